This design comes from an exercise in tuning for small area on the open sky130 flow, not from production work. At most, simulation tests tie the RTL to the original design; equivalence was not proved. Order is by start time. A run may have started before the one above it ended, and the first run may already hold edits. Some runs may be left out. An edit can pass the tests and still lose a function that they never use. The RTL of runs 1, 4 to 6, 8, 9, 13 and 14 was laid out without a check of its function. The flow treats the clock pin as an ideal source, which a real chip does not have. Power is estimated from default activity; no workload was simulated.

File: flow/run.sh
#!/bin/bash
# synth_recipe.tcl (not shown) runs the flow's synth.tcl, then flattens the netlist and writes it again
# the make line also repeats each setting of config.mk as NAME=value (left out here)
make -C /OpenROAD-flow-scripts/flow DESIGN_CONFIG=/design/flow/config.mk WORK_HOME=/design/flow/orfs CLKGATE_MAP_FILE= SYNTH_SCRIPT=/design/flow/synth_recipe.tcl finish
File: flow/config.mk
export PLATFORM = sky130hd
export DESIGN_NAME = api_extension
export DESIGN_NICKNAME = api_extension
export VERILOG_FILES = /design/flow/design.v
export SDC_FILE = /design/flow/constraint.sdc
export NUM_CORES = 4
export LEC_CHECK = 0
export CAP_MARGIN = 20
export CORE_MARGIN = 2
export CORE_UTILIZATION = 40
export SLEW_MARGIN = 20
File: flow/constraint.sdc
create_clock -name core_clock -period 5.0 [get_ports {clk}]
set_input_delay 1.0000 -clock core_clock [delete_from_list [all_inputs] [get_ports {clk}]]
set_output_delay 1.0000 -clock core_clock [all_outputs]
set_load 0.01 [all_outputs]
File: flow/design.v
module api_extension(
                     input wire           clk,
                     input wire           reset,
                     input wire [1 : 0]   command,
                     output wire [1 : 0]  status,
                     input wire [31 : 0]  address,
                     input wire [31 : 0]  write_data,
                     output wire [31 : 0] read_data,
                     output wire          nts_cs,
                     output wire          nts_we,
                     output wire [23 : 0] nts_address,
                     output wire [31 : 0] nts_write_data,
                     input wire  [31 : 0] nts_read_data,
                     input wire           nts_ready,
                     output wire          pp_cs,
                     output wire          pp_we,
                     output wire [23 : 0] pp_address,
                     output wire [31 : 0] pp_write_data,
                     input wire  [31 : 0] pp_read_data,
                     input wire           pp_ready,
                     output wire          dp_cs,
                     output wire          dp_we,
                     output wire [23 : 0] dp_address,
                     output wire [31 : 0] dp_write_data,
                     input wire  [31 : 0] dp_read_data,
                     input wire           dp_ready,
                     output wire          merge_cs,
                     output wire          merge_we,
                     output wire [7 : 0]  merge_address,
                     output wire [31 : 0] merge_write_data,
                     input wire  [31 : 0] merge_read_data,
                     input wire           merge_ready,
                     output wire          rosc_cs,
                     output wire          rosc_we,
                     output wire [7 : 0]  rosc_address,
                     output wire [31 : 0] rosc_write_data,
                     input wire  [31 : 0] rosc_read_data,
                     input wire           rosc_ready
                    );
  localparam API_PREFIX       = 8'h00;
  localparam PP_PREFIX        = 8'h10;
  localparam NTS_PREFIX       = 8'h20;
  localparam DP_PREFIX        = 8'h40;
  localparam MERGE_PREFIX     = 8'h60;
  localparam ROSC_PREFIX      = 8'hfe;
  localparam API_ADDR_NAME0   = 8'h00;
  localparam API_ADDR_NAME1   = 8'h01;
  localparam API_ADDR_VERSION = 8'h02;
  localparam API_ADDR_OP_A    = 8'h10;
  localparam API_ADDR_OP_B    = 8'h11;
  localparam API_ADDR_SUM     = 8'h12;
  localparam CORE_NAME0       = 32'h6170692d;  
  localparam CORE_NAME1       = 32'h65787420;  
  localparam CORE_VERSION     = 32'h302e3232;  
  localparam COMMAND_IDLE     = 2'h0;
  localparam COMMAND_READ     = 2'h1;
  localparam COMMAND_WRITE    = 2'h3;
  localparam STATUS_BUSY      = 2'h0;
  localparam STATUS_READY     = 2'h1;
  localparam STATUS_ERROR     = 2'h3;
  localparam API_CTRL_IDLE    = 2'h0;
  localparam API_CTRL_WAIT    = 2'h1;
  localparam API_CTRL_DONE    = 2'h2;
  localparam DEF_WAIT_CYCLES  = 3'h2;
  reg [1 : 0]  command_reg;
  reg [1 : 0]  status_reg;
  reg [1 : 0]  status_new;
  reg          status_we;
  reg          ready_reg;
  reg          ready_new;
  reg          cs_reg;
  reg          cs_new;
  reg          cs_we;
  reg          we_reg;
  reg          we_new;
  reg          we_we;
  reg [31 : 0] address_reg;
  reg          address_we;
  reg [31 : 0] read_data_reg;
  reg [31 : 0] read_data_new;
  reg          read_data_we;
  reg [31 : 0] write_data_reg;
  reg          write_data_we;
  reg [31 : 0] op_a_reg;
  reg          op_a_we;
  reg [31 : 0] op_b_reg;
  reg          op_b_we;
  reg [31 : 0] sum_reg;
  reg [2 : 0]  wait_cycles_ctr_reg;
  reg [2 : 0]  wait_cycles_ctr_new;
  reg          wait_cycles_ctr_rst;
  reg          wait_cycles_ctr_inc;
  reg          wait_cycles_ctr_we;
  reg [1 : 0]  api_extension_ctrl_reg;
  reg [1 : 0]  api_extension_ctrl_new;
  reg          api_extension_ctrl_we;
  reg tmp_nts_cs;
  reg tmp_nts_we;
  reg tmp_pp_cs;
  reg tmp_pp_we;
  reg tmp_dp_cs;
  reg tmp_dp_we;
  reg tmp_merge_cs;
  reg tmp_merge_we;
  reg tmp_rosc_cs;
  reg tmp_rosc_we;
  reg address_error;
  assign status          = status_reg;
  assign read_data       = read_data_reg;
  assign nts_cs          = tmp_nts_cs;
  assign nts_we          = tmp_nts_we;
  assign nts_address     = address_reg[23 : 0];
  assign nts_write_data  = write_data_reg;
  assign pp_cs           = tmp_pp_cs;
  assign pp_we           = tmp_pp_we;
  assign pp_address      = address_reg[23 : 0];
  assign pp_write_data   = write_data_reg;
  assign dp_cs           = tmp_dp_cs;
  assign dp_we           = tmp_dp_we;
  assign dp_address      = address_reg[23 : 0];
  assign dp_write_data   = write_data_reg;
  assign merge_cs         = tmp_merge_cs;
  assign merge_we         = tmp_merge_we;
  assign merge_address    = address_reg[7 : 0];
  assign merge_write_data = write_data_reg;
  assign rosc_cs         = tmp_rosc_cs;
  assign rosc_we         = tmp_rosc_we;
  assign rosc_address    = address_reg[7 : 0];
  assign rosc_write_data = write_data_reg;
  always @ (posedge clk or posedge reset)
    begin : reg_update
      if (reset)
        begin
          command_reg            <= 2'h0;
          status_reg             <= STATUS_READY;
          ready_reg              <= 1'h0;
          cs_reg                 <= 1'h0;
          we_reg                 <= 1'h0;
          address_reg            <= 32'h0;
          read_data_reg          <= 32'h0;
          op_a_reg               <= 32'h0;
          op_b_reg               <= 32'h0;
          sum_reg                <= 32'h0;
          write_data_reg         <= 32'h0;
          wait_cycles_ctr_reg    <= DEF_WAIT_CYCLES;
          api_extension_ctrl_reg <= API_CTRL_IDLE;
        end
      else
        begin
          command_reg <= command;
          ready_reg   <= ready_new;
          sum_reg     <= op_a_reg + op_b_reg;
          if (status_we)
            status_reg <= status_new;
          if (cs_we)
            cs_reg <= cs_new;
          if (we_we)
            we_reg <= we_new;
          if (address_we)
            address_reg <= address;
          if (read_data_we)
            read_data_reg <= read_data_new;
          if (write_data_we)
            write_data_reg <= write_data;
          if (op_a_we)
            op_a_reg <= write_data;
          if (op_b_we)
            op_b_reg <= write_data;
          if (wait_cycles_ctr_we)
            wait_cycles_ctr_reg <= wait_cycles_ctr_new;
          if (api_extension_ctrl_we)
            api_extension_ctrl_reg <= api_extension_ctrl_new;
        end
    end  
  always @*
    begin : addr_mux
      tmp_nts_cs    = 1'h0;
      tmp_nts_we    = 1'h0;
      tmp_pp_cs     = 1'h0;
      tmp_pp_we     = 1'h0;
      tmp_dp_cs     = 1'h0;
      tmp_dp_we     = 1'h0;
      tmp_merge_cs  = 1'h0;
      tmp_merge_we  = 1'h0;
      tmp_rosc_cs   = 1'h0;
      tmp_rosc_we   = 1'h0;
      ready_new     = 1'h0;
      read_data_new = 32'h0;
      op_a_we       = 1'h0;
      op_b_we       = 1'h0;
      address_error = 1'h0;
      case (address_reg[31 : 24])
        API_PREFIX:
          begin
            ready_new = 1'h1;
            if (cs_reg)
              begin
                if (we_reg)
                  begin
                    if (address_reg[7 : 0] == API_ADDR_OP_A)
                      op_a_we = 1'h1;
                    if (address_reg[7 : 0] == API_ADDR_OP_B)
                      op_b_we = 1'h1;
                  end
                else
                  begin
                    case (address_reg[7 : 0])
                      API_ADDR_NAME0:   read_data_new = CORE_NAME0;
                      API_ADDR_NAME1:   read_data_new = CORE_NAME1;
                      API_ADDR_VERSION: read_data_new = CORE_VERSION;
                      API_ADDR_OP_A:    read_data_new = op_a_reg;
                      API_ADDR_OP_B:    read_data_new = op_b_reg;
                      API_ADDR_SUM:     read_data_new = sum_reg;
                      default:
                        begin
                        end
                    endcase  
                  end
              end
          end
        PP_PREFIX:
          begin
            tmp_pp_cs     = cs_reg;
            tmp_pp_we     = we_reg;
            ready_new     = pp_ready;
            read_data_new = pp_read_data;
          end
        NTS_PREFIX:
          begin
            tmp_nts_cs    = cs_reg;
            tmp_nts_we    = we_reg;
            ready_new     = nts_ready;
            read_data_new = nts_read_data;
          end
        DP_PREFIX:
          begin
            tmp_dp_cs     = cs_reg;
            tmp_dp_we     = we_reg;
            ready_new     = dp_ready;
            read_data_new = dp_read_data;
          end
        MERGE_PREFIX:
          begin
            tmp_merge_cs  = cs_reg;
            tmp_merge_we  = we_reg;
            ready_new     = merge_ready;
            read_data_new = merge_read_data;
          end
        ROSC_PREFIX:
          begin
            tmp_rosc_cs   = cs_reg;
            tmp_rosc_we   = we_reg;
            ready_new     = rosc_ready;
            read_data_new = rosc_read_data;
          end
        default:
          begin
            ready_new     = 1'h1;
            read_data_new = 32'hdeaddead;
            address_error = 1'h1;
          end
      endcase  
    end  
  always @*
    begin : wait_cycles_ctr
      wait_cycles_ctr_new = 3'h0;
      wait_cycles_ctr_we  = 1'h0;
      if (wait_cycles_ctr_rst)
        wait_cycles_ctr_we = 1'h1;
      if (wait_cycles_ctr_inc)
        begin
          wait_cycles_ctr_new = wait_cycles_ctr_reg + 1'h1;
          wait_cycles_ctr_we  = 1'h1;
        end
    end
  always @*
    begin : api_extension_ctrl
      status_new             = STATUS_READY;
      status_we              = 1'h0;
      cs_new                 = 1'h0;
      cs_we                  = 1'h0;
      we_new                 = 1'h0;
      we_we                  = 1'h0;
      address_we             = 1'h0;
      read_data_we           = 1'h0;
      write_data_we          = 1'h0;
      wait_cycles_ctr_rst    = 1'h0;
      wait_cycles_ctr_inc    = 1'h0;
      api_extension_ctrl_new = API_CTRL_IDLE;
      api_extension_ctrl_we  = 1'h0;
      case (api_extension_ctrl_reg)
        API_CTRL_IDLE:
          begin
            if (command_reg != COMMAND_IDLE)
              begin
                if (command_reg == COMMAND_WRITE)
                  begin
                    write_data_we = 1'h1;
                    we_new        = 1'h1;
                    we_we         = 1'h1;
                  end
                status_new             = STATUS_BUSY;
                status_we              = 1'h1;
                cs_new                 = 1'h1;
                cs_we                  = 1'h1;
                address_we             = 1'h1;
                wait_cycles_ctr_rst    = 1'h1;
                api_extension_ctrl_new = API_CTRL_WAIT;
                api_extension_ctrl_we  = 1'h1;
              end
          end
        API_CTRL_WAIT:
          begin
            if (wait_cycles_ctr_reg == DEF_WAIT_CYCLES)
              begin
                if (ready_reg)
                  begin
                    if (address_error)
                      status_new = STATUS_ERROR;
                    else
                      status_new = STATUS_READY;
                    status_we              = 1'h1;
                    cs_new                 = 1'h0;
                    cs_we                  = 1'h1;
                    we_new                 = 1'h0;
                    we_we                  = 1'h1;
                    read_data_we           = 1'h1;
                    api_extension_ctrl_new = API_CTRL_DONE;
                    api_extension_ctrl_we  = 1'h1;
                  end
              end
            else
              wait_cycles_ctr_inc = 1'h1;
          end
        API_CTRL_DONE:
          begin
            if (command_reg == COMMAND_IDLE)
              begin
                status_new             = STATUS_READY;
                status_we              = 1'h1;
                api_extension_ctrl_new = API_CTRL_IDLE;
                api_extension_ctrl_we  = 1'h1;
              end
          end
        default:
          begin
          end
      endcase  
    end  
endmodule  
==> flow_metrics.tcl, run 1 <==
set metrics [dict create \
    status "complete, no violations" \
    rsz0062_at_grt "no" \
    setup_tns_ns 0 \
    slew_headroom_pct 33.8 \
    wl_per_cell_um 23.4 \
    rows 65 \
    post_cts_buffers 0 \
    final-seq-area_um2 5110 \
    worstSetupStartpointType "flip-flop" \
    cap_violations 0 \
    grt-ovfl-total 0 \
    cp_cell_sequence "or4_1 > nor3_4 > nand2_1 > nor3b_1 > clkdlybuf4s50_1" \
    grt_usage_pct 26.9 \
    worstSetupPathType "flip-flop to output pin" \
    final_cell_mix "524 x clkdlybuf4s50_1, 201 x dfrtp_1, 77 x mux2_2" \
    ys_warn_count 1 \
    hold_buffers 0 \
    final_common_cell "clkdlybuf4s50_1" \
    grt_max_degree 87 \
    postLayoutCellArea_um2 17900 \
    via_per_inst 5.44 \
    peakVddDrop_mv 0.292 \
    async_flop_share_pct 100 \
    cts_buffers 24 \
    syn_inst 1291 \
    synth_cell_types 71 \
    synth-edff-count 0 \
    clock-skew-final_ns 0.00736 \
    fillCellCount 2821 \
    clock-sinks 204 \
    core_area_um2 31700 \
    cp_slowest_stage_delay_ns 0.75 \
    yosys.area.top_type "dfrtp_1" \
    drt-initial-drc-count 725 \
    hold_violations 0 \
    multi_input_area_um2 5970 \
    clk_latency_ns 0.52 \
    synth_top_cells_by_area "dfrtp_1 39%, buf_4 13%, mux2_2 6.7%" \
    num_io_pins 525 \
    hp-class "flip-flop to flip-flop" \
    fin_util_pct 56.4 \
    holdPathStages 2 \
    worst_pin_slew_ns 0.991 \
    nNetsFinal 1844 \
    antenna_found_initial 5 \
    crit_arrival_ns 3.07 \
    ant_nets 0 \
    drive_gt1_share_pct 9.60 \
    cts_htree_levels 1 \
    setup.worst_path.end_class "output pin" \
    die_y_um 184 \
    yosys.area.top_type_share_pct 39.0 \
    synth_area_per_cell_um2 10.1 \
    clockBufferDepth 3 \
    drv_slew 0 \
    slowest_stage "or4_1" \
    clk_pin_slew_ns 0.06 \
    fmaxAchievable_mhz 246 \
    drc_errors 0 \
    worst-path-max-fanout 8 \
    powerDensity_nw_per_um2 545 \
    syn_area_um2 13000 \
    wirelength_um 46800 \
    cts_root_buf "clkbuf_16" \
    gp_congestion 0.915 \
    placed_cell_area_um2 17100 \
    port_buffers 524 \
    layout_worst_path_cycle_share_pct 81.5 \
    period_minus_slack_ns 4.07 \
    die_w_um 184 \
    ff2ff_path_depth 5 \
    leakage_uw 0.00721 \
    cts_resized 0 \
    ys_ff_latch 204 \
    cp_data_required_time_ns 4.00 \
    cts_tree "yes" \
    dieArea_um2 33900 \
    rrSetupSlack_ns 1.78 \
    grt_pass1_wl_um 69600 \
    first_global_vias 10900 \
    start_util_pct 40.9 \
    synth_flop_cell "dfrtp_1" \
    ys_seq_area_share_pct 39.4 \
    vias 10900 \
    drt-pass1-iter-count 5 \
    dpl.hpwl_um 36200 \
    finalSetupViolCount 0 \
    syn_to_final_growth_pct 37.8 \
]
[cell type report]
type                       count  share of cell area (%)
inverter                      11                   0.252
clock buffer                  32                    3.65
sequential                   204                    28.6
multi-input combinational    790                    33.4
tap                          402                    2.81
clock inverter                10                   0.882
antenna                        4                  0.0560
timing repair buffer         546                    30.4
[through the flow]
stage               hold slack (ns)  power, µW  std cells  worst slack (ns)
floorplan                     0.461       5920       1291              1.36
global placement              0.469       7890       1953              1.55
detailed placement            0.474       7940       1953              1.50
CTS                           0.488       9800       1995             0.940
global route                  0.505      10200       1999             0.781
finish                        0.486       9740       1999             0.927
[synth_stat cells, drive strengths merged, types with 10 or more instances]
| cell type | instances |
|---|---|
| a211oi | 10 |
| mux2i | 39 |
| and3 | 10 |
| clkbuf | 57 |
| a21oi | 61 |
| o21a | 15 |
| dfrtp | 202 |
| buf | 229 |
| a221o | 12 |
| o211ai | 15 |
| nor3 | 28 |
| a22o | 15 |
| nand3 | 12 |
| ha | 33 |
| nand2 | 76 |
| nor2 | 56 |
| mux2 | 140 |
| a22oi | 26 |
| a221oi | 26 |
| nand2b | 13 |
| inv | 11 |
| nor2b | 12 |
| o21ai | 78 |
| xnor2 | 16 |
[critical path, delay by kind of cell (launching register included)]
kind / cells / cell delay, ns
flops: 1 / 0.40
buf+inv: 1 / 0.57
simple gates: 4 / 1.59
[final timing paths]
path                                      endpoint              start
worst max-delay path                         dp_we    address_reg[24]
worst min-delay path             read_data_reg[19]  read_data_reg[19]
worst max register to register        op_a_reg[13]    address_reg[24]
worst min register to register   read_data_reg[19]  read_data_reg[19]
max in group asynchronous       write_data_reg[21]              reset
min in group asynchronous        read_data_reg[16]              reset
[power breakdown]
| part | switching (µW) | total (µW) | internal (µW) |
|---|---|---|---|
| sequential | 594 | 2760 | 2170 |
| combinational | 2280 | 5150 | 2870 |
| clock | 700 | 1820 | 1120 |
[cells by family after synthesis]
| group | synth area share, % |
|---|---|
| AO/OA/AOI/OAI | 15.9 |
| XOR/XNOR | 1.62 |
| adder cells (fa/ha/maj) | 3.34 |
| buffers and inverters | 15.0 |
| flip-flops | 39.4 |
| multiplexers | 15.2 |
| AND/OR/NAND/NOR | 9.64 |
[metal layers]
metal / GRT usage [%] / share of wire [%]
met5: 0 / 0.028
met4: 7.10 / 2.1
met3: 4.13 / 6.0
met2: 45.4 / 49
met1: 36.0 / 43
==> inputs of run 2 (changes only) <==
==> flow/design.v (replaced) <==
module api_extension(
                     input wire           clk,
                     input wire           reset,
                     input wire [1 : 0]   command,
                     output wire [1 : 0]  status,
                     input wire [31 : 0]  address,
                     input wire [31 : 0]  write_data,
                     output wire [31 : 0] read_data,
                     output wire          nts_cs,
                     output wire          nts_we,
                     output wire [23 : 0] nts_address,
                     output wire [31 : 0] nts_write_data,
                     input wire  [31 : 0] nts_read_data,
                     input wire           nts_ready,
                     output wire          pp_cs,
                     output wire          pp_we,
                     output wire [23 : 0] pp_address,
                     output wire [31 : 0] pp_write_data,
                     input wire  [31 : 0] pp_read_data,
                     input wire           pp_ready,
                     output wire          dp_cs,
                     output wire          dp_we,
                     output wire [23 : 0] dp_address,
                     output wire [31 : 0] dp_write_data,
                     input wire  [31 : 0] dp_read_data,
                     input wire           dp_ready,
                     output wire          merge_cs,
                     output wire          merge_we,
                     output wire [7 : 0]  merge_address,
                     output wire [31 : 0] merge_write_data,
                     input wire  [31 : 0] merge_read_data,
                     input wire           merge_ready,
                     output wire          rosc_cs,
                     output wire          rosc_we,
                     output wire [7 : 0]  rosc_address,
                     output wire [31 : 0] rosc_write_data,
                     input wire  [31 : 0] rosc_read_data,
                     input wire           rosc_ready
                    );
  localparam CORE_NAME0       = 32'h6170692d;  
  localparam CORE_NAME1       = 32'h65787420;  
  localparam CORE_VERSION     = 32'h302e3232;  
  localparam ERROR_DATA       = 32'hdeaddead;
  reg          status_lo_reg;
  reg          status_hi_reg;
  reg [1 : 0]  phase_reg;
  reg          op_a_set_reg;
  reg          op_b_set_reg;
  reg [31 : 0] op_a_reg;
  reg [31 : 0] op_b_reg;
  reg [2 : 0]  carry_reg;
  reg [31 : 0] read_data_reg;
  wire       busy     = ~status_lo_reg;
  wire       cmd_act  = |command;
  wire       cmd_wr   = &command;
  wire [7:0] prefix   = address[31 : 24];
  wire [7:0] low      = address[7 : 0];
  wire hit_api   = prefix == 8'h00;
  wire hit_pp    = prefix == 8'h10;
  wire hit_nts   = prefix == 8'h20;
  wire hit_dp    = prefix == 8'h40;
  wire hit_merge = prefix == 8'h60;
  wire hit_rosc  = prefix == 8'hfe;
  wire hit_none  = ~(hit_api | hit_pp | hit_nts | hit_dp | hit_merge | hit_rosc);
  wire target_ready = (hit_pp    & pp_ready)    |
                      (hit_nts   & nts_ready)   |
                      (hit_dp    & dp_ready)    |
                      (hit_merge & merge_ready) |
                      (hit_rosc  & rosc_ready)  |
                      hit_api | hit_none;
  wire write_op_a = busy & cmd_wr & hit_api & (low == 8'h10);
  wire write_op_b = busy & cmd_wr & hit_api & (low == 8'h11);
  assign status           = {status_hi_reg, status_lo_reg};
  assign read_data        = read_data_reg;
  assign nts_cs           = busy & hit_nts;
  assign nts_we           = busy & hit_nts & cmd_wr;
  assign nts_address      = address[23 : 0];
  assign nts_write_data   = write_data;
  assign pp_cs            = busy & hit_pp;
  assign pp_we            = busy & hit_pp & cmd_wr;
  assign pp_address       = address[23 : 0];
  assign pp_write_data    = write_data;
  assign dp_cs            = busy & hit_dp;
  assign dp_we            = busy & hit_dp & cmd_wr;
  assign dp_address       = address[23 : 0];
  assign dp_write_data    = write_data;
  assign merge_cs         = busy & hit_merge;
  assign merge_we         = busy & hit_merge & cmd_wr;
  assign merge_address    = address[7 : 0];
  assign merge_write_data = write_data;
  assign rosc_cs          = busy & hit_rosc;
  assign rosc_we          = busy & hit_rosc & cmd_wr;
  assign rosc_address     = address[7 : 0];
  assign rosc_write_data  = write_data;
  wire [31 : 0] carry;
  wire [31 : 0] sum;
  assign carry[0]  = 1'b0;
  assign carry[8]  = carry_reg[0];
  assign carry[16] = carry_reg[1];
  assign carry[24] = carry_reg[2];
  genvar i;
  generate
    for (i = 0 ; i < 32 ; i = i + 1)
      begin : adder
        assign sum[i] = op_a_reg[i] ^ op_b_reg[i] ^ carry[i];
        if ((i % 8) != 7)
          assign carry[i + 1] = (op_a_reg[i] & op_b_reg[i]) |
                                (carry[i] & (op_a_reg[i] ^ op_b_reg[i]));
      end
  endgenerate
  wire cout7  = (op_a_reg[7]  & op_b_reg[7])  | (carry[7]  & (op_a_reg[7]  ^ op_b_reg[7]));
  wire cout15 = (op_a_reg[15] & op_b_reg[15]) | (carry[15] & (op_a_reg[15] ^ op_b_reg[15]));
  wire cout23 = (op_a_reg[23] & op_b_reg[23]) | (carry[23] & (op_a_reg[23] ^ op_b_reg[23]));
  wire use_a   = hit_api & op_a_set_reg & ((low == 8'h10) | ((low == 8'h12) & ~op_b_set_reg));
  wire use_b   = hit_api & op_b_set_reg & ((low == 8'h11) | ((low == 8'h12) & ~op_a_set_reg));
  wire use_sum = hit_api & op_a_set_reg & op_b_set_reg & (low == 8'h12);
  wire [31 : 0] read_data_new =
    ({32{hit_pp}}    & pp_read_data)    |
    ({32{hit_nts}}   & nts_read_data)   |
    ({32{hit_dp}}    & dp_read_data)    |
    ({32{hit_merge}} & merge_read_data) |
    ({32{hit_rosc}}  & rosc_read_data)  |
    ({32{hit_none}}  & ERROR_DATA)      |
    ({32{use_a}}     & op_a_reg)        |
    ({32{use_b}}     & op_b_reg)        |
    ({32{use_sum}}   & sum)             |
    ({32{hit_api & (low == 8'h00)}} & CORE_NAME0)   |
    ({32{hit_api & (low == 8'h01)}} & CORE_NAME1)   |
    ({32{hit_api & (low == 8'h02)}} & CORE_VERSION);
  always @ (posedge clk)
    begin : data_update
      carry_reg <= {cout23, cout15, cout7};
      if (write_op_a)
        op_a_reg <= write_data;
      if (write_op_b)
        op_b_reg <= write_data;
      if (busy)
        read_data_reg <= read_data_new;
    end
  always @ (posedge clk or posedge reset)
    begin : ctrl_update
      if (reset)
        begin
          status_lo_reg <= 1'b1;
          status_hi_reg <= 1'b0;
          phase_reg     <= 2'h0;
          op_a_set_reg  <= 1'b0;
          op_b_set_reg  <= 1'b0;
        end
      else
        begin
          if (write_op_a)
            op_a_set_reg <= 1'b1;
          if (write_op_b)
            op_b_set_reg <= 1'b1;
          if (status_lo_reg)
            begin
              case (phase_reg)
                2'h0:
                  if (cmd_act)
                    phase_reg <= 2'h1;
                2'h1:
                  begin
                    status_lo_reg <= 1'b0;
                    phase_reg     <= 2'h0;
                  end
                2'h2:
                  if (!cmd_act)
                    phase_reg <= 2'h3;
                2'h3:
                  begin
                    status_hi_reg <= 1'b0;
                    phase_reg     <= cmd_act ? 2'h1 : 2'h0;
                  end
              endcase
            end
          else
            begin
              case (phase_reg)
                2'h0:
                  phase_reg <= 2'h1;
                2'h1, 2'h2:
                  phase_reg <= target_ready ? 2'h3 : 2'h2;
                2'h3:
                  begin
                    status_lo_reg <= 1'b1;
                    status_hi_reg <= hit_none;
                    phase_reg     <= 2'h2;
                  end
              endcase
            end
        end
    end
endmodule  
==> flow_metrics.tcl, run 2 <==
set metrics [dict create \
    status "complete, no violations" \
    ys_top_cells_by_count "255 x buf_4, 96 x edfxtp_1, 60 x inv_1, 60 x nand2_1, 39 x nor2_1" \
    leakage_uw 0.00426 \
    grt_max_degree 36 \
    syn_inst 856 \
    synth_xor_xnor_area_share_pct 0.206 \
    placed_cell_area_um2 11500 \
    via_per_inst 5.26 \
    clock-skew-final_ns 0.0125 \
    cap_violations 0 \
    dieArea_um2 22400 \
    grt_usage_pct 28.1 \
    cts_resized 0 \
    rsz0062_at_grt "no" \
    hold_violations 0 \
    clk_latency_ns 0.36 \
    worst_pin_slew_ns 1.21 \
    first_global_vias 7014 \
    gp_congestion 0.902 \
    wl_per_cell_um 24.2 \
    holdWs_ns 0.543 \
    vias 7048 \
    worstSetupPathType "input port to output pin" \
    clk_pin_slew_ns 0.08 \
    start_util_pct 40.6 \
    grt-ovfl-total 0 \
    powerDensity_nw_per_um2 227 \
    synth.most_common_cell "buf_4" \
    crit_arrival_ns 3.26 \
    die_w_um 150 \
    yosys.area.top_type "edfxtp_1" \
    final_cell_mix "460 x clkdlybuf4s50_1, 96 x edfxtp_1, 60 x inv_1, 60 x nand2_1, 39 x nor2_1" \
    core_area_um2 21000 \
    cts_tree "yes" \
    multi_input_area_um2 3130 \
    clockBufferDepth 2 \
    cp_slowest_stage_delay_ns 0.63 \
    synth_top_family_by_area "buffers and inverters" \
    yosys.area_share.simple_pct 12.8 \
    clock-sinks 105 \
    synthMuxAreaShare_pct 2.05 \
    syn_to_final_growth_pct 39.7 \
    cts_buffers 9 \
    synth_area_per_cell_um2 9.93 \
    wirelength_um 32500 \
    die_y_um 150 \
    synthAdderAreaFrac_pct 7.65 \
    period_minus_slack_ns 4.26 \
    setup_tns_ns 0 \
    drt-pass1-iter-count 5 \
    fillCellCount 1887 \
    synth-edff-count 96 \
    synth_cell_types 67 \
    grt_pass1_wl_um 45200 \
    crit_top_cell "clkdlybuf4s50_1" \
    postLayoutCellArea_um2 11900 \
    setup.worst_path.end_class "output pin" \
    drive_gt1_share_pct 5.26 \
    drv_slew 0 \
    ant_nets 0 \
    synth_compound_area_share_pct 13.8 \
    cp_cell_sequence "clkdlybuf4s50_1 > or3_1 > nor2_8 > nand3_1 > nor2_1 > clkdlybuf4s50_1" \
    ys_warn_count 1 \
    synth_flop_cell "edfxtp_1" \
    async_flop_share_pct 5.71 \
    setup_ws_ns 0.736 \
    antenna_found_initial 5 \
    total_power_uw 2700 \
    ys_ff_latch 105 \
    crit_buf_inv 2 \
    post_cts_buffers 0 \
    hold_buffers 0 \
    syn_area_um2 8500 \
    final-seq-area_um2 3090 \
    yosys.area.top_type_share_pct 33.9 \
    nNetsFinal 1326 \
    cp_data_required_time_ns 4.00 \
    rows 53 \
    worst-path-max-fanout 10 \
    synth_top_cells_by_area "edfxtp_1 34%, buf_4 23%, fa_1 7.1%" \
    layout_worst_path_cycle_share_pct 85.3 \
    worstSetupStartpointType "input port" \
    dpl.hpwl_um 25600 \
    hp-class "flip-flop to flip-flop" \
    port_buffers 460 \
    final_common_cell "clkdlybuf4s50_1" \
    slowest_stage "or3_1" \
    slew_headroom_pct 17.0 \
    cts_root_buf "clkbuf_16" \
    fmaxAchievable_mhz 234 \
    num_io_pins 525 \
    crit_family "simple AND/OR/NAND/NOR gates" \
    ys_seq_area_share_pct 36.4 \
    drt-initial-drc-count 517 \
    pre_cts_slack_ns 0.713 \
    peakVddDrop_mv 0.234 \
    finalSetupViolCount 0 \
    drc_errors 0 \
    cts_htree_levels 3 \
]
run 2: changes by cell type after synthesis, sizes merged, moves of 19 or more:
| cell | delta |
|---|---|
| mux2i | -25 |
| clkbuf | -45 |
| a221oi | -19 |
| o21ai | -59 |
| mux2 | -137 |
| buf | +46 |
| a21oi | -48 |
| dfrtp | -197 |
| edfxtp | +96 |
| fa | +29 |
| ha | -29 |
| inv | +49 |
run 2: per-layer routing:
metal  global-route usage [%]  share of wire, %  routed length [µm]
met5                        0             0.089                  29
met4                     6.89               1.4                 455
met3                     7.01               9.7                3150
met2                     46.7                49               15900
met1                     37.0                40               13000
run 2: cells by family after synthesis:
logic type               Yosys count
XOR/XNOR                           2
multiplexers                      17
flip-flops                       105
buffers and inverters            347
adder cells (fa/ha/maj)           34
AO/OA/AOI/OAI                    154
AND/OR/NAND/NOR                  197
run 2: path summary, 6_finish.rpt:
check / from / end / slack (ns) / cells after the start
worst min-delay path: op_a_set_reg / op_a_set_reg / 0.54 / 1
worst max register to register: op_a_reg[8] / read_data_reg[15] / 0.90 / 13
worst min register to register: op_a_set_reg / op_a_set_reg / 0.54 / 1
max in group asynchronous: reset / asynchronous set/reset pin / 3.86 / 2
worst max-delay path: address[31] / merge_we / 0.74 / 6
min in group asynchronous: reset / phase_reg[0] / 0.87 / 2
run 2: through the flow:
step,cells,util [%]
after floorplan,856,-
after global placement,1323,55.1
after detailed placement,1323,55.1
after CTS,1339,56.7
after global routing,1340,56.7
final,1341,56.7
run 2: power breakdown:
part           total (µW)  switching [µW]  internal [µW]
Clock                 784             374            410
Combinational         826             382            444
Sequential           1090            45.2           1040
Total                2700             801           1900
run 2: final cells by class:
class | instances | share of cell area, %
well taps | 275 | 2.90
clock inverters | 7 | 0.885
multi-input cells | 404 | 26.4
repair buffers | 479 | 40.0
flip-flops and latches | 105 | 26.1
clock buffers | 9 | 1.90
inverters | 60 | 1.90
diodes | 2 | 0.0421
==> inputs of run 3 (changes only) <==
==> flow/flow/run.sh (new file) <==
#!/bin/bash
# Standard layout, with buf_1 as the port buffer cell.
set -euo pipefail
bash standard.sh 'BUFFER_PORTS_ARGS=-buffer_cell sky130_fd_sc_hd__buf_1' finish > standard.log 2>&1
==> flow/standard.sh (new file) <==
#!/bin/bash
# synth_recipe.tcl (not shown) runs the flow's synth.tcl, then flattens the netlist and writes it again
# the make line also repeats each setting of config.mk as NAME=value (left out here)
make -C /OpenROAD-flow-scripts/flow DESIGN_CONFIG=/design/flow/config.mk WORK_HOME=/design/flow/orfs CLKGATE_MAP_FILE= SYNTH_SCRIPT=/design/flow/synth_recipe.tcl "${@:-finish}"
removed: flow/run.sh
==> flow_metrics.tcl, run 3 <==
set metrics [dict create \
    vias 7018 \
    ys_warn_count 1 \
    setup_tns_ns 0 \
    rr_endpoint "read_data_reg[23]" \
    total_power_uw 2410 \
    dieArea_um2 22400 \
    period_minus_slack_ns 4.10 \
    wl_per_cell_um 22.8 \
    wirelength_um 30500 \
    ys_ff_latch 105 \
    final_common_cell "buf_1" \
    worstSetupStartpointType "flip-flop" \
    powerDensity_nw_per_um2 268 \
    ys_top_cells_by_count "255 x buf_4, 96 x edfxtp_1, 60 x inv_1, 60 x nand2_1, 39 x nor2_1" \
    ant_nets 0 \
    cp_slowest_stage_delay_ns 0.43 \
    cts_htree_levels 3 \
    drc_errors 0 \
    synth_top_cells_by_area "edfxtp_1 34%, buf_4 23%, fa_1 7.1%" \
    crit_path_end "read_data_reg[23]" \
    cts_root_buf "clkbuf_16" \
    status "complete, no violations" \
    hold_violations 0 \
    synth-edff-count 96 \
    drv_slew 0 \
    antenna_found_initial 2 \
    cp-startpoint "op_a_reg[16]" \
    rows 53 \
    cp_cell_sequence "inv_1 > fa_1 > fa_1 > fa_1 > fa_1 > fa_1 > fa_1 > inv_1 > fa_1 > fa_1 > a22o_1 > nand2_1 > nand3_1" \
    die_y_um 150 \
    clockBufferDepth 2 \
    final_cell_mix "459 x buf_1, 96 x edfxtp_1, 60 x inv_1, 60 x nand2_1, 39 x nor2_1" \
    cts_tree "yes" \
    cts_buffers 9 \
    cap_violations 0 \
    hold_buffers 0 \
    cp_data_required_time_ns 5.08 \
    die_w_um 150 \
    clock-skew-final_ns 0.00600 \
    nNetsFinal 1325 \
    crit_top_cell "fa_1" \
    rrSetupSlack_ns 0.90 \
    yosys.area.top_type_share_pct 33.9 \
    drive_gt1_share_pct 5.27 \
    first_global_vias 6452 \
    grt_max_degree 37 \
    power_frac_seq_pct 45.0 \
    synth.most_common_cell "buf_4" \
    rr_startpoint "op_a_reg[16]" \
    via_per_inst 5.24 \
    grt_pass1_wl_um 42100 \
    dpl.hpwl_um 24200 \
    hp-class "flip-flop to flip-flop" \
    num_io_pins 525 \
    yosys.area.top_type "edfxtp_1" \
    clk_pin_slew_ns 0.08 \
    p_clk_share_pct 32.0 \
    worst_pin_slew_ns 0.876 \
    gp_congestion 0.874 \
    combPwrFrac_pct 23.0 \
    worstSetupPathType "flip-flop to flip-flop" \
    post_cts_buffers 0 \
    clk_latency_ns 0.36 \
    ys_seq_area_share_pct 36.4 \
    leakage_uw 0.00299 \
    core_area_um2 21000 \
    crit_arrival_ns 4.18 \
    synth_flop_cell "edfxtp_1" \
    drt-pass1-iter-count 5 \
    drt-initial-drc-count 425 \
    fmaxAchievable_mhz 244 \
    setup.worst_path.end_class "flip-flop" \
    switching_share_pct 32.4 \
    port_buffers 460 \
    async_flop_share_pct 5.71 \
    syn_area_um2 8500 \
    syn_inst 856 \
    p_int_uw 1630 \
    grt-ovfl-total 0 \
    peakVddDrop_mv 0.155 \
    slew_headroom_pct 41.4 \
    p_switching_uw 781 \
    synth_cell_types 67 \
    slowest_stage "fa_1" \
    rsz0062_at_grt "no" \
    cts_resized 0 \
    syn_to_final_growth_pct 5.64 \
    synth_area_per_cell_um2 9.93 \
    ff2ff_path_depth 13 \
    grt_usage_pct 26.3 \
    layout_worst_path_cycle_share_pct 82.0 \
    worst-path-max-fanout 2 \
    clock-sinks 105 \
    holdWs_ns 0.549 \
    holdPathStages 1 \
    finalSetupViolCount 0 \
    start_util_pct 40.6 \
]
-- run 3: cell counts after synthesis --
No cell type changed its count.
-- run 3: worst max-delay path: cells and delay by family, from the launching register on --
family / cells / cell delay [ns]
fa+ha+maj: 8 / 2.99
buf+inv: 2 / 0.14
compound gates: 1 / 0.20
simple gates: 2 / 0.14
flops: 1 / 0.35
-- run 3: worst min-delay path by stage --
| stage | start | to | slack (ns) |
|---|---|---|---|
| 2_1_floorplan | op_a_set_reg | op_a_set_reg | 0.49 |
| 3_3_place_gp | op_a_set_reg | op_a_set_reg | 0.52 |
| 3_5_place_dp | op_a_set_reg | op_a_set_reg | 0.53 |
| 4_1_cts | reset | status_hi_reg | 0.55 |
| 5_1_grt | reset | phase_reg[0] | 0.55 |
| 6_report | op_a_set_reg | op_a_set_reg | 0.55 |
-- run 3: per-stage QoR --
stage | util [%] | area (µm²) | std cells | worst slack, ns
floorplan | - | 8500 | 856 | 0.811
global placement | 41.3 | 8660 | 1322 | 0.986
detailed placement | 41.3 | 8660 | 1322 | 0.915
CTS | 42.8 | 8980 | 1338 | 0.875
global route | 42.9 | 8980 | 1339 | 0.717
finish | 42.9 | 8980 | 1339 | 0.902
-- run 3: routing by layer --
layer | routed length (µm) | track usage [%]
met1 | 12700 | 35.2
met2 | 14800 | 43.8
met3 | 2540 | 6.31
met4 | 423 | 5.52
met5 | 8 | 0
-- run 3: kinds of logic after synthesis --
group | synth area share (%)
fa+ha+maj | 7.65
mux | 2.05
xor+xnor | 0.206
buf+inv | 27.1
simple gates | 12.8
compound gates | 13.8
flops | 36.4
-- run 3: cell type report --
class / instances / area [µm²]
Clock buffer: 9 / 225
Timing Repair Buffer: 478 / 1860
Sequential cell: 105 / 3090
Clock inverter: 7 / 95.1
Antenna cell: 1 / 2.50
Inverter: 60 / 225
Multi-Input combinational cell: 404 / 3130
Fill cell: 2135 / 12000
Tap cell: 275 / 344
-- run 3: power groups by stage --
stage,combinational [µW],sequential (µW),clock [µW]
4_1_cts,561,1080,787
5_1_grt,602,1090,820
2_1_floorplan,431,1100,0
3_3_place_gp,555,1100,0
3_5_place_dp,558,1100,0
6_report,554,1080,770
==> inputs of run 4 (changes only) <==
--- a/flow/design.v
+++ b/flow/design.v
@@ -104,8 +104,8 @@
       begin : adder
         assign sum[i] = op_a_reg[i] ^ op_b_reg[i] ^ carry[i];
         if ((i % 8) != 7)
-          assign carry[i + 1] = (op_a_reg[i] & op_b_reg[i]) |
-                                (carry[i] & (op_a_reg[i] ^ op_b_reg[i]));
+          assign carry[i + 1] = (op_a_reg[i] & op_b_reg[i]) | (op_a_reg[i] & carry[i]) |
+                                (carry[i] & op_b_reg[i]);
       end
   endgenerate
   wire cout7  = (op_a_reg[7]  & op_b_reg[7])  | (carry[7]  & (op_a_reg[7]  ^ op_b_reg[7]));
@@ -114,7 +114,7 @@
   wire use_a   = hit_api & op_a_set_reg & ((low == 8'h10) | ((low == 8'h12) & ~op_b_set_reg));
   wire use_b   = hit_api & op_b_set_reg & ((low == 8'h11) | ((low == 8'h12) & ~op_a_set_reg));
   wire use_sum = hit_api & op_a_set_reg & op_b_set_reg & (low == 8'h12);
-  wire [31 : 0] read_data_new =
+  wire [31 : 0] read_data_new = {32{busy}} & (
     ({32{hit_pp}}    & pp_read_data)    |
     ({32{hit_nts}}   & nts_read_data)   |
     ({32{hit_dp}}    & dp_read_data)    |
@@ -126,7 +126,7 @@
     ({32{use_sum}}   & sum)             |
     ({32{hit_api & (low == 8'h00)}} & CORE_NAME0)   |
     ({32{hit_api & (low == 8'h01)}} & CORE_NAME1)   |
-    ({32{hit_api & (low == 8'h02)}} & CORE_VERSION);
+    ({32{hit_api & (low == 8'h02)}} & CORE_VERSION));
   always @ (posedge clk)
     begin : data_update
       carry_reg <= {cout23, cout15, cout7};
@@ -134,8 +134,7 @@
         op_a_reg <= write_data;
       if (write_op_b)
         op_b_reg <= write_data;
-      if (busy)
-        read_data_reg <= read_data_new;
+      read_data_reg <= read_data_new | ({32{~busy}} & read_data_reg);
     end
   always @ (posedge clk or posedge reset)
     begin : ctrl_update
--- a/flow/config.mk
+++ b/flow/config.mk
@@ -7,5 +7,6 @@
 export LEC_CHECK = 0
 export CAP_MARGIN = 20
 export CORE_MARGIN = 2
-export CORE_UTILIZATION = 40
+export CORE_UTILIZATION = 65
+export CTS_BUF_LIST = sky130_fd_sc_hd__clkbuf_4
 export SLEW_MARGIN = 20
==> flow_metrics.tcl, run 4 <==
set metrics [dict create \
    status "stopped before the end" \
    stop_stage "I/O pin placement" \
    error_line "[ERROR PPL-0024] Number of IO pins (525) exceeds maximum number of available positions (414). Increase the die perimeter from 467.94um to 714.00um." \
    syn_area_um2 8300 \
    synth_area_per_cell_um2 10.0 \
    ys_warn_count 1 \
    ys_ff_latch 105 \
    die_w_um 117 \
    synth-edff-count 96 \
    synth_cell_types 62 \
    yosys.area.top_type "edfxtp_1" \
    synth.most_common_cell "buf_4" \
    synth_flop_cell "edfxtp_1" \
    ys_top_cells_by_count "253 x buf_4, 96 x edfxtp_1, 62 x inv_1, 52 x nand2_1, 35 x nor2_1" \
    async_flop_share_pct 5.71 \
    syn_inst 829 \
    ys_seq_area_share_pct 37.3 \
    start_util_pct 66.3 \
    die_y_um 117 \
    yosys.area.top_type_share_pct 34.7 \
    synth_top_cells_by_area "edfxtp_1 35%, buf_4 23%, fa_1 7.2%" \
    rows 41 \
]
run 4: cell count changes after synthesis, sizes merged, moves of 8 or more:
| cell | before | now |
|---|---|---|
| a2111oi | 8 | 0 |
| a211o | 0 | 9 |
| a21oi | 13 | 25 |
| a221o | 13 | 2 |
| a222oi | 0 | 25 |
| a22oi | 26 | 10 |
| buf | 275 | 266 |
| clkbuf | 12 | 21 |
| mux2 | 3 | 12 |
| nand2 | 60 | 52 |
| nor3 | 19 | 11 |
run 4: cells by family after synthesis:
family                     Yosys count  synth area share [%]
and+or+nand+nor                    157                  9.71
muxes                               21                  2.71
adders and majority gates           34                  7.84
buffers and inverters              349                  27.5
DFF                                105                  37.3
AOI/OAI and AO/OA                  161                  14.7
xor gates and xnor gates             2                 0.211
==> inputs of run 5 (changes only) <==
--- a/flow/design.v
+++ b/flow/design.v
@@ -98,22 +98,24 @@
   assign carry[8]  = carry_reg[0];
   assign carry[16] = carry_reg[1];
   assign carry[24] = carry_reg[2];
+  wire gate_a = hit_api & op_a_set_reg & ((low == 8'h10) | (low == 8'h12));
+  wire gate_b = hit_api & op_b_set_reg & ((low == 8'h11) | (low == 8'h12));
+  wire [31 : 0] add_a = op_a_reg & {32{gate_a}};
+  wire [31 : 0] add_b = op_b_reg & {32{gate_b}};
   genvar i;
   generate
     for (i = 0 ; i < 32 ; i = i + 1)
       begin : adder
-        assign sum[i] = op_a_reg[i] ^ op_b_reg[i] ^ carry[i];
+        assign sum[i] = add_a[i] ^ add_b[i] ^ carry[i];
         if ((i % 8) != 7)
-          assign carry[i + 1] = (op_a_reg[i] & op_b_reg[i]) | (op_a_reg[i] & carry[i]) |
-                                (carry[i] & op_b_reg[i]);
+          assign carry[i + 1] = (add_a[i] & add_b[i]) | (add_a[i] & carry[i]) |
+                                (carry[i] & add_b[i]);
       end
   endgenerate
-  wire cout7  = (op_a_reg[7]  & op_b_reg[7])  | (carry[7]  & (op_a_reg[7]  ^ op_b_reg[7]));
-  wire cout15 = (op_a_reg[15] & op_b_reg[15]) | (carry[15] & (op_a_reg[15] ^ op_b_reg[15]));
-  wire cout23 = (op_a_reg[23] & op_b_reg[23]) | (carry[23] & (op_a_reg[23] ^ op_b_reg[23]));
-  wire use_a   = hit_api & op_a_set_reg & ((low == 8'h10) | ((low == 8'h12) & ~op_b_set_reg));
-  wire use_b   = hit_api & op_b_set_reg & ((low == 8'h11) | ((low == 8'h12) & ~op_a_set_reg));
-  wire use_sum = hit_api & op_a_set_reg & op_b_set_reg & (low == 8'h12);
+  wire cout7  = (add_a[7]  & add_b[7])  | (carry[7]  & (add_a[7]  ^ add_b[7]));
+  wire cout15 = (add_a[15] & add_b[15]) | (carry[15] & (add_a[15] ^ add_b[15]));
+  wire cout23 = (add_a[23] & add_b[23]) | (carry[23] & (add_a[23] ^ add_b[23]));
+  wire use_sum = hit_api & ((low == 8'h10) | (low == 8'h11) | (low == 8'h12));
   wire [31 : 0] read_data_new = {32{busy}} & (
     ({32{hit_pp}}    & pp_read_data)    |
     ({32{hit_nts}}   & nts_read_data)   |
@@ -121,8 +123,6 @@
     ({32{hit_merge}} & merge_read_data) |
     ({32{hit_rosc}}  & rosc_read_data)  |
     ({32{hit_none}}  & ERROR_DATA)      |
-    ({32{use_a}}     & op_a_reg)        |
-    ({32{use_b}}     & op_b_reg)        |
     ({32{use_sum}}   & sum)             |
     ({32{hit_api & (low == 8'h00)}} & CORE_NAME0)   |
     ({32{hit_api & (low == 8'h01)}} & CORE_NAME1)   |
--- a/flow/config.mk
+++ b/flow/config.mk
@@ -7,6 +7,6 @@
 export LEC_CHECK = 0
 export CAP_MARGIN = 20
 export CORE_MARGIN = 2
-export CORE_UTILIZATION = 65
+export CORE_UTILIZATION = 40
 export CTS_BUF_LIST = sky130_fd_sc_hd__clkbuf_4
 export SLEW_MARGIN = 20
==> flow_metrics.tcl, run 5 <==
set metrics [dict create \
    synth_area_per_cell_um2 10.3 \
    die_y_um 144 \
    ys_warn_count 1 \
    synth_cell_types 60 \
    synth_top_cells_by_area "edfxtp_1 37%, buf_4 24%, fa_1 7.6%" \
    status "stopped before the end" \
    start_util_pct 40.5 \
    die_w_um 144 \
    ys_seq_area_share_pct 39.4 \
    async_flop_share_pct 5.71 \
    syn_area_um2 7860 \
    stop_stage "I/O pin placement" \
    synth_flop_cell "edfxtp_1" \
    yosys.area.top_type_share_pct 36.7 \
    yosys.area.top_type "edfxtp_1" \
    ys_top_cells_by_count "251 x buf_4, 96 x edfxtp_1, 64 x nand2_1, 37 x nor2_1, 35 x a22oi_1" \
    synth.most_common_cell "buf_4" \
    rows 51 \
    syn_inst 760 \
    ys_ff_latch 105 \
    error_line "[ERROR PPL-0024] Number of IO pins (525) exceeds maximum number of available positions (514). Increase the die perimeter from 576.62um to 714.00um." \
    synth-edff-count 96 \
]
run 5: cells by family after synthesis:
group	count (synthesis)	synth area share (%)
muxes	3	0.382
and+or+nand+nor	186	12.7
xor gates and xnor gates	1	0.111
AOI/OAI and AO/OA	131	12.6
DFF	105	39.4
buffers and inverters	300	26.6
adders and majority gates	34	8.28
==> inputs of run 6 (changes only) <==
==> flow/flow/run.sh (replaced) <==
#!/bin/bash
# Standard layout (standard.sh) with three changes to how it is made:
# buf_1 as the port buffer cell, pins allowed on neighbouring tracks so a
# smaller die still holds all the ports, and a clock tree of small clock
# buffers without dummy loads.
set -euo pipefail
bash standard.sh \
  'BUFFER_PORTS_ARGS=-buffer_cell sky130_fd_sc_hd__buf_1' \
  'PLACE_PINS_ARGS=-min_distance 1 -min_distance_in_tracks' \
  'CTS_ARGS=-sink_clustering_enable -repair_clock_nets -dont_use_dummy_load -buf_list {sky130_fd_sc_hd__clkbuf_4 sky130_fd_sc_hd__clkbuf_8}' \
  finish > standard.log 2>&1
--- a/flow/config.mk
+++ b/flow/config.mk
@@ -7,6 +7,5 @@
 export LEC_CHECK = 0
 export CAP_MARGIN = 20
 export CORE_MARGIN = 2
-export CORE_UTILIZATION = 40
-export CTS_BUF_LIST = sky130_fd_sc_hd__clkbuf_4
+export CORE_UTILIZATION = 65
 export SLEW_MARGIN = 20
==> flow_metrics.tcl, run 6 <==
set metrics [dict create \
    worstSetupStartpointType "input port" \
    fmaxAchievable_mhz 203 \
    grt_pass1_wl_um 34400 \
    p_switching_uw 644 \
    yosys.area.top_type_share_pct 36.7 \
    hp-class "input port to asynchronous set/reset pin" \
    worst-path-max-fanout 4 \
    grt-ovfl-total 0 \
    drc_errors 0 \
    cts_root_buf "clkbuf_8" \
    cap_violations 0 \
    cts_tree "yes" \
    cts_buffers 9 \
    ant_nets 0 \
    fillCellCount 903 \
    first_global_vias 6296 \
    synth.most_common_cell "buf_4" \
    dieArea_um2 13000 \
    drive_gt1_share_pct 13.2 \
    via_per_inst 5.92 \
    hold_buffers 0 \
    p_int_uw 1380 \
    clockBufferDepth 2 \
    power_frac_seq_pct 53.4 \
    holdWs_ns 0.509 \
    setup.worst_path.end_class "flip-flop" \
    clk_pin_slew_ns 0.09 \
    synth_area_per_cell_um2 10.3 \
    worstSetupPathType "input port to flip-flop" \
    grt_max_degree 34 \
    place_inst 1126 \
    synth_cell_types 60 \
    ys_top_cells_by_count "251 x buf_4, 96 x edfxtp_1, 64 x nand2_1, 37 x nor2_1, 35 x a22oi_1" \
    die_y_um 114 \
    layout_worst_path_cycle_share_pct 98.6 \
    peakVddDrop_mv 0.149 \
    switching_share_pct 31.8 \
    wl_per_cell_um 21.5 \
    gp_congestion 0.899 \
    num_io_pins 525 \
    cp_data_required_time_ns 5.10 \
    p_clk_share_pct 20.9 \
    core_area_um2 11900 \
    period_minus_slack_ns 4.93 \
    grt_usage_pct 35.6 \
    finalSetupViolCount 0 \
    antenna_found_initial 1 \
    worst_pin_slew_ns 1.12 \
    clock-skew-final_ns 0.0306 \
    die_w_um 114 \
    drv_slew 0 \
    dpl.hpwl_um 19000 \
    final_common_cell "buf_1" \
    crit_arrival_ns 5.03 \
    slew_headroom_pct 25.7 \
    syn_inst 760 \
    status "complete, no violations" \
    synth-edff-count 96 \
    cts_htree_levels 3 \
    combPwrFrac_pct 25.7 \
    synth_flop_cell "edfxtp_1" \
    nNetsFinal 1270 \
    hold_violations 0 \
    vias 6799 \
    fin_cells 1149 \
    ys_ff_latch 105 \
    rows 40 \
    ys_seq_area_share_pct 39.4 \
    synth_top_cells_by_area "edfxtp_1 37%, buf_4 24%, fa_1 7.6%" \
    yosys.area.top_type "edfxtp_1" \
    final_cell_mix "456 x buf_1, 96 x edfxtp_1, 64 x nand2_1" \
    leakage_uw 0.00264 \
    powerDensity_nw_per_um2 238 \
    start_util_pct 66.0 \
    syn_area_um2 7860 \
    wirelength_um 24800 \
    async_flop_share_pct 5.71 \
    cp-startpoint "address[30]" \
    rr_startpoint "op_b_set_reg" \
    clk_latency_ns 0.38 \
    clock-sinks 105 \
    drt-initial-drc-count 672 \
    port_buffers 460 \
    syn_to_final_growth_pct 8.31 \
    rsz0062_at_grt "yes" \
    drt-pass1-iter-count 6 \
    ys_warn_count 1 \
]
[run 6: kinds of logic after synthesis]
| logic type | after synthesis | synth area share, % |
|---|---|---|
| and+or+nand+nor | 186 | 12.7 |
| AOI/OAI and AO/OA | 131 | 12.6 |
| DFF | 105 | 39.4 |
| muxes | 3 | 0.382 |
| xor gates and xnor gates | 1 | 0.111 |
| adders and majority gates | 34 | 8.28 |
| buffers and inverters | 300 | 26.6 |
[run 6: critical path, stage by stage]
cell	delay (ns)
buf_8	0.10
nor4_4	0.32
nand4_2	0.15
buf_6	0.17
a211oi_4	0.20
buf_6	0.15
buf_4	0.09
and2_1	0.14
fa_2	0.21
inv_2	0.04
fa_2	0.33
fa_2	0.35
fa_2	0.40
fa_2	0.36
fa_2	0.39
inv_2	0.06
fa_1	0.41
nand2_1	0.08
nand3_1	0.08
[run 6: cell type report]
type | instances | area [µm²] | area share (%)
diodes | 1 | 2.50 | 0.0294
flip-flops and latches | 105 | 3090 | 36.4
well taps | 147 | 184 | 2.16
repair buffers | 513 | 2190 | 25.7
inverters | 19 | 71.3 | 0.838
multi-input cells | 355 | 2850 | 33.4
clock buffers | 9 | 124 | 1.46
[run 6: path summary, 6_finish.rpt]
| path | endpoint | cells past startpoint | slack (ns) |
|---|---|---|---|
| max | flip-flop | 19 | 0.07 |
| min | status_hi_reg | 2 | 0.51 |
| max reg2reg | flip-flop | 16 | 0.93 |
| min reg2reg | op_b_set_reg | 1 | 0.55 |
| max in group asynchronous | asynchronous set/reset pin | 2 | 4.23 |
| min in group core_clock | op_b_set_reg | 1 | 0.55 |
[run 6: what timing repair did]
item                                    in CTS  in global routing
pin swaps                                    5                 37
endpoints found under the setup margin       6                  6
buffers inserted                             1                 12
resized for setup                            9                 30
[run 6: routing by layer]
metal	global-route usage, %	wire [µm]	vias to the layer above
li1	-	-	2914
met1	44.9	9130	3258
met2	59.1	11800	567
met3	9.03	3050	60
met4	13.9	727	0
met5	0	0	-
[run 6: power by group through the flow]
stage	combinational, µW	clock (µW)	sequential (µW)
after floorplan	395	0	1100
after global placement	495	0	1100
after detailed placement	507	0	1100
after CTS	512	420	1080
after global routing	552	449	1090
final	520	423	1080
[run 6: stage by stage]
| step | power [µW] | utilization [%] | area, µm² | worst slack, ns | TNS, ns |
|---|---|---|---|---|---|
| 4_1_cts | 2010 | 70.1 | 8350 | 0.00406 | 0 |
| 3_3_place_gp | 1590 | 68.7 | 8190 | -0.486 | -3.27 |
| 3_5_place_dp | 1600 | 68.7 | 8190 | -0.526 | -3.93 |
| 5_1_grt | 2090 | 71.4 | 8510 | -0.102 | -0.399 |
| 2_1_floorplan | 1500 | - | 7940 | -0.322 | -21.54 |
| 6_report | 2020 | 71.4 | 8510 | 0.0706 | 0 |
==> inputs of run 7 (changes only) <==
--- a/flow/design.v
+++ b/flow/design.v
@@ -49,6 +49,8 @@
   reg [31 : 0] op_a_reg;
   reg [31 : 0] op_b_reg;
   reg [2 : 0]  carry_reg;
+  reg          gate_a_reg;
+  reg          gate_b_reg;
   reg [31 : 0] read_data_reg;
   wire       busy     = ~status_lo_reg;
   wire       cmd_act  = |command;
@@ -98,10 +100,8 @@
   assign carry[8]  = carry_reg[0];
   assign carry[16] = carry_reg[1];
   assign carry[24] = carry_reg[2];
-  wire gate_a = hit_api & op_a_set_reg & ((low == 8'h10) | (low == 8'h12));
-  wire gate_b = hit_api & op_b_set_reg & ((low == 8'h11) | (low == 8'h12));
-  wire [31 : 0] add_a = op_a_reg & {32{gate_a}};
-  wire [31 : 0] add_b = op_b_reg & {32{gate_b}};
+  wire [31 : 0] add_a = op_a_reg & {32{gate_a_reg}};
+  wire [31 : 0] add_b = op_b_reg & {32{gate_b_reg}};
   genvar i;
   generate
     for (i = 0 ; i < 32 ; i = i + 1)
@@ -129,7 +129,9 @@
     ({32{hit_api & (low == 8'h02)}} & CORE_VERSION));
   always @ (posedge clk)
     begin : data_update
-      carry_reg <= {cout23, cout15, cout7};
+      carry_reg  <= {cout23, cout15, cout7};
+      gate_a_reg <= hit_api & op_a_set_reg & ((low == 8'h10) | (low == 8'h12));
+      gate_b_reg <= hit_api & op_b_set_reg & ((low == 8'h11) | (low == 8'h12));
       if (write_op_a)
         op_a_reg <= write_data;
       if (write_op_b)
==> flow_metrics.tcl, run 7 <==
set metrics [dict create \
    yosys.area.top_type_share_pct 35.7 \
    synth_cell_types 63 \
    p_int_uw 1390 \
    crit_top_cell "fa_1" \
    syn_area_um2 8070 \
    yosys.area.top_type "edfxtp_1" \
    cts_tree "yes" \
    grt_pass1_wl_um 31800 \
    worst_pin_slew_ns 0.947 \
    hold_violations 0 \
    slowest_stage "fa_1" \
    grt-ovfl-total 0 \
    drive_gt1_share_pct 5.03 \
    crit_family "adder cells" \
    synth-edff-count 96 \
    wirelength_um 22700 \
    ys_warn_count 1 \
    fillCellCount 972 \
    die_y_um 115 \
    synth_flop_cell "edfxtp_1" \
    cp_data_required_time_ns 5.13 \
    peakVddDrop_mv 0.167 \
    synth_top_cells_by_area "edfxtp_1 36%, buf_4 23%, fa_1 7.4%" \
    start_util_pct 66.9 \
    ys_top_cells_by_count "251 x buf_4, 96 x edfxtp_1, 80 x nand2_1, 31 x a22oi_1, 31 x nor2_1" \
    gp_congestion 0.942 \
    drc_errors 0 \
    syn_inst 794 \
    status "complete, no violations" \
    synth_area_per_cell_um2 10.2 \
    p_clk_share_pct 21.0 \
    crit_arrival_ns 4.49 \
    post_cts_buffers 0 \
    diodes 0 \
    wl_per_cell_um 19.6 \
    setup_tns_ns 0 \
    core_area_um2 12100 \
    grt_usage_pct 32.0 \
    cap_violations 0 \
    worstSetupPathType "flip-flop to flip-flop" \
    ant_nets 0 \
    async_flop_share_pct 5.61 \
    p_switching_uw 638 \
    worst-path-max-fanout 31 \
    fmaxAchievable_mhz 229 \
    finalSetupViolCount 0 \
    hold_buffers 0 \
    hp-class "flip-flop to flip-flop" \
    clockBufferDepth 2 \
    rows 40 \
    final_common_cell "buf_1" \
    total_power_uw 2030 \
    period_minus_slack_ns 4.36 \
    port_buffers 460 \
    synth.most_common_cell "buf_4" \
    drv_slew 0 \
    powerDensity_nw_per_um2 246 \
    nNetsFinal 1263 \
    layout_worst_path_cycle_share_pct 87.2 \
    clk_latency_ns 0.37 \
    cts_resized 0 \
    syn_to_final_growth_pct 1.91 \
    clk_pin_slew_ns 0.09 \
    ys_ff_latch 107 \
    cp_slowest_stage_delay_ns 0.48 \
    vias 6694 \
    num_io_pins 525 \
    leakage_uw 0.00257 \
    antenna_found_initial 0 \
    crit_buf_inv 3 \
    die_w_um 115 \
    first_global_vias 6013 \
    cts_buffers 9 \
    clock-skew-final_ns 0.0291 \
    grt_max_degree 35 \
    setup.worst_path.end_class "flip-flop" \
    combPwrFrac_pct 24.8 \
    via_per_inst 5.76 \
    slew_headroom_pct 35.2 \
    cts_htree_levels 3 \
    clock-sinks 107 \
    ys_seq_area_share_pct 38.9 \
    drt-pass1-iter-count 5 \
    worstSetupStartpointType "flip-flop" \
    drt-initial-drc-count 603 \
    rsz0062_at_grt "no" \
    power_frac_seq_pct 54.2 \
    final_cell_mix "458 x buf_1, 96 x edfxtp_1, 80 x nand2_1" \
    switching_share_pct 31.5 \
    dieArea_um2 13300 \
    cts_root_buf "clkbuf_8" \
    dpl.hpwl_um 17900 \
    fin_util_pct 68.2 \
    cp_cell_sequence "buf_4 > and2_1 > fa_1 > inv_1 > fa_1 > fa_1 > fa_1 > fa_1 > fa_1 > inv_1 > fa_1 > a22oi_1 > nand2_1" \
]
run 7: cell types whose count changed in the layout (fill, tap and decap cells not counted), sizes merged, moves of 5 or more:
cell / previous run / this run
a21oi: 15 / 6
a221oi: 19 / 8
buf: 511 / 473
mux2: 0 / 10
mux2i: 3 / 13
nand2: 64 / 80
nor2: 38 / 31
o2111ai: 6 / 1
o21ai: 10 / 31
o22ai: 7 / 13
run 7: worst paths after layout:
| kind | from | endpoint | slack (ns) | depth (start not counted) |
|---|---|---|---|---|
| setup / recovery | gate_a_reg | flip-flop | 0.64 | 13 |
| hold / removal | op_b_set_reg | op_b_set_reg | 0.49 | 1 |
| setup reg to reg | gate_a_reg | flip-flop | 0.64 | 13 |
| hold reg to reg | op_b_set_reg | op_b_set_reg | 0.49 | 1 |
| max in group asynchronous | reset | asynchronous set/reset pin | 4.25 | 2 |
| min in group asynchronous | reset | asynchronous set/reset pin | 0.50 | 2 |
run 7: layer usage:
| layer | wire length, µm | vias to the layer above | track usage, % |
|---|---|---|---|
| li1 | - | 2913 | - |
| met1 | 8560 | 3181 | 40.1 |
| met2 | 11200 | 520 | 54.0 |
| met3 | 2210 | 80 | 6.48 |
| met4 | 787 | 0 | 13.5 |
| met5 | 0 | - | 0 |
run 7: cells by family (layout without fill, tap and decap cells):
group                      count (synthesis)  after routing  share of synthesized area [%]
DFF                                      107            107                           38.9
adders and majority gates                 34             34                           8.07
buffers and inverters                    302            502                           26.0
and+or+nand+nor                          193            193                           11.9
xor gates and xnor gates                   3              3                          0.326
AOI/OAI and AO/OA                        132            132                           11.9
muxes                                     23             23                           3.01
run 7: layout make-up:
| class | count | area, µm² | area share, % |
|---|---|---|---|
| flip-flops and latches | 107 | 3130 | 38.1 |
| multi-input cells | 385 | 2840 | 34.6 |
| repair buffers | 475 | 1840 | 22.4 |
| well taps | 168 | 210 | 2.56 |
| clock buffers | 9 | 124 | 1.51 |
| inverters | 18 | 67.6 | 0.822 |
run 7: through the flow:
stage | cell area, µm² | hold WS, ns | setup WS, ns | instances
after global placement | 8100 | 0.451 | 0.738 | 1153
final | 8220 | 0.487 | 0.638 | 1162
after CTS | 8220 | 0.479 | 0.619 | 1162
after floorplan | 8070 | 0.433 | 0.672 | 794
after global routing | 8220 | 0.502 | 0.367 | 1162
after detailed placement | 8100 | 0.462 | 0.603 | 1153
run 7: power by group through the flow:
stage	Clock (µW)	Sequential [µW]	Combinational (µW)
2_1_floorplan	0	1120	408
3_3_place_gp	0	1110	486
3_5_place_dp	0	1120	494
4_1_cts	434	1100	497
5_1_grt	460	1100	544
6_report	426	1100	503
run 7: worst reg2reg max path, cell delays in order, from the launching register on:
cell and delay (ns):
dfxtp_1 0.33, buf_4 0.29, and2_1 0.20, fa_1 0.17, inv_1 0.06, fa_1 0.46, fa_1 0.49, fa_1 0.48
fa_1 0.47, fa_1 0.46, inv_1 0.10, fa_1 0.39, a22oi_1 0.17, nand2_1 0.07
==> inputs of run 8 (changes only) <==
--- a/flow/design.v
+++ b/flow/design.v
@@ -51,6 +51,11 @@
   reg [2 : 0]  carry_reg;
   reg          gate_a_reg;
   reg          gate_b_reg;
+  reg [31 : 0] const_data;
+  reg          k_none_reg;
+  reg          k_name0_reg;
+  reg          k_name1_reg;
+  reg          k_ver_reg;
   reg [31 : 0] read_data_reg;
   wire       busy     = ~status_lo_reg;
   wire       cmd_act  = |command;
@@ -100,8 +105,15 @@
   assign carry[8]  = carry_reg[0];
   assign carry[16] = carry_reg[1];
   assign carry[24] = carry_reg[2];
+  always @*
+    begin : const_mux
+      const_data = ({32{k_none_reg}}  & ERROR_DATA)  |
+                   ({32{k_name0_reg}} & CORE_NAME0)  |
+                   ({32{k_name1_reg}} & CORE_NAME1)  |
+                   ({32{k_ver_reg}}   & CORE_VERSION);
+    end
   wire [31 : 0] add_a = op_a_reg & {32{gate_a_reg}};
-  wire [31 : 0] add_b = op_b_reg & {32{gate_b_reg}};
+  wire [31 : 0] add_b = (op_b_reg & {32{gate_b_reg}}) | const_data;
   genvar i;
   generate
     for (i = 0 ; i < 32 ; i = i + 1)
@@ -115,28 +127,38 @@
   wire cout7  = (add_a[7]  & add_b[7])  | (carry[7]  & (add_a[7]  ^ add_b[7]));
   wire cout15 = (add_a[15] & add_b[15]) | (carry[15] & (add_a[15] ^ add_b[15]));
   wire cout23 = (add_a[23] & add_b[23]) | (carry[23] & (add_a[23] ^ add_b[23]));
-  wire use_sum = hit_api & ((low == 8'h10) | (low == 8'h11) | (low == 8'h12));
-  wire [31 : 0] read_data_new = {32{busy}} & (
-    ({32{hit_pp}}    & pp_read_data)    |
-    ({32{hit_nts}}   & nts_read_data)   |
-    ({32{hit_dp}}    & dp_read_data)    |
-    ({32{hit_merge}} & merge_read_data) |
-    ({32{hit_rosc}}  & rosc_read_data)  |
-    ({32{hit_none}}  & ERROR_DATA)      |
-    ({32{use_sum}}   & sum)             |
-    ({32{hit_api & (low == 8'h00)}} & CORE_NAME0)   |
-    ({32{hit_api & (low == 8'h01)}} & CORE_NAME1)   |
-    ({32{hit_api & (low == 8'h02)}} & CORE_VERSION));
+  wire ld_pp    = busy & hit_pp;
+  wire ld_nts   = busy & hit_nts;
+  wire ld_dp    = busy & hit_dp;
+  wire ld_merge = busy & hit_merge;
+  wire ld_rosc  = busy & hit_rosc;
+  wire ld_none  = busy & hit_none;
+  wire ld_sum   = busy & (hit_api | hit_none);
+  wire ld_name0 = busy & hit_api & (low == 8'h00);
+  wire ld_name1 = busy & hit_api & (low == 8'h01);
+  wire ld_ver   = busy & hit_api & (low == 8'h02);
+  wire [31 : 0] read_data_new =
+    ({32{ld_pp}}    & pp_read_data)    |
+    ({32{ld_nts}}   & nts_read_data)   |
+    ({32{ld_dp}}    & dp_read_data)    |
+    ({32{ld_merge}} & merge_read_data) |
+    ({32{ld_rosc}}  & rosc_read_data)  |
+    ({32{ld_sum}}   & sum)             |
+    ({32{status_lo_reg}} & read_data_reg);
   always @ (posedge clk)
     begin : data_update
       carry_reg  <= {cout23, cout15, cout7};
       gate_a_reg <= hit_api & op_a_set_reg & ((low == 8'h10) | (low == 8'h12));
       gate_b_reg <= hit_api & op_b_set_reg & ((low == 8'h11) | (low == 8'h12));
+      k_none_reg  <= hit_none;
+      k_name0_reg <= hit_api & (low == 8'h00);
+      k_name1_reg <= hit_api & (low == 8'h01);
+      k_ver_reg   <= hit_api & (low == 8'h02);
       if (write_op_a)
         op_a_reg <= write_data;
       if (write_op_b)
         op_b_reg <= write_data;
-      read_data_reg <= read_data_new | ({32{~busy}} & read_data_reg);
+      read_data_reg <= read_data_new;
     end
   always @ (posedge clk or posedge reset)
     begin : ctrl_update
==> flow_metrics.tcl, run 8 <==
set metrics [dict create \
    synth_flop_cell "edfxtp_1" \
    ys_warn_count 1 \
    hold_violations 0 \
    peakVddDrop_mv 0.229 \
    yosys.area.top_type_share_pct 23.8 \
    met1_usage_pct 39.1 \
    total_power_uw 2410 \
    ys_seq_area_share_pct 35.8 \
    nNetsFinal 1267 \
    syn_area_um2 8080 \
    final_common_cell "buf_1" \
    num_io_pins 525 \
    setup_tns_ns 0 \
    clockBufferDepth 2 \
    cts_htree_levels 3 \
    drt-initial-drc-count 466 \
    via_per_inst 5.55 \
    dieArea_um2 13300 \
    hold_start "op_b_set_reg" \
    synth-edff-count 64 \
    place_inst 1157 \
    synth_cell_types 56 \
    combPwrFrac_pct 31.7 \
    clk_pin_slew_ns 0.10 \
    dpl.hpwl_um 16800 \
    diodes 0 \
    port_buffers 460 \
    async_flop_share_pct 5.41 \
    grt-ovfl-total 0 \
    ff2ff_path_depth 11 \
    worst_pin_slew_ns 1.00 \
    post_cts_buffers 0 \
    switching_share_pct 34.7 \
    synth.most_common_cell "buf_4" \
    hold_buffers 0 \
    rr_startpoint "gate_b_reg" \
    grt_util_met3_pct 6.75 \
    grt_max_degree 51 \
    pre_cts_slack_ns 0.393 \
    worst-path-max-fanout 11 \
    power_frac_seq_pct 50.5 \
    first_global_vias 5561 \
    die_w_um 115 \
    syn_to_final_growth_pct 1.72 \
    cap_violations 0 \
    setup.worst_path.end_class "flip-flop" \
    cts_resized 0 \
    whs_endpoint "op_b_set_reg" \
    fmaxAchievable_mhz 217 \
    ys_top_cells_by_count "250 x buf_4, 64 x edfxtp_1, 48 x a22oi_1, 45 x nand2_1, 41 x dfxtp_1" \
    crit_arrival_ns 4.89 \
    cts_tree "yes" \
    rsz0062_at_grt "no" \
    cp-startpoint "gate_b_reg" \
    syn_inst 804 \
    grt_pass1_wl_um 29600 \
    p_clk_share_pct 17.8 \
    period_minus_slack_ns 4.60 \
    slew_headroom_pct 33.3 \
    powerDensity_nw_per_um2 293 \
    final_cell_mix "458 x buf_1, 64 x edfxtp_1, 48 x a22oi_1" \
    synth_area_per_cell_um2 10.1 \
    clock-skew-final_ns 0.0216 \
    wirelength_um 21500 \
    setup_ws_ns 0.401 \
    clk_latency_ns 0.37 \
    synth_top_cells_by_area "edfxtp_1 24%, buf_4 23%, dfxtp_1 10%" \
    worstSetupPathType "flip-flop to flip-flop" \
    grtUsageMet2_pct 46.6 \
    cts_root_buf "clkbuf_8" \
    antenna_found_initial 0 \
    ys_ff_latch 111 \
    p_switching_uw 836 \
    final-seq-area_um2 2890 \
    rrSetupSlack_ns 0.40 \
    fin_cells 1166 \
    drive_gt1_share_pct 6.11 \
    drt-pass1-iter-count 26 \
    holdPathStages 1 \
    fillCellCount 964 \
    rr_endpoint "read_data_reg[23]" \
    clock-sinks 111 \
    wl_per_cell_um 18.4 \
    multi_input_area_um2 3020 \
    finalSetupViolCount 0 \
    rows 40 \
    ant_nets 0 \
    leakage_uw 0.00297 \
    grt-busiest-layer "met2" \
    die_y_um 115 \
    grt_usage_pct 29.2 \
    p_int_uw 1570 \
    cp_data_required_time_ns 5.29 \
    vias 6477 \
    gp_congestion 0.946 \
    worstSetupStartpointType "flip-flop" \
    core_area_um2 12100 \
    drv_slew 0 \
    status "complete, no violations" \
    yosys.area.top_type "edfxtp_1" \
    start_util_pct 67.0 \
    drc_errors 0 \
    layout_worst_path_cycle_share_pct 92.0 \
    hp-class "flip-flop to flip-flop" \
    cts_buffers 9 \
]
-- run 8: cell count changes in the layout (fill, tap and decap cells not counted), moves of 16 or more --
| cell | previous run | this run |
|---|---|---|
| nand2_1 | 80 | 45 |
| o21ai_0 | 22 | 4 |
| mux2_2 | 10 | 26 |
| a22oi_1 | 31 | 48 |
| edfxtp_1 | 96 | 64 |
| o211ai_1 | 1 | 33 |
| inv_1 | 18 | 38 |
| dfxtp_1 | 5 | 41 |
-- run 8: worst max path at each step --
stage,end,cells after the start,slack [ns]
after floorplan,op_b_reg[0],5,0.27
after global placement,read_data_reg[23],11,0.47
after detailed placement,read_data_reg[23],11,0.39
after CTS,read_data_reg[23],11,0.37
after global routing,read_data_reg[15],11,0.23
final,read_data_reg[23],11,0.40
-- run 8: worst max-delay path: stages, from the launching register on --
cell and delay, ns:
dfxtp_1 0.44, a21o_1 0.23, fa_1 0.43, fa_1 0.46, fa_1 0.46, fa_1 0.47, fa_1 0.46, fa_1 0.47
fa_1 0.42, inv_1 0.08, fa_1 0.40, o211ai_1 0.19
-- run 8: metrics by stage --
stage | hold WS, ns | utilization (%) | cell area, µm²
final | 0.487 | 68.1 | 8220
after global routing | 0.520 | 68.1 | 8220
after CTS | 0.493 | 68.1 | 8220
after detailed placement | 0.471 | 67.1 | 8100
after global placement | 0.458 | 67.1 | 8100
after floorplan | 0.433 | - | 8080
-- run 8: layer usage --
layer | wire length, µm | vias up | part of all wire, %
met5 | 0 | - | 0
met4 | 557 | 0 | 2.6
met3 | 2260 | 56 | 11
met2 | 9760 | 421 | 45
met1 | 8900 | 3069 | 41
li1 | - | 2931 | -
-- run 8: logic make-up after synthesis --
| kind of cell | count (synthesis) | share of synthesized area [%] |
|---|---|---|
| simple gates | 149 | 9.97 |
| flops | 111 | 35.8 |
| xor+xnor | 3 | 0.325 |
| buf+inv | 326 | 27.1 |
| mux | 34 | 4.61 |
| fa+ha+maj | 34 | 8.05 |
| compound gates | 147 | 14.1 |
-- run 8: layout make-up --
type	instances	area share [%]
well taps	168	2.56
flip-flops and latches	111	35.2
clock buffers	9	1.51
repair buffers	473	22.2
inverters	38	1.74
multi-input cells	367	36.8
-- run 8: power groups by stage --
| stage | sequential (µW) | clock, µW | combinational [µW] |
|---|---|---|---|
| global route | 1230 | 476 | 819 |
| floorplan | 1200 | 0 | 639 |
| detailed placement | 1230 | 0 | 747 |
| global placement | 1220 | 0 | 733 |
| CTS | 1210 | 440 | 753 |
| finish | 1220 | 428 | 763 |
==> inputs of run 9 (changes only) <==
--- a/flow/config.mk
+++ b/flow/config.mk
@@ -5,7 +5,7 @@
 export SDC_FILE = /design/flow/constraint.sdc
 export NUM_CORES = 4
 export LEC_CHECK = 0
-export CAP_MARGIN = 20
+export CAP_MARGIN = 0
 export CORE_MARGIN = 2
 export CORE_UTILIZATION = 65
-export SLEW_MARGIN = 20
+export SLEW_MARGIN = 0
==> flow_metrics.tcl, run 9 <==
set metrics [dict create \
    total_power_uw 2410 \
    grt_max_degree 51 \
    antenna_found_initial 0 \
    start_util_pct 67.0 \
    rrSetupSlack_ns 0.40 \
    rsz0062_at_grt "no" \
    clock-skew-final_ns 0.0216 \
    final_common_cell "buf_1" \
    via_per_inst 5.55 \
    clockBufferDepth 2 \
    dieArea_um2 13300 \
    status "complete, no violations" \
    crit_cells 11 \
    ant_nets 0 \
    core_area_um2 12100 \
    synth-edff-count 64 \
    drc_errors 0 \
    crit_path_end "read_data_reg[23]" \
    post_cts_buffers 0 \
    ys_top_cells_by_count "250 x buf_4, 64 x edfxtp_1, 48 x a22oi_1, 45 x nand2_1, 41 x dfxtp_1" \
    period_minus_slack_ns 4.60 \
    drt-pass1-iter-count 26 \
    fmaxAchievable_mhz 217 \
    peakVddDrop_mv 0.229 \
    finalSetupViolCount 0 \
    cts_tree "yes" \
    synth.most_common_cell "buf_4" \
    rows 40 \
    hold_buffers 0 \
    drv_slew 0 \
    drt-initial-drc-count 466 \
    nNetsFinal 1267 \
    cts_root_buf "clkbuf_8" \
    crit_top_cell "fa_1" \
    worstSetupStartpointType "flip-flop" \
    synth_area_per_cell_um2 10.1 \
    die_y_um 115 \
    holdPathStages 1 \
    syn_inst 804 \
    vias 6477 \
    ys_ff_latch 111 \
    synth_cell_types 56 \
    clock-sinks 111 \
    cts_htree_levels 3 \
    cts_buffers 9 \
    drive_gt1_share_pct 6.11 \
    fin_cells 1166 \
    gp_congestion 0.946 \
    hp-class "flip-flop to flip-flop" \
    syn_to_final_growth_pct 1.72 \
    ys_warn_count 1 \
    die_w_um 115 \
    setup.worst_path.end_class "flip-flop" \
    place_inst 1157 \
    yosys.area.top_type "edfxtp_1" \
    leakage_uw 0.00297 \
    worst-path-max-fanout 11 \
    synth_top_cells_by_area "edfxtp_1 24%, buf_4 23%, dfxtp_1 10%" \
    rr_startpoint "gate_b_reg" \
    layout_worst_path_cycle_share_pct 92.0 \
    dpl.hpwl_um 16800 \
    wl_per_cell_um 18.4 \
    wirelength_um 21500 \
    worst_pin_slew_ns 1.00 \
    cp-startpoint "gate_b_reg" \
    cp_data_required_time_ns 5.29 \
    crit_family "adder cells" \
    cap_violations 0 \
    worstSetupPathType "flip-flop to flip-flop" \
    first_global_vias 5561 \
    syn_area_um2 8080 \
    port_buffers 460 \
    cts_resized 0 \
    crit_arrival_ns 4.89 \
    hold_violations 0 \
    final_cell_mix "458 x buf_1, 64 x edfxtp_1, 48 x a22oi_1" \
    diodes 0 \
    grt-ovfl-total 0 \
    clk_latency_ns 0.37 \
    crit_buf_inv 1 \
    ff2ff_path_depth 11 \
    grt_pass1_wl_um 29600 \
    yosys.area.top_type_share_pct 23.8 \
    placed_cell_area_um2 8100 \
    num_io_pins 525 \
    slowest_stage "fa_1" \
    synth_flop_cell "edfxtp_1" \
    powerDensity_nw_per_um2 293 \
    clk_pin_slew_ns 0.10 \
    slew_headroom_pct 33.3 \
    rr_endpoint "read_data_reg[23]" \
    grt_usage_pct 29.2 \
    cp_cell_sequence "a21o_1 > fa_1 > fa_1 > fa_1 > fa_1 > fa_1 > fa_1 > fa_1 > inv_1 > fa_1 > o211ai_1" \
    ys_seq_area_share_pct 35.8 \
    cp_slowest_stage_delay_ns 0.47 \
    setup_tns_ns 0 \
    postLayoutCellArea_um2 8220 \
    holdWs_ns 0.487 \
    async_flop_share_pct 5.41 \
]
-- run 9: cells by family (layout without fill, tap and decap cells) --
logic type | count (synthesis) | count (layout) | share of synthesized area [%]
DFF | 111 | 111 | 35.8
and+or+nand+nor | 149 | 149 | 9.97
AOI/OAI and AO/OA | 147 | 147 | 14.1
muxes | 34 | 34 | 4.61
adders and majority gates | 34 | 34 | 8.05
xor gates and xnor gates | 3 | 3 | 0.325
buffers and inverters | 326 | 520 | 27.1
-- run 9: final cells by class --
cell class                 count  area, µm²
clock buffer                   9        124
fill                         964       3840
sequential                   111       2890
timing repair buffer         473       1830
tap                          168        210
multi-input combinational    367       3020
inverter                      38        143
-- run 9: routing by layer --
layer  wire (µm)  up-vias  global-route usage [%]
li1            -     2931                       -
met1        8900     3069                    39.1
met2        9760      421                    46.6
met3        2260       56                    6.75
met4         557        0                    11.2
met5           0        -                       0
-- run 9: worst min-delay path by stage --
stage | from | end | slack, ns
floorplan | op_b_set_reg | op_b_set_reg | 0.43
global placement | op_a_set_reg | op_a_set_reg | 0.46
detailed placement | op_b_set_reg | op_b_set_reg | 0.47
CTS | reset | op_b_set_reg | 0.49
global route | op_b_set_reg | op_b_set_reg | 0.52
finish | op_b_set_reg | op_b_set_reg | 0.49
-- run 9: worst register-to-register path: cells and delay by family (launching register included) --
| kind | cells | cell delay (ns) |
|---|---|---|
| buffers and inverters | 1 | 0.09 |
| AO/OA/AOI/OAI | 2 | 0.42 |
| flip-flops | 1 | 0.44 |
| adder cells (fa/ha/maj) | 8 | 3.57 |
-- run 9: power by group --
group	leakage [µW]	switching, µW	internal, µW	total, µW
Sequential	0.000986	134	1080	1220
Combinational	0.00192	437	326	763
Clock	0.0000647	265	163	428
-- run 9: stage by stage --
stage | setup WS, ns | util, %
finish | 0.401 | 68.1
global route | 0.231 | 68.1
CTS | 0.365 | 68.1
detailed placement | 0.393 | 67.1
global placement | 0.468 | 67.1
floorplan | 0.274 | -
==> inputs of run 10 (changes only) <==
--- a/flow/design.v
+++ b/flow/design.v
@@ -51,11 +51,6 @@
   reg [2 : 0]  carry_reg;
   reg          gate_a_reg;
   reg          gate_b_reg;
-  reg [31 : 0] const_data;
-  reg          k_none_reg;
-  reg          k_name0_reg;
-  reg          k_name1_reg;
-  reg          k_ver_reg;
   reg [31 : 0] read_data_reg;
   wire       busy     = ~status_lo_reg;
   wire       cmd_act  = |command;
@@ -105,15 +100,8 @@
   assign carry[8]  = carry_reg[0];
   assign carry[16] = carry_reg[1];
   assign carry[24] = carry_reg[2];
-  always @*
-    begin : const_mux
-      const_data = ({32{k_none_reg}}  & ERROR_DATA)  |
-                   ({32{k_name0_reg}} & CORE_NAME0)  |
-                   ({32{k_name1_reg}} & CORE_NAME1)  |
-                   ({32{k_ver_reg}}   & CORE_VERSION);
-    end
   wire [31 : 0] add_a = op_a_reg & {32{gate_a_reg}};
-  wire [31 : 0] add_b = (op_b_reg & {32{gate_b_reg}}) | const_data;
+  wire [31 : 0] add_b = op_b_reg & {32{gate_b_reg}};
   genvar i;
   generate
     for (i = 0 ; i < 32 ; i = i + 1)
@@ -133,7 +121,7 @@
   wire ld_merge = busy & hit_merge;
   wire ld_rosc  = busy & hit_rosc;
   wire ld_none  = busy & hit_none;
-  wire ld_sum   = busy & (hit_api | hit_none);
+  wire ld_sum   = busy & hit_api & ((low == 8'h10) | (low == 8'h11) | (low == 8'h12));
   wire ld_name0 = busy & hit_api & (low == 8'h00);
   wire ld_name1 = busy & hit_api & (low == 8'h01);
   wire ld_ver   = busy & hit_api & (low == 8'h02);
@@ -143,17 +131,17 @@
     ({32{ld_dp}}    & dp_read_data)    |
     ({32{ld_merge}} & merge_read_data) |
     ({32{ld_rosc}}  & rosc_read_data)  |
+    ({32{ld_none}}  & ERROR_DATA)      |
     ({32{ld_sum}}   & sum)             |
+    ({32{ld_name0}} & CORE_NAME0)      |
+    ({32{ld_name1}} & CORE_NAME1)      |
+    ({32{ld_ver}}   & CORE_VERSION)    |
     ({32{status_lo_reg}} & read_data_reg);
   always @ (posedge clk)
     begin : data_update
       carry_reg  <= {cout23, cout15, cout7};
       gate_a_reg <= hit_api & op_a_set_reg & ((low == 8'h10) | (low == 8'h12));
       gate_b_reg <= hit_api & op_b_set_reg & ((low == 8'h11) | (low == 8'h12));
-      k_none_reg  <= hit_none;
-      k_name0_reg <= hit_api & (low == 8'h00);
-      k_name1_reg <= hit_api & (low == 8'h01);
-      k_ver_reg   <= hit_api & (low == 8'h02);
       if (write_op_a)
         op_a_reg <= write_data;
       if (write_op_b)
==> flow/flow/run.sh (replaced) <==
#!/bin/bash
# Standard layout (standard.sh) with these changes to how it is made:
# buf_1 as the port buffer cell, pins allowed on neighbouring tracks so a
# smaller die still holds all the ports, a clock tree of small clock buffers
# without dummy loads, and synthesis buffers removed at floorplan (global
# placement is not timing driven, so it does not remove them itself).
set -euo pipefail
bash standard.sh \
  'BUFFER_PORTS_ARGS=-buffer_cell sky130_fd_sc_hd__buf_1' \
  'PLACE_PINS_ARGS=-min_distance 1 -min_distance_in_tracks' \
  'CTS_ARGS=-sink_clustering_enable -repair_clock_nets -dont_use_dummy_load -buf_list {sky130_fd_sc_hd__clkbuf_4 sky130_fd_sc_hd__clkbuf_8}' \
  'REMOVE_ABC_BUFFERS=1' \
  finish > standard.log 2>&1
--- a/flow/config.mk
+++ b/flow/config.mk
@@ -5,7 +5,8 @@
 export SDC_FILE = /design/flow/constraint.sdc
 export NUM_CORES = 4
 export LEC_CHECK = 0
-export CAP_MARGIN = 0
+export CAP_MARGIN = 20
 export CORE_MARGIN = 2
 export CORE_UTILIZATION = 65
-export SLEW_MARGIN = 0
+export GPL_TIMING_DRIVEN = 0
+export SLEW_MARGIN = 20
==> flow_metrics.tcl, run 10 <==
set metrics [dict create \
    slowest_stage "dfxtp_2" \
    worstSetupStartpointType "flip-flop" \
    drt-pass1-iter-count 7 \
    gp_congestion 0.883 \
    synth-edff-count 64 \
    cts_buffers 9 \
    rr_endpoint "read_data_reg[23]" \
    syn_area_um2 7850 \
    fin_util_pct 67.8 \
    crit_arrival_ns 4.80 \
    rows 40 \
    final_common_cell "buf_1" \
    fillCellCount 983 \
    ys_seq_area_share_pct 35.9 \
    finalSetupViolCount 0 \
    drc_errors 0 \
    synth_area_per_cell_um2 9.85 \
    grt_pass1_wl_um 31100 \
    die_y_um 114 \
    cap_violations 0 \
    crit_buf_inv 2 \
    hold_violations 0 \
    status "complete, no violations" \
    synth.most_common_cell "buf_4" \
    async_flop_share_pct 5.61 \
    clock-skew-final_ns 0.0236 \
    ys_warn_count 1 \
    diodes 0 \
    rrSetupSlack_ns 0.44 \
    antenna_found_initial 0 \
    cp_cell_sequence "and2_1 > fa_1 > inv_1 > fa_1 > fa_1 > fa_1 > fa_1 > fa_1 > inv_1 > fa_1 > fa_1 > nand2_1 > nand3_1" \
    worst-path-max-fanout 32 \
    yosys.area.top_type "edfxtp_1" \
    grt_max_degree 56 \
    worst_pin_slew_ns 1.12 \
    cts_root_buf "clkbuf_8" \
    die_w_um 114 \
    setup.worst_path.end_class "flip-flop" \
    rr_startpoint "gate_a_reg" \
    dpl.hpwl_um 16300 \
    hp-class "flip-flop to flip-flop" \
    holdWs_ns 0.485 \
    num_io_pins 525 \
    leakage_uw 0.00261 \
    ys_top_cells_by_count "251 x buf_4, 75 x nand2_1, 64 x edfxtp_1, 37 x dfxtp_1" \
    clk_pin_slew_ns 0.09 \
    wl_per_cell_um 19.2 \
    ff2ff_path_depth 13 \
    synth_flop_cell "edfxtp_1" \
    rsz0062_at_grt "no" \
    cp_data_required_time_ns 5.24 \
    final-seq-area_um2 2820 \
    crit_top_cell "fa_1" \
    final_cell_mix "458 x buf_1, 75 x nand2_1, 64 x edfxtp_1" \
    powerDensity_nw_per_um2 296 \
    cts_htree_levels 3 \
    peakVddDrop_mv 0.164 \
    core_area_um2 11900 \
    ys_ff_latch 107 \
    first_global_vias 6121 \
    grt_usage_pct 31.5 \
    drive_gt1_share_pct 6.98 \
    wirelength_um 21800 \
    clk_latency_ns 0.37 \
    vias 6791 \
    port_buffers 460 \
    yosys.area.top_type_share_pct 24.5 \
    setup_tns_ns 0 \
    layout_worst_path_cycle_share_pct 91.2 \
    syn_to_final_growth_pct 2.85 \
    period_minus_slack_ns 4.56 \
    multi_input_area_um2 2980 \
    drv_slew 0 \
    hold_start "read_data_reg[25]" \
    via_per_inst 5.98 \
    crit_family "adder cells" \
    syn_inst 797 \
    nNetsFinal 1257 \
    cp_slowest_stage_delay_ns 0.74 \
    cts_tree "yes" \
    fmaxAchievable_mhz 219 \
    slew_headroom_pct 24.9 \
    start_util_pct 65.9 \
    clock-sinks 107 \
    synth_cell_types 58 \
    synth_top_cells_by_area "edfxtp_1 24%, buf_4 24%, dfxtp_1 9.4%" \
    dieArea_um2 13000 \
    holdPathStages 2 \
    drt-initial-drc-count 598 \
    whs_endpoint "read_data_reg[25]" \
    clockBufferDepth 2 \
    grt-ovfl-total 0 \
    worstSetupPathType "flip-flop to flip-flop" \
    ant_nets 0 \
]
## run 10: through the flow
stage / instances / power [µW] / setup slack, ns / area [µm²]
after floorplan: 507 / 1530 / 0.637 / 5810
after global placement: 1114 / 1930 / -2.58 / 7720
after detailed placement: 1126 / 1970 / 0.0140 / 7940
after CTS: 1135 / 2380 / 0.379 / 8070
after global routing: 1135 / 2510 / 0.172 / 8070
final: 1135 / 2390 / 0.441 / 8070
## run 10: area by class of cell
cell class	instances	share of cell area, %
multi-input combinational	384	36.9
sequential	107	34.9
inverter	16	0.744
clock buffer	9	1.53
timing repair buffer	472	23.6
tap	147	2.28
## run 10: cells by family after synthesis
logic type | count (synthesis) | share of synthesized area, %
AO/OA/AOI/OAI | 132 | 12.8
XOR/XNOR | 3 | 0.335
adder cells (fa/ha/maj) | 34 | 8.29
buffers and inverters | 306 | 26.7
flip-flops | 107 | 35.9
multiplexers | 28 | 3.97
AND/OR/NAND/NOR | 187 | 12.0
## run 10: per-layer routing
| layer | up-vias | GRT usage [%] | wire length [µm] |
|---|---|---|---|
| met1 | 3255 | 39.6 | 8350 |
| met2 | 529 | 52.9 | 10300 |
| met4 | 0 | 11.4 | 675 |
| met5 | - | 0.392 | 0 |
| met3 | 84 | 8.13 | 2400 |
| li1 | 2923 | - | - |
## run 10: repair_timing
| item | in CTS | in global routing |
|---|---|---|
| gates resized for setup | 1 | 0 |
| setup endpoints to repair | 1 | 0 |
| hold buffers | 0 | 0 |
| setup buffers | 0 | 0 |
## run 10: worst max-delay path by stage
stage,from,to,slack [ns],depth (start not counted)
floorplan,address[26],pp_cs,0.64,2
global placement,address[29],rosc_cs,-2.58,4
detailed placement,gate_b_reg,read_data_reg[23],0.01,13
CTS,gate_b_reg,read_data_reg[23],0.38,13
global route,gate_b_reg,read_data_reg[23],0.17,13
finish,gate_a_reg,read_data_reg[23],0.44,13
## run 10: power breakdown
group	switching [µW]	total, µW	internal [µW]	leakage (µW)
logic	451	766	315	0.00159
registers	146	1200	1050	0.000956
clock network	261	424	162	0.0000647
total	857	2390	1530	0.00261
## run 10: tightest hold or removal path: stages (launching register included)
cell,delay (ns)
dfxtp_1,0.34
a21oi_1,0.06
nand3_1,0.06
==> inputs of run 11 (changes only) <==
==> flow/flow/run.sh (replaced) <==
#!/bin/bash
# Standard layout (standard.sh) with three changes to how it is made:
# buf_1 as the port buffer cell, pins allowed on neighbouring tracks so a
# smaller die still holds all the ports, and a clock tree of small clock
# buffers without dummy loads.
set -euo pipefail
bash standard.sh \
  'BUFFER_PORTS_ARGS=-buffer_cell sky130_fd_sc_hd__buf_1' \
  'PLACE_PINS_ARGS=-min_distance 1 -min_distance_in_tracks' \
  'CTS_ARGS=-sink_clustering_enable -repair_clock_nets -dont_use_dummy_load -buf_list {sky130_fd_sc_hd__clkbuf_4 sky130_fd_sc_hd__clkbuf_8}' \
  finish > standard.log 2>&1
--- a/flow/config.mk
+++ b/flow/config.mk
@@ -8,5 +8,4 @@
 export CAP_MARGIN = 20
 export CORE_MARGIN = 2
 export CORE_UTILIZATION = 65
-export GPL_TIMING_DRIVEN = 0
 export SLEW_MARGIN = 20
==> flow_metrics.tcl, run 11 <==
set metrics [dict create \
    clockBufferDepth 2 \
    setup.worst_path.end_class "flip-flop" \
    slew_headroom_pct 28.6 \
    cts_resized 0 \
    ys_seq_area_share_pct 35.9 \
    gp_congestion 0.887 \
    drt-initial-drc-count 529 \
    synth_cell_types 58 \
    ys_ff_latch 107 \
    dieArea_um2 13000 \
    nNetsFinal 1257 \
    leakage_uw 0.00258 \
    hold_violations 0 \
    drc_errors 0 \
    syn_to_final_growth_pct 1.64 \
    cts_tree "yes" \
    ys_warn_count 1 \
    ant_nets 0 \
    grt_pass1_wl_um 31700 \
    synth-edff-count 64 \
    rows 40 \
    yosys.area.top_type_share_pct 24.5 \
    setup_tns_ns 0 \
    clock-skew-final_ns 0.0361 \
    synth_area_per_cell_um2 9.85 \
    powerDensity_nw_per_um2 297 \
    num_io_pins 525 \
    final_common_cell "buf_1" \
    post_cts_buffers 0 \
    crit_arrival_ns 4.48 \
    async_flop_share_pct 5.61 \
    syn_inst 797 \
    cts_htree_levels 3 \
    placed_cell_area_um2 7850 \
    die_w_um 114 \
    die_y_um 114 \
    antenna_found_initial 3 \
    hold_buffers 0 \
    rsz0062_at_grt "no" \
    fillCellCount 1013 \
    drt-pass1-iter-count 5 \
    cts_buffers 9 \
    synth.most_common_cell "buf_4" \
    cap_violations 0 \
    clock-sinks 107 \
    hp-class "flip-flop to flip-flop" \
    postLayoutCellArea_um2 7980 \
    via_per_inst 5.77 \
    finalSetupViolCount 0 \
    vias 6554 \
    wl_per_cell_um 19.5 \
    synth_top_cells_by_area "edfxtp_1 24%, buf_4 24%, dfxtp_1 9.4%" \
    period_minus_slack_ns 4.24 \
    grt_usage_pct 32.1 \
    start_util_pct 65.9 \
    worstSetupPathType "flip-flop to flip-flop" \
    fmaxAchievable_mhz 236 \
    grt-ovfl-total 0 \
    dpl.hpwl_um 16500 \
    clk_latency_ns 0.39 \
    yosys.area.top_type "edfxtp_1" \
    drv_slew 0 \
    worst-path-max-fanout 13 \
    clk_pin_slew_ns 0.09 \
    grt_max_degree 55 \
    wirelength_um 22100 \
    cts_root_buf "clkbuf_8" \
    peakVddDrop_mv 0.188 \
    worst_pin_slew_ns 1.07 \
    status "complete, no violations" \
    cp_data_required_time_ns 5.24 \
    layout_worst_path_cycle_share_pct 84.8 \
    drive_gt1_share_pct 6.68 \
    core_area_um2 11900 \
    syn_area_um2 7850 \
    ys_top_cells_by_count "251 x buf_4, 75 x nand2_1, 64 x edfxtp_1, 37 x dfxtp_1" \
    final_cell_mix "458 x buf_1, 75 x nand2_1, 64 x edfxtp_1" \
    port_buffers 460 \
    first_global_vias 6079 \
    synth_flop_cell "edfxtp_1" \
    worstSetupStartpointType "flip-flop" \
]
==> run 11: cell counts after synthesis <==
Identical to the previous run, type by type.
==> run 11: stage by stage <==
step / std cells / hold WS, ns / utilization, % / power [µW] / setup WS, ns
floorplan: 797 / 0.430 / - / 1780 / 0.912
global placement: 1126 / 0.455 / 65.9 / 1940 / 0.836
detailed placement: 1126 / 0.460 / 65.9 / 1960 / 0.776
CTS: 1135 / 0.477 / 67.0 / 2370 / 0.753
global route: 1135 / 0.502 / 67.0 / 2510 / 0.512
finish: 1136 / 0.477 / 67.0 / 2370 / 0.758
==> run 11: path summary, 6_finish.rpt <==
check                        startpoint                          to  slack, ns  cells after the start
max                          gate_b_reg           read_data_reg[23]       0.76                     13
min                        op_b_set_reg                op_b_set_reg       0.48                      1
max reg2reg                  gate_b_reg           read_data_reg[23]       0.76                     13
min reg2reg                op_b_set_reg                op_b_set_reg       0.48                      1
max in group asynchronous         reset  asynchronous set/reset pin       4.23                      2
min in group asynchronous         reset  asynchronous set/reset pin       0.51                      2
==> run 11: metal layers <==
metal	part of all wire [%]	track usage, %
met5	0	0
met4	2.8	10.0
met3	11	8.02
met2	47	54.4
met1	39	40.9
==> run 11: cell type report <==
class                      instances  area (µm²)  area share [%]
timing repair buffer             472        1820            22.8
multi-input combinational        384        2970            37.3
antenna                            1        2.50          0.0314
tap                              147         184            2.31
inverter                          16        60.1           0.753
clock buffer                       9         124            1.55
sequential                       107        2810            35.3
==> run 11: logic make-up (layout without fill, tap and decap cells) <==
logic type	after synthesis	in the layout	synth area share [%]
fa+ha+maj	34	34	8.29
buf+inv	306	497	26.7
simple gates	187	187	12.0
mux	28	28	3.97
other cells	0	1	0
xor+xnor	3	3	0.335
flops	107	107	35.9
compound gates	132	132	12.8
==> run 11: worst max-delay path, stage by stage, from the launching register on <==
cell     delay (ns)
dfxtp_1        0.57
and2_1         0.21
fa_1           0.16
inv_1          0.05
fa_1           0.44
fa_1           0.47
fa_1           0.48
fa_1           0.46
fa_1           0.43
inv_1          0.09
fa_1           0.20
fa_1           0.39
nand2_1        0.07
nand3_1        0.09
==> run 11: report_power, final <==
group	switching (µW)	total [µW]	internal, µW
Combinational	515	833	318
Sequential	67.4	1110	1050
Clock	262	424	162
Total	844	2370	1530
==> inputs of run 12 (changes only) <==
--- a/flow/design.v
+++ b/flow/design.v
@@ -48,7 +48,8 @@
   reg          op_b_set_reg;
   reg [31 : 0] op_a_reg;
   reg [31 : 0] op_b_reg;
-  reg [2 : 0]  carry_reg;
+  reg          carry_reg;
+  reg [1 : 0]  rot_reg;
   reg          gate_a_reg;
   reg          gate_b_reg;
   reg [31 : 0] read_data_reg;
@@ -70,8 +71,8 @@
                       (hit_merge & merge_ready) |
                       (hit_rosc  & rosc_ready)  |
                       hit_api | hit_none;
-  wire write_op_a = busy & cmd_wr & hit_api & (low == 8'h10);
-  wire write_op_b = busy & cmd_wr & hit_api & (low == 8'h11);
+  wire write_op_a = cmd_wr & hit_api & (low == 8'h10) & (rot_reg == 2'h3);
+  wire write_op_b = cmd_wr & hit_api & (low == 8'h11) & (rot_reg == 2'h3);
   assign status           = {status_hi_reg, status_lo_reg};
   assign read_data        = read_data_reg;
   assign nts_cs           = busy & hit_nts;
@@ -94,37 +95,39 @@
   assign rosc_we          = busy & hit_rosc & cmd_wr;
   assign rosc_address     = address[7 : 0];
   assign rosc_write_data  = write_data;
-  wire [31 : 0] carry;
-  wire [31 : 0] sum;
-  assign carry[0]  = 1'b0;
-  assign carry[8]  = carry_reg[0];
-  assign carry[16] = carry_reg[1];
-  assign carry[24] = carry_reg[2];
-  wire [31 : 0] add_a = op_a_reg & {32{gate_a_reg}};
-  wire [31 : 0] add_b = op_b_reg & {32{gate_b_reg}};
+  wire [7 : 0] add_a = op_a_reg[7 : 0] & {8{gate_a_reg}};
+  wire [7 : 0] add_b = op_b_reg[7 : 0] & {8{gate_b_reg}};
+  wire [8 : 0] carry;
+  wire [7 : 0] sum;
+  assign carry[0] = carry_reg & gate_a_reg & gate_b_reg & (rot_reg != 2'h0);
   genvar i;
   generate
-    for (i = 0 ; i < 32 ; i = i + 1)
+    for (i = 0 ; i < 8 ; i = i + 1)
       begin : adder
-        assign sum[i] = add_a[i] ^ add_b[i] ^ carry[i];
-        if ((i % 8) != 7)
-          assign carry[i + 1] = (add_a[i] & add_b[i]) | (add_a[i] & carry[i]) |
-                                (carry[i] & add_b[i]);
+        assign sum[i]       = add_a[i] ^ add_b[i] ^ carry[i];
+        assign carry[i + 1] = (add_a[i] & add_b[i]) | (add_a[i] & carry[i]) |
+                              (carry[i] & add_b[i]);
       end
   endgenerate
-  wire cout7  = (add_a[7]  & add_b[7])  | (carry[7]  & (add_a[7]  ^ add_b[7]));
-  wire cout15 = (add_a[15] & add_b[15]) | (carry[15] & (add_a[15] ^ add_b[15]));
-  wire cout23 = (add_a[23] & add_b[23]) | (carry[23] & (add_a[23] ^ add_b[23]));
+  wire in_ctrl_wr   = ~status_lo_reg & (phase_reg == 2'h3);
+  wire in_ctrl_done = status_lo_reg & (phase_reg == 2'h2);
+  wire drop_early   = cmd_act & hit_api & ~in_ctrl_wr & ~in_ctrl_done;
+  wire gate_a_new   = op_a_set_reg & ~(drop_early & (low == 8'h11));
+  wire gate_b_new   = op_b_set_reg & ~(drop_early & (low == 8'h10));
+  wire int_sum  = hit_api & ((low == 8'h10) | (low == 8'h11) | (low == 8'h12));
   wire ld_pp    = busy & hit_pp;
   wire ld_nts   = busy & hit_nts;
   wire ld_dp    = busy & hit_dp;
   wire ld_merge = busy & hit_merge;
   wire ld_rosc  = busy & hit_rosc;
   wire ld_none  = busy & hit_none;
-  wire ld_sum   = busy & hit_api & ((low == 8'h10) | (low == 8'h11) | (low == 8'h12));
   wire ld_name0 = busy & hit_api & (low == 8'h00);
   wire ld_name1 = busy & hit_api & (low == 8'h01);
   wire ld_ver   = busy & hit_api & (low == 8'h02);
+  wire in_ctrl_s1 = status_lo_reg & (phase_reg == 2'h1);
+  wire [3 : 0] ld_sum = {4{int_sum & (busy | in_ctrl_s1)}} &
+                        {rot_reg == 2'h3, rot_reg == 2'h2, rot_reg == 2'h1, rot_reg == 2'h0};
+  wire [3 : 0] hold   = {4{~busy | int_sum}} & ~ld_sum;
   wire [31 : 0] read_data_new =
     ({32{ld_pp}}    & pp_read_data)    |
     ({32{ld_nts}}   & nts_read_data)   |
@@ -132,20 +135,24 @@
     ({32{ld_merge}} & merge_read_data) |
     ({32{ld_rosc}}  & rosc_read_data)  |
     ({32{ld_none}}  & ERROR_DATA)      |
-    ({32{ld_sum}}   & sum)             |
     ({32{ld_name0}} & CORE_NAME0)      |
     ({32{ld_name1}} & CORE_NAME1)      |
     ({32{ld_ver}}   & CORE_VERSION)    |
-    ({32{status_lo_reg}} & read_data_reg);
+    ({{8{ld_sum[3]}}, {8{ld_sum[2]}}, {8{ld_sum[1]}}, {8{ld_sum[0]}}} & {4{sum}}) |
+    ({{8{hold[3]}}, {8{hold[2]}}, {8{hold[1]}}, {8{hold[0]}}} & read_data_reg);
   always @ (posedge clk)
     begin : data_update
-      carry_reg  <= {cout23, cout15, cout7};
-      gate_a_reg <= hit_api & op_a_set_reg & ((low == 8'h10) | (low == 8'h12));
-      gate_b_reg <= hit_api & op_b_set_reg & ((low == 8'h11) | (low == 8'h12));
+      carry_reg  <= carry[8];
+      gate_a_reg <= gate_a_new;
+      gate_b_reg <= gate_b_new;
       if (write_op_a)
         op_a_reg <= write_data;
+      else
+        op_a_reg <= {op_a_reg[7 : 0], op_a_reg[31 : 8]};
       if (write_op_b)
         op_b_reg <= write_data;
+      else
+        op_b_reg <= {op_b_reg[7 : 0], op_b_reg[31 : 8]};
       read_data_reg <= read_data_new;
     end
   always @ (posedge clk or posedge reset)
@@ -157,9 +164,11 @@
           phase_reg     <= 2'h0;
           op_a_set_reg  <= 1'b0;
           op_b_set_reg  <= 1'b0;
+          rot_reg       <= 2'h0;
         end
       else
         begin
+          rot_reg <= rot_reg + 2'h1;
           if (write_op_a)
             op_a_set_reg <= 1'b1;
           if (write_op_b)
==> flow_metrics.tcl, run 12 <==
set metrics [dict create \
    status "complete, no violations" \
    grt_usage_pct 32.3 \
    drt-pass1-iter-count 21 \
    grt-ovfl-total 0 \
    ys_seq_area_share_pct 29.2 \
    hold_buffers 0 \
    dpl.hpwl_um 17400 \
    grt_pass1_wl_um 31900 \
    antenna_found_initial 0 \
    p_clk_share_pct 17.7 \
    gp_congestion 0.965 \
    cts_tree "yes" \
    period_minus_slack_ns 4.72 \
    setup_tns_ns 0 \
    yosys.area.top_type "dfxtp_1" \
    ant_nets 0 \
    slowest_stage "fa_2" \
    cap_violations 0 \
    clk_pin_slew_ns 0.08 \
    final-seq-area_um2 2180 \
    synth.most_common_cell "buf_4" \
    cts_buffers 9 \
    synth_flop_cell "dfxtp_1" \
    final_common_cell "buf_1" \
    via_per_inst 5.67 \
    hold_violations 0 \
    vias 6401 \
    die_w_um 111 \
    layout_worst_path_cycle_share_pct 94.3 \
    grt_max_degree 36 \
    crit_top_cell "fa_1" \
    die_y_um 111 \
    yosys.area.top_type_share_pct 26.5 \
    synth-edff-count 0 \
    first_global_vias 5792 \
    cts_htree_levels 3 \
    wl_per_cell_um 19.0 \
    worstSetupPathType "flip-flop to flip-flop" \
    clockBufferDepth 2 \
    num_io_pins 525 \
    worst-path-max-fanout 4 \
    ys_top_cells_by_count "250 x buf_4, 99 x dfxtp_1, 47 x a22oi_1, 46 x mux2_2, 37 x nand2_1" \
    setup.worst_path.end_class "flip-flop" \
    start_util_pct 66.0 \
    multi_input_area_um2 3230 \
    clock-skew-final_ns 0.0296 \
    power_frac_seq_pct 46.9 \
    async_flop_share_pct 7.48 \
    drt-initial-drc-count 664 \
    syn_area_um2 7470 \
    fmaxAchievable_mhz 212 \
    rsz0062_at_grt "no" \
    port_buffers 460 \
    peakVddDrop_mv 0.257 \
    syn_to_final_growth_pct 1.17 \
    crit_buf_inv 5 \
    wirelength_um 21400 \
    drc_errors 0 \
    nNetsFinal 1235 \
    placed_cell_area_um2 7420 \
    worstSetupStartpointType "flip-flop" \
    clk_latency_ns 0.37 \
    p_switching_uw 874 \
    core_area_um2 11300 \
    postLayoutCellArea_um2 7560 \
    cp_slowest_stage_delay_ns 0.52 \
    worst_pin_slew_ns 1.07 \
    powerDensity_nw_per_um2 306 \
    drv_slew 0 \
    crit_family "adder cells" \
    combPwrFrac_pct 35.5 \
    crit_arrival_ns 4.95 \
    synth_top_cells_by_area "dfxtp_1 27%, buf_4 25%, mux2_2 6.9%" \
    drive_gt1_share_pct 9.55 \
    ys_warn_count 1 \
    slew_headroom_pct 28.2 \
    cts_root_buf "clkbuf_8" \
    cp_data_required_time_ns 5.23 \
    p_int_uw 1440 \
    rows 39 \
    switching_share_pct 37.8 \
    dieArea_um2 12400 \
    finalSetupViolCount 0 \
    final_cell_mix "459 x buf_1, 99 x dfxtp_1, 46 x mux2_2" \
    synth_cell_types 62 \
    hp-class "flip-flop to flip-flop" \
    synth_area_per_cell_um2 9.46 \
    cp_cell_sequence "inv_1 > ha_2 > and4b_1 > fa_1 > inv_1 > fa_1 > inv_1 > fa_1 > fa_2 > fa_1 > inv_1 > fa_1 > inv_1 > fa_1 > fa_2 > a22oi_1 > nand3_1" \
    syn_inst 790 \
    clock-sinks 107 \
    ys_ff_latch 107 \
    fillCellCount 971 \
    leakage_uw 0.00288 \
]
[run 12: cell count changes after synthesis, sizes merged, moves of 22 or more]
| cell | delta |
|---|---|
| dfxtp | +62 |
| edfxtp | -64 |
| mux2 | +53 |
| nand2 | -38 |
| a22oi | +23 |
| fa | -22 |
[run 12: per-stage QoR]
stage                     total power (µW)  instances  setup slack [ns]  util (%)  hold WS [ns]
after detailed placement              1900       1118             0.153      65.5         0.422
final                                 2310       1128             0.283      66.8         0.436
after floorplan                       1690        790             0.519         -         0.410
after global placement                1870       1118             0.325      65.5         0.413
after CTS                             2300       1127             0.129      66.6         0.442
after global routing                  2430       1127            0.0451      66.8         0.465
[run 12: routing by layer]
metal | part of all wire [%] | track usage (%) | up-vias
met5 | 0 | 0 | -
met4 | 2.7 | 12.3 | 0
met3 | 10 | 7.60 | 49
li1 | - | - | 2939
met2 | 47 | 53.0 | 434
met1 | 40 | 41.5 | 2979
[run 12: path summary, 6_finish.rpt]
kind | to | startpoint | slack, ns | cells after the start
max | read_data_reg[7] | rot_reg[0] | 0.28 | 17
min | op_a_reg[23] | op_a_reg[31] | 0.44 | 1
max reg2reg | read_data_reg[7] | rot_reg[0] | 0.28 | 17
min reg2reg | op_a_reg[23] | op_a_reg[31] | 0.44 | 1
max in group asynchronous | asynchronous set/reset pin | reset | 4.14 | 2
min in group asynchronous | op_b_set_reg | reset | 0.55 | 2
[run 12: area by class of cell]
| cell class | count | share of cell area (%) |
|---|---|---|
| well taps | 143 | 2.37 |
| repair buffers | 469 | 23.7 |
| inverters | 12 | 0.596 |
| clock buffers | 9 | 1.64 |
| multi-input cells | 387 | 42.7 |
| diodes | 1 | 0.0331 |
| flip-flops and latches | 107 | 28.9 |
[run 12: power by group through the flow]
stage | Clock, µW | Combinational, µW | Sequential, µW
final | 408 | 820 | 1080
after global routing | 452 | 885 | 1090
after CTS | 416 | 805 | 1080
after detailed placement | 0 | 802 | 1090
after global placement | 0 | 779 | 1090
after floorplan | 0 | 613 | 1080
[run 12: kinds of logic (layout without fill, tap and decap cells)]
group / count (synthesis) / in the layout / synth area share, %
other: 0 / 1 / 0
buffers and inverters: 296 / 490 / 27.9
adders and majority gates: 16 / 16 / 3.48
DFF: 107 / 107 / 29.2
AOI/OAI and AO/OA: 130 / 130 / 13.0
muxes: 102 / 102 / 15.0
and+or+nand+nor: 139 / 139 / 11.4
[run 12: timing repair]
| action | CTS | global route |
|---|---|---|
| gates resized for setup | 0 | 5 |
| setup endpoints to repair | 0 | 4 |
| buffers inserted | 0 | 0 |
==> inputs of run 13 (changes only) <==
--- a/flow/design.v
+++ b/flow/design.v
@@ -112,8 +112,8 @@
   wire in_ctrl_wr   = ~status_lo_reg & (phase_reg == 2'h3);
   wire in_ctrl_done = status_lo_reg & (phase_reg == 2'h2);
   wire drop_early   = cmd_act & hit_api & ~in_ctrl_wr & ~in_ctrl_done;
-  wire gate_a_new   = op_a_set_reg & ~(drop_early & (low == 8'h11));
-  wire gate_b_new   = op_b_set_reg & ~(drop_early & (low == 8'h10));
+  wire gate_a_new   = (op_a_set_reg | write_op_a) & ~(drop_early & (low == 8'h11));
+  wire gate_b_new   = (op_b_set_reg | write_op_b) & ~(drop_early & (low == 8'h10));
   wire int_sum  = hit_api & ((low == 8'h10) | (low == 8'h11) | (low == 8'h12));
   wire ld_pp    = busy & hit_pp;
   wire ld_nts   = busy & hit_nts;
==> flow_metrics.tcl, run 13 <==
set metrics [dict create \
    status "complete, no violations" \
    p_switching_uw 841 \
    cp_data_required_time_ns 5.24 \
    synth_area_per_cell_um2 9.51 \
    crit_buf_inv 6 \
    syn_inst 809 \
    synth_flop_cell "dfxtp_1" \
    cts_htree_levels 3 \
    whs_endpoint "op_a_reg[17]" \
    layout_worst_path_cycle_share_pct 94.9 \
    ant_nets 0 \
    via_per_inst 5.65 \
    drt-pass1-iter-count 5 \
    holdPathStages 1 \
    synth_top_cells_by_area "dfxtp_1 26%, buf_4 24%, mux2_2 9.4%" \
    core_area_um2 11500 \
    clk_pin_slew_ns 0.10 \
    syn_to_final_growth_pct 0.423 \
    hp-class "flip-flop to flip-flop" \
    hold_buffers 0 \
    synth_cell_types 63 \
    syn_area_um2 7690 \
    p_int_uw 1420 \
    setup.worst_path.end_class "flip-flop" \
    dieArea_um2 12700 \
    nNetsFinal 1251 \
    hold_violations 0 \
    ys_top_cells_by_count "251 x buf_4, 99 x dfxtp_1, 64 x mux2_2, 47 x nand2_1, 29 x mux2_4" \
    cp_slowest_stage_delay_ns 0.47 \
    powerDensity_nw_per_um2 293 \
    clockBufferDepth 2 \
    worstSetupStartpointType "flip-flop" \
    start_util_pct 67.1 \
    grt_pass1_wl_um 30900 \
    rows 39 \
    placed_cell_area_um2 7600 \
    combPwrFrac_pct 35.4 \
    drv_slew 0 \
    cap_violations 0 \
    synth-edff-count 0 \
    rrSetupSlack_ns 0.26 \
    synth.most_common_cell "buf_4" \
    num_io_pins 525 \
    grt_max_degree 38 \
    slowest_stage "fa_2" \
    ys_seq_area_share_pct 28.4 \
    crit_top_cell "fa_1" \
    slew_headroom_pct 28.6 \
    crit_arrival_ns 4.98 \
    worstSetupPathType "flip-flop to flip-flop" \
    yosys.area.top_type_share_pct 25.8 \
    cp_cell_sequence "inv_1 > ha_1 > inv_1 > and4_1 > fa_1 > inv_1 > fa_1 > inv_1 > fa_1 > fa_1 > fa_1 > inv_1 > fa_1 > inv_1 > fa_1 > fa_2 > a221o_1" \
    first_global_vias 5754 \
    gp_congestion 0.912 \
    pre_cts_slack_ns 0.108 \
    p_clk_share_pct 18.1 \
    crit_family "adder cells" \
    switching_share_pct 37.2 \
    antenna_found_initial 0 \
    ys_warn_count 1 \
    cp-startpoint "rot_reg[0]" \
    cts_tree "yes" \
    cts_buffers 9 \
    dpl.hpwl_um 17400 \
    async_flop_share_pct 7.48 \
    fmaxAchievable_mhz 211 \
    drive_gt1_share_pct 12.6 \
    hold_start "op_a_reg[25]" \
    wirelength_um 21600 \
    period_minus_slack_ns 4.74 \
    worst_pin_slew_ns 1.07 \
    power_frac_seq_pct 46.5 \
    drt-initial-drc-count 565 \
    fin_util_pct 67.4 \
    drc_errors 0 \
    ff2ff_path_depth 17 \
    die_w_um 113 \
    grt_usage_pct 30.6 \
    rr_endpoint "read_data_reg[31]" \
    diodes 0 \
    final_cell_mix "459 x buf_1, 99 x dfxtp_1, 64 x mux2_2" \
    ys_ff_latch 107 \
    port_buffers 460 \
    die_y_um 113 \
    clk_latency_ns 0.37 \
    cts_root_buf "clkbuf_8" \
    setup_tns_ns 0 \
    rr_startpoint "rot_reg[0]" \
    grt-ovfl-total 0 \
    setup_ws_ns 0.256 \
    clock-sinks 107 \
    leakage_uw 0.00293 \
    worst-path-max-fanout 4 \
    yosys.area.top_type "dfxtp_1" \
    peakVddDrop_mv 0.217 \
    finalSetupViolCount 0 \
    wl_per_cell_um 18.9 \
    postLayoutCellArea_um2 7730 \
    rsz0062_at_grt "no" \
    vias 6461 \
    clock-skew-final_ns 0.0273 \
    final_common_cell "buf_1" \
]
## run 13: cell types whose count changed after synthesis, moves of 7 or more
| cell | change |
|---|---|
| o21ai_0 | -11 |
| mux2_1 | -32 |
| nor2_1 | +18 |
| a221o_1 | +12 |
| nand2_1 | +10 |
| mux2_4 | +29 |
| buf_2 | +7 |
| a22oi_1 | -23 |
| clkbuf_1 | -11 |
| a2bb2oi_1 | -7 |
| o2bb2ai_1 | +8 |
| mux2_2 | +18 |
| mux2i_1 | -16 |
## run 13: routing by layer
metal	global-route usage, %	routed length [µm]	up-vias
met5	0	0	-
met4	9.27	539	0
met3	5.78	2150	36
met2	51.3	10200	407
met1	40.3	8780	3027
li1	-	-	2991
## run 13: timing repair
| item | in CTS | in global routing |
|---|---|---|
| setup endpoints to repair | 0 | 4 |
| setup buffers | 0 | 0 |
| hold endpoints to repair | 0 | 0 |
| resized for setup | 0 | 1 |
## run 13: worst max path at each step
stage                              endpoint  slack (ns)  cells past startpoint
after floorplan           read_data_reg[15]        0.41                     17
after global routing      read_data_reg[15]        0.02                     17
final                     read_data_reg[31]        0.26                     17
after detailed placement  read_data_reg[31]        0.11                     17
after global placement    read_data_reg[31]        0.26                     17
after CTS                 read_data_reg[31]        0.10                     17
## run 13: cells by family (layout without fill, tap and decap cells)
| kind of cell | count (synthesis) | in the layout | share of synthesized area, % |
|---|---|---|---|
| adders and majority gates | 16 | 16 | 3.38 |
| AOI/OAI and AO/OA | 119 | 119 | 12.4 |
| buffers and inverters | 299 | 490 | 27.7 |
| muxes | 101 | 101 | 16.1 |
| and+or+nand+nor | 167 | 167 | 12.0 |
| DFF | 107 | 107 | 28.4 |
## run 13: area by class of cell
cell class	count	area, µm²
tap	143	179
clock buffer	9	124
fill	970	3740
multi-input combinational	403	3400
timing repair buffer	468	1790
inverter	13	48.8
sequential	107	2180
## run 13: stage by stage
| stage | cells | hold WS [ns] | total power (µW) |
|---|---|---|---|
| 6_report | 1143 | 0.445 | 2260 |
| 4_1_cts | 1143 | 0.448 | 2260 |
| 3_5_place_dp | 1134 | 0.442 | 1850 |
| 2_1_floorplan | 809 | 0.433 | 1670 |
| 3_3_place_gp | 1134 | 0.437 | 1840 |
| 5_1_grt | 1143 | 0.448 | 2370 |
## run 13: power groups by stage
stage / logic [µW] / clock network (µW) / registers (µW)
2_1_floorplan: 598 / 0 / 1070
3_3_place_gp: 775 / 0 / 1060
3_5_place_dp: 786 / 0 / 1070
4_1_cts: 794 / 420 / 1050
5_1_grt: 858 / 449 / 1060
6_report: 801 / 408 / 1050
==> inputs of run 14 (changes only) <==
--- a/flow/design.v
+++ b/flow/design.v
@@ -65,34 +65,48 @@
   wire hit_merge = prefix == 8'h60;
   wire hit_rosc  = prefix == 8'hfe;
   wire hit_none  = ~(hit_api | hit_pp | hit_nts | hit_dp | hit_merge | hit_rosc);
-  wire target_ready = (hit_pp    & pp_ready)    |
-                      (hit_nts   & nts_ready)   |
-                      (hit_dp    & dp_ready)    |
-                      (hit_merge & merge_ready) |
-                      (hit_rosc  & rosc_ready)  |
-                      hit_api | hit_none;
+  reg sel_pp_reg, sel_nts_reg, sel_dp_reg, sel_merge_reg, sel_rosc_reg;
+  reg sel_none_reg, sel_name0_reg, sel_name1_reg, sel_ver_reg, sel_sum_reg;
+  always @ (posedge clk)
+    begin : decode_update
+      sel_pp_reg    <= hit_pp;
+      sel_nts_reg   <= hit_nts;
+      sel_dp_reg    <= hit_dp;
+      sel_merge_reg <= hit_merge;
+      sel_rosc_reg  <= hit_rosc;
+      sel_none_reg  <= hit_none;
+      sel_name0_reg <= hit_api & (low == 8'h00);
+      sel_name1_reg <= hit_api & (low == 8'h01);
+      sel_ver_reg   <= hit_api & (low == 8'h02);
+      sel_sum_reg   <= hit_api & ((low == 8'h10) | (low == 8'h11) | (low == 8'h12));
+    end
+  wire target_ready = ~((sel_pp_reg    & ~pp_ready)    |
+                        (sel_nts_reg   & ~nts_ready)   |
+                        (sel_dp_reg    & ~dp_ready)    |
+                        (sel_merge_reg & ~merge_ready) |
+                        (sel_rosc_reg  & ~rosc_ready));
   wire write_op_a = cmd_wr & hit_api & (low == 8'h10) & (rot_reg == 2'h3);
   wire write_op_b = cmd_wr & hit_api & (low == 8'h11) & (rot_reg == 2'h3);
   assign status           = {status_hi_reg, status_lo_reg};
   assign read_data        = read_data_reg;
-  assign nts_cs           = busy & hit_nts;
-  assign nts_we           = busy & hit_nts & cmd_wr;
+  assign nts_cs           = busy & sel_nts_reg;
+  assign nts_we           = busy & sel_nts_reg & cmd_wr;
   assign nts_address      = address[23 : 0];
   assign nts_write_data   = write_data;
-  assign pp_cs            = busy & hit_pp;
-  assign pp_we            = busy & hit_pp & cmd_wr;
+  assign pp_cs            = busy & sel_pp_reg;
+  assign pp_we            = busy & sel_pp_reg & cmd_wr;
   assign pp_address       = address[23 : 0];
   assign pp_write_data    = write_data;
-  assign dp_cs            = busy & hit_dp;
-  assign dp_we            = busy & hit_dp & cmd_wr;
+  assign dp_cs            = busy & sel_dp_reg;
+  assign dp_we            = busy & sel_dp_reg & cmd_wr;
   assign dp_address       = address[23 : 0];
   assign dp_write_data    = write_data;
-  assign merge_cs         = busy & hit_merge;
-  assign merge_we         = busy & hit_merge & cmd_wr;
+  assign merge_cs         = busy & sel_merge_reg;
+  assign merge_we         = busy & sel_merge_reg & cmd_wr;
   assign merge_address    = address[7 : 0];
   assign merge_write_data = write_data;
-  assign rosc_cs          = busy & hit_rosc;
-  assign rosc_we          = busy & hit_rosc & cmd_wr;
+  assign rosc_cs          = busy & sel_rosc_reg;
+  assign rosc_we          = busy & sel_rosc_reg & cmd_wr;
   assign rosc_address     = address[7 : 0];
   assign rosc_write_data  = write_data;
   wire [7 : 0] add_a = op_a_reg[7 : 0] & {8{gate_a_reg}};
@@ -114,16 +128,16 @@
   wire drop_early   = cmd_act & hit_api & ~in_ctrl_wr & ~in_ctrl_done;
   wire gate_a_new   = (op_a_set_reg | write_op_a) & ~(drop_early & (low == 8'h11));
   wire gate_b_new   = (op_b_set_reg | write_op_b) & ~(drop_early & (low == 8'h10));
-  wire int_sum  = hit_api & ((low == 8'h10) | (low == 8'h11) | (low == 8'h12));
-  wire ld_pp    = busy & hit_pp;
-  wire ld_nts   = busy & hit_nts;
-  wire ld_dp    = busy & hit_dp;
-  wire ld_merge = busy & hit_merge;
-  wire ld_rosc  = busy & hit_rosc;
-  wire ld_none  = busy & hit_none;
-  wire ld_name0 = busy & hit_api & (low == 8'h00);
-  wire ld_name1 = busy & hit_api & (low == 8'h01);
-  wire ld_ver   = busy & hit_api & (low == 8'h02);
+  wire int_sum  = sel_sum_reg;
+  wire ld_pp    = busy & sel_pp_reg;
+  wire ld_nts   = busy & sel_nts_reg;
+  wire ld_dp    = busy & sel_dp_reg;
+  wire ld_merge = busy & sel_merge_reg;
+  wire ld_rosc  = busy & sel_rosc_reg;
+  wire ld_none  = busy & sel_none_reg;
+  wire ld_name0 = busy & sel_name0_reg;
+  wire ld_name1 = busy & sel_name1_reg;
+  wire ld_ver   = busy & sel_ver_reg;
   wire in_ctrl_s1 = status_lo_reg & (phase_reg == 2'h1);
   wire [3 : 0] ld_sum = {4{int_sum & (busy | in_ctrl_s1)}} &
                         {rot_reg == 2'h3, rot_reg == 2'h2, rot_reg == 2'h1, rot_reg == 2'h0};
@@ -204,7 +218,7 @@
                 2'h3:
                   begin
                     status_lo_reg <= 1'b1;
-                    status_hi_reg <= hit_none;
+                    status_hi_reg <= sel_none_reg;
                     phase_reg     <= 2'h2;
                   end
               endcase
==> flow_metrics.tcl, run 14 <==
set metrics [dict create \
    syn_to_final_growth_pct 1.37 \
    drv_slew 0 \
    crit_arrival_ns 5.05 \
    period_minus_slack_ns 4.75 \
    synth_cell_types 58 \
    syn_inst 769 \
    cts_root_buf "clkbuf_8" \
    synth_flop_cell "dfxtp_1" \
    drt-pass1-iter-count 6 \
    powerDensity_nw_per_um2 335 \
    cts_tree "yes" \
    wirelength_um 22300 \
    drive_gt1_share_pct 10.2 \
    core_area_um2 11300 \
    holdWs_ns 0.429 \
    p_switching_uw 905 \
    first_global_vias 6083 \
    ys_top_cells_by_count "251 x buf_4, 109 x dfxtp_1, 49 x a22oi_1, 34 x mux2_2, 32 x nand2_1" \
    worst_pin_slew_ns 0.952 \
    hp-class "flip-flop to flip-flop" \
    clock-skew-final_ns 0.0280 \
    gp_congestion 0.994 \
    async_flop_share_pct 6.84 \
    clk_latency_ns 0.43 \
    ys_ff_latch 117 \
    grt_max_degree 35 \
    clk_pin_slew_ns 0.07 \
    syn_area_um2 7490 \
    final_cell_mix "460 x buf_1, 109 x dfxtp_1, 49 x a22oi_1" \
    ant_nets 0 \
    grt-ovfl-total 0 \
    setup_tns_ns 0 \
    dpl.hpwl_um 17300 \
    peakVddDrop_mv 0.267 \
    cap_violations 0 \
    hold_buffers 0 \
    worstSetupPathType "flip-flop to flip-flop" \
    final_common_cell "buf_1" \
    num_io_pins 525 \
    synth.most_common_cell "buf_4" \
    ys_seq_area_share_pct 31.8 \
    port_buffers 460 \
    yosys.area.top_type "dfxtp_1" \
    synth-edff-count 0 \
    clockBufferDepth 2 \
    wl_per_cell_um 20.0 \
    synth_area_per_cell_um2 9.74 \
    ys_warn_count 1 \
    cts_buffers 17 \
    vias 6513 \
    setup.worst_path.end_class "flip-flop" \
    power_frac_seq_pct 45.6 \
    nNetsFinal 1219 \
    die_y_um 111 \
    rows 39 \
    die_w_um 111 \
    switching_share_pct 35.5 \
    fmaxAchievable_mhz 211 \
    p_clk_share_pct 23.9 \
    grt_pass1_wl_um 33300 \
    worst-path-max-fanout 5 \
    clock-sinks 117 \
    cts_htree_levels 4 \
    dieArea_um2 12400 \
    start_util_pct 66.1 \
    drt-initial-drc-count 568 \
    finalSetupViolCount 0 \
    layout_worst_path_cycle_share_pct 94.9 \
    leakage_uw 0.00284 \
    rsz0062_at_grt "no" \
    p_int_uw 1640 \
    antenna_found_initial 5 \
    cp_data_required_time_ns 5.30 \
    grt_usage_pct 34.5 \
    slew_headroom_pct 36.4 \
    hold_violations 0 \
    synth_top_cells_by_area "dfxtp_1 29%, buf_4 25%, mux2_4 5.6%" \
    status "complete, no violations" \
    drc_errors 0 \
    via_per_inst 5.84 \
    worstSetupStartpointType "flip-flop" \
    yosys.area.top_type_share_pct 29.1 \
    combPwrFrac_pct 30.5 \
]
==> run 14: final cells by class <==
cell class,instances,area (µm²)
tap,143,179
fill,968,3730
multi-input combinational,357,2970
timing repair buffer,465,1760
sequential,117,2380
clock buffer,17,234
inverter,12,45.0
antenna,5,12.5
==> run 14: kinds of logic (layout without fill, tap and decap cells) <==
group                    count (synthesis)  in the layout  share of synthesized area [%]
AO/OA/AOI/OAI                          136            136                           14.0
other                                    0              5                              0
AND/OR/NAND/NOR                        137            137                           10.4
buffers and inverters                  295            494                           28.7
adder cells (fa/ha/maj)                 16             16                           3.48
multiplexers                            68             68                           11.6
flip-flops                             117            117                           31.8
==> run 14: final timing paths <==
check                             start                    endpoint  slack, ns  depth (start not counted)
max in group asynchronous         reset  asynchronous set/reset pin       4.19                          2
max                          rot_reg[0]           read_data_reg[23]       0.25                         17
min reg2reg                op_b_reg[12]                 op_b_reg[4]       0.43                          1
max reg2reg                  rot_reg[0]           read_data_reg[23]       0.25                         17
min in group asynchronous         reset                  rot_reg[1]       0.50                          2
min                        op_b_reg[12]                 op_b_reg[4]       0.43                          1
==> run 14: routing by layer <==
metal / routed length (µm) / track usage [%] / part of all wire [%]
met1: 8230 / 40.1 / 37
met2: 10500 / 55.9 / 47
met3: 2050 / 9.40 / 9.2
met4: 1520 / 23.2 / 6.8
met5: 0 / 0 / 0
==> run 14: through the flow <==
| stage | area (µm²) | total power (µW) | cells | utilization [%] | setup slack [ns] |
|---|---|---|---|---|---|
| 6_report | 7590 | 2540 | 1116 | 67.0 | 0.254 |
| 2_1_floorplan | 7490 | 1750 | 769 | - | 0.510 |
| 4_1_cts | 7560 | 2530 | 1111 | 66.8 | 0.163 |
| 3_5_place_dp | 7330 | 1930 | 1094 | 64.8 | 0.185 |
| 3_3_place_gp | 7330 | 1910 | 1094 | 64.8 | 0.356 |
| 5_1_grt | 7590 | 2670 | 1116 | 67.0 | 0.0380 |
==> run 14: worst max-delay path: stages (launching register included) <==
cell	delay (ns)
dfrtp_1	0.40
inv_1	0.15
ha_4	0.18
and4b_1	0.23
fa_1	0.43
inv_1	0.09
fa_1	0.20
fa_1	0.18
inv_1	0.06
fa_1	0.45
fa_1	0.42
inv_1	0.08
fa_1	0.17
inv_1	0.06
fa_1	0.44
fa_1	0.52
and3_1	0.22
a221o_1	0.35
==> run 14: what timing repair did <==
action / 4_1_cts / 5_1_grt
resized for setup: 0 / 2
endpoints found under the setup margin: 0 / 3
buffers inserted: 0 / 0
==> run 14: power by group through the flow <==
stage	Combinational, µW	Sequential, µW	Clock [µW]
final	775	1160	608
after CTS	763	1160	614
after floorplan	579	1170	0
after global routing	840	1170	654
after detailed placement	757	1170	0
after global placement	736	1170	0
==> inputs of run 15 (changes only) <==
--- a/flow/design.v
+++ b/flow/design.v
@@ -85,8 +85,8 @@
                         (sel_dp_reg    & ~dp_ready)    |
                         (sel_merge_reg & ~merge_ready) |
                         (sel_rosc_reg  & ~rosc_ready));
-  wire write_op_a = cmd_wr & hit_api & (low == 8'h10) & (rot_reg == 2'h3);
-  wire write_op_b = cmd_wr & hit_api & (low == 8'h11) & (rot_reg == 2'h3);
+  wire write_op_a = cmd_wr & hit_api & (low == 8'h10);
+  wire write_op_b = cmd_wr & hit_api & (low == 8'h11);
   assign status           = {status_hi_reg, status_lo_reg};
   assign read_data        = read_data_reg;
   assign nts_cs           = busy & sel_nts_reg;
@@ -109,6 +109,10 @@
   assign rosc_we          = busy & sel_rosc_reg & cmd_wr;
   assign rosc_address     = address[7 : 0];
   assign rosc_write_data  = write_data;
+  wire [7 : 0] write_byte = ({8{rot_reg == 2'h0}} & write_data[7 : 0])   |
+                            ({8{rot_reg == 2'h1}} & write_data[15 : 8])  |
+                            ({8{rot_reg == 2'h2}} & write_data[23 : 16]) |
+                            ({8{rot_reg == 2'h3}} & write_data[31 : 24]);
   wire [7 : 0] add_a = op_a_reg[7 : 0] & {8{gate_a_reg}};
   wire [7 : 0] add_b = op_b_reg[7 : 0] & {8{gate_b_reg}};
   wire [8 : 0] carry;
@@ -159,14 +163,8 @@
       carry_reg  <= carry[8];
       gate_a_reg <= gate_a_new;
       gate_b_reg <= gate_b_new;
-      if (write_op_a)
-        op_a_reg <= write_data;
-      else
-        op_a_reg <= {op_a_reg[7 : 0], op_a_reg[31 : 8]};
-      if (write_op_b)
-        op_b_reg <= write_data;
-      else
-        op_b_reg <= {op_b_reg[7 : 0], op_b_reg[31 : 8]};
+      op_a_reg <= {write_op_a ? write_byte : op_a_reg[7 : 0], op_a_reg[31 : 8]};
+      op_b_reg <= {write_op_b ? write_byte : op_b_reg[7 : 0], op_b_reg[31 : 8]};
       read_data_reg <= read_data_new;
     end
   always @ (posedge clk or posedge reset)
==> flow/flow/run.sh (replaced) <==
#!/bin/bash
set -euo pipefail
bash standard.sh \
  'BUFFER_PORTS_ARGS=-buffer_cell sky130_fd_sc_hd__buf_1' \
  'CTS_ARGS=-sink_clustering_enable -repair_clock_nets -dont_use_dummy_load -buf_list {sky130_fd_sc_hd__clkbuf_4 sky130_fd_sc_hd__clkbuf_8}' \
  finish > standard.log 2>&1
--- a/flow/config.mk
+++ b/flow/config.mk
@@ -6,6 +6,7 @@
 export NUM_CORES = 4
 export LEC_CHECK = 0
 export CAP_MARGIN = 20
+export CORE_ASPECT_RATIO = 0.25
 export CORE_MARGIN = 2
-export CORE_UTILIZATION = 65
+export CORE_UTILIZATION = 60
 export SLEW_MARGIN = 20
==> flow_metrics.tcl, run 15 <==
set metrics [dict create \
    synthMuxAreaShare_pct 2.78 \
    whs_endpoint "op_b_reg[6]" \
    grt-ovfl-total 0 \
    cp-startpoint "rot_reg[0]" \
    nNetsFinal 1187 \
    clk_pin_slew_ns 0.07 \
    synth_compound_area_share_pct 19.1 \
    via_per_inst 5.89 \
    rr_endpoint "read_data_reg[31]" \
    worst_pin_slew_ns 1.07 \
    holdPathStages 0 \
    leakage_uw 0.00253 \
    wirelength_um 26800 \
    rr_startpoint "rot_reg[0]" \
    gp_congestion 1.00 \
    hp-class "flip-flop to flip-flop" \
    cts_resized 0 \
    clock-skew-final_ns 0.0331 \
    worstSetupStartpointType "flip-flop" \
    setup_tns_ns 0 \
    drt-initial-drc-count 876 \
    syn_area_um2 6850 \
    synth_top_cells_by_area "dfxtp_1 32%, buf_4 27%, a22oi_1 7.7%" \
    holdWs_ns 0.328 \
    clockBufferDepth 2 \
    cts_buffers 17 \
    period_minus_slack_ns 4.47 \
    vias 6439 \
    antenna_found_initial 1 \
    core_area_um2 11000 \
    rrSetupSlack_ns 0.53 \
    peakVddDrop_mv 0.286 \
    wl_per_cell_um 24.6 \
    cts_htree_levels 4 \
    finalSetupViolCount 0 \
    synth_xor_xnor_area_share_pct 0 \
    ff2ff_path_depth 16 \
    die_w_um 218 \
    layout_worst_path_cycle_share_pct 89.4 \
    synth_top_family_by_area "buffers and inverters" \
    cts_tree "yes" \
    dieArea_um2 12500 \
    total_power_uw 2560 \
    synth_area_per_cell_um2 9.33 \
    drc_errors 0 \
    cp_data_required_time_ns 5.33 \
    final_cell_mix "460 x buf_1, 109 x dfxtp_1, 70 x a22oi_1" \
    yosys.area.top_type "dfxtp_1" \
    ys_seq_area_share_pct 34.8 \
    grt_max_degree 36 \
    final_common_cell "buf_1" \
    diodes 0 \
    yosys.area.top_type_share_pct 31.9 \
    post_cts_buffers 0 \
    cap_violations 0 \
    crit_arrival_ns 4.80 \
    synthAdderAreaFrac_pct 3.80 \
    grt_usage_pct 42.0 \
    synth.most_common_cell "buf_4" \
    ant_nets 0 \
    rows 19 \
    port_buffers 460 \
    yosys.area_share.simple_pct 9.37 \
    syn_inst 734 \
    ys_ff_latch 117 \
    rsz0062_at_grt "no" \
    worst-path-max-fanout 4 \
    slew_headroom_pct 28.5 \
    die_y_um 57.4 \
    start_util_pct 62.2 \
    powerDensity_nw_per_um2 363 \
    async_flop_share_pct 6.84 \
    first_global_vias 5808 \
    synth_flop_cell "dfxtp_1" \
    num_io_pins 525 \
    cts_root_buf "clkbuf_8" \
    drt-pass1-iter-count 7 \
    drv_slew 0 \
    clock-sinks 117 \
    clk_latency_ns 0.47 \
    ys_warn_count 1 \
    ys_top_cells_by_count "250 x buf_4, 109 x dfxtp_1, 70 x a22oi_1, 40 x nand2_1, 29 x a221o_1" \
    hold_buffers 0 \
    hold_violations 0 \
    grt_pass1_wl_um 37100 \
    worstSetupPathType "flip-flop to flip-flop" \
    drive_gt1_share_pct 5.45 \
    hold_start "op_b_reg[14]" \
    synth-edff-count 0 \
    setup.worst_path.end_class "flip-flop" \
    synth_cell_types 51 \
    fin_util_pct 64.1 \
    status "complete, no violations" \
    dpl.hpwl_um 21800 \
    syn_to_final_growth_pct 3.09 \
    fmaxAchievable_mhz 224 \
]
-- run 15: cell count changes after synthesis, moves of 5 or more --
| cell | delta |
|---|---|
| mux2_4 | -28 |
| a22oi_1 | +21 |
| mux2_2 | -18 |
| a221o_1 | +17 |
| a221oi_1 | -16 |
| nand3_1 | -15 |
| a31oi_1 | +11 |
| and3_1 | -9 |
| nand2_1 | +8 |
| inv_1 | +6 |
| nor2_1 | -6 |
| nor3_1 | +6 |
| a41oi_1 | +5 |
-- run 15: stage by stage --
step	instances	instance area, µm²	setup WS (ns)
2_1_floorplan	734	6850	0.536
3_3_place_gp	1076	6830	0.590
3_5_place_dp	1076	6830	0.522
4_1_cts	1093	7060	0.501
5_1_grt	1093	7060	0.318
6_report	1093	7060	0.530
-- run 15: worst max-delay path: stages, from the launching register on --
cell and delay, ns:
dfrtp_1 0.37, inv_1 0.08, ha_1 0.21, and4b_1 0.28, fa_1 0.17, inv_1 0.06
fa_1 0.42, inv_1 0.09, fa_1 0.16, inv_1 0.05, fa_1 0.45, fa_1 0.46
fa_1 0.43, inv_1 0.09, fa_1 0.20, fa_1 0.46, a221o_1 0.35
-- run 15: cell families (layout without fill, tap and decap cells) --
kind of cell / Yosys count / after routing
adders and majority gates: 16 / 16
muxes: 17 / 17
and+or+nand+nor: 116 / 116
buffers and inverters: 300 / 502
AOI/OAI and AO/OA: 168 / 168
DFF: 117 / 117
-- run 15: area by class of cell --
type | count | area, µm²
fill | 965 | 3950
multi-input combinational | 317 | 2400
sequential | 117 | 2380
timing repair buffer | 466 | 1770
clock buffer | 17 | 234
tap | 157 | 196
inverter | 19 | 71.3
-- run 15: power by group --
group	internal (µW)	total (µW)	switching [µW]
registers	1050	1170	129
clock network	297	630	333
logic	290	755	465
-- run 15: how the worst max path moves through the flow --
stage / endpoint / slack [ns] / depth (start not counted)
after detailed placement: read_data_reg[31] / 0.52 / 16
after floorplan: read_data_reg[31] / 0.54 / 17
after CTS: read_data_reg[31] / 0.50 / 16
after global routing: read_data_reg[31] / 0.32 / 16
final: read_data_reg[31] / 0.53 / 16
after global placement: read_data_reg[31] / 0.59 / 16
-- run 15: layer usage --
| metal | wire [µm] | track usage [%] | vias up |
|---|---|---|---|
| li1 | - | - | 2764 |
| met1 | 11100 | 57.7 | 3115 |
| met2 | 11100 | 58.1 | 518 |
| met3 | 4220 | 21.9 | 40 |
| met4 | 353 | 9.30 | 2 |
| met5 | 34 | 0 | - |
==> inputs of run 16 (changes only) <==
--- a/flow/config.mk
+++ b/flow/config.mk
@@ -8,5 +8,5 @@
 export CAP_MARGIN = 20
 export CORE_ASPECT_RATIO = 0.25
 export CORE_MARGIN = 2
-export CORE_UTILIZATION = 60
+export CORE_UTILIZATION = 55
 export SLEW_MARGIN = 20
==> flow_metrics.tcl, run 16 <==
set metrics [dict create \
    status "complete, no violations" \
    die_y_um 59.8 \
    rows 20 \
    switching_share_pct 36.1 \
    place_inst 1093 \
    grt-ovfl-total 0 \
    vias 6322 \
    dieArea_um2 13600 \
    clockBufferDepth 2 \
    worst-path-max-fanout 4 \
    synth_top_cells_by_area "dfxtp_1 32%, buf_4 27%, a22oi_1 7.7%" \
    worst_pin_slew_ns 0.934 \
    yosys.area_share.simple_pct 9.37 \
    gp_congestion 0.947 \
    p_clk_share_pct 24.5 \
    ys_ff_latch 117 \
    wirelength_um 24900 \
    crit_top_cell "fa_1" \
    pre_cts_slack_ns 0.510 \
    port_buffers 460 \
    start_util_pct 56.5 \
    cap_violations 0 \
    yosys.area.top_type "dfxtp_1" \
    setup_ws_ns 0.516 \
    crit_family "adder cells" \
    syn_inst 734 \
    ys_top_cells_by_count "250 x buf_4, 109 x dfxtp_1, 70 x a22oi_1, 40 x nand2_1, 29 x a221o_1" \
    p_int_uw 1630 \
    fin_cells 1111 \
    synth_top_family_by_area "buffers and inverters" \
    synth_compound_area_share_pct 19.1 \
    nNetsFinal 1186 \
    synth.most_common_cell "buf_4" \
    clk_latency_ns 0.46 \
    powerDensity_nw_per_um2 360 \
    clock-sinks 117 \
    post_cts_buffers 0 \
    hp-class "flip-flop to flip-flop" \
    cts_tree "yes" \
    setup_tns_ns 0 \
    async_flop_share_pct 6.84 \
    crit_arrival_ns 4.82 \
    syn_area_um2 6850 \
    num_io_pins 525 \
    synth_xor_xnor_area_share_pct 0 \
    grt_max_degree 36 \
    rsz0062_at_grt "no" \
    syn_to_final_growth_pct 3.49 \
    synth_flop_cell "dfxtp_1" \
    cp_data_required_time_ns 5.33 \
    grt_usage_pct 36.1 \
    cts_resized 0 \
    cp_slowest_stage_delay_ns 0.48 \
    power_frac_seq_pct 46.2 \
    synth_area_per_cell_um2 9.33 \
    placed_cell_area_um2 6840 \
    postLayoutCellArea_um2 7090 \
    leakage_uw 0.00253 \
    drive_gt1_share_pct 5.45 \
    synthMuxAreaShare_pct 2.78 \
    cts_root_buf "clkbuf_8" \
    ant_nets 0 \
    clock-skew-final_ns 0.0311 \
    dpl.hpwl_um 20100 \
    drt-initial-drc-count 713 \
    die_w_um 227 \
    via_per_inst 5.69 \
    antenna_found_initial 1 \
    fmaxAchievable_mhz 223 \
    layout_worst_path_cycle_share_pct 89.7 \
    final_common_cell "buf_1" \
    synth_cell_types 51 \
    synthAdderAreaFrac_pct 3.80 \
    hold_buffers 0 \
    p_switching_uw 921 \
    ys_seq_area_share_pct 34.8 \
    first_global_vias 5644 \
    clk_pin_slew_ns 0.08 \
    ys_warn_count 1 \
    cp_cell_sequence "inv_1 > ha_1 > and4b_1 > fa_1 > inv_1 > fa_1 > inv_1 > fa_1 > inv_1 > fa_1 > fa_1 > fa_1 > inv_1 > fa_1 > fa_1 > a221o_1" \
    yosys.area.top_type_share_pct 31.9 \
    drc_errors 0 \
    worstSetupPathType "flip-flop to flip-flop" \
    cts_buffers 17 \
    peakVddDrop_mv 0.163 \
    drt-pass1-iter-count 8 \
    grt_pass1_wl_um 34800 \
    setup.worst_path.end_class "flip-flop" \
    diodes 0 \
    wl_per_cell_um 22.4 \
    combPwrFrac_pct 29.3 \
    final_cell_mix "460 x buf_1, 109 x dfxtp_1, 70 x a22oi_1" \
    worstSetupStartpointType "flip-flop" \
    period_minus_slack_ns 4.48 \
    drv_slew 0 \
    finalSetupViolCount 0 \
    crit_buf_inv 5 \
    core_area_um2 12100 \
    cts_htree_levels 4 \
    hold_violations 0 \
    synth-edff-count 0 \
    slew_headroom_pct 37.6 \
    slowest_stage "fa_1" \
]
[run 16: cell count changes in the layout (fill, tap and decap cells not counted), sizes merged]
cell | previous run | this run
buf | 466 | 465
[run 16: cell families after synthesis]
family                   count (synthesis)
buffers and inverters                  300
AO/OA/AOI/OAI                          168
flip-flops                             117
AND/OR/NAND/NOR                        116
multiplexers                            17
adder cells (fa/ha/maj)                 16
[run 16: cell type report]
| class | instances | area (µm²) |
|---|---|---|
| fillers | 1133 | 5020 |
| clock buffers | 17 | 234 |
| flip-flops and latches | 117 | 2380 |
| multi-input cells | 317 | 2410 |
| well taps | 176 | 220 |
| inverters | 19 | 71.3 |
| repair buffers | 465 | 1770 |
[run 16: power by group through the flow]
stage | Sequential, µW | Combinational [µW] | Clock [µW]
finish | 1180 | 749 | 625
global route | 1190 | 810 | 675
CTS | 1170 | 737 | 628
detailed placement | 1180 | 736 | 0
global placement | 1190 | 721 | 0
floorplan | 1160 | 552 | 0
[run 16: path summary, 6_finish.rpt]
kind                       slack, ns  cells after the start                          to          from
min in group asynchronous       0.53                      2                op_b_set_reg         reset
hold / removal                  0.32                      0                op_b_reg[14]  op_b_reg[22]
setup / recovery                0.52                     16            read_data_reg[7]    rot_reg[0]
max in group asynchronous       4.11                      2  asynchronous set/reset pin         reset
hold reg to reg                 0.32                      0                op_b_reg[14]  op_b_reg[22]
setup reg to reg                0.52                     16            read_data_reg[7]    rot_reg[0]
[run 16: through the flow]
step	total power, µW	utilization, %	hold WS [ns]
floorplan	1710	-	0.310
global placement	1910	56.5	0.310
detailed placement	1920	56.5	0.312
CTS	2530	58.4	0.317
global route	2670	58.5	0.318
finish	2550	58.5	0.318
[run 16: layer usage]
metal	wire, µm	track usage, %	up-vias	share of wire [%]
met5	0	0	-	0
li1	-	-	2764	-
met3	2980	14.0	45	12
met1	10800	49.7	3104	43
met4	491	11.6	0	2.0
met2	10700	52.1	409	43
[run 16: worst register-to-register path, cell delays in order, from the launching register on]
cell and delay [ns]:
dfrtp_1 0.38, inv_1 0.09, ha_1 0.21, and4b_1 0.27, fa_1 0.18, inv_1 0.06
fa_1 0.42, inv_1 0.09, fa_1 0.18, inv_1 0.06, fa_1 0.45, fa_1 0.46
fa_1 0.42, inv_1 0.08, fa_1 0.20, fa_1 0.48, a221o_1 0.36
==> inputs of run 17 (changes only) <==
==> flow/flow/run.sh (replaced) <==
#!/bin/bash
set -euo pipefail
bash standard.sh \
  'BUFFER_PORTS_ARGS=-buffer_cell sky130_fd_sc_hd__buf_1' \
  'CTS_ARGS=-sink_clustering_enable -repair_clock_nets -dont_use_dummy_load -buf_list {sky130_fd_sc_hd__clkbuf_4}' \
  finish > standard.log 2>&1
==> flow_metrics.tcl, run 17 <==
set metrics [dict create \
    status "complete, no violations" \
    grt_max_degree 36 \
    rows 20 \
    finalSetupViolCount 0 \
    async_flop_share_pct 6.84 \
    setup.worst_path.end_class "flip-flop" \
    peakVddDrop_mv 0.155 \
    powerDensity_nw_per_um2 342 \
    wirelength_um 24900 \
    diodes 0 \
    die_y_um 59.8 \
    rr_endpoint "read_data_reg[7]" \
    synth_flop_cell "dfxtp_1" \
    num_io_pins 525 \
    synth_cell_types 51 \
    ff2ff_path_depth 16 \
    rsz0062_at_grt "no" \
    crit_arrival_ns 4.93 \
    hold_start "op_b_reg[26]" \
    fmaxAchievable_mhz 223 \
    clock-skew-final_ns 0.0504 \
    ys_ff_latch 117 \
    pre_cts_slack_ns 0.510 \
    ys_top_cells_by_count "250 x buf_4, 109 x dfxtp_1, 70 x a22oi_1, 40 x nand2_1, 29 x a221o_1" \
    cts_buffers 17 \
    drive_gt1_share_pct 5.45 \
    cts_resized 0 \
    ys_seq_area_share_pct 34.8 \
    hold_violations 0 \
    hold_buffers 0 \
    synth_top_cells_by_area "dfxtp_1 32%, buf_4 27%, a22oi_1 7.7%" \
    cap_violations 0 \
    rrSetupSlack_ns 0.52 \
    ys_warn_count 1 \
    drt-pass1-iter-count 5 \
    grt-ovfl-total 0 \
    grt_pass1_wl_um 34800 \
    nNetsFinal 1186 \
    period_minus_slack_ns 4.48 \
    layout_worst_path_cycle_share_pct 89.6 \
    worstSetupStartpointType "flip-flop" \
    syn_inst 734 \
    syn_to_final_growth_pct 1.99 \
    clk_pin_slew_ns 0.13 \
    start_util_pct 56.5 \
    clock-sinks 117 \
    via_per_inst 5.68 \
    hp-class "flip-flop to flip-flop" \
    vias 6315 \
    final_common_cell "buf_1" \
    antenna_found_initial 1 \
    grt_usage_pct 36.1 \
    dpl.hpwl_um 20100 \
    cts_tree "yes" \
    cp_data_required_time_ns 5.44 \
    yosys.area.top_type_share_pct 31.9 \
    ant_nets 0 \
    first_global_vias 5645 \
    die_w_um 227 \
    gp_congestion 0.947 \
    yosys.area.top_type "dfxtp_1" \
    synth_area_per_cell_um2 9.33 \
    worstSetupPathType "flip-flop to flip-flop" \
    post_cts_buffers 0 \
    worst_pin_slew_ns 0.901 \
    clk_latency_ns 0.57 \
    holdPathStages 0 \
    cts_root_buf "clkbuf_4" \
    final_cell_mix "460 x buf_1, 109 x dfxtp_1, 70 x a22oi_1" \
    slew_headroom_pct 39.8 \
    syn_area_um2 6850 \
    clockBufferDepth 2 \
    total_power_uw 2390 \
    rr_startpoint "rot_reg[0]" \
    synth-edff-count 0 \
    postLayoutCellArea_um2 6990 \
    core_area_um2 12100 \
    synth.most_common_cell "buf_4" \
    setup_tns_ns 0 \
    port_buffers 460 \
    cts_htree_levels 4 \
    dieArea_um2 13600 \
    placed_cell_area_um2 6840 \
    worst-path-max-fanout 4 \
    drc_errors 0 \
    cp-startpoint "rot_reg[0]" \
    whs_endpoint "op_b_reg[18]" \
    setup_ws_ns 0.518 \
    drv_slew 0 \
    leakage_uw 0.00249 \
    wl_per_cell_um 22.4 \
    drt-initial-drc-count 685 \
    fin_util_pct 57.7 \
]
run 17: cell types whose count changed in the layout (fill, tap and decap cells not counted):
cell	previous run	this run
clkbuf_4	0	17
clkbuf_8	17	0
buf_6	1	0
buf_8	0	1
run 17: worst max-delay path, stage by stage (launching register included):
cell	delay, ns
dfrtp_1	0.39
inv_1	0.09
ha_1	0.21
and4b_1	0.27
fa_1	0.17
inv_1	0.06
fa_1	0.41
inv_1	0.09
fa_1	0.18
inv_1	0.06
fa_1	0.46
fa_1	0.46
fa_1	0.42
inv_1	0.08
fa_1	0.21
fa_1	0.47
a221o_1	0.35
run 17: per-stage QoR:
step | instances | hold slack (ns)
global route | 1111 | 0.310
detailed placement | 1093 | 0.312
finish | 1111 | 0.311
CTS | 1110 | 0.318
global placement | 1093 | 0.310
floorplan | 734 | 0.310
run 17: logic make-up after synthesis:
logic type      after synthesis  share of synthesized area [%]
buf+inv                     300                           30.1
compound gates              168                           19.1
flops                       117                           34.8
simple gates                116                           9.37
mux                          17                           2.78
fa+ha+maj                    16                           3.80
run 17: how the worst max path moves through the flow:
stage | to | slack, ns | cells past startpoint
detailed placement | read_data_reg[31] | 0.51 | 16
CTS | read_data_reg[7] | 0.50 | 16
finish | read_data_reg[7] | 0.52 | 16
floorplan | read_data_reg[31] | 0.54 | 17
global route | read_data_reg[23] | 0.29 | 16
global placement | read_data_reg[31] | 0.59 | 16
run 17: final cells by class:
| type | count | area (µm²) |
|---|---|---|
| sequential | 117 | 2380 |
| fill | 1145 | 5130 |
| tap | 176 | 220 |
| inverter | 19 | 71.3 |
| clock buffer | 17 | 128 |
| multi-input combinational | 317 | 2410 |
| timing repair buffer | 465 | 1770 |
run 17: power breakdown:
part | internal, µW | leakage, µW | switching, µW | total (µW)
Combinational | 289 | 0.00142 | 459 | 748
Clock | 154 | 0.0000782 | 309 | 463
Sequential | 1040 | 0.000983 | 134 | 1180
run 17: metal layers:
| metal | wire (µm) | vias up | global-route usage (%) | part of all wire [%] |
|---|---|---|---|---|
| li1 | - | 2768 | - | - |
| met1 | 10800 | 3067 | 49.2 | 43 |
| met2 | 10500 | 418 | 51.9 | 42 |
| met3 | 2910 | 62 | 14.8 | 12 |
| met4 | 642 | 0 | 11.9 | 2.6 |
| met5 | 0 | - | 0 | 0 |
==> inputs of run 18 (changes only) <==
==> flow/flow/run.sh (replaced) <==
#!/bin/bash
set -euo pipefail
bash standard.sh \
  'BUFFER_PORTS_ARGS=-buffer_cell sky130_fd_sc_hd__buf_1' \
  'CTS_ARGS=-sink_clustering_enable -repair_clock_nets -dont_use_dummy_load -sink_clustering_size 20 -buf_list {sky130_fd_sc_hd__clkbuf_4}' \
  finish > standard.log 2>&1
==> flow_metrics.tcl, run 18 <==
set metrics [dict create \
    grt_pass1_wl_um 34800 \
    leakage_uw 0.00249 \
    finalSetupViolCount 0 \
    clockBufferDepth 2 \
    clock-sinks 117 \
    yosys.area.top_type_share_pct 31.9 \
    via_per_inst 5.68 \
    status "complete, no violations" \
    clk_pin_slew_ns 0.13 \
    nNetsFinal 1186 \
    slew_headroom_pct 39.8 \
    crit_arrival_ns 4.93 \
    fillCellCount 1145 \
    wirelength_um 24900 \
    hp-class "flip-flop to flip-flop" \
    dpl.hpwl_um 20100 \
    ys_seq_area_share_pct 34.8 \
    hold_violations 0 \
    drt-pass1-iter-count 5 \
    rows 20 \
    antenna_found_initial 1 \
    drv_slew 0 \
    yosys.area.top_type "dfxtp_1" \
    clk_latency_ns 0.57 \
    slowest_stage "fa_1" \
    async_flop_share_pct 6.84 \
    ys_ff_latch 117 \
    drc_errors 0 \
    worst-path-max-fanout 4 \
    rr_startpoint "rot_reg[0]" \
    crit_buf_inv 5 \
    period_minus_slack_ns 4.48 \
    die_y_um 59.8 \
    cp_slowest_stage_delay_ns 0.47 \
    syn_area_um2 6850 \
    ant_nets 0 \
    peakVddDrop_mv 0.155 \
    grt-ovfl-total 0 \
    ys_top_cells_by_count "250 x buf_4, 109 x dfxtp_1, 70 x a22oi_1, 40 x nand2_1, 29 x a221o_1" \
    wl_per_cell_um 22.4 \
    cts_htree_levels 4 \
    drive_gt1_share_pct 5.45 \
    synth-edff-count 0 \
    layout_worst_path_cycle_share_pct 89.6 \
    die_w_um 227 \
    synth_cell_types 51 \
    num_io_pins 525 \
    dieArea_um2 13600 \
    syn_to_final_growth_pct 1.99 \
    cts_root_buf "clkbuf_4" \
    synth_area_per_cell_um2 9.33 \
    hold_buffers 0 \
    setup_tns_ns 0 \
    fin_util_pct 57.7 \
    first_global_vias 5645 \
    crit_top_cell "fa_1" \
    cap_violations 0 \
    diodes 0 \
    vias 6315 \
    drt-initial-drc-count 685 \
    final_common_cell "buf_1" \
    cp_data_required_time_ns 5.44 \
    grt_max_degree 36 \
    cp_cell_sequence "inv_1 > ha_1 > and4b_1 > fa_1 > inv_1 > fa_1 > inv_1 > fa_1 > inv_1 > fa_1 > fa_1 > fa_1 > inv_1 > fa_1 > fa_1 > a221o_1" \
    syn_inst 734 \
    core_area_um2 12100 \
    fin_cells 1111 \
    powerDensity_nw_per_um2 342 \
    fmaxAchievable_mhz 223 \
    post_cts_buffers 0 \
    synth_top_cells_by_area "dfxtp_1 32%, buf_4 27%, a22oi_1 7.7%" \
    rsz0062_at_grt "no" \
    place_inst 1093 \
    grt_usage_pct 36.1 \
    setup.worst_path.end_class "flip-flop" \
    synth_flop_cell "dfxtp_1" \
    worstSetupStartpointType "flip-flop" \
    hold_start "op_b_reg[26]" \
    cts_tree "yes" \
    ys_warn_count 1 \
    worst_pin_slew_ns 0.901 \
    start_util_pct 56.5 \
    port_buffers 460 \
    cts_resized 0 \
    clock-skew-final_ns 0.0504 \
    gp_congestion 0.947 \
    cts_buffers 17 \
    final_cell_mix "460 x buf_1, 109 x dfxtp_1, 70 x a22oi_1" \
    crit_family "adder cells" \
    synth.most_common_cell "buf_4" \
    cp-startpoint "rot_reg[0]" \
    worstSetupPathType "flip-flop to flip-flop" \
]
[run 18: power by group]
part | internal (µW) | switching, µW
registers | 1040 | 134
clock network | 154 | 309
logic | 289 | 459
total | 1490 | 901
[run 18: metal layers]
layer  up-vias  part of all wire, %  global-route usage [%]  routed length [µm]
li1       2768                    -                       -                   -
met1      3067                   43                    49.2               10800
met4         0                  2.6                    11.9                 642
met3        62                   12                    14.8                2910
met2       418                   42                    51.9               10500
met5         -                    0                       0                   0
[run 18: worst paths after layout]
check	end	slack [ns]	cells after the start
setup / recovery	read_data_reg[7]	0.52	16
hold / removal	op_b_reg[18]	0.31	0
setup reg to reg	read_data_reg[7]	0.52	16
hold reg to reg	op_b_reg[18]	0.31	0
max in group asynchronous	asynchronous set/reset pin	4.20	2
min in group asynchronous	op_b_set_reg	0.43	2
[run 18: final cells by class]
class | count | area, µm² | share of cell area [%]
multi-input cells | 317 | 2410 | 34.5
flip-flops and latches | 117 | 2380 | 34.1
repair buffers | 465 | 1770 | 25.4
well taps | 176 | 220 | 3.15
clock buffers | 17 | 128 | 1.83
inverters | 19 | 71.3 | 1.02
[run 18: metrics by stage]
stage,cell area (µm²),setup WS [ns],power [µW],hold WS (ns)
final,6990,0.518,2390,0.311
after global routing,6990,0.286,2510,0.310
after CTS,6970,0.499,2370,0.318
after detailed placement,6840,0.510,1920,0.312
after global placement,6840,0.594,1910,0.310
after floorplan,6850,0.536,1710,0.310
[run 18: cells by family after synthesis]
logic type                 count (synthesis)  synth area share [%]
adders and majority gates                 16                  3.80
AOI/OAI and AO/OA                        168                  19.1
muxes                                     17                  2.78
and+or+nand+nor                          116                  9.37
buffers and inverters                    300                  30.1
DFF                                      117                  34.8
==> inputs of run 19 (changes only) <==
==> flow/flow/run.sh (replaced) <==
#!/bin/bash
set -euo pipefail
args=(
  'BUFFER_PORTS_ARGS=-buffer_cell sky130_fd_sc_hd__buf_1'
  'CTS_ARGS=-sink_clustering_enable -repair_clock_nets -dont_use_dummy_load -buf_list {sky130_fd_sc_hd__clkbuf_4}'
)
bash standard.sh "${args[@]}" cts > standard_cts.log 2>&1
openroad -no_init -exit flow/clock_upsize.tcl > clock_upsize.log 2>&1
bash standard.sh "${args[@]}" finish > standard.log 2>&1
==> flow/flow/clock_upsize.tcl (new file) <==
# Upsize the clock buffers that drive 10 or more pins to clkbuf_8, then
# legalize the placement again.
set results orfs/results/$::env(FLOW_PLATFORM)/api_extension/base
read_liberty $::env(FLOW_HOME)/platforms/sky130hd/lib/sky130_fd_sc_hd__tt_025C_1v80.lib
read_db $results/4_cts.odb
set db [ord::get_db]
set big [$db findMaster sky130_fd_sc_hd__clkbuf_8]
set block [ord::get_db_block]
set n_up 0
foreach inst [$block getInsts] {
  if { [[$inst getMaster] getName] ne "sky130_fd_sc_hd__clkbuf_4" } { continue }
  set out [$inst findITerm X]
  set net [$out getNet]
  if { $net eq "NULL" } { continue }
  set loads [expr { [llength [$net getITerms]] - 1 }]
  if { $loads >= 10 } {
    puts "upsize [$inst getName] ($loads loads)"
    $inst swapMaster $big
    incr n_up
  }
}
puts "upsized $n_up clock buffers"
detailed_placement
check_placement -verbose
write_db $results/4_cts.odb
==> flow_metrics.tcl, run 19 <==
set metrics [dict create \
    hold_start "op_b_reg[19]" \
    grt_max_degree 36 \
    rrSetupSlack_ns 0.52 \
    status "complete, no violations" \
    holdWs_ns 0.313 \
    clk_pin_slew_ns 0.09 \
    slowest_stage "fa_1" \
    finalSetupViolCount 0 \
    powerDensity_nw_per_um2 347 \
    via_per_inst 5.68 \
    drt-initial-drc-count 745 \
    post_cts_buffers 0 \
    ys_seq_area_share_pct 34.8 \
    final_common_cell "buf_1" \
    rsz0062_at_grt "no" \
    synth_top_family_by_area "buffers and inverters" \
    worstSetupStartpointType "flip-flop" \
    synth_cell_types 51 \
    yosys.area.top_type_share_pct 31.9 \
    rows 20 \
    grt_usage_pct 36.1 \
    cts_tree "yes" \
    ant_nets 0 \
    period_minus_slack_ns 4.48 \
    port_buffers 460 \
    dieArea_um2 13600 \
    crit_top_cell "fa_1" \
    hp-class "flip-flop to flip-flop" \
    yosys.area_share.simple_pct 9.37 \
    clk_latency_ns 0.43 \
    synthAdderAreaFrac_pct 3.80 \
    cts_buffers 17 \
    setup_tns_ns 0 \
    antenna_found_initial 1 \
    ff2ff_path_depth 16 \
    worstSetupPathType "flip-flop to flip-flop" \
    clock-sinks 117 \
    drv_slew 0 \
    p_clk_share_pct 20.7 \
    worst-path-max-fanout 4 \
    nNetsFinal 1186 \
    core_area_um2 12100 \
    cp_data_required_time_ns 5.33 \
    num_io_pins 525 \
    rr_startpoint "rot_reg[0]" \
    synth.most_common_cell "buf_4" \
    wl_per_cell_um 22.5 \
    start_util_pct 56.5 \
    wirelength_um 24900 \
    grt_pass1_wl_um 34800 \
    fillCellCount 1145 \
    cp_slowest_stage_delay_ns 0.47 \
    total_power_uw 2430 \
    cts_resized 0 \
    cp_cell_sequence "inv_1 > ha_1 > and4b_1 > fa_1 > inv_1 > fa_1 > inv_1 > fa_1 > inv_1 > fa_1 > fa_1 > fa_1 > inv_1 > fa_1 > fa_1 > a221o_1" \
    dpl.hpwl_um 20100 \
    layout_worst_path_cycle_share_pct 89.6 \
    hold_buffers 0 \
    crit_arrival_ns 4.81 \
    setup_ws_ns 0.522 \
    synth_flop_cell "dfxtp_1" \
    syn_to_final_growth_pct 2.36 \
    fmaxAchievable_mhz 223 \
    clock-skew-final_ns 0.0268 \
    syn_inst 734 \
    ys_warn_count 1 \
    synth_xor_xnor_area_share_pct 0 \
    syn_area_um2 6850 \
    pre_cts_slack_ns 0.510 \
    combPwrFrac_pct 30.9 \
    grt-ovfl-total 0 \
    yosys.area.top_type "dfxtp_1" \
    synth_compound_area_share_pct 19.1 \
    setup.worst_path.end_class "flip-flop" \
    drt-pass1-iter-count 6 \
    peakVddDrop_mv 0.154 \
    synth_top_cells_by_area "dfxtp_1 32%, buf_4 27%, a22oi_1 7.7%" \
    drc_errors 0 \
    whs_endpoint "op_b_reg[11]" \
    cap_violations 0 \
    async_flop_share_pct 6.84 \
    die_y_um 59.8 \
    leakage_uw 0.00250 \
    worst_pin_slew_ns 0.914 \
    die_w_um 227 \
    rr_endpoint "read_data_reg[23]" \
    vias 6312 \
    fin_cells 1111 \
    hold_violations 0 \
    final_cell_mix "460 x buf_1, 109 x dfxtp_1, 70 x a22oi_1" \
    power_frac_seq_pct 48.4 \
    drive_gt1_share_pct 5.45 \
    ys_top_cells_by_count "250 x buf_4, 109 x dfxtp_1, 70 x a22oi_1, 40 x nand2_1, 29 x a221o_1" \
    synth_area_per_cell_um2 9.33 \
    p_int_uw 1520 \
    cts_root_buf "clkbuf_4" \
    cts_htree_levels 4 \
    holdPathStages 0 \
    gp_congestion 0.947 \
    synth-edff-count 0 \
    place_inst 1093 \
    switching_share_pct 37.3 \
    first_global_vias 5641 \
    clockBufferDepth 2 \
    p_switching_uw 908 \
    slew_headroom_pct 39.0 \
    synthMuxAreaShare_pct 2.78 \
    ys_ff_latch 117 \
    diodes 0 \
]
-- run 19: cell type report --
type / instances / area, µm² / share of cell area (%)
well taps: 176 / 220 / 3.14
inverters: 19 / 71.3 / 1.02
repair buffers: 465 / 1770 / 25.3
clock buffers: 17 / 153 / 2.18
multi-input cells: 317 / 2410 / 34.4
flip-flops and latches: 117 / 2380 / 34.0
-- run 19: worst max-delay path: cells and delay by family (launching register included) --
family | cells | cell delay, ns
AOI/OAI and AO/OA | 1 | 0.35
adders and majority gates | 9 | 2.99
DFF | 1 | 0.38
and+or+nand+nor | 1 | 0.27
buffers and inverters | 5 | 0.38
-- run 19: worst max path at each step --
| stage | startpoint | endpoint | slack (ns) | cells after the start |
|---|---|---|---|---|
| after floorplan | rot_reg[0] | read_data_reg[31] | 0.54 | 17 |
| after CTS | rot_reg[0] | read_data_reg[7] | 0.50 | 16 |
| after global placement | rot_reg[0] | read_data_reg[31] | 0.59 | 16 |
| final | rot_reg[0] | read_data_reg[23] | 0.52 | 16 |
| after detailed placement | rot_reg[0] | read_data_reg[31] | 0.51 | 16 |
| after global routing | rot_reg[0] | read_data_reg[23] | 0.29 | 16 |
-- run 19: per-stage QoR --
| step | util (%) | area, µm² |
|---|---|---|
| 6_report | 57.9 | 7010 |
| 5_1_grt | 57.9 | 7010 |
| 4_1_cts | 57.5 | 6970 |
| 3_5_place_dp | 56.5 | 6840 |
| 3_3_place_gp | 56.5 | 6840 |
| 2_1_floorplan | - | 6850 |
-- run 19: logic make-up after synthesis --
logic type,count (synthesis)
flip-flops,117
adder cells (fa/ha/maj),16
AND/OR/NAND/NOR,116
AO/OA/AOI/OAI,168
multiplexers,17
buffers and inverters,300
-- run 19: per-layer routing --
metal	global-route usage [%]	up-vias	share of wire, %
met3	14.8	47	12
met5	0	-	0
met4	11.9	0	2.0
li1	-	2764	-
met1	49.2	3105	43
met2	51.9	396	43
-- run 19: power by group through the flow --
stage / clock [µW] / sequential, µW / combinational [µW]
after floorplan: 0 / 1160 / 552
after global placement: 0 / 1190 / 721
after detailed placement: 0 / 1180 / 736
after CTS: 467 / 1170 / 737
after global routing: 549 / 1190 / 810
final: 504 / 1180 / 751
==> inputs of run 20 (changes only) <==
--- a/flow/design.v
+++ b/flow/design.v
@@ -66,7 +66,7 @@
   wire hit_rosc  = prefix == 8'hfe;
   wire hit_none  = ~(hit_api | hit_pp | hit_nts | hit_dp | hit_merge | hit_rosc);
   reg sel_pp_reg, sel_nts_reg, sel_dp_reg, sel_merge_reg, sel_rosc_reg;
-  reg sel_none_reg, sel_name0_reg, sel_name1_reg, sel_ver_reg, sel_sum_reg;
+  reg sel_sum_reg;
   always @ (posedge clk)
     begin : decode_update
       sel_pp_reg    <= hit_pp;
@@ -74,10 +74,6 @@
       sel_dp_reg    <= hit_dp;
       sel_merge_reg <= hit_merge;
       sel_rosc_reg  <= hit_rosc;
-      sel_none_reg  <= hit_none;
-      sel_name0_reg <= hit_api & (low == 8'h00);
-      sel_name1_reg <= hit_api & (low == 8'h01);
-      sel_ver_reg   <= hit_api & (low == 8'h02);
       sel_sum_reg   <= hit_api & ((low == 8'h10) | (low == 8'h11) | (low == 8'h12));
     end
   wire target_ready = ~((sel_pp_reg    & ~pp_ready)    |
@@ -138,10 +134,10 @@
   wire ld_dp    = busy & sel_dp_reg;
   wire ld_merge = busy & sel_merge_reg;
   wire ld_rosc  = busy & sel_rosc_reg;
-  wire ld_none  = busy & sel_none_reg;
-  wire ld_name0 = busy & sel_name0_reg;
-  wire ld_name1 = busy & sel_name1_reg;
-  wire ld_ver   = busy & sel_ver_reg;
+  wire ld_none  = busy & hit_none;
+  wire ld_name0 = busy & hit_api & (low == 8'h00);
+  wire ld_name1 = busy & hit_api & (low == 8'h01);
+  wire ld_ver   = busy & hit_api & (low == 8'h02);
   wire in_ctrl_s1 = status_lo_reg & (phase_reg == 2'h1);
   wire [3 : 0] ld_sum = {4{int_sum & (busy | in_ctrl_s1)}} &
                         {rot_reg == 2'h3, rot_reg == 2'h2, rot_reg == 2'h1, rot_reg == 2'h0};
@@ -216,7 +212,7 @@
                 2'h3:
                   begin
                     status_lo_reg <= 1'b1;
-                    status_hi_reg <= sel_none_reg;
+                    status_hi_reg <= hit_none;
                     phase_reg     <= 2'h2;
                   end
               endcase
--- a/flow/config.mk
+++ b/flow/config.mk
@@ -8,5 +8,5 @@
 export CAP_MARGIN = 20
 export CORE_ASPECT_RATIO = 0.25
 export CORE_MARGIN = 2
-export CORE_UTILIZATION = 55
+export CORE_UTILIZATION = 45
 export SLEW_MARGIN = 20
==> flow_metrics.tcl, run 20 <==
set metrics [dict create \
    status "complete, no violations" \
    synth_top_family_by_area "buffers and inverters" \
    drt-pass1-iter-count 8 \
    hold_buffers 0 \
    holdWs_ns 0.303 \
    ys_top_cells_by_count "250 x buf_4, 105 x dfxtp_1, 48 x a22oi_1, 41 x nand2_1, 32 x a222oi_1" \
    synth.most_common_cell "buf_4" \
    crit_top_cell "fa_1" \
    slowest_stage "fa_1" \
    fmaxAchievable_mhz 220 \
    first_global_vias 5276 \
    rrSetupSlack_ns 0.45 \
    die_w_um 250 \
    syn_area_um2 6780 \
    placed_cell_area_um2 6810 \
    clk_latency_ns 0.57 \
    synth_flop_cell "dfxtp_1" \
    cp_cell_sequence "inv_1 > ha_1 > and4b_1 > fa_1 > inv_1 > fa_1 > inv_1 > fa_1 > inv_1 > fa_1 > fa_1 > fa_1 > inv_1 > fa_1 > fa_1 > a221oi_1 > nand2_1" \
    syn_to_final_growth_pct 3.49 \
    cts_root_buf "clkbuf_4" \
    layout_worst_path_cycle_share_pct 90.9 \
    rr_startpoint "rot_reg[0]" \
    crit_arrival_ns 4.94 \
    synth_compound_area_share_pct 18.3 \
    worstSetupPathType "flip-flop to flip-flop" \
    ff2ff_path_depth 17 \
    ant_nets 0 \
    port_buffers 460 \
    hp-class "flip-flop to flip-flop" \
    num_io_pins 525 \
    yosys.area_share.simple_pct 9.63 \
    antenna_found_initial 3 \
    fin_cells 1154 \
    final_cell_mix "460 x buf_1, 105 x dfxtp_1, 48 x a22oi_1" \
    hold_start "op_b_reg[15]" \
    cp_data_required_time_ns 5.39 \
    yosys.area.top_type "dfxtp_1" \
    place_inst 1125 \
    rr_endpoint "read_data_reg[7]" \
    holdPathStages 0 \
    syn_inst 739 \
    synth-edff-count 0 \
    ys_seq_area_share_pct 34.0 \
    ys_ff_latch 113 \
    clockBufferDepth 3 \
    slew_headroom_pct 41.5 \
    period_minus_slack_ns 4.55 \
    synthAdderAreaFrac_pct 3.84 \
    dpl.hpwl_um 22700 \
    cts_tree "yes" \
    cts_buffers 25 \
    wirelength_um 27800 \
    cap_violations 0 \
    start_util_pct 46.2 \
    hold_violations 0 \
    setup.worst_path.end_class "flip-flop" \
    wl_per_cell_um 24.1 \
    clk_pin_slew_ns 0.09 \
    finalSetupViolCount 0 \
    grt_pass1_wl_um 36700 \
    leakage_uw 0.00257 \
    grt_max_degree 36 \
    setup_tns_ns 0 \
    crit_family "adder cells" \
    post_cts_buffers 0 \
    clock-skew-final_ns 0.0488 \
    powerDensity_nw_per_um2 360 \
    drc_errors 0 \
    synth_top_cells_by_area "dfxtp_1 31%, buf_4 28%, a22oi_1 5.3%" \
    rsz0062_at_grt "no" \
    gp_congestion 0.968 \
    synthMuxAreaShare_pct 3.43 \
    drt-initial-drc-count 1044 \
    final_common_cell "buf_1" \
    clock-sinks 113 \
    pre_cts_slack_ns 0.446 \
    synth_cell_types 50 \
    ys_warn_count 1 \
    cts_htree_levels 4 \
    crit_buf_inv 5 \
    core_area_um2 14700 \
    worstSetupStartpointType "flip-flop" \
    yosys.area.top_type_share_pct 31.0 \
    synth_xor_xnor_area_share_pct 0.129 \
    rows 22 \
    worst_pin_slew_ns 0.872 \
    vias 6399 \
    nNetsFinal 1197 \
    whs_endpoint "op_b_reg[7]" \
    cts_resized 0 \
    grt-ovfl-total 0 \
    drv_slew 0 \
    async_flop_share_pct 7.08 \
    worst-path-max-fanout 4 \
    grt_usage_pct 31.7 \
    die_y_um 65.4 \
    postLayoutCellArea_um2 7020 \
    cp_slowest_stage_delay_ns 0.50 \
    dieArea_um2 16300 \
    via_per_inst 5.55 \
    drive_gt1_share_pct 5.92 \
    peakVddDrop_mv 0.138 \
    setup_ws_ns 0.454 \
    synth_area_per_cell_um2 9.18 \
]
==> run 20: changes by cell type in the layout (fill, tap and decap cells not counted), sizes merged, moves of 10 or more <==
cell    change
a221oi     +27
a21oi      +18
a31oi      -13
a222oi     +27
nand3      +10
a22oi      -22
a221o      -28
==> run 20: report_power, final <==
part / total [µW] / switching (µW) / internal (µW)
clock network: 571 / 323 / 248
registers: 1150 / 131 / 1020
logic: 806 / 518 / 288
==> run 20: layout make-up <==
type	count	area [µm²]
tap	204	255
antenna	4	10.0
inverter	19	71.3
clock buffer	25	200
fill	1536	7650
sequential	113	2300
timing repair buffer	467	1780
multi-input combinational	322	2400
==> run 20: stage by stage <==
step,total power [µW],util [%]
global route,2630,47.8
detailed placement,1930,46.4
CTS,2470,47.7
global placement,1930,46.4
finish,2520,47.8
floorplan,1710,-
==> run 20: how the worst max path moves through the flow <==
stage | start | depth (start not counted) | to | slack (ns)
floorplan | rot_reg[0] | 18 | read_data_reg[15] | 0.53
global placement | rot_reg[0] | 17 | read_data_reg[7] | 0.50
detailed placement | rot_reg[0] | 17 | read_data_reg[7] | 0.45
CTS | rot_reg[0] | 17 | read_data_reg[23] | 0.44
global route | rot_reg[0] | 17 | read_data_reg[7] | 0.14
finish | rot_reg[0] | 17 | read_data_reg[7] | 0.45
==> run 20: worst register-to-register path, delay by kind of cell, from the launching register on <==
| kind | cells | cell delay (ns) |
|---|---|---|
| fa+ha+maj | 9 | 2.99 |
| flops | 1 | 0.37 |
| buf+inv | 5 | 0.37 |
| simple gates | 2 | 0.36 |
| compound gates | 1 | 0.32 |
==> run 20: routing by layer <==
metal	share of wire [%]	vias to the layer above	GRT usage, %	wire, µm
li1	-	2812	-	-
met1	42	3093	43.9	11700
met2	43	445	46.4	12000
met3	13	49	12.5	3690
met4	1.3	0	5.87	367
met5	0	-	3.81	0
==> run 20: cell families after synthesis <==
family          after synthesis
compound gates              162
xor+xnor                      1
fa+ha+maj                    16
buf+inv                     304
flops                       113
mux                          21
simple gates                122
==> inputs of run 21 (changes only) <==
--- a/flow/config.mk
+++ b/flow/config.mk
@@ -8,5 +8,5 @@
 export CAP_MARGIN = 20
 export CORE_ASPECT_RATIO = 0.25
 export CORE_MARGIN = 2
-export CORE_UTILIZATION = 45
+export CORE_UTILIZATION = 55
 export SLEW_MARGIN = 20
==> flow_metrics.tcl, run 21 <==
set metrics [dict create \
    placed_cell_area_um2 6770 \
    die_y_um 59.5 \
    grt_max_degree 36 \
    crit_arrival_ns 5.00 \
    postLayoutCellArea_um2 6940 \
    synth_flop_cell "dfxtp_1" \
    vias 6753 \
    syn_area_um2 6780 \
    drt-pass1-iter-count 9 \
    clk_latency_ns 0.44 \
    port_buffers 460 \
    clock-skew-final_ns 0.0363 \
    grtUsageMet2_pct 58.5 \
    nNetsFinal 1189 \
    ys_top_cells_by_count "250 x buf_4, 105 x dfxtp_1, 48 x a22oi_1, 41 x nand2_1, 32 x a222oi_1" \
    period_minus_slack_ns 4.72 \
    syn_to_final_growth_pct 2.34 \
    drive_gt1_share_pct 5.12 \
    gp_congestion 0.996 \
    synth.most_common_cell "buf_4" \
    wl_per_cell_um 27.9 \
    worst_pin_slew_ns 1.11 \
    yosys.area.top_type "dfxtp_1" \
    setup_tns_ns 0 \
    post_cts_buffers 0 \
    rr_startpoint "rot_reg[0]" \
    whs_endpoint "op_b_reg[9]" \
    async_flop_share_pct 7.08 \
    die_w_um 226 \
    holdPathStages 0 \
    worstSetupStartpointType "flip-flop" \
    first_global_vias 5733 \
    ys_ff_latch 113 \
    cp_data_required_time_ns 5.28 \
    grt-busiest-layer "met1" \
    rsz0062_at_grt "no" \
    via_per_inst 6.03 \
    status "complete, no violations" \
    pre_cts_slack_ns 0.372 \
    syn_inst 739 \
    cts_root_buf "clkbuf_4" \
    drt-initial-drc-count 1252 \
    dieArea_um2 13500 \
    hold_buffers 0 \
    setup.worst_path.end_class "flip-flop" \
    drc_errors 0 \
    dpl.hpwl_um 25000 \
    rr_endpoint "read_data_reg[7]" \
    cts_resized 0 \
    cap_violations 0 \
    synth_cell_types 50 \
    slew_headroom_pct 25.5 \
    cts_tree "yes" \
    cts_htree_levels 4 \
    synth-edff-count 0 \
    hold_start "op_b_reg[17]" \
    worst-path-max-fanout 4 \
    antenna_found_initial 6 \
    fillCellCount 1140 \
    synth_top_cells_by_area "dfxtp_1 31%, buf_4 28%, a22oi_1 5.3%" \
    peakVddDrop_mv 0.203 \
    ys_warn_count 1 \
    num_io_pins 525 \
    setup_ws_ns 0.280 \
    ys_seq_area_share_pct 34.0 \
    grt_usage_pct 45.7 \
    leakage_uw 0.00254 \
    hp-class "flip-flop to flip-flop" \
    yosys.area.top_type_share_pct 31.0 \
    clk_pin_slew_ns 0.09 \
    powerDensity_nw_per_um2 360 \
    total_power_uw 2500 \
    fmaxAchievable_mhz 212 \
    start_util_pct 56.2 \
    ff2ff_path_depth 17 \
    cts_buffers 17 \
    finalSetupViolCount 0 \
    clock-sinks 113 \
    drv_slew 0 \
    synth_area_per_cell_um2 9.18 \
    rrSetupSlack_ns 0.28 \
    wirelength_um 31300 \
    grt-ovfl-total 0 \
    core_area_um2 12100 \
    met1_usage_pct 60.9 \
    rows 20 \
    worstSetupPathType "flip-flop to flip-flop" \
    layout_worst_path_cycle_share_pct 94.4 \
    ant_nets 0 \
    final_common_cell "buf_1" \
    grt_util_met3_pct 28.9 \
    grt_pass1_wl_um 41300 \
    hold_violations 0 \
    clockBufferDepth 2 \
    final_cell_mix "460 x buf_1, 105 x dfxtp_1, 48 x a22oi_1" \
]
-- run 21: logic make-up (layout without fill, tap and decap cells) --
group	Yosys count	count (layout)	share of synthesized area, %
buf+inv	304	503	30.7
compound gates	162	162	18.3
simple gates	122	122	9.63
flops	113	113	34.0
mux	21	21	3.43
fa+ha+maj	16	16	3.84
xor+xnor	1	1	0.129
other cells	0	6	0
-- run 21: cell type report --
cell class | instances | area, µm² | area share [%]
Timing Repair Buffer | 467 | 1780 | 25.6
Inverter | 19 | 71.3 | 1.03
Multi-Input combinational cell | 322 | 2400 | 34.6
Tap cell | 176 | 220 | 3.17
Sequential cell | 113 | 2300 | 33.2
Clock buffer | 17 | 153 | 2.20
Antenna cell | 6 | 15.0 | 0.216
-- run 21: worst max path at each step --
stage,to,from,cells past startpoint
after floorplan,read_data_reg[15],rot_reg[0],18
after global placement,read_data_reg[31],rot_reg[0],17
after detailed placement,read_data_reg[23],rot_reg[0],17
after CTS,read_data_reg[7],rot_reg[0],17
after global routing,read_data_reg[7],rot_reg[0],17
final,read_data_reg[7],rot_reg[0],17
-- run 21: power by group --
group	total (µW)	switching, µW	internal (µW)
logic	865	576	289
clock network	506	315	191
registers	1130	111	1020
total	2500	1000	1500
-- run 21: per-layer routing --
| metal | up-vias | share of wire, % |
|---|---|---|
| met3 | 75 | 17 |
| li1 | 2794 | - |
| met2 | 590 | 38 |
| met4 | 6 | 2.1 |
| met5 | - | 0.37 |
| met1 | 3288 | 42 |
-- run 21: worst max-delay path: stages (launching register included) --
cell and delay (ns):
dfrtp_1 0.41, inv_1 0.10, ha_1 0.22, and4b_1 0.29, fa_1 0.18, inv_1 0.05
fa_1 0.42, inv_1 0.09, fa_1 0.18, inv_1 0.06, fa_1 0.44, fa_1 0.46
fa_1 0.43, inv_1 0.09, fa_1 0.21, fa_1 0.50, a221oi_1 0.36, nand2_1 0.09
-- run 21: metrics by stage --
stage               instances  hold slack [ns]  util [%]
finish                   1120            0.307      57.5
detailed placement       1097            0.312      56.2
global placement         1097            0.310      56.2
global route             1115            0.311      57.4
CTS                      1114            0.319      57.2
floorplan                 739            0.310         -

afterwards: timing with drivers on the ports:
Ports are ideal in the flow. The routed layouts listed here were re-timed in OpenROAD. Step 1: set_driving_cell puts a clkbuf_16 on clk and a buf_2 on each other input, an assumption about the parent block. Step 2, shift: input delay + t, output delay - t, t = (earliest + latest rising clock arrival at the registers) / 2. This alone moves slack from input paths to output paths. Three values: ideal, step 1, step 2; two values: the first two.
| run | t, ns | setup slack, ns | hold slack, ns | worst setup path at the end |
|---|---|---|---|---|
| run 1 | 0.562 | 0.927 / 0.876 / 1.439 | 0.486 / 0.486 / 0.486 | register to output |
| run 2 | 0.403 | 0.736 / 0.704 / 0.491 | 0.543 / 0.543 / 0.543 | input to register |
| run 3 | 0.407 | 0.902 / 0.902 / 0.902 | 0.549 / 0.531 / 0.549 | register to register |
| run 6 | 0.395 | 0.071 / 0.062 / -0.333 | 0.509 / 0.500 / 0.551 | input to register |
| run 7 | 0.399 | 0.638 / 0.638 / 0.638 | 0.487 / 0.487 / 0.487 | register to register |
| run 8 | 0.396 | 0.401 / 0.401 / 0.401 | 0.487 / 0.487 / 0.487 | register to register |
| run 9 | 0.396 | 0.401 / 0.401 / 0.401 | 0.487 / 0.487 / 0.487 | register to register |
| run 10 | 0.393 | 0.441 / 0.441 / 0.441 | 0.485 / 0.485 / 0.485 | register to register |
| run 11 | 0.404 | 0.758 / 0.758 / 0.758 | 0.477 / 0.477 / 0.477 | register to register |
| run 12 | 0.390 | 0.283 / 0.283 / 0.283 | 0.436 / 0.436 / 0.436 | register to register |
| run 13 | 0.383 | 0.256 / 0.256 / 0.256 | 0.445 / 0.445 / 0.445 | register to register |
| run 14 | 0.451 | 0.254 / 0.254 / 0.254 | 0.429 / 0.429 / 0.429 | register to register |
| run 15 | 0.486 | 0.530 / 0.530 / 0.530 | 0.328 / 0.328 / 0.328 | register to register |
| run 16 | 0.475 | 0.516 / 0.516 / 0.516 | 0.318 / 0.318 / 0.318 | register to register |
| run 17 | 0.576 | 0.518 / 0.518 / 0.518 | 0.311 / 0.311 / 0.311 | register to register |
| run 18 | 0.576 | 0.518 / 0.518 / 0.518 | 0.311 / 0.311 / 0.311 | register to register |
| run 19 | 0.452 | 0.522 / 0.522 / 0.522 | 0.313 / 0.313 / 0.313 | register to register |
| run 20 | 0.572 | 0.454 / 0.454 / 0.454 | 0.303 / 0.303 / 0.303 | register to register |
| run 21 | 0.459 | 0.280 / 0.280 / 0.280 | 0.307 / 0.307 / 0.307 | register to register |
With both steps, setup timing fails in run 6, where it was met with ideal ports. The setup slack of run 6, which loses most, moves by -0.009 ns with the drivers and by -0.404 ns with both steps.
